This design comes from an exercise in tuning for a short achievable clock period and few clock cycles on the open sky130 flow, not from production work. Function was checked by simulation only, so behaviour that the tests miss may differ from the original. The runs stand in the order in which they began. Some may have run side by side, so a run need not build on the results above it, and the first need not be the original design. The series may have gaps, and a smaller design here may also do less where the tests do not look. Power is estimated from default activity; no workload was simulated.

File: run.sh
#!/bin/bash
# synth_recipe.tcl (not shown) runs the flow's synth.tcl, then flattens the netlist and writes it again
# the make line also repeats each setting of config.mk as NAME=value (left out here)
make -C /OpenROAD-flow-scripts/flow DESIGN_CONFIG=/design/flow/config.mk WORK_HOME=/design/flow/orfs CLKGATE_MAP_FILE= SYNTH_SCRIPT=/design/flow/synth_recipe.tcl finish
File: config.mk
export PLATFORM = sky130hd
export DESIGN_NAME = CPU_TOP
export DESIGN_NICKNAME = CPU_TOP
export VERILOG_FILES = /design/flow/design.v
export SDC_FILE = /design/flow/constraint.sdc
export NUM_CORES = 4
export LEC_CHECK = 0
export CAP_MARGIN = 20
export CORE_MARGIN = 2
export CORE_UTILIZATION = 40
export SLEW_MARGIN = 20
File: constraint.sdc
create_clock -name core_clock -period 15.0 [get_ports {clk}]
set_input_delay 3.0000 -clock core_clock [delete_from_list [all_inputs] [get_ports {clk}]]
set_output_delay 3.0000 -clock core_clock [all_outputs]
set_load 0.01 [all_outputs]
File: design.v
    typedef enum logic [6:0] {
        OPCODE_RTYPE = 7'b0110011,
        OPCODE_ITYPE = 7'b0010011,
        OPCODE_BTYPE = 7'b1100011,
        OPCODE_JAL   = 7'b1101111,
        OPCODE_JALR  = 7'b1100111,
        OPCODE_STYPE = 7'b0100011,
        OPCODE_AUIPC = 7'b0010111,
        OPCODE_LUI   = 7'b0110111,
        OPCODE_LTYPE = 7'b0000011,
        OPCODE_ZICSR = 7'b1110011,
        OPCODE_FENCE = 7'b0001111,
        OPCODE_ZERO  = 7'b0000000
    } opcode_e;
    typedef enum logic [1:0] {
        NONE         = 0,
        STATIC       = 1,
        DYNAMIC_1bit = 2,
        GSHARE       = 3
    } bpu_type_e;
module PC (
    input  logic        clk,
    input  logic        rst_n,
    input  logic        keep_pc,
    input  logic        branch_op,
    input  logic [31:0] branch_target,
    output logic [31:0] pc_if,
    output logic [31:0] pc4_if
);
    assign pc4_if = pc_if + 4;
    always_ff @(posedge clk or negedge rst_n) begin
        if (!rst_n)         pc_if <= 32'h0000_0000;
        else if (branch_op) pc_if <= branch_target;
        else if (keep_pc)   pc_if <= pc_if;
        else                pc_if <= pc4_if;
    end
endmodule
module PR_IF_ID (
    input  logic        clk,
    input  logic        rst_n,
    input  logic        flush,
    input  logic        stall,
    input  logic [31:0] pc_if_i,
    input  logic [31:0] pc4_if_i,
    input  logic [31:0] instr_if_i,
    output logic [31:0] pc_id_o,
    output logic [31:0] pc4_id_o,
    output logic [31:0] instr_id_o,
    input  logic        instr_valid_if_i,
    output logic        instr_valid_id_o
);
    always_ff @(posedge clk or negedge rst_n) begin
        if (!rst_n) begin
            pc_id_o          <= 32'b0;
            pc4_id_o         <= 32'b0;
            instr_id_o       <= 32'b0;
            instr_valid_id_o <= 1'b0;
        end else if (flush) begin
            pc_id_o          <= 32'b0;
            pc4_id_o         <= 32'b0;
            instr_id_o       <= 32'b0;
            instr_valid_id_o <= 1'b0;   
        end else if (stall) begin
            pc_id_o          <= pc_id_o;
            pc4_id_o         <= pc4_id_o;
            instr_id_o       <= instr_id_o;
            instr_valid_id_o <= instr_valid_id_o;
        end else begin
            pc_id_o          <= pc_if_i;
            pc4_id_o         <= pc4_if_i;
            instr_id_o       <= instr_if_i;
            instr_valid_id_o <= instr_valid_if_i;
        end
    end
endmodule
module imm_extender (
    input  logic [31:0] instr,
    output logic [31:0] imm_out
);
    logic [6:0] opcode;
    assign opcode = opcode_e'(instr[6:0]);
    always_comb begin : imm_classifier
        unique case (opcode)
            OPCODE_ITYPE, OPCODE_LTYPE, OPCODE_JALR: begin   
                imm_out = {{20{instr[31]}}, instr[31:20]};
            end
            OPCODE_BTYPE: begin   
                imm_out = {{20{instr[31]}}, instr[7], instr[30:25], instr[11:8], 1'b0};
            end
            OPCODE_JAL: begin   
                imm_out = {{12{instr[31]}}, instr[19:12], instr[20], instr[30:21], 1'b0};
            end
            OPCODE_STYPE: begin   
                imm_out = {{20{instr[31]}}, instr[31:25], instr[11:7]};
            end
            OPCODE_AUIPC, OPCODE_LUI: begin   
                imm_out = {instr[31:12], 12'b0};
            end
            OPCODE_ZICSR: begin   
                imm_out = {27'b0, instr[19:15]};
            end
            default: begin
                imm_out = 32'b0;
            end
        endcase
    end
endmodule
module RegisterF (
    input  logic        clk,
    input  logic        rf_we,
    input  logic [ 4:0] rR1,
    input  logic [ 4:0] rR2,
    input  logic [ 4:0] wR,
    input  logic [31:0] wD,
    output logic [31:0] rD1,
    output logic [31:0] rD2,
    output logic [31:0] x7_o
);
    logic [31:0] rf_in[32];   
    always_ff @(posedge clk) begin
        if (rf_we && wR != 5'd0) begin
            rf_in[wR] <= wD;
        end
    end
    always_comb begin
        rD1 = (rR1 == 0) ? {32{1'b0}} : rf_in[rR1];   
        rD2 = (rR2 == 0) ? {32{1'b0}} : rf_in[rR2];
        x7_o = rf_in[7];
    end
endmodule
module Decoder (
    input  logic [31:0] instr,
    output logic [ 4:0] alu_op,
    output logic        is_auipc,
    output logic        alu_src,
    output logic        dram_we,           
    output logic        rf_we,
    output logic [ 2:0] wd_sel,
    output logic        is_branch_instr,
    output logic [ 2:0] branch_type,
    output logic [ 1:0] jump_type,
    output logic [ 3:0] sl_type,
    output logic        rs1_used,
    output logic        rs2_used,
    output logic        is_mul_instr,
    output logic [ 1:0] mul_op,
    output logic        is_csr_instr,      
    output logic [ 2:0] csr_op,            
    output logic [11:0] csr_addr,          
    output logic        is_ecall,          
    output logic        is_mret,           
    output logic        is_sret,           
    output logic        is_lpad_instr,     
    output logic        is_illegal_instr   
);
    logic [6:0] opcode;
    logic [2:0] funct3;
    logic [6:0] funct7;
    always_comb begin
        opcode = opcode_e'(instr[6:0]);
        funct3 = instr[14:12];
        funct7 = instr[31:25];
    end
    logic is_mul_funct3;
    assign is_mul_funct3 = (funct3 == 3'h0) || (funct3 == 3'h1) ||
        (funct3 == 3'h2) || (funct3 == 3'h3);
    logic is_lpad_internal;
    logic is_sspush_internal;
    logic is_sspopchk_internal;
    logic is_ssrdp_encoding;
    logic is_ssrdp_internal;
    assign is_lpad_internal = ((instr & 32'h0000_0FFF) == 32'h0000_0017);
    assign is_sspush_internal = ((instr & 32'hFE0F_FFFF) == 32'hCE00_4073);
    assign is_ssrdp_encoding = ((instr & 32'hFFFF_F07F) == 32'hCDC0_4073);
    assign is_ssrdp_internal = is_ssrdp_encoding && (instr[11:7] != 5'd0);
    assign
        is_sspopchk_internal = !is_ssrdp_encoding && ((instr & 32'hFFF0_7FFF) == 32'hCDC0_4073);
    assign is_lpad_instr = is_lpad_internal;
    logic is_mul_internal;
    assign is_mul_internal = (opcode == OPCODE_RTYPE) && (funct7 == 7'b0000001) && is_mul_funct3;
    always_comb begin
        case (opcode)
            OPCODE_JAL:  jump_type = 2'b01;
            OPCODE_JALR: jump_type = 2'b10;
            default:     jump_type = 2'b00;
        endcase
    end
    logic csr_use_imm;
    assign csr_use_imm = (opcode == OPCODE_ZICSR) &&
        (funct3[2] == 1'b1);   
    assign rs1_used = is_sspopchk_internal ?
        1'b1 : (is_lpad_internal || is_sspush_internal || is_ssrdp_encoding) ? 1'b0 :
        ~((opcode == OPCODE_LUI) || (opcode == OPCODE_AUIPC) || (opcode == OPCODE_JAL) ||
          (opcode == OPCODE_ZERO) || csr_use_imm || (
          (opcode == OPCODE_ZICSR) && (funct3 == 3'h0)));   
    assign rs2_used = is_sspush_internal || (opcode == OPCODE_RTYPE) || (opcode == OPCODE_BTYPE) ||
        (opcode == OPCODE_STYPE);
    assign is_auipc = (opcode == OPCODE_AUIPC) && !is_lpad_internal;
    always_comb begin : alu_src_selection
        unique case (opcode)
            OPCODE_RTYPE,
            OPCODE_BTYPE:  alu_src = 1'b0;   
            OPCODE_ITYPE,
            OPCODE_LTYPE,
            OPCODE_STYPE,
            OPCODE_AUIPC,
            OPCODE_JALR:
                            alu_src = 1'b1;   
            default:        alu_src = 1'b0;
        endcase
    end
    always_comb begin : wb_source_selection
        if (is_mul_internal) begin
            wd_sel = 3'd4;
        end else if (is_ssrdp_internal) begin
            wd_sel = 3'd6;
        end else if (is_lpad_internal) begin
            wd_sel = 3'b0;
        end else begin
            unique case (opcode)
                OPCODE_RTYPE,
                OPCODE_ITYPE:  wd_sel = 3'd0;
                OPCODE_LTYPE:  wd_sel = 3'd1;
                OPCODE_JAL,
                OPCODE_JALR:   wd_sel = 3'd2;
                OPCODE_LUI,
                OPCODE_AUIPC:  wd_sel = 3'd3;
                OPCODE_ZICSR:  wd_sel = (funct3 != 3'h0) ? 3'd5 : 3'b0;
                default:        wd_sel = 3'b0;
            endcase
        end
    end
    always_comb begin : rf_write_enable
        if (is_mul_internal) begin
            rf_we = 1'b0;   
        end else if (is_ssrdp_internal) begin
            rf_we = 1'b1;
        end else if (is_lpad_internal || is_sspush_internal || is_sspopchk_internal) begin
            rf_we = 1'b0;
        end else begin
            unique case (opcode)
                OPCODE_RTYPE,
                OPCODE_ITYPE,
                OPCODE_LTYPE,
                OPCODE_LUI,
                OPCODE_AUIPC,
                OPCODE_JAL,
                OPCODE_JALR:   rf_we = 1'b1;
                OPCODE_ZICSR:  rf_we = (funct3 != 3'h0) && (instr[11:7] != 5'b0);
                OPCODE_BTYPE,
                OPCODE_STYPE:  rf_we = 1'b0;
                default:        rf_we = 1'b0;   
            endcase
        end
    end
    assign dram_we = (opcode == OPCODE_STYPE) || is_sspush_internal;
    always_comb begin : ALUOp_selection
        alu_op          = 5'd0;
        branch_type     = 3'b000;
        is_branch_instr = 1'b0;
        unique case (opcode)
            OPCODE_RTYPE, OPCODE_ITYPE: begin
                unique case (funct3)
                    3'h0:
                        case (1'b1)
                            (opcode == OPCODE_RTYPE) &&         
                            (funct7 == 7'b0100000):
                                            alu_op = 5'd2;
                            (opcode == OPCODE_RTYPE):           
                                            alu_op = 5'd1;
                            default:                             
                                            alu_op = 5'd1;
                        endcase
                    3'h1:       alu_op = 5'd6;
                    3'h2:     alu_op = 5'd9;
                    3'h3:     alu_op = 5'd10;
                    3'h4:        alu_op = 5'd5;
                    3'h5:   alu_op = (funct7 == 7'b0100000) ?
                                                     5'd8 : 5'd7;
                    3'h6:         alu_op = 5'd3;
                    3'h7:       alu_op = 5'd4;
                    default:                alu_op = 5'd0;   
                endcase
            end
            OPCODE_BTYPE: begin
                alu_op = (funct3 == 3'h6 || funct3 == 3'h7) ? 5'd10 :
                    5'd2;   
                unique case (funct3)
                    3'h0:  branch_type = 3'b011;
                    3'h1:  branch_type = 3'b001;
                    3'h4:  branch_type = 3'b100;
                    3'h5:  branch_type = 3'b101;
                    3'h6: branch_type = 3'b110;
                    3'h7: branch_type = 3'b111;
                    default:      branch_type = 3'b000;
                endcase
                is_branch_instr = 1'b1;
            end
            OPCODE_JAL,
            OPCODE_LUI:            alu_op = 5'd11;   
            OPCODE_JALR,
            OPCODE_AUIPC:          alu_op = 5'd1;
            OPCODE_LTYPE: begin
                unique case (funct3)
                    3'h0:     alu_op = 5'd21;
                    3'h4:    alu_op = 5'd22;
                    3'h1:     alu_op = 5'd23;
                    3'h5:    alu_op = 5'd24;
                    3'h2:     alu_op = 5'd25;
                    default:        alu_op = 5'd0;
                endcase
            end
            OPCODE_STYPE: begin
                unique case (funct3)
                    3'h0:     alu_op = 5'd26;
                    3'h1:     alu_op = 5'd27;
                    3'h2:     alu_op = 5'd28;
                    default:        alu_op = 5'd0;
                endcase
            end
            default:                alu_op = 5'd0;   
        endcase
    end
    always_comb begin : sl_selection
        if (is_sspush_internal) begin
            sl_type = 4'b11_00;
        end else if (is_sspopchk_internal) begin
            sl_type = 4'b11_01;
        end else begin
            unique case (opcode)
                OPCODE_LTYPE: begin
                    case (funct3)
                        3'h0:     sl_type = 4'b00_01;
                        3'h4:    sl_type = 4'b01_01;
                        3'h1:     sl_type = 4'b00_10;
                        3'h5:    sl_type = 4'b01_10;
                        3'h2:     sl_type = 4'b00_11;
                        default:        sl_type = 4'b00_00;
                    endcase
                end
                OPCODE_STYPE:begin
                    case (funct3)
                        3'h0:     sl_type = 4'b10_01;
                        3'h1:     sl_type = 4'b10_10;
                        3'h2:     sl_type = 4'b10_11;
                        default:        sl_type = 4'b00_00;
                    endcase
                end
                default:                sl_type = 4'b00_00;
            endcase
        end
    end
    always_comb begin : mul_detection
        is_mul_instr = is_mul_internal;
        if (is_mul_internal) begin
            mul_op = funct3[1:0];   
        end else begin
            mul_op = 2'b00;   
        end
    end
    always_comb begin : csr_detection
        csr_addr = instr[31:20];
        csr_op   = funct3;
        if (is_sspush_internal || is_sspopchk_internal || is_ssrdp_encoding) begin
            is_csr_instr = 1'b0;
            is_ecall     = 1'b0;
            is_mret      = 1'b0;
            is_sret      = 1'b0;
        end else if (opcode == OPCODE_ZICSR) begin
            if (funct3 == 3'h0) begin
                is_csr_instr = 1'b0;
                is_ecall     = (instr[31:7] == 25'b0);
                is_mret      = (instr[31:7] == 25'b0011000000100000000000000);
                is_sret      = (instr[31:7] == 25'b0001000000100000000000000);
            end else begin
                is_csr_instr = 1'b1;
                is_ecall     = 1'b0;
                is_mret      = 1'b0;
                is_sret      = 1'b0;
            end
        end else begin
            is_csr_instr = 1'b0;
            is_ecall     = 1'b0;
            is_mret      = 1'b0;
            is_sret      = 1'b0;
        end
    end
    always_comb begin : illegal_instr_detection
        is_illegal_instr = 1'b0;
        case (opcode)
            OPCODE_LUI,
            OPCODE_AUIPC,
            OPCODE_JAL: begin
                is_illegal_instr = 1'b0;
            end
            OPCODE_JALR: begin
                is_illegal_instr = (funct3 != 3'b000);
            end
            OPCODE_BTYPE: begin
                is_illegal_instr = (funct3 == 3'b010) || (funct3 == 3'b011);
            end
            OPCODE_LTYPE: begin
                is_illegal_instr = (funct3 == 3'b011) || (funct3 == 3'b110) || (funct3 == 3'b111);
            end
            OPCODE_STYPE: begin
                is_illegal_instr = (funct3 == 3'b011) || (funct3 == 3'b100) || 
                                   (funct3 == 3'b101) || (funct3 == 3'b110) || (funct3 == 3'b111);
            end
            OPCODE_ITYPE: begin
                case (funct3)
                    3'h0,   
                    3'h2,    
                    3'h3,    
                    3'h4,       
                    3'h6,        
                    3'h7: begin  
                        is_illegal_instr = 1'b0;
                    end
                    3'h1: begin  
                        is_illegal_instr = (funct7 != 7'b0000000);
                    end
                    3'h5: begin  
                        is_illegal_instr = (funct7 != 7'b0000000) && (funct7 != 7'b0100000);
                    end
                    default: begin
                        is_illegal_instr = 1'b1;
                    end
                endcase
            end
            OPCODE_RTYPE: begin
                if (funct7 == 7'b0000001) begin
                    is_illegal_instr = !is_mul_funct3;
                end else begin
                    case (funct3)
                        3'h0: begin  
                            is_illegal_instr = (funct7 != 7'b0000000) && (funct7 != 7'b0100000);
                        end
                        3'h1: begin  
                            is_illegal_instr = (funct7 != 7'b0000000);
                        end
                        3'h2: begin  
                            is_illegal_instr = (funct7 != 7'b0000000);
                        end
                        3'h3: begin  
                            is_illegal_instr = (funct7 != 7'b0000000);
                        end
                        3'h4: begin  
                            is_illegal_instr = (funct7 != 7'b0000000);
                        end
                        3'h5: begin  
                            is_illegal_instr = (funct7 != 7'b0000000) && (funct7 != 7'b0100000);
                        end
                        3'h6: begin  
                            is_illegal_instr = (funct7 != 7'b0000000);
                        end
                        3'h7: begin  
                            is_illegal_instr = (funct7 != 7'b0000000);
                        end
                        default: begin
                            is_illegal_instr = 1'b1;
                        end
                    endcase
                end
            end
            OPCODE_ZICSR: begin
                if (is_sspush_internal || is_sspopchk_internal || is_ssrdp_internal) begin
                    is_illegal_instr = 1'b0;
                end else if (is_ssrdp_encoding) begin
                    is_illegal_instr = 1'b1;   
                end else if (funct3 == 3'h0) begin
                    is_illegal_instr = !((instr == 32'h00000073) ||   
                                         (instr == 32'h30200073) ||   
                                         (instr == 32'h10200073));    
                end else begin
                    is_illegal_instr = (funct3 == 3'b100);
                end
            end
            OPCODE_FENCE: begin
                is_illegal_instr = 1'b0;
            end
            OPCODE_ZERO: begin
                is_illegal_instr = 1'b1;
            end
            default: begin
                is_illegal_instr = 1'b1;
            end
        endcase
    end
endmodule
module Static_Predictor #(
    parameter int unsigned META_BITS = 8
) (
    input  logic                 clk,
    input  logic                 rst_n,
    input  logic                 valid_i,
    input  logic [         31:0] pc_i,
    input  logic                 is_branch_instr_i,
    input  logic [          1:0] jump_type_i,
    input  logic [         31:0] imm_i,
    input  logic [         31:0] branch_target_i,
    input  logic                 update_valid_i,
    input  logic [         31:0] update_pc_i,
    input  logic                 update_is_branch_i,
    input  logic                 update_taken_i,
    input  logic [META_BITS-1:0] update_meta_i,
    output logic                 predict_taken_o,
    output logic [         31:0] predict_target_o,
    output logic [META_BITS-1:0] predict_meta_o
);
    always_comb begin
        predict_taken_o  = 1'b0;
        predict_target_o = branch_target_i;
        if (valid_i) begin
            unique case (jump_type_i)
                2'b01:  predict_taken_o = 1'b1;
                2'b10: predict_taken_o = 1'b0;
                default: begin
                    if (is_branch_instr_i) begin
                        predict_taken_o = imm_i[31];
                    end
                end
            endcase
        end
    end
    assign predict_meta_o = '0;
    logic unused_signals;
    assign unused_signals = clk ^ rst_n ^ pc_i[0] ^ update_valid_i ^ update_pc_i[0] ^
        update_is_branch_i ^ update_taken_i ^ update_meta_i[0];
endmodule
module Dynamic_1bit_Predictor #(
    parameter int unsigned INDEX_BITS = 8,
    parameter int unsigned META_BITS  = 8
) (
    input  logic                 clk,
    input  logic                 rst_n,
    input  logic                 valid_i,
    input  logic [         31:0] pc_i,
    input  logic                 is_branch_instr_i,
    input  logic [          1:0] jump_type_i,
    input  logic [         31:0] imm_i,
    input  logic [         31:0] branch_target_i,
    input  logic                 update_valid_i,
    input  logic [         31:0] update_pc_i,
    input  logic                 update_is_branch_i,
    input  logic                 update_taken_i,
    input  logic [META_BITS-1:0] update_meta_i,
    output logic                 predict_taken_o,
    output logic [         31:0] predict_target_o,
    output logic [META_BITS-1:0] predict_meta_o
);
    localparam int unsigned BHT_ENTRIES = 1 << INDEX_BITS;
    logic   [BHT_ENTRIES-1:0] bht_table;
    logic   [ INDEX_BITS-1:0] predict_idx;
    logic   [ INDEX_BITS-1:0] update_idx;
    integer                   i;
    assign predict_idx = pc_i[INDEX_BITS+1:2];
    assign update_idx  = update_pc_i[INDEX_BITS+1:2];
    always_comb begin
        predict_taken_o  = 1'b0;
        predict_target_o = branch_target_i;
        predict_meta_o   = '0;
        if (valid_i) begin
            unique case (jump_type_i)
                2'b01:  predict_taken_o = 1'b1;
                2'b10: predict_taken_o = 1'b0;
                default: begin
                    if (is_branch_instr_i) begin
                        predict_taken_o = bht_table[predict_idx];
                    end
                end
            endcase
        end
    end
    always_ff @(posedge clk or negedge rst_n) begin
        if (!rst_n) begin
            for (i = 0; i < BHT_ENTRIES; i++) begin
                bht_table[i] <= 1'b0;
            end
        end else if (update_valid_i && update_is_branch_i) begin
            bht_table[update_idx] <= update_taken_i;
        end
    end
    logic unused_imm_bit;
    assign unused_imm_bit = imm_i[0] ^ update_meta_i[0];
endmodule
module Dynamic_Gshare_Predictor #(
    parameter int unsigned INDEX_BITS = 8,
    parameter int unsigned META_BITS  = 2
) (
    input  logic                 clk,
    input  logic                 rst_n,
    input  logic                 valid_i,
    input  logic [         31:0] pc_i,
    input  logic                 is_branch_instr_i,
    input  logic [          1:0] jump_type_i,
    input  logic [         31:0] imm_i,
    input  logic [         31:0] branch_target_i,
    input  logic                 update_valid_i,
    input  logic [         31:0] update_pc_i,
    input  logic                 update_is_branch_i,
    input  logic                 update_taken_i,
    input  logic [META_BITS-1:0] update_meta_i,
    output logic                 predict_taken_o,
    output logic [         31:0] predict_target_o,
    output logic [META_BITS-1:0] predict_meta_o
);
    localparam int unsigned PHT_ENTRIES = 1 << INDEX_BITS;
    localparam int unsigned HASH_BITS = (INDEX_BITS < META_BITS) ? INDEX_BITS : META_BITS;
    logic   [           1:0] pht_table   [0:PHT_ENTRIES-1];
    logic   [ META_BITS-1:0] ghr_q;
    logic   [INDEX_BITS-1:0] predict_idx;
    logic   [INDEX_BITS-1:0] update_idx;
    integer                  i;
    function automatic logic [INDEX_BITS-1:0] gshare_index(input logic [31:0] pc,
                                                           input logic [META_BITS-1:0] history);
        logic [INDEX_BITS-1:0] pc_idx;
        logic [INDEX_BITS-1:0] history_folded;
        begin
            pc_idx         = pc[INDEX_BITS+1:2];
            history_folded = '0;
            if (HASH_BITS > 0) begin
                history_folded[HASH_BITS-1:0] = history[HASH_BITS-1:0];
            end
            gshare_index = pc_idx ^ history_folded;
        end
    endfunction
    function automatic logic [1:0] next_counter(input logic [1:0] counter, input logic taken);
        begin
            if (taken) begin
                if (counter != 2'b11) begin
                    next_counter = counter + 2'b01;
                end else begin
                    next_counter = counter;
                end
            end else if (counter != 2'b00) begin
                next_counter = counter - 2'b01;
            end else begin
                next_counter = counter;
            end
        end
    endfunction
    assign predict_idx    = gshare_index(pc_i, ghr_q);
    assign update_idx     = gshare_index(update_pc_i, update_meta_i);
    assign predict_meta_o = ghr_q;
    always_comb begin
        predict_taken_o  = 1'b0;
        predict_target_o = branch_target_i;
        if (valid_i) begin
            unique case (jump_type_i)
                2'b01:  predict_taken_o = 1'b1;
                2'b10: predict_taken_o = 1'b0;
                default: begin
                    if (is_branch_instr_i) begin
                        predict_taken_o = pht_table[predict_idx][1];
                    end
                end
            endcase
        end
    end
    always_ff @(posedge clk or negedge rst_n) begin
        if (!rst_n) begin
            ghr_q <= '0;
            for (i = 0; i < PHT_ENTRIES; i++) begin
                pht_table[i] = 2'b01;
            end
        end else if (update_valid_i && update_is_branch_i) begin
            pht_table[update_idx] <= next_counter(pht_table[update_idx], update_taken_i);
            ghr_q                 <= {ghr_q[META_BITS-2:0], update_taken_i};
        end
    end
    logic unused_imm_bit;
    assign unused_imm_bit = imm_i[0];
endmodule
module BPU #(
    parameter logic [1:0]  BPU_TYPE   = 2'd1,   
    parameter int unsigned INDEX_BITS = 8,
    parameter int unsigned META_BITS  = 8
) (
    input  logic                 clk,
    input  logic                 rst_n,
    input  logic                 valid_i,
    input  logic [         31:0] pc_i,
    input  logic                 is_branch_instr_i,
    input  logic [          1:0] jump_type_i,
    input  logic [         31:0] imm_i,
    input  logic [         31:0] branch_target_i,
    input  logic                 update_valid_i,
    input  logic [         31:0] update_pc_i,
    input  logic                 update_is_branch_i,
    input  logic                 update_taken_i,
    input  logic [META_BITS-1:0] update_meta_i,
    output logic                 predict_taken_o,
    output logic [         31:0] predict_target_o,
    output logic [META_BITS-1:0] predict_meta_o
);
    generate
        if (BPU_TYPE == NONE) begin : gen_none
            assign predict_taken_o  = 1'b0;
            assign predict_target_o = branch_target_i;
            assign predict_meta_o   = '0;
        end else if (BPU_TYPE == STATIC) begin : gen_static
            Static_Predictor #(
                .META_BITS(META_BITS)
            ) u_bpu (
                .clk               (clk),
                .rst_n             (rst_n),
                .valid_i           (valid_i),
                .pc_i              (pc_i),
                .is_branch_instr_i (is_branch_instr_i),
                .jump_type_i       (jump_type_i),
                .imm_i             (imm_i),
                .branch_target_i   (branch_target_i),
                .update_valid_i    (update_valid_i),
                .update_pc_i       (update_pc_i),
                .update_is_branch_i(update_is_branch_i),
                .update_taken_i    (update_taken_i),
                .update_meta_i     (update_meta_i),
                .predict_taken_o   (predict_taken_o),
                .predict_target_o  (predict_target_o),
                .predict_meta_o    (predict_meta_o)
            );
        end else if (BPU_TYPE == DYNAMIC_1bit) begin : gen_dynamic_1bit
            Dynamic_1bit_Predictor #(
                .INDEX_BITS(INDEX_BITS),   
                .META_BITS (META_BITS)
            ) u_bpu (
                .clk               (clk),
                .rst_n             (rst_n),
                .valid_i           (valid_i),
                .pc_i              (pc_i),
                .is_branch_instr_i (is_branch_instr_i),
                .jump_type_i       (jump_type_i),
                .imm_i             (imm_i),
                .branch_target_i   (branch_target_i),
                .update_valid_i    (update_valid_i),
                .update_pc_i       (update_pc_i),
                .update_is_branch_i(update_is_branch_i),
                .update_taken_i    (update_taken_i),
                .update_meta_i     (update_meta_i),
                .predict_taken_o   (predict_taken_o),
                .predict_target_o  (predict_target_o),
                .predict_meta_o    (predict_meta_o)
            );
        end else if (BPU_TYPE == GSHARE) begin : gen_gshare
            Dynamic_Gshare_Predictor #(
                .INDEX_BITS(INDEX_BITS),
                .META_BITS (META_BITS)
            ) u_bpu (
                .clk               (clk),
                .rst_n             (rst_n),
                .valid_i           (valid_i),
                .pc_i              (pc_i),
                .is_branch_instr_i (is_branch_instr_i),
                .jump_type_i       (jump_type_i),
                .imm_i             (imm_i),
                .branch_target_i   (branch_target_i),
                .update_valid_i    (update_valid_i),
                .update_pc_i       (update_pc_i),
                .update_is_branch_i(update_is_branch_i),
                .update_taken_i    (update_taken_i),
                .update_meta_i     (update_meta_i),
                .predict_taken_o   (predict_taken_o),
                .predict_target_o  (predict_target_o),
                .predict_meta_o    (predict_meta_o)
            );
        end else begin : gen_default
            initial $fatal(1, "Invalid BPU_TYPE = %0d", BPU_TYPE);
        end
    endgenerate
endmodule
module PR_ID_EX #(
    parameter int unsigned PREDICT_META_BITS = 8
) (
    input  logic        clk,
    input  logic        rst_n,
    input  logic        flush,
    input  logic [31:0] pc_id_i,
    input  logic [31:0] pc4_id_i,
    input  logic [31:0] instr_id_i,
    output logic [31:0] pc_ex_o,
    output logic [31:0] pc4_ex_o,
    output logic [31:0] instr_ex_o,
    input  logic        instr_valid_id_i,
    output logic        instr_valid_ex_o,
    input  logic [31:0] rD1_i,
    output logic [31:0] rD1_o,
    input  logic [31:0] rD2_i,
    output logic [31:0] rD2_o,
    input  logic [                  4:0] alu_op_id_i,
    output logic [                  4:0] alu_op_ex_o,
    input  logic                         is_auipc_id_i,
    output logic                         is_auipc_ex_o,
    input  logic                         alu_src2_sel_id_i,
    output logic                         alu_src2_sel_ex_o,
    input  logic                         dram_we_id_i,
    output logic                         dram_we_ex_o,
    input  logic                         rf_we_id_i,
    output logic                         rf_we_ex_o,
    input  logic [                  2:0] wd_sel_id_i,
    output logic [                  2:0] wd_sel_ex_o,
    input  logic [                  4:0] wr_id_i,
    output logic [                  4:0] wr_ex_o,
    input  logic                         is_branch_instr_id_i,
    output logic                         is_branch_instr_ex_o,
    input  logic [                  2:0] branch_type_id_i,
    output logic [                  2:0] branch_type_ex_o,
    input  logic [                  1:0] jump_type_id_i,
    output logic [                  1:0] jump_type_ex_o,
    input  logic [                  3:0] sl_type_id_i,
    output logic [                  3:0] sl_type_ex_o,
    input  logic [                 31:0] imm_id_i,
    output logic [                 31:0] imm_ex_o,
    input  logic [                 31:0] pc_jump_id_i,
    output logic [                 31:0] pc_jump_ex_o,
    input  logic                         predicted_taken_id_i,
    output logic                         predicted_taken_ex_o,
    input  logic [                 31:0] predicted_target_id_i,
    output logic [                 31:0] predicted_target_ex_o,
    input  logic [PREDICT_META_BITS-1:0] predicted_meta_id_i,
    output logic [PREDICT_META_BITS-1:0] predicted_meta_ex_o,
    input                                fwd_rD1e_EX,
    input                                fwd_rD2e_EX,
    input  logic [                 31:0] fwd_rD1_EX,
    input  logic [                 31:0] fwd_rD2_EX,
    input  logic                         is_mul_instr_id_i,
    output logic                         is_mul_instr_ex_o,
    input  logic [                  1:0] mul_op_id_i,
    output logic [                  1:0] mul_op_ex_o,
    input  logic                         is_csr_instr_id_i,
    output logic                         is_csr_instr_ex_o,
    input  logic [                  2:0] csr_op_id_i,
    output logic [                  2:0] csr_op_ex_o,
    input  logic [                 11:0] csr_addr_id_i,
    output logic [                 11:0] csr_addr_ex_o,
    input  logic                         is_ecall_id_i,
    output logic                         is_ecall_ex_o,
    input  logic                         is_mret_id_i,
    output logic                         is_mret_ex_o,
    input  logic                         is_sret_id_i,
    output logic                         is_sret_ex_o,
    input  logic                         is_illegal_instr_id_i,
    output logic                         is_illegal_instr_ex_o
);
    logic [31:0] rD1_forwarded, rD2_forwarded;
    always_comb begin
        rD1_forwarded = fwd_rD1e_EX ? fwd_rD1_EX : rD1_i;
        rD2_forwarded = fwd_rD2e_EX ? fwd_rD2_EX : rD2_i;
    end
    always_ff @(posedge clk or negedge rst_n) begin
        if (!rst_n) begin
            rD1_o <= 32'b0;
            rD2_o <= 32'b0;
        end else begin
            rD1_o <= rD1_forwarded;
            rD2_o <= rD2_forwarded;
        end
    end
    always_ff @(posedge clk or negedge rst_n) begin
        if (!rst_n) begin
            is_branch_instr_ex_o <= 1'b0;
            branch_type_ex_o     <= 3'b0;
            jump_type_ex_o       <= 2'b0;
        end else if (flush) begin
            is_branch_instr_ex_o <= 1'b0;
            branch_type_ex_o     <= 3'b0;
            jump_type_ex_o       <= 2'b0;
        end else begin
            is_branch_instr_ex_o <= is_branch_instr_id_i;
            branch_type_ex_o     <= branch_type_id_i;
            jump_type_ex_o       <= jump_type_id_i;
        end
    end
    always_ff @(posedge clk or negedge rst_n) begin
        if (!rst_n) begin
            alu_op_ex_o       <= 5'b0;
            is_auipc_ex_o     <= 1'b0;
            alu_src2_sel_ex_o <= 1'b0;
            dram_we_ex_o      <= 1'b0;
            sl_type_ex_o      <= 4'b0;
            imm_ex_o          <= 32'b0;
        end else if (flush) begin
            alu_op_ex_o       <= 5'b0;
            is_auipc_ex_o     <= 1'b0;
            alu_src2_sel_ex_o <= 1'b0;
            dram_we_ex_o      <= 1'b0;
            sl_type_ex_o      <= sl_type_id_i;
            imm_ex_o          <= 32'b0;
        end else begin
            alu_op_ex_o       <= alu_op_id_i;
            is_auipc_ex_o     <= is_auipc_id_i;
            alu_src2_sel_ex_o <= alu_src2_sel_id_i;
            dram_we_ex_o      <= dram_we_id_i;
            sl_type_ex_o      <= sl_type_id_i;
            imm_ex_o          <= imm_id_i;
        end
    end
    always_ff @(posedge clk or negedge rst_n) begin
        if (!rst_n) begin
            pc_ex_o          <= 32'b0;
            pc4_ex_o         <= 32'b0;
            instr_ex_o       <= 32'b0;
            instr_valid_ex_o <= 1'b0;
            rf_we_ex_o       <= 1'b0;
            wd_sel_ex_o      <= 3'b0;
            pc_jump_ex_o     <= 32'b0;
        end else if (flush && pc_id_i) begin   
            pc_ex_o          <= 32'b0;
            pc4_ex_o         <= 32'b0;
            instr_ex_o       <= 32'b0;
            instr_valid_ex_o <= 1'b0;
            rf_we_ex_o       <= 1'b0;
            wd_sel_ex_o      <= 3'b0;
            pc_jump_ex_o     <= 32'b0;
        end else begin
            pc_ex_o          <= pc_id_i;
            pc4_ex_o         <= pc4_id_i;
            instr_ex_o       <= instr_id_i;
            instr_valid_ex_o <= instr_valid_id_i;
            rf_we_ex_o       <= rf_we_id_i;
            wd_sel_ex_o      <= wd_sel_id_i;
            pc_jump_ex_o     <= pc_jump_id_i;
        end
    end
    always_ff @(posedge clk or negedge rst_n) begin
        if (!rst_n) begin
            wr_ex_o <= 5'b0;
        end else if (flush) begin
            wr_ex_o <= 5'b0;
        end else begin
            wr_ex_o <= wr_id_i;
        end
    end
    always_ff @(posedge clk or negedge rst_n) begin
        if (!rst_n) begin
            predicted_taken_ex_o  <= 1'b0;
            predicted_target_ex_o <= 32'b0;
            predicted_meta_ex_o   <= '0;
        end else if (flush) begin
            predicted_taken_ex_o  <= 1'b0;
            predicted_target_ex_o <= 32'b0;
            predicted_meta_ex_o   <= '0;
        end else begin
            predicted_taken_ex_o  <= predicted_taken_id_i;
            predicted_target_ex_o <= predicted_target_id_i;
            predicted_meta_ex_o   <= predicted_meta_id_i;
        end
    end
    always_ff @(posedge clk or negedge rst_n) begin
        if (!rst_n) begin
            is_mul_instr_ex_o <= 1'b0;
            mul_op_ex_o       <= 2'b0;
        end else if (flush) begin
            is_mul_instr_ex_o <= 1'b0;
            mul_op_ex_o       <= 2'b0;
        end else begin
            is_mul_instr_ex_o <= is_mul_instr_id_i;
            mul_op_ex_o       <= mul_op_id_i;
        end
    end
    always_ff @(posedge clk or negedge rst_n) begin
        if (!rst_n) begin
            is_csr_instr_ex_o     <= 1'b0;
            csr_op_ex_o           <= 3'b0;
            csr_addr_ex_o         <= 12'b0;
            is_ecall_ex_o         <= 1'b0;
            is_mret_ex_o          <= 1'b0;
            is_sret_ex_o          <= 1'b0;
            is_illegal_instr_ex_o <= 1'b0;
        end else if (flush) begin
            is_csr_instr_ex_o     <= 1'b0;
            csr_op_ex_o           <= 3'b0;
            csr_addr_ex_o         <= 12'b0;
            is_ecall_ex_o         <= 1'b0;
            is_mret_ex_o          <= 1'b0;
            is_sret_ex_o          <= 1'b0;
            is_illegal_instr_ex_o <= 1'b0;
        end else begin
            is_csr_instr_ex_o     <= is_csr_instr_id_i;
            csr_op_ex_o           <= csr_op_id_i;
            csr_addr_ex_o         <= csr_addr_id_i;
            is_ecall_ex_o         <= is_ecall_id_i;
            is_mret_ex_o          <= is_mret_id_i;
            is_sret_ex_o          <= is_sret_id_i;
            is_illegal_instr_ex_o <= is_illegal_instr_id_i;
        end
    end
endmodule
module ALU (
    input  logic [ 4:0] alu_op,
    input  logic [31:0] src1,
    input  logic [31:0] src2,
    input  logic [31:0] imm,
    input  logic        alu_src2_sel,
    output logic [31:0] alu_result,
    output logic        zero,
    output logic        sign,
    output logic        alu_unsigned
);
    logic [31:0] src2_inner;
    assign src2_inner = (alu_src2_sel) ? imm : src2;
    always_comb begin : alu_operation
        case (alu_op)
            5'd1:   alu_result = src1 + src2_inner;
            5'd2:   alu_result = src1 - src2_inner;   
            5'd3:    alu_result = src1 | src2_inner;
            5'd4:   alu_result = src1 & src2_inner;
            5'd5:   alu_result = src1 ^ src2_inner;
            5'd6:   alu_result = src1 << src2_inner[4:0];
            5'd7:   alu_result = src1 >> src2_inner[4:0];
            5'd8:   alu_result = $signed(src1) >>> src2_inner[4:0];
            5'd9:   alu_result = ($signed(src1) < $signed(src2_inner)) ? 1 : 0;
            5'd10:  alu_result = (src1 < src2_inner) ? 1 : 0;
            5'd11: alu_result = src2_inner;   
            5'd21,
            5'd23,
            5'd25,
            5'd22,
            5'd24:   alu_result = src1 + src2_inner;   
            5'd26,
            5'd27,
            5'd28:    alu_result = src1 + src2_inner;   
            default:    alu_result = 0;
        endcase
    end
    always_comb begin
        zero         = (alu_result == 32'b0);
        sign         = alu_result[31];
        alu_unsigned = (src1 < src2_inner);
    end
endmodule
module MUL (
    input logic clk,
    input logic rst_n,
    input  logic             mul_valid_i,
    input  logic [ 1:0]      mul_op_i,
    input  logic [31:0]      mul_src1_i,
    input  logic [31:0]      mul_src2_i,
    input  logic [ 4:0]      mul_rd_i,
    input  logic             flush_i,
    input  logic [ 4:0]      cancel_rd_i,
    output logic             mul_valid_o,
    output logic [31:0]      mul_result_o,
    output logic [ 4:0]      mul_rd_o,
    output logic             mul_rf_we_o,
    output logic             mul_busy_o,         
    output logic [ 3:0]      mul_stage_busy_o,
    output logic [ 3:0][4:0] mul_rd_s_o          
);
    localparam MUL_OP_MUL    = 2'b00;   
    localparam MUL_OP_MULH   = 2'b01;   
    localparam MUL_OP_MULHSU = 2'b10;   
    localparam MUL_OP_MULHU  = 2'b11;   
    logic       s1_valid;
    logic [1:0] s1_op;
    logic [4:0] s1_rd;
    logic       s1_canceled;
    logic signed [16:0] s1_a_hi, s1_b_hi;   
    logic [15:0] s1_a_lo, s1_b_lo;   
    logic [31:0] s1_pp_ll;   
    logic        s2_valid;
    logic [ 1:0] s2_op;
    logic [ 4:0] s2_rd;
    logic        s2_canceled;
    logic signed [16:0] s2_a_hi, s2_b_hi;
    logic        [31:0] s2_pp_ll;
    logic signed [32:0] s2_pp_lh;   
    logic signed [32:0] s2_pp_hl;   
    logic               s3_valid;
    logic        [ 1:0] s3_op;
    logic        [ 4:0] s3_rd;
    logic               s3_canceled;
    logic        [31:0] s3_pp_ll;
    logic signed [33:0] s3_pp_mid;   
    logic signed [33:0] s3_pp_hh;   
    logic               s4_valid;
    logic        [ 1:0] s4_op;
    logic        [ 4:0] s4_rd;
    logic               s4_canceled;
    logic        [63:0] s4_product;   
    logic signed [32:0] src1_signed, src2_signed;
    logic [31:0] pp_ll_comb;
    always_comb begin
        case (mul_op_i)
            MUL_OP_MUL, MUL_OP_MULH: begin
                src1_signed = {mul_src1_i[31], mul_src1_i};   
                src2_signed = {mul_src2_i[31], mul_src2_i};   
            end
            MUL_OP_MULHSU: begin
                src1_signed = {mul_src1_i[31], mul_src1_i};   
                src2_signed = {1'b0, mul_src2_i};   
            end
            MUL_OP_MULHU: begin
                src1_signed = {1'b0, mul_src1_i};   
                src2_signed = {1'b0, mul_src2_i};   
            end
            default: begin
                src1_signed = 33'b0;
                src2_signed = 33'b0;
            end
        endcase
        pp_ll_comb = src1_signed[15:0] * src2_signed[15:0];
    end
    always_ff @(posedge clk or negedge rst_n) begin
        if (!rst_n) begin
            s1_valid    <= 1'b0;
            s1_op       <= 2'b0;
            s1_rd       <= 5'b0;
            s1_canceled <= 1'b0;
            s1_a_hi     <= 17'b0;
            s1_b_hi     <= 17'b0;
            s1_a_lo     <= 16'b0;
            s1_b_lo     <= 16'b0;
            s1_pp_ll    <= 32'b0;
        end else if (flush_i) begin
            s1_valid    <= 1'b0;
            s1_op       <= 2'b0;
            s1_rd       <= 5'b0;
            s1_canceled <= 1'b0;
            s1_a_hi     <= 17'b0;
            s1_b_hi     <= 17'b0;
            s1_a_lo     <= 16'b0;
            s1_b_lo     <= 16'b0;
            s1_pp_ll    <= 32'b0;
        end else begin
            s1_valid    <= mul_valid_i;
            s1_op       <= mul_op_i;
            s1_rd       <= mul_rd_i;
            s1_canceled <= (cancel_rd_i != 5'b0) && (cancel_rd_i == mul_rd_i) && mul_valid_i;
            s1_a_hi     <= src1_signed[32:16];
            s1_b_hi     <= src2_signed[32:16];
            s1_a_lo     <= src1_signed[15:0];
            s1_b_lo     <= src2_signed[15:0];
            s1_pp_ll    <= pp_ll_comb;
        end
    end
    logic signed [32:0] pp_lh_comb, pp_hl_comb;
    always_comb begin
        pp_lh_comb = $signed({1'b0, s1_a_lo}) * s1_b_hi;
        pp_hl_comb = s1_a_hi * $signed({1'b0, s1_b_lo});
    end
    always_ff @(posedge clk or negedge rst_n) begin
        if (!rst_n) begin
            s2_valid    <= 1'b0;
            s2_op       <= 2'b0;
            s2_rd       <= 5'b0;
            s2_canceled <= 1'b0;
            s2_a_hi     <= 17'b0;
            s2_b_hi     <= 17'b0;
            s2_pp_ll    <= 32'b0;
            s2_pp_lh    <= 33'b0;
            s2_pp_hl    <= 33'b0;
        end else if (flush_i) begin
            s2_valid    <= 1'b0;
            s2_op       <= 2'b0;
            s2_rd       <= 5'b0;
            s2_canceled <= 1'b0;
            s2_a_hi     <= 17'b0;
            s2_b_hi     <= 17'b0;
            s2_pp_ll    <= 32'b0;
            s2_pp_lh    <= 33'b0;
            s2_pp_hl    <= 33'b0;
        end else begin
            s2_valid <= s1_valid;
            s2_op <= s1_op;
            s2_rd <= s1_rd;
            s2_canceled <= s1_canceled ||
                ((cancel_rd_i != 5'b0) && (cancel_rd_i == s1_rd) && s1_valid);
            s2_a_hi <= s1_a_hi;
            s2_b_hi <= s1_b_hi;
            s2_pp_ll <= s1_pp_ll;
            s2_pp_lh <= pp_lh_comb;
            s2_pp_hl <= pp_hl_comb;
        end
    end
    logic signed [33:0] pp_hh_comb;
    logic signed [33:0] pp_mid_comb;
    always_comb begin
        pp_hh_comb  = s2_a_hi * s2_b_hi;
        pp_mid_comb = $signed(s2_pp_lh) + $signed(s2_pp_hl);
    end
    always_ff @(posedge clk or negedge rst_n) begin
        if (!rst_n) begin
            s3_valid    <= 1'b0;
            s3_op       <= 2'b0;
            s3_rd       <= 5'b0;
            s3_canceled <= 1'b0;
            s3_pp_ll    <= 32'b0;
            s3_pp_mid   <= 34'b0;
            s3_pp_hh    <= 34'b0;
        end else if (flush_i) begin
            s3_valid    <= 1'b0;
            s3_op       <= 2'b0;
            s3_rd       <= 5'b0;
            s3_canceled <= 1'b0;
            s3_pp_ll    <= 32'b0;
            s3_pp_mid   <= 34'b0;
            s3_pp_hh    <= 34'b0;
        end else begin
            s3_valid <= s2_valid;
            s3_op <= s2_op;
            s3_rd <= s2_rd;
            s3_canceled <= s2_canceled ||
                ((cancel_rd_i != 5'b0) && (cancel_rd_i == s2_rd) && s2_valid);
            s3_pp_ll <= s2_pp_ll;
            s3_pp_mid <= pp_mid_comb;
            s3_pp_hh <= pp_hh_comb;
        end
    end
    logic [63:0] product_comb;
    always_comb begin
        product_comb = {32'b0, s3_pp_ll} + ({{30{s3_pp_mid[33]}}, s3_pp_mid} << 16) +
            ({{30{s3_pp_hh[33]}}, s3_pp_hh} << 32);
    end
    always_ff @(posedge clk or negedge rst_n) begin
        if (!rst_n) begin
            s4_valid    <= 1'b0;
            s4_op       <= 2'b0;
            s4_rd       <= 5'b0;
            s4_canceled <= 1'b0;
            s4_product  <= 64'b0;
        end else if (flush_i) begin
            s4_valid    <= 1'b0;
            s4_op       <= 2'b0;
            s4_rd       <= 5'b0;
            s4_canceled <= 1'b0;
            s4_product  <= 64'b0;
        end else begin
            s4_valid <= s3_valid;
            s4_op <= s3_op;
            s4_rd <= s3_rd;
            s4_canceled <= s3_canceled ||
                ((cancel_rd_i != 5'b0) && (cancel_rd_i == s3_rd) && s3_valid);
            s4_product <= product_comb;
        end
    end
    always_comb begin
        case (s4_op)
            MUL_OP_MUL: mul_result_o = s4_product[31:0];   
            MUL_OP_MULH, MUL_OP_MULHSU, MUL_OP_MULHU:
            mul_result_o = s4_product[63:32];   
            default: mul_result_o = 32'b0;
        endcase
    end
    assign mul_valid_o = s4_valid && !s4_canceled;   
    assign mul_rd_o    = s4_rd;
    logic s4_cancel_current_cycle;
    assign s4_cancel_current_cycle = (cancel_rd_i != 5'b0) && (cancel_rd_i == s4_rd);
    assign mul_rf_we_o = s4_valid && !s4_canceled && !s4_cancel_current_cycle && (s4_rd != 5'b0);
    always_comb begin
        mul_stage_busy_o = {s4_valid, s3_valid, s2_valid, s1_valid};
        mul_busy_o       = |mul_stage_busy_o;
    end
    assign mul_rd_s_o = {s4_rd, s3_rd, s2_rd, s1_rd};
endmodule
module CSR (
    input logic clk,
    input logic rst_n,
    input  logic        csr_we,
    input  logic [11:0] csr_addr,
    input  logic [31:0] csr_wdata,
    input  logic [ 2:0] csr_op,
    output logic [31:0] csr_rdata,
    input logic        exception_valid,
    input logic [31:0] exception_pc,
    input logic [31:0] exception_cause,
    input logic [31:0] exception_tval,
    input logic mret_valid,
    input logic sret_valid,
    input logic        ssp_update_valid,
    input logic [31:0] ssp_update_data,
    input logic        elp_update_valid,
    input logic        elp_update_expected,
    output logic        trap_to_mmode,
    output logic [31:0] trap_target,
    output logic [31:0] xret_target,
    output logic [ 1:0] current_priv_mode,
    output logic        mstatus_tsr,
    output logic        mstatus_tvm,
    output logic        current_sse_enabled,
    output logic        current_lpe_enabled,
    output logic        elp_expected,
    output logic [31:0] ssp_value
);
    logic [31:0] mstatus;
    logic [31:0] mstatush;
    logic [31:0] mtvec;
    logic [31:0] mepc;
    logic [31:0] mcause;
    logic [31:0] mscratch;
    logic [31:0] mtval;
    logic [31:0] mie;
    logic [31:0] mip;
    logic [31:0] misa;
    logic [31:0] medeleg;
    logic [31:0] mideleg;
    logic [31:0] menvcfg;
    logic [31:0] mseccfg;
    logic [31:0] mcounteren;
    logic [31:0] mnstatus;
    logic [31:0] pmpcfg0;
    logic [31:0] pmpaddr0;
    logic [31:0] stvec;
    logic [31:0] sepc;
    logic [31:0] scause;
    logic [31:0] sscratch;
    logic [31:0] stval;
    logic [31:0] satp;
    logic [31:0] senvcfg;
    logic [31:0] scounteren;
    logic [31:0] ssp;
    logic        elp_state;
    logic [63:0] mcycle;
    logic [ 1:0] priv_mode;
    localparam integer SIE_BIT = 1;
    localparam integer MIE_BIT = 3;
    localparam integer SPIE_BIT = 5;
    localparam integer MPIE_BIT = 7;
    localparam integer SPP_BIT = 8;
    localparam integer MPP_LOW = 11;
    localparam integer MPP_HIGH = 12;
    localparam integer TVM_BIT = 20;
    localparam integer TSR_BIT = 22;
    localparam integer SPELP_BIT = 23;
    localparam integer MPELP_BIT = 9;
    localparam logic [31:0] MSTATUS_WRITABLE_MASK = 32'h00F0_19AA;
    localparam logic [31:0] MSTATUSH_WRITABLE_MASK = 32'h0000_0200;
    localparam logic [31:0] SSTATUS_MASK = 32'h0080_0122;
    localparam logic [31:0] MENVCFG_WRITABLE_MASK = 32'h0000_000C;
    localparam logic [31:0] SENVCFG_WRITABLE_MASK = 32'h0000_000C;
    localparam logic [31:0] MSECCFG_WRITABLE_MASK = 32'h0000_0400;
    function automatic [31:0] align_trap_vector(input logic [31:0] value);
        begin
            align_trap_vector = {value[31:2], 2'b00};
        end
    endfunction
    function automatic [31:0] align_epc(input logic [31:0] value);
        begin
            align_epc = {value[31:2], 2'b00};
        end
    endfunction
    function automatic [31:0] compose_sstatus(input logic [31:0] mstatus_value);
        begin
            compose_sstatus = mstatus_value & SSTATUS_MASK;
        end
    endfunction
    function automatic [31:0] compose_senvcfg(input logic [31:0] menvcfg_value,
                                              input logic [31:0] senvcfg_value);
        logic [31:0] view_value;
        begin
            view_value = senvcfg_value & SENVCFG_WRITABLE_MASK;
            if (!menvcfg_value[3]) begin
                view_value[3] = 1'b0;
            end
            compose_senvcfg = view_value;
        end
    endfunction
    function automatic [31:0] sanitize_mstatus(input logic [31:0] new_value);
        logic [31:0] sanitized;
        begin
            sanitized = new_value & MSTATUS_WRITABLE_MASK;
            if (sanitized[MPP_HIGH:MPP_LOW] == 2'b10) begin
                sanitized[MPP_HIGH:MPP_LOW] = 2'b00;
            end
            sanitize_mstatus = sanitized;
        end
    endfunction
    function automatic [31:0] sanitize_mstatush(input logic [31:0] new_value);
        begin
            sanitize_mstatush = new_value & MSTATUSH_WRITABLE_MASK;
        end
    endfunction
    function automatic [31:0] sanitize_menvcfg(input logic [31:0] new_value);
        begin
            sanitize_menvcfg = new_value & MENVCFG_WRITABLE_MASK;
        end
    endfunction
    function automatic [31:0] sanitize_senvcfg(input logic [31:0] new_value,
                                               input logic [31:0] menvcfg_value);
        logic [31:0] sanitized;
        begin
            sanitized = new_value & SENVCFG_WRITABLE_MASK;
            if (!menvcfg_value[3]) begin
                sanitized[3] = 1'b0;
            end
            sanitize_senvcfg = sanitized;
        end
    endfunction
    function automatic [31:0] sanitize_mseccfg(input logic [31:0] new_value);
        begin
            sanitize_mseccfg = new_value & MSECCFG_WRITABLE_MASK;
        end
    endfunction
    function automatic [31:0] update_sstatus_view(input logic [31:0] old_mstatus,
                                                  input logic [31:0] new_sstatus);
        logic [31:0] merged;
        begin
            merged              = old_mstatus;
            merged[SIE_BIT]     = new_sstatus[SIE_BIT];
            merged[SPIE_BIT]    = new_sstatus[SPIE_BIT];
            merged[SPP_BIT]     = new_sstatus[SPP_BIT];
            merged[SPELP_BIT]   = new_sstatus[SPELP_BIT];
            update_sstatus_view = merged;
        end
    endfunction
    function automatic logic shadow_stack_enabled(
        input logic [1:0] priv, input logic [31:0] menvcfg_value, input logic [31:0] senvcfg_value);
        begin
            unique case (priv)
                2'b01: shadow_stack_enabled = menvcfg_value[3];
                2'b00:
                shadow_stack_enabled = menvcfg_value[3] &&
                    senvcfg_value[3];
                default: shadow_stack_enabled = 1'b0;
            endcase
        end
    endfunction
    function automatic logic landing_pad_enabled(
        input logic [1:0] priv, input logic [31:0] menvcfg_value, input logic [31:0] senvcfg_value,
        input logic [31:0] mseccfg_value);
        begin
            unique case (priv)
                2'b11:  landing_pad_enabled = mseccfg_value[10];
                2'b01:  landing_pad_enabled = menvcfg_value[2];
                2'b00:  landing_pad_enabled = senvcfg_value[2];
                default: landing_pad_enabled = 1'b0;
            endcase
        end
    endfunction
    function automatic logic take_delegated_trap(input logic [1:0] priv, input logic [31:0] cause,
                                                 input logic [31:0] medeleg_value,
                                                 input logic [31:0] mideleg_value);
        begin
            if (priv == 2'b11) begin
                take_delegated_trap = 1'b0;
            end else if (cause[31]) begin
                take_delegated_trap = mideleg_value[cause[4:0]];
            end else begin
                take_delegated_trap = medeleg_value[cause[4:0]];
            end
        end
    endfunction
    logic [31:0] senvcfg_view;
    assign senvcfg_view = compose_senvcfg(menvcfg, senvcfg);
    always_comb begin
        case (csr_addr)
            12'h011:                  csr_rdata = ssp;
            12'h100:              csr_rdata = compose_sstatus(mstatus);
            12'h104:                  csr_rdata = mie & mideleg;
            12'h105:                csr_rdata = stvec;
            12'h106:           csr_rdata = scounteren;
            12'h10A:              csr_rdata = senvcfg_view;
            12'h140:             csr_rdata = sscratch;
            12'h141:                 csr_rdata = sepc;
            12'h142:               csr_rdata = scause;
            12'h143:                csr_rdata = stval;
            12'h144:                  csr_rdata = mip & mideleg;
            12'h180:                 csr_rdata = satp;
            12'h300:              csr_rdata = mstatus;
            12'h301:                 csr_rdata = misa;
            12'hF11:            csr_rdata = 32'b0;
            12'hF12:              csr_rdata = 32'b0;
            12'hF13:               csr_rdata = 32'b0;
            12'hF14:              csr_rdata = 32'b0;
            12'h302:              csr_rdata = medeleg;
            12'h303:              csr_rdata = mideleg;
            12'h304:                  csr_rdata = mie;
            12'h744:             csr_rdata = mnstatus;
            12'h305:                csr_rdata = mtvec;
            12'h310:             csr_rdata = mstatush;
            12'h30A:              csr_rdata = menvcfg;
            12'h306:           csr_rdata = mcounteren;
            12'h340:             csr_rdata = mscratch;
            12'h341:                 csr_rdata = mepc;
            12'h342:               csr_rdata = mcause;
            12'h343:                csr_rdata = mtval;
            12'h344:                  csr_rdata = mip;
            12'h747:              csr_rdata = mseccfg;
            12'h3A0:              csr_rdata = pmpcfg0;
            12'h3B0:             csr_rdata = pmpaddr0;
            12'hB00, 12'hC00:   csr_rdata = mcycle[31:0];
            12'hB80, 12'hC80: csr_rdata = mcycle[63:32];
            12'hC02:              csr_rdata = mcycle[31:0];
            12'hC82:             csr_rdata = mcycle[63:32];
            default:                   csr_rdata = 32'b0;
        endcase
    end
    logic [31:0] csr_new_value;
    always_comb begin
        case (csr_op)
            3'h1, 3'h5: csr_new_value = csr_wdata;
            3'h2, 3'h6: csr_new_value = csr_rdata | csr_wdata;
            3'h3, 3'h7: csr_new_value = csr_rdata & (~csr_wdata);
            default:                       csr_new_value = csr_rdata;
        endcase
    end
    logic delegated_exception;
    assign delegated_exception = exception_valid && take_delegated_trap(
        priv_mode, exception_cause, medeleg, mideleg
    );
    logic [1:0] mret_target_priv;
    logic [1:0] sret_target_priv;
    assign mret_target_priv = mstatus[MPP_HIGH:MPP_LOW];
    assign sret_target_priv = mstatus[SPP_BIT] ? 2'b01 : 2'b00;
    always_ff @(posedge clk or negedge rst_n) begin
        if (!rst_n) begin
            mstatus    <= 32'h0000_1800;
            mstatush   <= 32'h0000_0000;
            mtvec      <= 32'h0114_5140;
            mepc       <= 32'h0000_0000;
            mcause     <= 32'h0000_0000;
            mscratch   <= 32'h0000_0000;
            mtval      <= 32'h0000_0000;
            mie        <= 32'h0000_0000;
            mip        <= 32'h0000_0000;
            misa       <= 32'h4014_0100;   
            medeleg    <= 32'h0000_0000;
            mideleg    <= 32'h0000_0000;
            menvcfg    <= 32'h0000_0000;
            mseccfg    <= 32'h0000_0000;
            mcounteren <= 32'h0000_0000;
            mnstatus   <= 32'h0000_0000;
            pmpcfg0    <= 32'h0000_0000;
            pmpaddr0   <= 32'h0000_0000;
            stvec      <= 32'h0114_5140;
            scounteren <= 32'h0000_0000;
            senvcfg    <= 32'h0000_0000;
            sepc       <= 32'h0000_0000;
            scause     <= 32'h0000_0000;
            sscratch   <= 32'h0000_0000;
            stval      <= 32'h0000_0000;
            satp       <= 32'h0000_0000;
            ssp        <= 32'h0000_0000;
            elp_state  <= 1'b0;
            priv_mode  <= 2'b11;
        end else if (exception_valid) begin
            if (delegated_exception) begin
                sepc               <= align_epc(exception_pc);
                scause             <= exception_cause;
                stval              <= exception_tval;
                mstatus[SPIE_BIT]  <= mstatus[SIE_BIT];
                mstatus[SIE_BIT]   <= 1'b0;
                mstatus[SPP_BIT]   <= (priv_mode == 2'b01);
                mstatus[SPELP_BIT] <= elp_state;
                elp_state          <= 1'b0;
                priv_mode          <= 2'b01;
            end else begin
                mepc                      <= align_epc(exception_pc);
                mcause                    <= exception_cause;
                mtval                     <= exception_tval;
                mstatus[MPIE_BIT]         <= mstatus[MIE_BIT];
                mstatus[MIE_BIT]          <= 1'b0;
                mstatus[MPP_HIGH:MPP_LOW] <= priv_mode;
                mstatush[MPELP_BIT]       <= elp_state;
                elp_state                 <= 1'b0;
                priv_mode                 <= 2'b11;
            end
        end else if (mret_valid) begin
            priv_mode <= mret_target_priv;
            mstatus[MIE_BIT] <= mstatus[MPIE_BIT];
            mstatus[MPIE_BIT] <= 1'b1;
            mstatus[MPP_HIGH:MPP_LOW] <= 2'b00;
            elp_state <= landing_pad_enabled(
                mret_target_priv, menvcfg, senvcfg, mseccfg
            ) ? mstatush[MPELP_BIT] : 1'b0;
            mstatush[MPELP_BIT] <= 1'b0;
        end else if (sret_valid) begin
            priv_mode <= sret_target_priv;
            mstatus[SIE_BIT] <= mstatus[SPIE_BIT];
            mstatus[SPIE_BIT] <= 1'b1;
            mstatus[SPP_BIT] <= 1'b0;
            elp_state <= landing_pad_enabled(
                sret_target_priv, menvcfg, senvcfg, mseccfg
            ) ? mstatus[SPELP_BIT] : 1'b0;
            mstatus[SPELP_BIT] <= 1'b0;
        end else if (ssp_update_valid) begin
            ssp <= ssp_update_data;
        end else if (elp_update_valid) begin
            elp_state <= elp_update_expected;
        end else if (csr_we) begin
            case (csr_addr)
                12'h011:        ssp <= csr_new_value;
                12'h100:    mstatus <= update_sstatus_view(mstatus, csr_new_value);
                12'h104:        mie <= (mie & ~mideleg) | (csr_new_value & mideleg);
                12'h105:      stvec <= align_trap_vector(csr_new_value);
                12'h106: scounteren <= csr_new_value;
                12'h10A:    senvcfg <= sanitize_senvcfg(csr_new_value, menvcfg);
                12'h140:   sscratch <= csr_new_value;
                12'h141:       sepc <= align_epc(csr_new_value);
                12'h142:     scause <= csr_new_value;
                12'h143:      stval <= csr_new_value;
                12'h144:        mip <= (mip & ~mideleg) | (csr_new_value & mideleg);
                12'h180:       satp <= csr_new_value;
                12'h300:    mstatus <= sanitize_mstatus(csr_new_value);
                12'h302:    medeleg <= csr_new_value;
                12'h303:    mideleg <= csr_new_value;
                12'h304:        mie <= csr_new_value;
                12'h744:   mnstatus <= csr_new_value;
                12'h305:      mtvec <= align_trap_vector(csr_new_value);
                12'h310:   mstatush <= sanitize_mstatush(csr_new_value);
                12'h30A:    menvcfg <= sanitize_menvcfg(csr_new_value);
                12'h306: mcounteren <= csr_new_value;
                12'h340:   mscratch <= csr_new_value;
                12'h341:       mepc <= align_epc(csr_new_value);
                12'h342:     mcause <= csr_new_value;
                12'h343:      mtval <= csr_new_value;
                12'h344:        mip <= csr_new_value;
                12'h747:    mseccfg <= sanitize_mseccfg(csr_new_value);
                12'h3A0:    pmpcfg0 <= csr_new_value;
                12'h3B0:   pmpaddr0 <= csr_new_value;
                default:         ;
            endcase
        end
    end
    always_ff @(posedge clk or negedge rst_n) begin
        if (!rst_n) begin
            mcycle <= 64'h0;
        end else if (csr_we && csr_addr == 12'hB00) begin
            mcycle[31:0] <= csr_new_value;
        end else if (csr_we && csr_addr == 12'hB80) begin
            mcycle[63:32] <= csr_new_value;
        end else begin
            mcycle <= mcycle + 64'h1;
        end
    end
    assign trap_to_mmode = exception_valid && !delegated_exception;
    assign trap_target = delegated_exception ? align_trap_vector(stvec) : align_trap_vector(mtvec);
    assign xret_target = mret_valid ? mepc : sepc;
    assign current_priv_mode = priv_mode;
    assign mstatus_tsr = mstatus[TSR_BIT];
    assign mstatus_tvm = mstatus[TVM_BIT];
    assign current_sse_enabled = shadow_stack_enabled(priv_mode, menvcfg, senvcfg_view);
    assign current_lpe_enabled = landing_pad_enabled(priv_mode, menvcfg, senvcfg_view, mseccfg);
    assign elp_expected = elp_state;
    assign ssp_value = ssp;
endmodule
module NextPC_Generator (
    input  logic        is_branch_instr,
    input  logic [ 2:0] branch_type,
    input  logic [ 1:0] jump_type,
    input  logic [31:0] alu_result,
    input  logic [31:0] branch_target_i,
    input  logic        alu_zero,
    input  logic        alu_sign,
    input  logic        alu_unsigned,
    output logic        take_branch,
    output logic [31:0] branch_target_NextPC
);
    always_comb begin
        if (jump_type)        take_branch = 1'b1;
        else if (is_branch_instr) begin
            unique case (branch_type)
                3'b011:  take_branch = alu_zero;
                3'b001:  take_branch = ~alu_zero;
                3'b100:  take_branch = alu_sign;
                3'b101:  take_branch = ~alu_sign;
                3'b110: take_branch = alu_unsigned;
                3'b111: take_branch = ~alu_unsigned;
                default:      take_branch = 1'b0;
            endcase
        end else              take_branch = 1'b0;
    end
    assign branch_target_NextPC = (jump_type == 2'b10) ?
                                  {alu_result[31:1], 1'b0} : branch_target_i;
endmodule
module PR_EX_MEM (
    input  logic        clk,
    input  logic        rst_n,
    input  logic        flush,               
    input  logic [31:0] pc_ex_i,
    output logic [31:0] pc_mem_o,
    input  logic        instr_valid_ex_i,
    output logic        instr_valid_mem_o,
    input  logic        dram_we_ex_i,
    output logic        dram_we_mem_o,
    input  logic        rf_we_ex_i,
    output logic        rf_we_mem_o,
    input  logic [ 2:0] wd_sel_ex_i,
    output logic [ 2:0] wd_sel_mem_o,
    input  logic [ 4:0] wr_ex_i,
    output logic [ 4:0] wr_mem_o,
    input  logic [31:0] alu_result_ex_i,
    output logic [31:0] alu_result_mem_o,
    input  logic [31:0] wd_ex_i,
    output logic [31:0] wd_mem_o,
    input  logic [31:0] rD2_ex_i,
    output logic [31:0] rD2_mem_o,
    input  logic [ 3:0] sl_type_ex_i,
    output logic [ 3:0] sl_type_mem_o
);
    always_ff @(posedge clk or negedge rst_n) begin
        if (!rst_n) begin
            pc_mem_o          <= 32'b0;
            instr_valid_mem_o <= 1'b0;
            dram_we_mem_o     <= 1'b0;
            rf_we_mem_o       <= 1'b0;
            wd_sel_mem_o      <= 3'b0;
            alu_result_mem_o  <= 32'b0;
            wd_mem_o          <= 32'b0;
            rD2_mem_o         <= 32'b0;
            sl_type_mem_o     <= 4'b0;
        end else if (flush) begin
            pc_mem_o          <= 32'b0;
            instr_valid_mem_o <= 1'b0;
            dram_we_mem_o     <= 1'b0;
            rf_we_mem_o       <= 1'b0;
            wd_sel_mem_o      <= 3'b0;
            alu_result_mem_o  <= 32'b0;
            wd_mem_o          <= 32'b0;
            rD2_mem_o         <= 32'b0;
            sl_type_mem_o     <= 4'b0;
        end else begin
            pc_mem_o          <= pc_ex_i;
            instr_valid_mem_o <= instr_valid_ex_i;
            dram_we_mem_o     <= dram_we_ex_i;
            rf_we_mem_o       <= rf_we_ex_i;
            wd_sel_mem_o      <= wd_sel_ex_i;
            alu_result_mem_o  <= alu_result_ex_i;
            wd_mem_o          <= wd_ex_i;
            rD2_mem_o         <= rD2_ex_i;
            sl_type_mem_o     <= sl_type_ex_i;
        end
    end
    always_ff @(posedge clk or negedge rst_n) begin
        if (!rst_n) begin
            wr_mem_o <= 5'b0;
        end else if (flush) begin
            wr_mem_o <= 5'b0;
        end else begin
            wr_mem_o <= wr_ex_i;
        end
    end
endmodule
module StoreUnit (
    input  logic [ 3:0] sl_type,        
    input  logic [31:0] addr,           
    input  logic [31:0] store_data_i,   
    output logic [31:0] store_data_o,   
    input  logic        dram_we,        
    output logic [ 3:0] wstrb           
);
    always_comb begin
        wstrb        = 4'b0000;
        store_data_o = 32'b0;
        if (dram_we) begin
            if (sl_type == 4'b11_00) begin
                wstrb        = 4'b1111;
                store_data_o = store_data_i;
            end else begin
                unique case (sl_type[1:0])
                2'b01: begin   
                    logic [4:0] shift;
                    shift = {addr[1:0], 3'b000};   
                    unique case (addr[1:0])
                        2'b00:   wstrb = 4'b0001;
                        2'b01:   wstrb = 4'b0010;
                        2'b10:   wstrb = 4'b0100;
                        2'b11:   wstrb = 4'b1000;
                        default: wstrb = 4'b0000;
                    endcase
                    store_data_o = ({24'b0, store_data_i[7:0]} << shift);
                end
                2'b10: begin   
                    logic [4:0] shift;
                    shift = {addr[1], 4'b0000};   
                    unique case (addr[1])
                        1'b0:    wstrb = 4'b0011;
                        1'b1:    wstrb = 4'b1100;
                        default: wstrb = 4'b0000;
                    endcase
                    store_data_o = ({16'b0, store_data_i[15:0]} << shift);
                end
                2'b11: begin   
                    wstrb        = 4'b1111;
                    store_data_o = store_data_i;
                end
                default: begin
                    wstrb        = 4'b0000;
                    store_data_o = 32'b0;
                end
                endcase
            end
        end
    end
endmodule
module PR_MEM_WB (
    input  logic        clk,
    input  logic        rst_n,
    input  logic        flush,               
    input  logic [31:0] pc_mem_i,
    output logic [31:0] pc_wb_o,
    input  logic        instr_valid_mem_i,
    output logic        instr_valid_wb_o,
    input  logic        rf_we_mem_i,
    output logic        rf_we_wb_o,
    input  logic [ 4:0] wr_mem_i,
    output logic [ 4:0] wr_wb_o,
    input  logic [31:0] wd_mem_i,
    output logic [31:0] wd_wb_o,
    input  logic [ 2:0] wd_sel_mem_i,
    output logic [ 2:0] wd_sel_wb_o,
    input  logic [ 3:0] sl_type_mem_i,
    output logic [ 3:0] sl_type_wb_o,
    input  logic [31:0] alu_result_mem_i,
    output logic [31:0] alu_result_wb_o
);
    always_ff @(posedge clk or negedge rst_n) begin
        if (!rst_n) begin
            pc_wb_o          <= 32'b0;
            instr_valid_wb_o <= 1'b0;
            rf_we_wb_o       <= 1'b0;
            wr_wb_o          <= 5'b0;
            wd_wb_o          <= 32'b0;
            wd_sel_wb_o      <= 3'b0;
            sl_type_wb_o     <= 4'b0;
            alu_result_wb_o  <= 32'b0;
        end else if (flush) begin
            pc_wb_o          <= 32'b0;
            instr_valid_wb_o <= 1'b0;
            rf_we_wb_o       <= 1'b0;
            wr_wb_o          <= 5'b0;
            wd_wb_o          <= 32'b0;
            wd_sel_wb_o      <= 3'b0;
            sl_type_wb_o     <= 4'b0;
            alu_result_wb_o  <= 32'b0;
        end else begin
            pc_wb_o          <= pc_mem_i;
            instr_valid_wb_o <= instr_valid_mem_i;
            rf_we_wb_o       <= rf_we_mem_i;
            wr_wb_o          <= wr_mem_i;
            wd_wb_o          <= wd_mem_i;
            wd_sel_wb_o      <= wd_sel_mem_i;
            sl_type_wb_o     <= sl_type_mem_i;
            alu_result_wb_o  <= alu_result_mem_i;
        end
    end
endmodule
module LoadUnit (
    input  logic [ 3:0] sl_type,       
    input  logic [31:0] addr,          
    input  logic [31:0] load_data_i,   
    output logic [31:0] load_data_o    
);
    logic is_load_unsigned;
    assign is_load_unsigned = (sl_type[2] == 1'b1);
    always_comb begin
        logic [31:0] raw;
        raw         = 32'b0;
        load_data_o = 32'b0;
        if (sl_type == 4'b11_01) begin
            load_data_o = load_data_i;
        end else begin
            case (sl_type[1:0])
                2'b01: begin   
                    raw = (load_data_i >> (addr[1:0] * 8)) & 32'h000000FF;
                end
                2'b10: begin   
                    raw = (load_data_i >> (addr[1] * 16)) & 32'h0000FFFF;
                end
                2'b11: begin   
                    raw = load_data_i;
                end
                default: raw = 32'b0;
            endcase
            if (is_load_unsigned) begin
                load_data_o = raw;   
            end else begin
                case (sl_type[1:0])
                    2'b01:   load_data_o = {{24{raw[7]}}, raw[7:0]};   
                    2'b10:   load_data_o = {{16{raw[15]}}, raw[15:0]};   
                    2'b11:   load_data_o = raw;   
                    default: load_data_o = 32'b0;
                endcase
            end
        end
    end
endmodule
module HazardUnit (
    input  logic [ 2:0]      wd_sel_EX,
    input  logic [ 2:0]      wd_sel_MEM,
    input  logic             rs1_used_ID,
    input  logic             rs2_used_ID,
    input  logic [ 4:0]      rR1_ID,
    input  logic [ 4:0]      rR2_ID,
    input  logic [ 4:0]      wR_EX,
    input  logic [ 4:0]      wR_MEM,
    input  logic [ 4:0]      wR_WB,
    input  logic             rf_we_EX,
    input  logic             rf_we_MEM,
    input  logic             rf_we_WB,
    input  logic [31:0]      rf_wd_EX,
    input  logic [31:0]      rf_wd_MEM,
    input  logic [31:0]      rf_wd_WB,
    input  logic             take_branch_NextPC,
    input  logic             branch_predicted_i,
    input  logic [ 3:0]      mul_stage_busy,       
    input  logic [ 3:0][4:0] mul_rd_s,             
    input  logic             is_mul_instr_ID,      
    input  logic             is_mul_instr_EX,      
    input  logic [ 4:0]      wR_ID,                
    input  logic             rf_we_ID,             
    input  logic             shadow_serialize_EX,
    input  logic             shadow_serialize_MEM,
    input  logic             shadow_serialize_WB,
    output logic             keep_pc,
    output logic             stall_IF_ID,
    output logic             flush_IF_ID,
    output logic             flush_ID_EX,
    output logic             fwd_rD1e_EX,
    output logic             fwd_rD2e_EX,
    output logic [31:0]      fwd_rD1_EX,
    output logic [31:0]      fwd_rD2_EX,
    output logic [ 4:0]      mul_cancel_rd
);
    logic RAW_1_rD1, RAW_1_rD2;
    logic RAW_2_rD1, RAW_2_rD2;
    logic RAW_3_rD1, RAW_3_rD2;
    always_comb begin
        RAW_1_rD1 = (wR_EX ==  rR1_ID) &&  rf_we_EX && rs1_used_ID && (wR_EX != 5'b0);
        RAW_1_rD2 = (wR_EX ==  rR2_ID) &&  rf_we_EX && rs2_used_ID && (wR_EX != 5'b0);
        RAW_2_rD1 = (wR_MEM == rR1_ID) && rf_we_MEM && rs1_used_ID && (wR_MEM != 5'b0);
        RAW_2_rD2 = (wR_MEM == rR2_ID) && rf_we_MEM && rs2_used_ID && (wR_MEM != 5'b0);
        RAW_3_rD1 = (wR_WB ==  rR1_ID) &&  rf_we_WB && rs1_used_ID && (wR_WB != 5'b0);
        RAW_3_rD2 = (wR_WB ==  rR2_ID) &&  rf_we_WB && rs2_used_ID && (wR_WB != 5'b0);
    end
    always_comb begin
        fwd_rD1e_EX = RAW_1_rD1 || RAW_2_rD1 || RAW_3_rD1;
        fwd_rD2e_EX = RAW_1_rD2 || RAW_2_rD2 || RAW_3_rD2;
    end
    always_comb begin
        case (1'b1)
            RAW_1_rD1: fwd_rD1_EX = rf_wd_EX;   
            RAW_2_rD1: fwd_rD1_EX = rf_wd_MEM;  
            RAW_3_rD1: fwd_rD1_EX = rf_wd_WB;
            default:   fwd_rD1_EX = 32'b0;
        endcase
        case (1'b1)
            RAW_1_rD2: fwd_rD2_EX = rf_wd_EX;   
            RAW_2_rD2: fwd_rD2_EX = rf_wd_MEM;  
            RAW_3_rD2: fwd_rD2_EX = rf_wd_WB;
            default:   fwd_rD2_EX = 32'b0;
        endcase
    end
    logic load_use_hazard;
    logic load_use_hazard_ex;   
    logic load_use_hazard_mem;   
    assign load_use_hazard_ex  = (wd_sel_EX == 3'd1) && (RAW_1_rD1 || RAW_1_rD2);
    assign load_use_hazard_mem = (wd_sel_MEM == 3'd1) && (RAW_2_rD1 || RAW_2_rD2);
    assign load_use_hazard     = load_use_hazard_ex || load_use_hazard_mem;
    logic mul_use_hazard;
    logic mul_struct_hazard;
    logic mul_waw_hazard;
    logic mul_commit_serialize_hazard;
    assign mul_struct_hazard = is_mul_instr_ID && mul_stage_busy[0];
    logic [4:0][4:0] mul_rd_all;
    logic [4:0]      mul_vld_all;
    assign mul_rd_all  = {mul_rd_s, wR_EX};
    assign mul_vld_all = {mul_stage_busy, is_mul_instr_EX};
    logic [4:0] mul_raw_hit_r1;
    logic [4:0] mul_raw_hit_r2;
    logic [4:0] id_reads_mul_rd;
    logic [4:0] mul_waw_conflict;
    always_comb begin
        mul_raw_hit_r1   = '0;
        mul_raw_hit_r2   = '0;
        id_reads_mul_rd  = '0;
        mul_waw_conflict = '0;
        for (int i = 0; i < 5; i++) begin
            mul_raw_hit_r1[i] = mul_vld_all[i] && (mul_rd_all[i] != 5'd0) && rs1_used_ID &&
                (mul_rd_all[i] == rR1_ID);
            mul_raw_hit_r2[i] = mul_vld_all[i] && (mul_rd_all[i] != 5'd0) && rs2_used_ID &&
                (mul_rd_all[i] == rR2_ID);
            id_reads_mul_rd[i] = (mul_rd_all[i] != 5'd0) &&
                ((rs1_used_ID && (rR1_ID == mul_rd_all[i])) ||
                 (rs2_used_ID && (rR2_ID == mul_rd_all[i])));
            mul_waw_conflict[i] = mul_vld_all[i] && rf_we_ID && (wR_ID != 5'd0) &&
                (mul_rd_all[i] == wR_ID);
        end
        mul_use_hazard = (|mul_raw_hit_r1) || (|mul_raw_hit_r2);
        mul_waw_hazard = |(mul_waw_conflict & id_reads_mul_rd);
    end
    assign mul_commit_serialize_hazard = is_mul_instr_EX || (|mul_stage_busy);
    assign mul_cancel_rd = 5'd0;
    logic any_hazard;
    logic shadow_serialize_hazard;
    assign shadow_serialize_hazard = shadow_serialize_EX || shadow_serialize_MEM || shadow_serialize_WB;
    assign any_hazard = load_use_hazard || mul_use_hazard || mul_struct_hazard || mul_waw_hazard ||
                        mul_commit_serialize_hazard || shadow_serialize_hazard;
    always_comb begin
        keep_pc     = any_hazard;
        stall_IF_ID = any_hazard;
        flush_IF_ID = take_branch_NextPC || branch_predicted_i;
        flush_ID_EX = take_branch_NextPC || any_hazard;
    end
endmodule
module CPU_TOP #(
    parameter logic [1:0] BPU_TYPE = 2'd1  
) (
    input  logic        clk,
    input  logic        rst_n,
    input  logic [31:0] instr,
    output logic [13:0] pc,
    output logic [13:0] dmem_addr,
    output logic [ 3:0] dmem_we,
    output logic [31:0] dmem_wdata,
    input  logic [31:0] dmem_rdata
);
    localparam int unsigned XLEN           = 32;
    localparam int unsigned BPU_INDEX_BITS = 8;
    localparam int unsigned BPU_META_BITS  = 2;
    logic         valid_IF,  valid_ID,  valid_EX,  valid_MEM,  valid_WB;
    logic [31:0]     pc_IF,     pc_ID,     pc_EX,     pc_MEM,     pc_WB;
    logic [31:0]    pc4_IF,    pc4_ID,    pc4_EX,    pc4_MEM,    pc4_WB;
    logic [31:0]  instr_IF,  instr_ID,  instr_EX,  instr_MEM,  instr_WB;
    logic [31:0] load_data_WB;
    logic [31:0] rf_wd_WB_from_ALU;
    logic        rf_we_commit;
    logic [ 4:0] wR_commit;
    logic [31:0] rf_wd_commit;
    logic [4:0]             alu_op_ID, alu_op_EX;
    logic                  dram_we_ID,dram_we_EX,dram_we_MEM;
    logic                    rf_we_ID,  rf_we_EX,  rf_we_MEM,  rf_we_WB;
    logic [2:0]             wd_sel_ID, wd_sel_EX, wd_sel_MEM, wd_sel_WB;
    logic [4:0]                 wR_ID,     wR_EX,     wR_MEM,     wR_WB;
    logic [31:0]                        rf_wd_EX,  rf_wd_MEM,  rf_wd_WB;
    logic                 is_auipc_ID,is_auipc_EX;
    logic                  alu_src_ID, alu_src_EX;
    logic [31:0]            rf_rd1_ID, rf_rd1_EX;
    logic [31:0]            rf_rd2_ID, rf_rd2_EX,rf_rd2_MEM;
    logic          is_branch_instr_ID, is_branch_instr_EX;
    logic [2:0]        branch_type_ID,     branch_type_EX;
    logic [1:0]          jump_type_ID,       jump_type_EX;
    logic [3:0]            sl_type_ID,         sl_type_EX,         sl_type_MEM,         sl_type_WB;
    logic [31:0]               imm_ID,             imm_EX;
    logic [31:0]     branch_target_ID,   branch_target_EX;
    logic            branch_predicted_ID, branch_predicted_fire_ID, branch_predicted_EX;
    logic [31:0]     branch_predicted_target_ID, branch_predicted_target_EX;
    logic [BPU_META_BITS-1:0] branch_predict_meta_ID, branch_predict_meta_EX;
    logic            bpu_update_valid_EX;
    logic            take_branch_normal;
    logic            exception_valid_EX;
    logic [63:0]     mispredict_counter;
    logic [31:0]                            alu_result_EX,      alu_result_MEM,      alu_result_WB;
    logic                   is_mul_instr_ID, is_mul_instr_EX;
    logic [1:0]                mul_op_ID,       mul_op_EX;
    logic                   mul_valid_i;
    logic                   mul_valid_o;
    logic [31:0]            mul_result;
    logic [ 4:0]            mul_rd_o;
    logic                   mul_rf_we_o;
    logic                   mul_busy;
    logic [ 3:0]            mul_stage_busy;
    logic [ 3:0][4:0]       mul_rd_s;
    logic [ 4:0]            mul_cancel_rd;     
    logic flush_IF_ID, flush_ID_EX;
    logic keep_PC, stall_IF_ID;
    logic pc_redirect_op;
    logic [31:0] pc_redirect_target;
    logic        is_csr_instr_ID, is_csr_instr_EX;
    logic [ 2:0] csr_op_ID, csr_op_EX;
    logic [11:0] csr_addr_ID, csr_addr_EX;
    logic        is_ecall_ID, is_ecall_EX;
    logic        is_mret_ID, is_mret_EX;
    logic        is_sret_ID, is_sret_EX;
    logic        is_lpad_instr_ID;
    logic [31:0] csr_rdata_EX;
    logic [31:0] csr_wdata_EX;
    logic        csr_write_intent_ID, csr_write_intent_EX;
    logic [ 1:0] current_priv_mode;
    logic        mstatus_tsr;
    logic        mstatus_tvm;
    logic        current_sse_enabled;
    logic        current_lpe_enabled;
    logic        elp_expected;
    logic [31:0] ssp_value;
    logic        is_illegal_instr_ID, is_illegal_instr_EX;
    logic        privileged_illegal_instr_ID;
    logic        illegal_instr_exception_effective_ID;
    logic        software_check_exception_effective_ID;
    logic        flushes_id_exception_ID;
    logic        redirect_from_ex_stage;
    logic        csr_implemented_ID;
    logic        csr_implemented_EX;
    logic        exception_valid;
    logic [31:0] exception_pc;
    logic [31:0] exception_cause;
    logic [31:0] exception_tval;
    logic        trap_to_mmode;
    logic [31:0] trap_target;
    logic [31:0] xret_target;
    logic        illegal_instr_exception_ID;
    logic [31:0] illegal_instr_pc_ID;
    logic [31:0] illegal_instr_encoding_ID;
    logic [31:0] x7_rf_ID;
    logic [31:0] x7_effective_ID;
    logic        lpad_pass_ID;
    logic        software_check_exception_ID;
    logic [31:0] software_check_tval_ID;
    logic [ 3:0] sl_type_effective_EX;
    logic [31:0] shadow_addr_EX;
    logic        shadow_mem_active_EX;
    logic        mul_commit_serialize_active;
    logic        shadow_serialize_EX;
    logic        shadow_serialize_MEM;
    logic        shadow_serialize_WB;
    logic        shadow_access_fault_EX;
    logic        sspopchk_fault_WB;
    logic        sspopchk_success_WB;
    logic        ssp_update_valid;
    logic [31:0] ssp_update_data;
    logic        elp_update_valid;
    logic        elp_update_expected;
    function automatic logic csr_is_implemented(input logic [11:0] addr);
        begin
            unique case (addr)
                12'h011, 12'h100, 12'h104, 12'h105, 12'h106,
                12'h10A, 12'h140, 12'h141, 12'h142, 12'h143,
                12'h144, 12'h180, 12'h300, 12'h301, 12'hF11,
                12'hF12, 12'hF13, 12'hF14, 12'h302,
                12'h303, 12'h304, 12'h744, 12'h305,
                12'h310, 12'h3A0, 12'h3B0, 12'h30A,
                12'h306, 12'h340, 12'h341, 12'h342,
                12'h343, 12'h344, 12'h747, 12'hB00, 12'hC00,
                12'hB80, 12'hC80, 12'hC02, 12'hC82:
                    csr_is_implemented = 1'b1;
                default:
                    csr_is_implemented = 1'b0;
            endcase
        end
    endfunction
    assign instr_IF = instr;
    assign pc       = pc_IF[15:2];
    logic        take_branch_NextPC;
    logic [31:0] branch_target_NextPC;
    PC U_PC (
        .clk          (clk),
        .rst_n        (rst_n),
        .keep_pc      (keep_PC),
        .branch_op    (pc_redirect_op),
        .branch_target(pc_redirect_target),
        .pc_if        (pc_IF),
        .pc4_if       (pc4_IF)
    );
    assign valid_IF = 1'b1;   
    PR_IF_ID u_PR_IF_ID (
        .clk             (clk),
        .rst_n           (rst_n),
        .flush           (flush_IF_ID),
        .stall           (stall_IF_ID),
        .pc_if_i         (pc_IF),
        .pc4_if_i        (pc4_IF),
        .instr_if_i      (instr_IF),
        .pc_id_o         (pc_ID),
        .pc4_id_o        (pc4_ID),
        .instr_id_o      (instr_ID),
        .instr_valid_if_i(valid_IF),
        .instr_valid_id_o(valid_ID)
    );
    assign wR_ID = instr_ID[11:7];
    imm_extender u_imm_extender (
        .instr  (instr_ID),
        .imm_out(imm_ID)
    );
    assign branch_target_ID = pc_ID + imm_ID;
    logic [4:0] rR1, rR2;
    assign rR1 = instr_ID[19:15], rR2 = instr_ID[24:20];
    logic [31:0] rf_wd_WB_from_ALU_or_DRAM;
    RegisterF u_registerf (
        .clk   (clk),
        .rf_we (rf_we_commit),
        .wR    (wR_commit),
        .wD    (rf_wd_commit),
        .rR1   (rR1),
        .rR2   (rR2),
        .rD1   (rf_rd1_ID),
        .rD2   (rf_rd2_ID),
        .x7_o  (x7_rf_ID)
    );
    logic rs1_used_ID;
    logic rs2_used_ID;
    Decoder u_Decoder (
        .instr          (instr_ID),
        .alu_op         (alu_op_ID),
        .is_auipc       (is_auipc_ID),
        .alu_src        (alu_src_ID),
        .dram_we        (dram_we_ID),
        .rf_we          (rf_we_ID),
        .wd_sel         (wd_sel_ID),
        .is_branch_instr(is_branch_instr_ID),
        .branch_type    (branch_type_ID),
        .jump_type      (jump_type_ID),
        .sl_type        (sl_type_ID),
        .rs1_used       (rs1_used_ID),
        .rs2_used       (rs2_used_ID),
        .is_mul_instr   (is_mul_instr_ID),
        .mul_op         (mul_op_ID),
        .is_csr_instr   (is_csr_instr_ID),
        .csr_op         (csr_op_ID),
        .csr_addr       (csr_addr_ID),
        .is_ecall       (is_ecall_ID),
        .is_mret        (is_mret_ID),
        .is_sret        (is_sret_ID),
        .is_lpad_instr  (is_lpad_instr_ID),
        .is_illegal_instr(is_illegal_instr_ID)
    );
    BPU #(
        .BPU_TYPE  (BPU_TYPE),
        .INDEX_BITS(BPU_INDEX_BITS),
        .META_BITS (BPU_META_BITS)
    ) u_BPU (
        .clk               (clk),
        .rst_n             (rst_n),
        .valid_i           (valid_ID),
        .pc_i              (pc_ID),
        .is_branch_instr_i (is_branch_instr_ID),
        .jump_type_i       (jump_type_ID),
        .imm_i             (imm_ID),
        .branch_target_i   (branch_target_ID),
        .update_valid_i    (bpu_update_valid_EX),
        .update_pc_i       (pc_EX),
        .update_is_branch_i(is_branch_instr_EX),
        .update_taken_i    (take_branch_normal),
        .update_meta_i     (branch_predict_meta_EX),
        .predict_taken_o   (branch_predicted_ID),
        .predict_target_o  (branch_predicted_target_ID),
        .predict_meta_o    (branch_predict_meta_ID)
    );
    always_comb begin
        unique case (csr_op_ID)
            3'h1, 3'h5: csr_write_intent_ID = is_csr_instr_ID;
            3'h2, 3'h3, 3'h6, 3'h7:
                csr_write_intent_ID = is_csr_instr_ID && (instr_ID[19:15] != 5'b0);
            default: csr_write_intent_ID = 1'b0;
        endcase
    end
    always_comb begin
        x7_effective_ID = x7_rf_ID;
        if (rf_we_commit && (wR_commit == 5'd7)) begin
            x7_effective_ID = rf_wd_commit;
        end
        if (rf_we_MEM && (wR_MEM == 5'd7)) begin
            x7_effective_ID = rf_wd_MEM;
        end
        if (rf_we_EX && (wR_EX == 5'd7)) begin
            x7_effective_ID = rf_wd_EX;
        end
    end
    assign privileged_illegal_instr_ID =
        (is_csr_instr_ID && !csr_implemented_ID) ||
        (is_csr_instr_ID && (current_priv_mode < csr_addr_ID[9:8])) ||
        (is_csr_instr_ID && csr_write_intent_ID && (csr_addr_ID[11:10] == 2'b11)) ||
        (is_csr_instr_ID && (csr_addr_ID == 12'h011) &&
         (current_priv_mode != 2'b11) && !current_sse_enabled) ||
        (is_csr_instr_ID && (csr_addr_ID == 12'h180) &&
         (current_priv_mode == 2'b01) && mstatus_tvm) ||
        (is_mret_ID && (current_priv_mode != 2'b11)) ||
        (is_sret_ID &&
         ((current_priv_mode == 2'b00) ||
          ((current_priv_mode == 2'b01) && mstatus_tsr)));
    assign lpad_pass_ID = is_lpad_instr_ID &&
                          (pc_ID[1:0] == 2'b00) &&
                          ((instr_ID[31:12] == 20'b0) ||
                           (instr_ID[31:12] == x7_effective_ID[31:12]));
    assign software_check_exception_ID = valid_ID && current_lpe_enabled && elp_expected && !lpad_pass_ID;
    assign software_check_tval_ID = 32'd2;
    assign illegal_instr_exception_ID = (is_illegal_instr_ID || privileged_illegal_instr_ID) && valid_ID;
    assign illegal_instr_pc_ID = pc_ID;
    assign illegal_instr_encoding_ID = instr_ID;
    assign csr_implemented_ID = csr_is_implemented(csr_addr_ID);
    logic        fwd_rD1e_EX;
    logic        fwd_rD2e_EX;
    logic [31:0] fwd_rD1_EX;
    logic [31:0] fwd_rD2_EX;
    PR_ID_EX #(
        .PREDICT_META_BITS(BPU_META_BITS)
    ) u_PR_ID_EX (
        .clk                 (clk),
        .rst_n               (rst_n),
        .flush               (flush_ID_EX),
        .pc_id_i             (pc_ID),
        .pc4_id_i            (pc4_ID),
        .instr_id_i          (instr_ID),
        .pc_ex_o             (pc_EX),
        .pc4_ex_o            (pc4_EX),
        .instr_ex_o          (instr_EX),
        .instr_valid_id_i    (valid_ID),
        .instr_valid_ex_o    (valid_EX),
        .rD1_i               (rf_rd1_ID),
        .rD1_o               (rf_rd1_EX),
        .rD2_i               (rf_rd2_ID),
        .rD2_o               (rf_rd2_EX),
        .alu_op_id_i         (alu_op_ID),
        .alu_op_ex_o         (alu_op_EX),
        .is_auipc_id_i       (is_auipc_ID),
        .is_auipc_ex_o       (is_auipc_EX),
        .alu_src2_sel_id_i   (alu_src_ID),
        .alu_src2_sel_ex_o   (alu_src_EX),
        .dram_we_id_i        (dram_we_ID),
        .dram_we_ex_o        (dram_we_EX),
        .rf_we_id_i          (rf_we_ID),
        .rf_we_ex_o          (rf_we_EX),
        .wd_sel_id_i         (wd_sel_ID),
        .wd_sel_ex_o         (wd_sel_EX),
        .wr_id_i             (wR_ID),
        .wr_ex_o             (wR_EX),
        .is_branch_instr_id_i(is_branch_instr_ID),
        .is_branch_instr_ex_o(is_branch_instr_EX),
        .branch_type_id_i    (branch_type_ID),
        .branch_type_ex_o    (branch_type_EX),
        .jump_type_id_i      (jump_type_ID),
        .jump_type_ex_o      (jump_type_EX),
        .sl_type_id_i        (sl_type_ID),
        .sl_type_ex_o        (sl_type_EX),
        .imm_id_i            (imm_ID),
        .imm_ex_o            (imm_EX),
        .pc_jump_id_i        (branch_target_ID),
        .pc_jump_ex_o        (branch_target_EX),
        .predicted_taken_id_i(branch_predicted_fire_ID),
        .predicted_taken_ex_o(branch_predicted_EX),
        .predicted_target_id_i(branch_predicted_target_ID),
        .predicted_target_ex_o(branch_predicted_target_EX),
        .predicted_meta_id_i (branch_predict_meta_ID),
        .predicted_meta_ex_o (branch_predict_meta_EX),
        .fwd_rD1e_EX         (fwd_rD1e_EX),
        .fwd_rD2e_EX         (fwd_rD2e_EX),
        .fwd_rD1_EX          (fwd_rD1_EX),
        .fwd_rD2_EX          (fwd_rD2_EX),
        .is_mul_instr_id_i   (is_mul_instr_ID),
        .is_mul_instr_ex_o   (is_mul_instr_EX),
        .mul_op_id_i         (mul_op_ID),
        .mul_op_ex_o         (mul_op_EX),
        .is_csr_instr_id_i   (is_csr_instr_ID),
        .is_csr_instr_ex_o   (is_csr_instr_EX),
        .csr_op_id_i         (csr_op_ID),
        .csr_op_ex_o         (csr_op_EX),
        .csr_addr_id_i       (csr_addr_ID),
        .csr_addr_ex_o       (csr_addr_EX),
        .is_ecall_id_i       (is_ecall_ID),
        .is_ecall_ex_o       (is_ecall_EX),
        .is_mret_id_i        (is_mret_ID),
        .is_mret_ex_o        (is_mret_EX),
        .is_sret_id_i        (is_sret_ID),
        .is_sret_ex_o        (is_sret_EX),
        .is_illegal_instr_id_i(is_illegal_instr_ID || privileged_illegal_instr_ID),
        .is_illegal_instr_ex_o(is_illegal_instr_EX)
    );
    logic alu_zero;
    logic alu_sign;
    logic alu_unsigned;
    ALU u_ALU (
        .alu_op      (alu_op_EX),
        .src1        (rf_rd1_EX),
        .src2        (rf_rd2_EX),
        .imm         (imm_EX),
        .alu_src2_sel(alu_src_EX),
        .alu_result  (alu_result_EX),
        .zero        (alu_zero),
        .sign        (alu_sign),
        .alu_unsigned(alu_unsigned)
    );
    assign mul_valid_i = is_mul_instr_EX && valid_EX && !redirect_from_ex_stage;
    MUL u_MUL (
        .clk             (clk),
        .rst_n           (rst_n),
        .mul_valid_i     (mul_valid_i),
        .mul_op_i        (mul_op_EX),
        .mul_src1_i      (rf_rd1_EX),
        .mul_src2_i      (rf_rd2_EX),
        .mul_rd_i        (wR_EX),
        .flush_i         (redirect_from_ex_stage),   
        .cancel_rd_i     (mul_cancel_rd),        
        .mul_valid_o     (mul_valid_o),
        .mul_result_o    (mul_result),
        .mul_rd_o        (mul_rd_o),
        .mul_rf_we_o     (mul_rf_we_o),
        .mul_busy_o      (mul_busy),
        .mul_stage_busy_o(mul_stage_busy),
        .mul_rd_s_o      (mul_rd_s)
    );
    always_comb begin
        if (csr_op_EX[2]) begin
            csr_wdata_EX = {27'b0, imm_EX[4:0]};
        end else begin
            csr_wdata_EX = rf_rd1_EX;
        end
    end
    always_comb begin
        unique case (csr_op_EX)
            3'h1, 3'h5: csr_write_intent_EX = is_csr_instr_EX;
            3'h2, 3'h3, 3'h6, 3'h7:
                csr_write_intent_EX = is_csr_instr_EX && (instr_EX[19:15] != 5'b0);
            default: csr_write_intent_EX = 1'b0;
        endcase
    end
    assign shadow_mem_active_EX = valid_EX && current_sse_enabled &&
                                  ((sl_type_EX == 4'b11_00) || (sl_type_EX == 4'b11_01));
    assign csr_implemented_EX = csr_is_implemented(csr_addr_EX);
    assign sl_type_effective_EX =
        shadow_mem_active_EX ? sl_type_EX :
        (((sl_type_EX == 4'b11_00) || (sl_type_EX == 4'b11_01)) ? 4'b00_00 : sl_type_EX);
    assign shadow_addr_EX = (sl_type_EX == 4'b11_00) ? (ssp_value - 32'd4) : ssp_value;
    logic instr_misaligned_EX;
    logic [31:0] jalr_target_EX;
    logic [31:0] branch_target_normal;
    logic [31:0] instr_target_EX;
    logic branch_jal_target_misaligned_EX;
    logic normal_control_mispredict_EX;
    logic [31:0] normal_control_recover_target_EX;
    assign jalr_target_EX = {alu_result_EX[31:1], 1'b0};   
    assign branch_jal_target_misaligned_EX = take_branch_normal &&
                                             (jump_type_EX != 2'b10) &&
                                             (branch_target_normal[1] != 1'b0);
    assign instr_misaligned_EX = ((jump_type_EX == 2'b10) && (alu_result_EX[1] != 1'b0)) ||
                                 branch_jal_target_misaligned_EX;
    assign instr_target_EX = (jump_type_EX == 2'b10) ? jalr_target_EX : branch_target_normal;
    logic load_misaligned_EX;
    logic store_misaligned_EX;
    always_comb begin
        load_misaligned_EX = 1'b0;
        store_misaligned_EX = 1'b0;
        case (sl_type_effective_EX)
            4'b00_11:  load_misaligned_EX  = (alu_result_EX[1:0] != 2'b00);
            4'b00_10,
            4'b01_10: load_misaligned_EX  = (alu_result_EX[0] != 1'b0);
            4'b10_11:  store_misaligned_EX = (alu_result_EX[1:0] != 2'b00);
            4'b10_10:  store_misaligned_EX = (alu_result_EX[0] != 1'b0);
            default: begin
                load_misaligned_EX  = 1'b0;
                store_misaligned_EX = 1'b0;
            end
        endcase
    end
    assign shadow_access_fault_EX = shadow_mem_active_EX && (shadow_addr_EX[1:0] != 2'b00);
    assign exception_valid_EX = (instr_misaligned_EX || load_misaligned_EX ||
                                 store_misaligned_EX || shadow_access_fault_EX ||
                                 is_ecall_EX) && valid_EX;
    assign bpu_update_valid_EX = valid_EX && is_branch_instr_EX && !exception_valid_EX;
    assign mul_commit_serialize_active = is_mul_instr_EX || mul_busy;
    assign redirect_from_ex_stage = normal_control_mispredict_EX ||
                                    exception_valid_EX ||
                                    (is_mret_EX && valid_EX) ||
                                    (is_sret_EX && valid_EX);
    assign flushes_id_exception_ID = redirect_from_ex_stage || sspopchk_fault_WB ||
                                     mul_commit_serialize_active || shadow_serialize_EX ||
                                     shadow_serialize_MEM || shadow_serialize_WB;
    assign software_check_exception_effective_ID =
        software_check_exception_ID && !flushes_id_exception_ID;
    assign illegal_instr_exception_effective_ID =
        illegal_instr_exception_ID && !flushes_id_exception_ID && !software_check_exception_ID;
    assign exception_valid = sspopchk_fault_WB ||
                             exception_valid_EX ||
                             software_check_exception_effective_ID ||
                             illegal_instr_exception_effective_ID;
    always_comb begin
        if (sspopchk_fault_WB) begin
            exception_pc    = pc_WB;
            exception_cause = 32'd18;
            exception_tval  = 32'd3;
        end else if (instr_misaligned_EX && valid_EX) begin
            exception_pc    = pc_EX;
            exception_cause = 32'd0;   
            exception_tval  = instr_target_EX;
        end else if (load_misaligned_EX && valid_EX) begin
            exception_pc    = pc_EX;
            exception_cause = 32'd4;   
            exception_tval  = alu_result_EX;
        end else if (store_misaligned_EX && valid_EX) begin
            exception_pc    = pc_EX;
            exception_cause = 32'd6;
            exception_tval  = alu_result_EX;
        end else if (shadow_access_fault_EX && valid_EX) begin
            exception_pc    = pc_EX;
            exception_cause = 32'd7;
            exception_tval  = shadow_addr_EX;
        end else if (is_ecall_EX && valid_EX) begin
            exception_pc    = pc_EX;
            case (current_priv_mode)
                2'b00:  exception_cause = 32'd8;
                2'b01:  exception_cause = 32'd9;
                default: exception_cause = 32'd11;
            endcase
            exception_tval  = 32'b0;
        end else if (software_check_exception_effective_ID) begin
            exception_pc    = pc_ID;
            exception_cause = 32'd18;
            exception_tval  = software_check_tval_ID;
        end else if (illegal_instr_exception_effective_ID) begin
            exception_pc    = illegal_instr_pc_ID;
            exception_cause = 32'd2;
            exception_tval  = illegal_instr_encoding_ID;
        end else begin
            exception_pc    = pc_EX;
            exception_cause = 32'd0;
            exception_tval  = 32'b0;
        end
    end
    CSR u_CSR (
        .clk            (clk),
        .rst_n          (rst_n),
        .csr_we         (is_csr_instr_EX && valid_EX && csr_write_intent_EX && csr_implemented_EX),
        .csr_addr       (csr_addr_EX),
        .csr_wdata      (csr_wdata_EX),
        .csr_op         (csr_op_EX),
        .csr_rdata      (csr_rdata_EX),
        .exception_valid(exception_valid),
        .exception_pc   (exception_pc),
        .exception_cause(exception_cause),
        .exception_tval (exception_tval),
        .mret_valid     (is_mret_EX && valid_EX),
        .sret_valid     (is_sret_EX && valid_EX),
        .ssp_update_valid(ssp_update_valid),
        .ssp_update_data(ssp_update_data),
        .elp_update_valid(elp_update_valid),
        .elp_update_expected(elp_update_expected),
        .trap_to_mmode  (trap_to_mmode),
        .trap_target    (trap_target),
        .xret_target    (xret_target),
        .current_priv_mode(current_priv_mode),
        .mstatus_tsr    (mstatus_tsr),
        .mstatus_tvm    (mstatus_tvm),
        .current_sse_enabled(current_sse_enabled),
        .current_lpe_enabled(current_lpe_enabled),
        .elp_expected   (elp_expected),
        .ssp_value      (ssp_value)
    );
    assign sspopchk_fault_WB = valid_WB && (sl_type_WB == 4'b11_01) &&
                               (load_data_WB != rf_wd_WB_from_ALU);
    assign sspopchk_success_WB = valid_WB && (sl_type_WB == 4'b11_01) &&
                                 (load_data_WB == rf_wd_WB_from_ALU);
    assign ssp_update_valid = (shadow_mem_active_EX && (sl_type_EX == 4'b11_00) &&
                               !shadow_access_fault_EX) || sspopchk_success_WB;
    assign ssp_update_data = (shadow_mem_active_EX && (sl_type_EX == 4'b11_00)) ?
                             shadow_addr_EX : (ssp_value + 32'd4);
    assign elp_update_valid = (valid_EX && current_lpe_enabled &&
                               (jump_type_EX == 2'b10) &&
                               (instr_EX[19:15] != 5'd1) &&
                               (instr_EX[19:15] != 5'd5) &&
                               (instr_EX[19:15] != 5'd7) &&
                               !exception_valid_EX) ||
                              (lpad_pass_ID && valid_ID && !flushes_id_exception_ID);
    assign elp_update_expected = valid_EX && current_lpe_enabled &&
                                 (jump_type_EX == 2'b10) &&
                                 (instr_EX[19:15] != 5'd1) &&
                                 (instr_EX[19:15] != 5'd5) &&
                                 (instr_EX[19:15] != 5'd7) &&
                                 !exception_valid_EX;
    NextPC_Generator u_NextPC_Generator (
        .is_branch_instr     (is_branch_instr_EX),
        .branch_type         (branch_type_EX),
        .jump_type           (jump_type_EX),
        .alu_result          (alu_result_EX),
        .branch_target_i     (branch_target_EX),
        .alu_zero            (alu_zero),
        .alu_sign            (alu_sign),
        .alu_unsigned        (alu_unsigned),
        .take_branch         (take_branch_normal),
        .branch_target_NextPC(branch_target_normal)
    );
    assign normal_control_mispredict_EX =
        valid_EX && 
        ((branch_predicted_EX != take_branch_normal) ||
         (branch_predicted_EX && take_branch_normal &&
          (branch_predicted_target_EX != branch_target_normal)));
    assign normal_control_recover_target_EX = take_branch_normal ? branch_target_normal : pc4_EX;
    always_comb begin
        if (exception_valid) begin
            take_branch_NextPC    = 1'b1;
            branch_target_NextPC  = trap_target;
        end else if ((is_mret_EX || is_sret_EX) && valid_EX) begin
            take_branch_NextPC    = 1'b1;
            branch_target_NextPC  = xret_target;
        end else if (normal_control_mispredict_EX) begin
            take_branch_NextPC    = 1'b1;
            branch_target_NextPC  = normal_control_recover_target_EX;
        end else begin
            take_branch_NextPC    = 1'b0;
            branch_target_NextPC  = 32'b0;
        end
    end
    assign branch_predicted_fire_ID = (BPU_TYPE != 2'b00) && branch_predicted_ID && !keep_PC && !take_branch_NextPC;
    assign pc_redirect_op = take_branch_NextPC || branch_predicted_fire_ID;
    assign pc_redirect_target = take_branch_NextPC ? branch_target_NextPC : branch_predicted_target_ID;
    always_ff @(posedge clk or negedge rst_n) begin
        if (!rst_n) begin
            mispredict_counter <= 64'd0;
        end
        else if (BPU_TYPE == NONE) begin
            mispredict_counter <= 64'd0;
        end
        else if (normal_control_mispredict_EX)begin
            mispredict_counter <= mispredict_counter + 64'd1;
        end
    end
    logic [31:0] shadow_operand_EX;
    always_comb begin
        unique case (sl_type_EX)
            4'b11_00:   shadow_operand_EX = rf_rd2_EX;
            4'b11_01: shadow_operand_EX = rf_rd1_EX;
            default:       shadow_operand_EX = 32'b0;
        endcase
    end
    always_comb begin : wd_EX_MUX
        if (shadow_mem_active_EX &&
            ((sl_type_EX == 4'b11_00) || (sl_type_EX == 4'b11_01))) begin
            rf_wd_EX = shadow_operand_EX;
        end else begin
            case (wd_sel_EX)
                3'd0:  rf_wd_EX = alu_result_EX;
                3'd2:  rf_wd_EX = pc4_EX;
                3'd3: rf_wd_EX = (is_auipc_EX) ? branch_target_EX : imm_EX;
                3'd5:  rf_wd_EX = csr_rdata_EX;
                3'd6:  rf_wd_EX = current_sse_enabled ? ssp_value : 32'b0;
                default:           rf_wd_EX = 32'b0;
            endcase
        end
    end
    logic flush_EX_MEM;
    logic flush_MEM_WB;
    assign flush_EX_MEM = exception_valid_EX || sspopchk_fault_WB;
    assign flush_MEM_WB = sspopchk_fault_WB;
    PR_EX_MEM u_PR_EX_MEM (
        .clk              (clk),
        .rst_n            (rst_n),
        .flush            (flush_EX_MEM),
        .pc_ex_i          (pc_EX),
        .pc_mem_o         (pc_MEM),
        .instr_valid_ex_i (valid_EX),
        .instr_valid_mem_o(valid_MEM),
        .dram_we_ex_i     (dram_we_EX),
        .dram_we_mem_o    (dram_we_MEM),
        .rf_we_ex_i       (rf_we_EX),
        .rf_we_mem_o      (rf_we_MEM),
        .wd_sel_ex_i      (wd_sel_EX),
        .wd_sel_mem_o     (wd_sel_MEM),
        .wr_ex_i          (wR_EX),
        .wr_mem_o         (wR_MEM),
        .alu_result_ex_i  (shadow_mem_active_EX ? shadow_addr_EX : alu_result_EX),
        .alu_result_mem_o (alu_result_MEM),
        .wd_ex_i          (rf_wd_EX),
        .wd_mem_o         (rf_wd_MEM),
        .rD2_ex_i         (rf_rd2_EX),
        .rD2_mem_o        (rf_rd2_MEM),
        .sl_type_ex_i     (sl_type_effective_EX),
        .sl_type_mem_o    (sl_type_MEM)
    );
    logic [31:0] DRAM_input_data;   
    logic [ 3:0] dram_we_MEM_strbe;
    StoreUnit u_StoreUnit_MEM (
        .sl_type      (sl_type_MEM),
        .addr         (alu_result_MEM),
        .store_data_i ((sl_type_MEM == 4'b11_00) ? rf_wd_MEM : rf_rd2_MEM),
        .store_data_o (DRAM_input_data),
        .dram_we      (dram_we_MEM),
        .wstrb        (dram_we_MEM_strbe)
    );
    logic [31:0] DRAM_output_data;   
    assign dmem_addr        = alu_result_MEM[15:2];
    assign dmem_we          = dram_we_MEM_strbe;
    assign dmem_wdata       = DRAM_input_data;
    assign DRAM_output_data = dmem_rdata;
    PR_MEM_WB u_PR_MEM_WB (
        .clk              (clk),
        .rst_n            (rst_n),
        .flush            (flush_MEM_WB),
        .pc_mem_i         (pc_MEM),
        .pc_wb_o          (pc_WB),
        .instr_valid_mem_i(valid_MEM),
        .instr_valid_wb_o (valid_WB),
        .rf_we_mem_i      (rf_we_MEM),
        .rf_we_wb_o       (rf_we_WB),
        .wr_mem_i         (wR_MEM),
        .wr_wb_o          (wR_WB),
        .wd_mem_i         (rf_wd_MEM),
        .wd_wb_o          (rf_wd_WB_from_ALU),
        .wd_sel_mem_i     (wd_sel_MEM),
        .wd_sel_wb_o      (wd_sel_WB),
        .sl_type_mem_i    (sl_type_MEM),
        .sl_type_wb_o     (sl_type_WB),
        .alu_result_mem_i (alu_result_MEM),
        .alu_result_wb_o  (alu_result_WB)
    );
    LoadUnit u_LoadUnit_WB (
        .sl_type    (sl_type_WB),
        .addr       (alu_result_WB),
        .load_data_i(DRAM_output_data),
        .load_data_o(load_data_WB)
    );
    assign shadow_serialize_EX = shadow_mem_active_EX;
    assign shadow_serialize_MEM = valid_MEM &&
                                  ((sl_type_MEM == 4'b11_00) || (sl_type_MEM == 4'b11_01));
    assign shadow_serialize_WB = valid_WB &&
                                 ((sl_type_WB == 4'b11_00) || (sl_type_WB == 4'b11_01));
    always_comb begin
        if (wd_sel_WB == 3'd1) begin
            rf_wd_WB_from_ALU_or_DRAM = load_data_WB;
        end else begin
            rf_wd_WB_from_ALU_or_DRAM = rf_wd_WB_from_ALU;
        end
    end
    always_comb begin
        rf_we_commit = 1'b0;
        wR_commit    = 5'b0;
        rf_wd_commit = 32'b0;
        if (rf_we_WB) begin
            rf_we_commit = 1'b1;
            wR_commit    = wR_WB;
            rf_wd_commit = rf_wd_WB_from_ALU_or_DRAM;
        end else if (mul_rf_we_o) begin
            rf_we_commit = 1'b1;
            wR_commit    = mul_rd_o;
            rf_wd_commit = mul_result;
        end
    end
    assign rf_wd_WB = rf_wd_WB_from_ALU_or_DRAM;
    HazardUnit u_HazardUnit (
        .wd_sel_EX         (wd_sel_EX),
        .wd_sel_MEM        (wd_sel_MEM),
        .rs1_used_ID       (rs1_used_ID),
        .rs2_used_ID       (rs2_used_ID),
        .rR1_ID            (rR1),
        .rR2_ID            (rR2),
        .wR_EX             (wR_EX),
        .wR_MEM            (wR_MEM),
        .wR_WB             (wR_WB),
        .rf_we_EX          (rf_we_EX),
        .rf_we_MEM         (rf_we_MEM),
        .rf_we_WB          (rf_we_WB),
        .rf_wd_EX          (rf_wd_EX),
        .rf_wd_MEM         (rf_wd_MEM),
        .rf_wd_WB          (rf_wd_WB),
        .take_branch_NextPC(take_branch_NextPC),
        .branch_predicted_i(branch_predicted_fire_ID),
        .mul_stage_busy    (mul_stage_busy),
        .mul_rd_s          (mul_rd_s),
        .is_mul_instr_ID   (is_mul_instr_ID),
        .is_mul_instr_EX   (is_mul_instr_EX),
        .wR_ID             (wR_ID),
        .rf_we_ID          (rf_we_ID),
        .shadow_serialize_EX(shadow_serialize_EX),
        .shadow_serialize_MEM(shadow_serialize_MEM),
        .shadow_serialize_WB(shadow_serialize_WB),
        .keep_pc           (keep_PC),
        .stall_IF_ID       (stall_IF_ID),
        .flush_IF_ID       (flush_IF_ID),
        .flush_ID_EX       (flush_ID_EX),
        .fwd_rD1e_EX       (fwd_rD1e_EX),
        .fwd_rD2e_EX       (fwd_rD2e_EX),
        .fwd_rD1_EX        (fwd_rD1_EX),
        .fwd_rD2_EX        (fwd_rD2_EX),
        .mul_cancel_rd     (mul_cancel_rd)
    );
endmodule
==> impl.org, run 1 <==
** Status
- The run finished with no timing, DRC or antenna violations.

** Floorplanning
- between 100 and 150 I/O pins were placed.
- Die Outline Area :: 472000 um2
- After floorplanning, the core was divided into 250 placement rows.
- Starting density of the core :: about two fifths
- Die Span X :: 687 um
- After floorplanning, the core was sized to cover approximately 460000 um2.
- The floorplan step set the die height to slightly below 700 um.

** Clock tree
- Setup Fix Bufs, Post-CTS :: 0
- The tree built by TritonCTS fans out to 2804 sinks.
- CTS tree :: done
- Gates resized during post-CTS repair numbered 0.
- Clock root cell :: clkbuf_16
- Source-to-sink clock delay at the later pin of the worst-skew pair :: ~1 ns
- H-tree lvl count :: 5
- CTS buffer count :: 322
- After clock tree synthesis, the flow added hold-fix buffers numbering 0.
- Clk slew on worst S/H paths :: 0.06 ns
- No sink is reached through more buffers than the 4 on the longest clock path.

** Place
- IO Port Bufs :: roughly 130
- The congestion estimate from routability-driven global placement came to between 1 and 1.5.
- Estimated wirelength of the detail-placed design :: around 600000 um

** Routing
- Residual DRC count :: 0
- For this block, the routed nets add up to 845000 um of wire.
- In the routed layout, each cell is associated on average with a via count of approximately 6.4.
- Routed length per placed instance :: roughly 36 um
- The first TritonRoute pass finished after 10 iterations.
- Total number of vias :: approximately 150k
- The detailed router finished its first iteration with 21500 violations.
- Post-route antenna net violation count :: 0

** Hold path
- Min-delay src :: u_MUL.s3_rd[4]
- Worst Hold Path Cells :: 1
- The min-delay analysis places its worst path in the category reg -> reg.
- Worst hold path endpoint :: u_MUL.s4_rd[4]

** Setup path
- Counting cells, the worst reg-to-reg path comes to 35.
- The worst setup path is captured at a flop.
- The largest single stage delay on the critical path is a little under 0.9 ns.
- Cell with the largest stage delay on the worst path :: a311oi_1
- The worst register-to-register path begins at u_PR_ID_EX.alu_src2_sel_ex_o.
- In this design, the critical path's most frequently occurring cell is buf_4.
- The setup check on the worst reg-to-reg path leaves a slack of approximately 1.6 ns.
- Required time of the critical path :: roughly 16 ns
- STA classifies the critical path startpoint as a flop.
- Worst-path fanout max :: 35
- Crit path kind :: reg -> reg
- RR Endpoint :: u_CSR.sepc[29]
- Data arrives at the worst endpoint at between 10 and 15 ns.

** Synthesis
- Post-synthesis cell type count :: between 100 and 150
- Number of enable-type register cells in the synthesized netlist :: about 1000
- The cell count after synthesis came out at between 15000 and 20000.
- Counting flops with an async set or reset pin after synthesis yields a share of a little under two thirds.
- In the synthesized netlist the dominant register cell turns out to be dfrtp_1.
- Seq cells post-synth :: around 2800
- After synthesis, flip-flops and latches occupy around 40% of the total area.
- Yosys printed 17 warnings.
- Averaged over all synthesized cells, the footprint is 11.0 um2.
- After synthesis the cells add up to between 150000 and 200000 um2.

** Timing
- Setup repair after global routing left no endpoint under its margin.
- For this run, the top clock speed supported by timing is between 70 and 80 MHz.
- Worst-case clock skew :: 0.128 ns
- Setup violations remaining at the end of the flow were counted as 0.
- Transition time at the pin with the least slew margin :: between 1 and 1.5 ns
- The number of hold violations in the final report came to 0.
- Setup tns final :: 0 ns
- The total count of max-transition violations in the final report is 0.
- After layout, the minimum clock period comes to approximately 13 ns.
- In this run the tightest slew margin relative to its limit is under 10%.
- Part of the cycle the worst path needs :: 89.3%

** Layout
- In the final design database the tool counted between 15000 and 20000 nets.
- Relative to the synthesized area, the layout overhead comes to 11.4%.
- Fill cell count :: 43100
- Share of final-layout standard cells stronger than drive strength 1 :: between 10% and 20%

** Global route
- The first global-routing pass estimated 1170000 um of wire.
- GRT Resource Usage Total :: about a third
- Maximum number of pins on one net before global-route repair :: about 190
- Initial antenna violation count :: about 110
- Congestion Overflow GR :: 0
- Via count of the first global-routing pass :: 143000

** Run
- Count of maximum capacitance violations :: 0
==> synthesized netlist by cell type (58+ instances only) <==
cell type / n / area (um2)
nand3_1: 255 / 1280
inv_1: 1346 / 5050
a31oi_1: 70 / 438
o21ai_0: 706 / 3530
mux2i_1: 360 / 3600
a221oi_1: 126 / 1100
and3_1: 155 / 970
nor3_1: 264 / 1320
mux4_2: 702 / 15800
buf_2: 87 / 435
nor4_1: 96 / 601
a22o_1: 192 / 1680
fa_1: 965 / 19300
nor2b_1: 163 / 1020
o211ai_1: 81 / 608
a21o_1: 94 / 706
a221o_1: 58 / 581
a21oi_1: 535 / 2680
ha_1: 609 / 7620
and2_1: 866 / 5420
nand2b_1: 108 / 676
xnor2_1: 266 / 2330
dfrtp_1: 1762 / 44100
o22ai_1: 118 / 738
a222oi_1: 116 / 1160
nand2_1: 1535 / 5760
nand4_1: 114 / 713
a22oi_1: 235 / 1760
or3_1: 69 / 432
clkbuf_1: 933 / 3500
xor2_1: 159 / 1390
buf_1: 140 / 526
nor2_1: 1007 / 3780
a211oi_1: 82 / 616
mux2_2: 588 / 6620
edfxtp_1: 1024 / 30700
==> worst max-delay path by stage <==
stage | start | to | slack, ns | depth (start not counted)
3_3_place_gp | u_PR_ID_EX.alu_src2_sel_ex_o | u_CSR.scause[30] | 2.09 | 36
2_1_floorplan | u_PR_ID_EX.alu_src2_sel_ex_o | U_PC.pc_if[25] | 4.47 | 40
4_1_cts | u_PR_ID_EX.alu_src2_sel_ex_o | u_CSR.scause[23] | 1.89 | 35
3_5_place_dp | u_PR_ID_EX.alu_src2_sel_ex_o | u_CSR.scause[17] | 1.93 | 35
6_report | u_PR_ID_EX.alu_src2_sel_ex_o | u_CSR.sepc[29] | 1.60 | 35
5_1_grt | u_PR_ID_EX.alu_src2_sel_ex_o | u_CSR.sepc[18] | 1.26 | 35
==> cells by family (layout without fill, tap and decap cells) <==
logic type               Yosys count  after routing  share of synthesized area [%]
AO/OA/AOI/OAI                   3030           3030                           11.2
adder cells (fa/ha/maj)         1574           1574                           14.4
XOR/XNOR                         425            425                           1.99
other                              1            112                        0.00201
multiplexers                    1667           1667                           14.1
buffers and inverters           2559           2653                           5.30
flip-flops                      2804           2804                           40.3
AND/OR/NAND/NOR                 4863           4863                           12.8
==> sequential cells by signal, indices dropped and copies added, names as in the netlist, 33 cells and up, named ones only <==
register,flops
u_MUL.s3_pp_mid,34
u_registerf.rf_in,1024
u_CSR.mcycle,64
u_MUL.s2_pp_lh,33
u_MUL.s4_product,64
u_MUL.s2_pp_hl,33
==> routing by layer <==
metal	track usage [%]	up-vias	share of wire (%)
li1	-	60200	-
met1	47.8	77100	40
met2	50.0	9683	42
met3	10.5	2079	12
met4	19.4	50	6.8
met5	0	-	0.039
==> area by class of cell <==
cell class / count / area, um2 / area share, %
Antenna cell: 80 / 200 / 0.0962
Tap cell: 6174 / 7720 / 3.71
Clock inverter: 156 / 1740 / 0.836
Multi-Input combinational cell: 11600 / 103000 / 49.5
Timing Repair Buffer: 713 / 5970 / 2.87
Clock buffer: 427 / 9040 / 4.35
Sequential cell: 2804 / 75400 / 36.2
Inverter: 1357 / 5100 / 2.45
==> stage by stage <==
step           utilization, %  worst slack [ns]  area, um2  hold slack (ns)  instances
2_1_floorplan               -              4.47     187000            0.417      17000
3_3_place_gp             42.4              2.09     197000            0.430      22600
3_5_place_dp             42.4              1.93     197000            0.432      22600
4_1_cts                  44.7              1.89     208000            0.437      23200
5_1_grt                  44.8              1.26     208000            0.448      23200
6_report                 44.8              1.60     208000            0.430      23300
==> critical path, delay by kind of cell (launching register included) <==
kind	cells	cell delay, ns
multiplexers	2	0.85
AND/OR/NAND/NOR	11	3.46
flip-flops	1	0.64
AO/OA/AOI/OAI	15	5.32
buffers and inverters	5	1.88
adder cells (fa/ha/maj)	2	0.95
==> layout by cell type (no fill, tap or decap), types with 115 or more instances in the layout <==
cell type / n
clkdlybuf4s50_1: 128
a222oi_1: 116
fa_1: 965
inv_1: 1345
a22o_1: 184
clkbuf_16: 330
mux2i_1: 354
mux2_2: 588
nor2b_1: 159
dfrtp_1: 1743
a221oi_1: 124
xor2_1: 159
o22ai_1: 115
and2_1: 865
o21ai_0: 691
edfxtp_1: 1024
xnor2_1: 265
nand2_1: 1525
a21oi_1: 529
mux4_2: 702
nor3_1: 235
and3_1: 155
ha_1: 609
buf_4: 552
a22oi_1: 234
nor2_1: 956
nand3_1: 255
Testbench counts, summed over its fixed seeds: cycles 424,352.
Power of run 1 is not shown: default switching activity piles up to over one toggle a cycle in this logic, so the estimate is an artifact.
==> inputs of run 2 (changes only) <==
--- a/design.v
+++ b/design.v
@@ -1028,235 +1028,91 @@
         alu_unsigned = (src1 < src2_inner);
     end
 endmodule
-module MUL (
-    input logic clk,
-    input logic rst_n,
-    input  logic             mul_valid_i,
-    input  logic [ 1:0]      mul_op_i,
-    input  logic [31:0]      mul_src1_i,
-    input  logic [31:0]      mul_src2_i,
-    input  logic [ 4:0]      mul_rd_i,
-    input  logic             flush_i,
-    input  logic [ 4:0]      cancel_rd_i,
-    output logic             mul_valid_o,
-    output logic [31:0]      mul_result_o,
-    output logic [ 4:0]      mul_rd_o,
-    output logic             mul_rf_we_o,
-    output logic             mul_busy_o,         
-    output logic [ 3:0]      mul_stage_busy_o,
-    output logic [ 3:0][4:0] mul_rd_s_o          
+module MUL_S1 (
+    input  logic [ 1:0] mul_op,       
+    input  logic [31:0] src1,
+    input  logic [31:0] src2,
+    output logic [63:0] row0,
+    output logic [63:0] row1,
+    output logic [63:0] row2,
+    output logic [63:0] row3
 );
-    localparam MUL_OP_MUL    = 2'b00;   
-    localparam MUL_OP_MULH   = 2'b01;   
-    localparam MUL_OP_MULHSU = 2'b10;   
-    localparam MUL_OP_MULHU  = 2'b11;   
-    logic       s1_valid;
-    logic [1:0] s1_op;
-    logic [4:0] s1_rd;
-    logic       s1_canceled;
-    logic signed [16:0] s1_a_hi, s1_b_hi;   
-    logic [15:0] s1_a_lo, s1_b_lo;   
-    logic [31:0] s1_pp_ll;   
-    logic        s2_valid;
-    logic [ 1:0] s2_op;
-    logic [ 4:0] s2_rd;
-    logic        s2_canceled;
-    logic signed [16:0] s2_a_hi, s2_b_hi;
-    logic        [31:0] s2_pp_ll;
-    logic signed [32:0] s2_pp_lh;   
-    logic signed [32:0] s2_pp_hl;   
-    logic               s3_valid;
-    logic        [ 1:0] s3_op;
-    logic        [ 4:0] s3_rd;
-    logic               s3_canceled;
-    logic        [31:0] s3_pp_ll;
-    logic signed [33:0] s3_pp_mid;   
-    logic signed [33:0] s3_pp_hh;   
-    logic               s4_valid;
-    logic        [ 1:0] s4_op;
-    logic        [ 4:0] s4_rd;
-    logic               s4_canceled;
-    logic        [63:0] s4_product;   
-    logic signed [32:0] src1_signed, src2_signed;
-    logic [31:0] pp_ll_comb;
-    always_comb begin
-        case (mul_op_i)
-            MUL_OP_MUL, MUL_OP_MULH: begin
-                src1_signed = {mul_src1_i[31], mul_src1_i};   
-                src2_signed = {mul_src2_i[31], mul_src2_i};   
-            end
-            MUL_OP_MULHSU: begin
-                src1_signed = {mul_src1_i[31], mul_src1_i};   
-                src2_signed = {1'b0, mul_src2_i};   
-            end
-            MUL_OP_MULHU: begin
-                src1_signed = {1'b0, mul_src1_i};   
-                src2_signed = {1'b0, mul_src2_i};   
-            end
-            default: begin
-                src1_signed = 33'b0;
-                src2_signed = 33'b0;
-            end
-        endcase
-        pp_ll_comb = src1_signed[15:0] * src2_signed[15:0];
-    end
-    always_ff @(posedge clk or negedge rst_n) begin
-        if (!rst_n) begin
-            s1_valid    <= 1'b0;
-            s1_op       <= 2'b0;
-            s1_rd       <= 5'b0;
-            s1_canceled <= 1'b0;
-            s1_a_hi     <= 17'b0;
-            s1_b_hi     <= 17'b0;
-            s1_a_lo     <= 16'b0;
-            s1_b_lo     <= 16'b0;
-            s1_pp_ll    <= 32'b0;
-        end else if (flush_i) begin
-            s1_valid    <= 1'b0;
-            s1_op       <= 2'b0;
-            s1_rd       <= 5'b0;
-            s1_canceled <= 1'b0;
-            s1_a_hi     <= 17'b0;
-            s1_b_hi     <= 17'b0;
-            s1_a_lo     <= 16'b0;
-            s1_b_lo     <= 16'b0;
-            s1_pp_ll    <= 32'b0;
-        end else begin
-            s1_valid    <= mul_valid_i;
-            s1_op       <= mul_op_i;
-            s1_rd       <= mul_rd_i;
-            s1_canceled <= (cancel_rd_i != 5'b0) && (cancel_rd_i == mul_rd_i) && mul_valid_i;
-            s1_a_hi     <= src1_signed[32:16];
-            s1_b_hi     <= src2_signed[32:16];
-            s1_a_lo     <= src1_signed[15:0];
-            s1_b_lo     <= src2_signed[15:0];
-            s1_pp_ll    <= pp_ll_comb;
-        end
-    end
-    logic signed [32:0] pp_lh_comb, pp_hl_comb;
-    always_comb begin
-        pp_lh_comb = $signed({1'b0, s1_a_lo}) * s1_b_hi;
-        pp_hl_comb = s1_a_hi * $signed({1'b0, s1_b_lo});
-    end
-    always_ff @(posedge clk or negedge rst_n) begin
-        if (!rst_n) begin
-            s2_valid    <= 1'b0;
-            s2_op       <= 2'b0;
-            s2_rd       <= 5'b0;
-            s2_canceled <= 1'b0;
-            s2_a_hi     <= 17'b0;
-            s2_b_hi     <= 17'b0;
-            s2_pp_ll    <= 32'b0;
-            s2_pp_lh    <= 33'b0;
-            s2_pp_hl    <= 33'b0;
-        end else if (flush_i) begin
-            s2_valid    <= 1'b0;
-            s2_op       <= 2'b0;
-            s2_rd       <= 5'b0;
-            s2_canceled <= 1'b0;
-            s2_a_hi     <= 17'b0;
-            s2_b_hi     <= 17'b0;
-            s2_pp_ll    <= 32'b0;
-            s2_pp_lh    <= 33'b0;
-            s2_pp_hl    <= 33'b0;
-        end else begin
-            s2_valid <= s1_valid;
-            s2_op <= s1_op;
-            s2_rd <= s1_rd;
-            s2_canceled <= s1_canceled ||
-                ((cancel_rd_i != 5'b0) && (cancel_rd_i == s1_rd) && s1_valid);
-            s2_a_hi <= s1_a_hi;
-            s2_b_hi <= s1_b_hi;
-            s2_pp_ll <= s1_pp_ll;
-            s2_pp_lh <= pp_lh_comb;
-            s2_pp_hl <= pp_hl_comb;
-        end
-    end
-    logic signed [33:0] pp_hh_comb;
-    logic signed [33:0] pp_mid_comb;
-    always_comb begin
-        pp_hh_comb  = s2_a_hi * s2_b_hi;
-        pp_mid_comb = $signed(s2_pp_lh) + $signed(s2_pp_hl);
-    end
-    always_ff @(posedge clk or negedge rst_n) begin
-        if (!rst_n) begin
-            s3_valid    <= 1'b0;
-            s3_op       <= 2'b0;
-            s3_rd       <= 5'b0;
-            s3_canceled <= 1'b0;
-            s3_pp_ll    <= 32'b0;
-            s3_pp_mid   <= 34'b0;
-            s3_pp_hh    <= 34'b0;
-        end else if (flush_i) begin
-            s3_valid    <= 1'b0;
-            s3_op       <= 2'b0;
-            s3_rd       <= 5'b0;
-            s3_canceled <= 1'b0;
-            s3_pp_ll    <= 32'b0;
-            s3_pp_mid   <= 34'b0;
-            s3_pp_hh    <= 34'b0;
-        end else begin
-            s3_valid <= s2_valid;
-            s3_op <= s2_op;
-            s3_rd <= s2_rd;
-            s3_canceled <= s2_canceled ||
-                ((cancel_rd_i != 5'b0) && (cancel_rd_i == s2_rd) && s2_valid);
-            s3_pp_ll <= s2_pp_ll;
-            s3_pp_mid <= pp_mid_comb;
-            s3_pp_hh <= pp_hh_comb;
-        end
-    end
-    logic [63:0] product_comb;
+    logic [33:0] a, b;    
     always_comb begin
-        product_comb = {32'b0, s3_pp_ll} + ({{30{s3_pp_mid[33]}}, s3_pp_mid} << 16) +
-            ({{30{s3_pp_hh[33]}}, s3_pp_hh} << 32);
+        case (mul_op)
+            2'b11:   begin a = {2'b00, src1};            b = {2'b00, src2}; end
+            2'b10:   begin a = {{2{src1[31]}}, src1};    b = {2'b00, src2}; end
+            default: begin a = {{2{src1[31]}}, src1};    b = {{2{src2[31]}}, src2}; end
+        endcase
     end
-    always_ff @(posedge clk or negedge rst_n) begin
-        if (!rst_n) begin
-            s4_valid    <= 1'b0;
-            s4_op       <= 2'b0;
-            s4_rd       <= 5'b0;
-            s4_canceled <= 1'b0;
-            s4_product  <= 64'b0;
-        end else if (flush_i) begin
-            s4_valid    <= 1'b0;
-            s4_op       <= 2'b0;
-            s4_rd       <= 5'b0;
-            s4_canceled <= 1'b0;
-            s4_product  <= 64'b0;
-        end else begin
-            s4_valid <= s3_valid;
-            s4_op <= s3_op;
-            s4_rd <= s3_rd;
-            s4_canceled <= s3_canceled ||
-                ((cancel_rd_i != 5'b0) && (cancel_rd_i == s3_rd) && s3_valid);
-            s4_product <= product_comb;
+    function automatic [127:0] csa(input [63:0] x, input [63:0] y, input [63:0] z);
+        logic [63:0] s, c;
+        begin
+            s   = x ^ y ^ z;
+            c   = ((x & y) | (x & z) | (y & z)) << 1;
+            csa = {c, s};
         end
+    endfunction
+    logic [63:0] aext;
+    assign aext = {{30{a[33]}}, a};
+    logic [63:0] pp [18];
+    always_comb begin
+        logic [63:0] corr;
+        corr = 64'b0;
+        for (int i = 0; i < 17; i++) begin
+            logic b_hi, b_mid, b_lo;
+            logic neg, one, two;
+            logic [63:0] mag;
+            b_hi  = b[2*i+1];
+            b_mid = b[2*i];
+            b_lo  = (i == 0) ? 1'b0 : b[2*i-1];
+            neg   = b_hi;
+            one   = b_mid ^ b_lo;
+            two   = (b_hi & ~b_mid & ~b_lo) | (~b_hi & b_mid & b_lo);
+            mag   = two ? (aext << 1) : (one ? aext : 64'b0);
+            pp[i] = (neg ? ~mag : mag) << (2 * i);
+            corr[2*i] = neg;
+        end
+        pp[17] = corr;
+    end
+    logic [63:0] l1 [12];
+    logic [63:0] l2 [8];
+    logic [63:0] l3 [6];
+    always_comb begin
+        for (int i = 0; i < 6; i++) {l1[2*i+1], l1[2*i]} = csa(pp[3*i], pp[3*i+1], pp[3*i+2]);
+        for (int i = 0; i < 4; i++) {l2[2*i+1], l2[2*i]} = csa(l1[3*i], l1[3*i+1], l1[3*i+2]);
+        for (int i = 0; i < 2; i++) {l3[2*i+1], l3[2*i]} = csa(l2[3*i], l2[3*i+1], l2[3*i+2]);
+        l3[4] = l2[6];
+        l3[5] = l2[7];
+        {row1, row0} = csa(l3[0], l3[1], l3[2]);
+        {row3, row2} = csa(l3[3], l3[4], l3[5]);
     end
+endmodule
+module MUL_S2 (
+    input  logic        hi,
+    input  logic [63:0] row0,
+    input  logic [63:0] row1,
+    input  logic [63:0] row2,
+    input  logic [63:0] row3,
+    output logic [31:0] result
+);
+    logic [63:0] s1, c1, s2, c2, p;
     always_comb begin
-        case (s4_op)
-            MUL_OP_MUL: mul_result_o = s4_product[31:0];   
-            MUL_OP_MULH, MUL_OP_MULHSU, MUL_OP_MULHU:
-            mul_result_o = s4_product[63:32];   
-            default: mul_result_o = 32'b0;
-        endcase
-    end
-    assign mul_valid_o = s4_valid && !s4_canceled;   
-    assign mul_rd_o    = s4_rd;
-    logic s4_cancel_current_cycle;
-    assign s4_cancel_current_cycle = (cancel_rd_i != 5'b0) && (cancel_rd_i == s4_rd);
-    assign mul_rf_we_o = s4_valid && !s4_canceled && !s4_cancel_current_cycle && (s4_rd != 5'b0);
-    always_comb begin
-        mul_stage_busy_o = {s4_valid, s3_valid, s2_valid, s1_valid};
-        mul_busy_o       = |mul_stage_busy_o;
+        s1 = row0 ^ row1 ^ row2;
+        c1 = ((row0 & row1) | (row0 & row2) | (row1 & row2)) << 1;
+        s2 = s1 ^ c1 ^ row3;
+        c2 = ((s1 & c1) | (s1 & row3) | (c1 & row3)) << 1;
+        p  = s2 + c2;
     end
-    assign mul_rd_s_o = {s4_rd, s3_rd, s2_rd, s1_rd};
+    assign result = hi ? p[63:32] : p[31:0];
 endmodule
 module CSR (
     input logic clk,
     input logic rst_n,
     input  logic        csr_we,
     input  logic [11:0] csr_addr,
+    input  logic [11:0] csr_raddr,      
+    input  logic [31:0] csr_rdata_q,    
     input  logic [31:0] csr_wdata,
     input  logic [ 2:0] csr_op,
     output logic [31:0] csr_rdata,
@@ -1442,7 +1298,7 @@
     logic [31:0] senvcfg_view;
     assign senvcfg_view = compose_senvcfg(menvcfg, senvcfg);
     always_comb begin
-        case (csr_addr)
+        case (csr_raddr)
             12'h011:                  csr_rdata = ssp;
             12'h100:              csr_rdata = compose_sstatus(mstatus);
             12'h104:                  csr_rdata = mie & mideleg;
@@ -1488,9 +1344,9 @@
     always_comb begin
         case (csr_op)
             3'h1, 3'h5: csr_new_value = csr_wdata;
-            3'h2, 3'h6: csr_new_value = csr_rdata | csr_wdata;
-            3'h3, 3'h7: csr_new_value = csr_rdata & (~csr_wdata);
-            default:                       csr_new_value = csr_rdata;
+            3'h2, 3'h6: csr_new_value = csr_rdata_q | csr_wdata;
+            3'h3, 3'h7: csr_new_value = csr_rdata_q & (~csr_wdata);
+            default:                       csr_new_value = csr_rdata_q;
         endcase
     end
     logic delegated_exception;
@@ -1993,7 +1849,7 @@
     end
 endmodule
 module CPU_TOP #(
-    parameter logic [1:0] BPU_TYPE = 2'd1  
+    parameter logic [1:0] BPU_TYPE = 2'd1
 ) (
     input  logic        clk,
     input  logic        rst_n,
@@ -2004,111 +1860,9 @@
     output logic [31:0] dmem_wdata,
     input  logic [31:0] dmem_rdata
 );
-    localparam int unsigned XLEN           = 32;
-    localparam int unsigned BPU_INDEX_BITS = 8;
-    localparam int unsigned BPU_META_BITS  = 2;
-    logic         valid_IF,  valid_ID,  valid_EX,  valid_MEM,  valid_WB;
-    logic [31:0]     pc_IF,     pc_ID,     pc_EX,     pc_MEM,     pc_WB;
-    logic [31:0]    pc4_IF,    pc4_ID,    pc4_EX,    pc4_MEM,    pc4_WB;
-    logic [31:0]  instr_IF,  instr_ID,  instr_EX,  instr_MEM,  instr_WB;
-    logic [31:0] load_data_WB;
-    logic [31:0] rf_wd_WB_from_ALU;
-    logic        rf_we_commit;
-    logic [ 4:0] wR_commit;
-    logic [31:0] rf_wd_commit;
-    logic [4:0]             alu_op_ID, alu_op_EX;
-    logic                  dram_we_ID,dram_we_EX,dram_we_MEM;
-    logic                    rf_we_ID,  rf_we_EX,  rf_we_MEM,  rf_we_WB;
-    logic [2:0]             wd_sel_ID, wd_sel_EX, wd_sel_MEM, wd_sel_WB;
-    logic [4:0]                 wR_ID,     wR_EX,     wR_MEM,     wR_WB;
-    logic [31:0]                        rf_wd_EX,  rf_wd_MEM,  rf_wd_WB;
-    logic                 is_auipc_ID,is_auipc_EX;
-    logic                  alu_src_ID, alu_src_EX;
-    logic [31:0]            rf_rd1_ID, rf_rd1_EX;
-    logic [31:0]            rf_rd2_ID, rf_rd2_EX,rf_rd2_MEM;
-    logic          is_branch_instr_ID, is_branch_instr_EX;
-    logic [2:0]        branch_type_ID,     branch_type_EX;
-    logic [1:0]          jump_type_ID,       jump_type_EX;
-    logic [3:0]            sl_type_ID,         sl_type_EX,         sl_type_MEM,         sl_type_WB;
-    logic [31:0]               imm_ID,             imm_EX;
-    logic [31:0]     branch_target_ID,   branch_target_EX;
-    logic            branch_predicted_ID, branch_predicted_fire_ID, branch_predicted_EX;
-    logic [31:0]     branch_predicted_target_ID, branch_predicted_target_EX;
-    logic [BPU_META_BITS-1:0] branch_predict_meta_ID, branch_predict_meta_EX;
-    logic            bpu_update_valid_EX;
-    logic            take_branch_normal;
-    logic            exception_valid_EX;
-    logic [63:0]     mispredict_counter;
-    logic [31:0]                            alu_result_EX,      alu_result_MEM,      alu_result_WB;
-    logic                   is_mul_instr_ID, is_mul_instr_EX;
-    logic [1:0]                mul_op_ID,       mul_op_EX;
-    logic                   mul_valid_i;
-    logic                   mul_valid_o;
-    logic [31:0]            mul_result;
-    logic [ 4:0]            mul_rd_o;
-    logic                   mul_rf_we_o;
-    logic                   mul_busy;
-    logic [ 3:0]            mul_stage_busy;
-    logic [ 3:0][4:0]       mul_rd_s;
-    logic [ 4:0]            mul_cancel_rd;     
-    logic flush_IF_ID, flush_ID_EX;
-    logic keep_PC, stall_IF_ID;
-    logic pc_redirect_op;
-    logic [31:0] pc_redirect_target;
-    logic        is_csr_instr_ID, is_csr_instr_EX;
-    logic [ 2:0] csr_op_ID, csr_op_EX;
-    logic [11:0] csr_addr_ID, csr_addr_EX;
-    logic        is_ecall_ID, is_ecall_EX;
-    logic        is_mret_ID, is_mret_EX;
-    logic        is_sret_ID, is_sret_EX;
-    logic        is_lpad_instr_ID;
-    logic [31:0] csr_rdata_EX;
-    logic [31:0] csr_wdata_EX;
-    logic        csr_write_intent_ID, csr_write_intent_EX;
-    logic [ 1:0] current_priv_mode;
-    logic        mstatus_tsr;
-    logic        mstatus_tvm;
-    logic        current_sse_enabled;
-    logic        current_lpe_enabled;
-    logic        elp_expected;
-    logic [31:0] ssp_value;
-    logic        is_illegal_instr_ID, is_illegal_instr_EX;
-    logic        privileged_illegal_instr_ID;
-    logic        illegal_instr_exception_effective_ID;
-    logic        software_check_exception_effective_ID;
-    logic        flushes_id_exception_ID;
-    logic        redirect_from_ex_stage;
-    logic        csr_implemented_ID;
-    logic        csr_implemented_EX;
-    logic        exception_valid;
-    logic [31:0] exception_pc;
-    logic [31:0] exception_cause;
-    logic [31:0] exception_tval;
-    logic        trap_to_mmode;
-    logic [31:0] trap_target;
-    logic [31:0] xret_target;
-    logic        illegal_instr_exception_ID;
-    logic [31:0] illegal_instr_pc_ID;
-    logic [31:0] illegal_instr_encoding_ID;
-    logic [31:0] x7_rf_ID;
-    logic [31:0] x7_effective_ID;
-    logic        lpad_pass_ID;
-    logic        software_check_exception_ID;
-    logic [31:0] software_check_tval_ID;
-    logic [ 3:0] sl_type_effective_EX;
-    logic [31:0] shadow_addr_EX;
-    logic        shadow_mem_active_EX;
-    logic        mul_commit_serialize_active;
-    logic        shadow_serialize_EX;
-    logic        shadow_serialize_MEM;
-    logic        shadow_serialize_WB;
-    logic        shadow_access_fault_EX;
-    logic        sspopchk_fault_WB;
-    logic        sspopchk_success_WB;
-    logic        ssp_update_valid;
-    logic [31:0] ssp_update_data;
-    logic        elp_update_valid;
-    logic        elp_update_expected;
+    localparam int BTB_IDX = 5;
+    localparam int BTB_N   = 1 << BTB_IDX;
+    localparam int TAG_W   = 14 - BTB_IDX;
     function automatic logic csr_is_implemented(input logic [11:0] addr);
         begin
             unique case (addr)
@@ -2127,103 +1881,204 @@
             endcase
         end
     endfunction
-    assign instr_IF = instr;
-    assign pc       = pc_IF[15:2];
-    logic        take_branch_NextPC;
-    logic [31:0] branch_target_NextPC;
-    PC U_PC (
-        .clk          (clk),
-        .rst_n        (rst_n),
-        .keep_pc      (keep_PC),
-        .branch_op    (pc_redirect_op),
-        .branch_target(pc_redirect_target),
-        .pc_if        (pc_IF),
-        .pc4_if       (pc4_IF)
-    );
-    assign valid_IF = 1'b1;   
-    PR_IF_ID u_PR_IF_ID (
-        .clk             (clk),
-        .rst_n           (rst_n),
-        .flush           (flush_IF_ID),
-        .stall           (stall_IF_ID),
-        .pc_if_i         (pc_IF),
-        .pc4_if_i        (pc4_IF),
-        .instr_if_i      (instr_IF),
-        .pc_id_o         (pc_ID),
-        .pc4_id_o        (pc4_ID),
-        .instr_id_o      (instr_ID),
-        .instr_valid_if_i(valid_IF),
-        .instr_valid_id_o(valid_ID)
-    );
+    logic        trap_q;             
+    logic        exc_now;            
+    logic        exc_ex_kill;        
+    logic        redirect_EX;        
+    logic [31:0] redirect_tgt_EX;
+    logic        stall_ID;           
+    logic [31:0] trap_target;
+    logic [31:0] xret_target;
+    logic [31:0] pc_IF;
+    logic [31:0] pc4_IF;
+    assign pc     = pc_IF[15:2];
+    assign pc4_IF = pc_IF + 32'd4;
+    logic [BTB_N-1:0]  btb_v;
+    logic [TAG_W-1:0]  btb_tag[BTB_N];
+    logic [31:0]       btb_tgt[BTB_N];
+    logic [1:0]        btb_ctr[BTB_N];
+    logic [BTB_IDX-1:0] btb_ridx;
+    logic               btb_hit_IF;
+    logic               pred_taken_IF;
+    logic [31:0]        pred_tgt_IF;
+    assign btb_ridx      = pc_IF[BTB_IDX+1:2];
+    assign btb_hit_IF    = btb_v[btb_ridx] && (btb_tag[btb_ridx] == pc_IF[15:BTB_IDX+2]);
+    assign pred_taken_IF = btb_hit_IF && btb_ctr[btb_ridx][1];
+    assign pred_tgt_IF   = btb_tgt[btb_ridx];
+    always_ff @(posedge clk or negedge rst_n) begin
+        if (!rst_n)           pc_IF <= 32'h0000_0000;
+        else if (trap_q)      pc_IF <= trap_target;
+        else if (redirect_EX) pc_IF <= redirect_tgt_EX;
+        else if (stall_ID)    pc_IF <= pc_IF;
+        else if (pred_taken_IF) pc_IF <= pred_tgt_IF;
+        else                  pc_IF <= pc4_IF;
+    end
+    logic        valid_ID;
+    logic [31:0] pc_ID, pc4_ID, instr_ID;
+    logic        pred_taken_ID;
+    logic [31:0] pred_tgt_ID;
+    logic        flush_IF_ID;
+    assign flush_IF_ID = trap_q || exc_now || redirect_EX;
+    always_ff @(posedge clk or negedge rst_n) begin
+        if (!rst_n)            valid_ID <= 1'b0;
+        else if (flush_IF_ID)  valid_ID <= 1'b0;
+        else if (!stall_ID)    valid_ID <= 1'b1;
+    end
+    always_ff @(posedge clk) begin
+        if (!stall_ID) begin
+            pc_ID         <= pc_IF;
+            pc4_ID        <= pc4_IF;
+            instr_ID      <= instr;
+            pred_taken_ID <= pred_taken_IF;
+            pred_tgt_ID   <= pred_tgt_IF;
+        end
+    end
+    logic [4:0]  rR1, rR2, wR_ID;
+    assign rR1   = instr_ID[19:15];
+    assign rR2   = instr_ID[24:20];
     assign wR_ID = instr_ID[11:7];
+    logic [31:0] imm_ID;
     imm_extender u_imm_extender (
         .instr  (instr_ID),
         .imm_out(imm_ID)
     );
+    logic [31:0] branch_target_ID;
     assign branch_target_ID = pc_ID + imm_ID;
-    logic [4:0] rR1, rR2;
-    assign rR1 = instr_ID[19:15], rR2 = instr_ID[24:20];
-    logic [31:0] rf_wd_WB_from_ALU_or_DRAM;
-    RegisterF u_registerf (
-        .clk   (clk),
-        .rf_we (rf_we_commit),
-        .wR    (wR_commit),
-        .wD    (rf_wd_commit),
-        .rR1   (rR1),
-        .rR2   (rR2),
-        .rD1   (rf_rd1_ID),
-        .rD2   (rf_rd2_ID),
-        .x7_o  (x7_rf_ID)
-    );
-    logic rs1_used_ID;
-    logic rs2_used_ID;
+    logic [4:0]  alu_op_ID;
+    logic        is_auipc_ID, alu_src_ID, dram_we_ID, rf_we_dec_ID;
+    logic [2:0]  wd_sel_ID;
+    logic        is_branch_instr_ID;
+    logic [2:0]  branch_type_ID;
+    logic [1:0]  jump_type_ID;
+    logic [3:0]  sl_type_ID;
+    logic        rs1_used_ID, rs2_used_ID;
+    logic        is_mul_instr_ID;
+    logic [1:0]  mul_op_ID;
+    logic        is_csr_instr_ID;
+    logic [2:0]  csr_op_ID;
+    logic [11:0] csr_addr_ID;
+    logic        is_ecall_ID, is_mret_ID, is_sret_ID, is_lpad_instr_ID;
+    logic        is_illegal_instr_ID;
     Decoder u_Decoder (
-        .instr          (instr_ID),
-        .alu_op         (alu_op_ID),
-        .is_auipc       (is_auipc_ID),
-        .alu_src        (alu_src_ID),
-        .dram_we        (dram_we_ID),
-        .rf_we          (rf_we_ID),
-        .wd_sel         (wd_sel_ID),
-        .is_branch_instr(is_branch_instr_ID),
-        .branch_type    (branch_type_ID),
-        .jump_type      (jump_type_ID),
-        .sl_type        (sl_type_ID),
-        .rs1_used       (rs1_used_ID),
-        .rs2_used       (rs2_used_ID),
-        .is_mul_instr   (is_mul_instr_ID),
-        .mul_op         (mul_op_ID),
-        .is_csr_instr   (is_csr_instr_ID),
-        .csr_op         (csr_op_ID),
-        .csr_addr       (csr_addr_ID),
-        .is_ecall       (is_ecall_ID),
-        .is_mret        (is_mret_ID),
-        .is_sret        (is_sret_ID),
-        .is_lpad_instr  (is_lpad_instr_ID),
+        .instr           (instr_ID),
+        .alu_op          (alu_op_ID),
+        .is_auipc        (is_auipc_ID),
+        .alu_src         (alu_src_ID),
+        .dram_we         (dram_we_ID),
+        .rf_we           (rf_we_dec_ID),
+        .wd_sel          (wd_sel_ID),
+        .is_branch_instr (is_branch_instr_ID),
+        .branch_type     (branch_type_ID),
+        .jump_type       (jump_type_ID),
+        .sl_type         (sl_type_ID),
+        .rs1_used        (rs1_used_ID),
+        .rs2_used        (rs2_used_ID),
+        .is_mul_instr    (is_mul_instr_ID),
+        .mul_op          (mul_op_ID),
+        .is_csr_instr    (is_csr_instr_ID),
+        .csr_op          (csr_op_ID),
+        .csr_addr        (csr_addr_ID),
+        .is_ecall        (is_ecall_ID),
+        .is_mret         (is_mret_ID),
+        .is_sret         (is_sret_ID),
+        .is_lpad_instr   (is_lpad_instr_ID),
         .is_illegal_instr(is_illegal_instr_ID)
     );
-    BPU #(
-        .BPU_TYPE  (BPU_TYPE),
-        .INDEX_BITS(BPU_INDEX_BITS),
-        .META_BITS (BPU_META_BITS)
-    ) u_BPU (
-        .clk               (clk),
-        .rst_n             (rst_n),
-        .valid_i           (valid_ID),
-        .pc_i              (pc_ID),
-        .is_branch_instr_i (is_branch_instr_ID),
-        .jump_type_i       (jump_type_ID),
-        .imm_i             (imm_ID),
-        .branch_target_i   (branch_target_ID),
-        .update_valid_i    (bpu_update_valid_EX),
-        .update_pc_i       (pc_EX),
-        .update_is_branch_i(is_branch_instr_EX),
-        .update_taken_i    (take_branch_normal),
-        .update_meta_i     (branch_predict_meta_EX),
-        .predict_taken_o   (branch_predicted_ID),
-        .predict_target_o  (branch_predicted_target_ID),
-        .predict_meta_o    (branch_predict_meta_ID)
+    logic rf_we_ID;
+    assign rf_we_ID = rf_we_dec_ID || is_mul_instr_ID;
+    logic        rf_we_WB_q, valid_WB;
+    logic [4:0]  wR_WB;
+    logic [31:0] rf_wd_WB;
+    logic        is_load_WB;
+    logic [31:0] wd_WB;           
+    logic        rf_wr_WB;
+    assign rf_wr_WB = valid_WB && rf_we_WB_q;
+    logic [31:0] rf_rd1, rf_rd2, x7_rf;
+    RegisterF u_registerf (
+        .clk  (clk),
+        .rf_we(rf_wr_WB),
+        .wR   (wR_WB),
+        .wD   (wd_WB),
+        .rR1  (rR1),
+        .rR2  (rR2),
+        .rD1  (rf_rd1),
+        .rD2  (rf_rd2),
+        .x7_o (x7_rf)
     );
+    logic        valid_EX, rf_we_EX;
+    logic [4:0]  wR_EX;
+    logic        is_load_EX, is_mul_EX, is_csr_EX;
+    logic [31:0] rf_wd_EX;
+    logic        valid_MEM, rf_we_MEM;
+    logic [4:0]  wR_MEM;
+    logic        is_load_MEM, is_mul_MEM;
+    logic [31:0] rf_wd_MEM;       
+    logic ex_w, mem_w, wb_w;
+    assign ex_w  = valid_EX  && rf_we_EX  && (wR_EX  != 5'd0);
+    assign mem_w = valid_MEM && rf_we_MEM && (wR_MEM != 5'd0);
+    assign wb_w  = rf_wr_WB && (wR_WB != 5'd0);
+    logic raw1_ex, raw2_ex, raw1_mem, raw2_mem, raw1_wb, raw2_wb;
+    assign raw1_ex  = ex_w  && (wR_EX  == rR1);
+    assign raw2_ex  = ex_w  && (wR_EX  == rR2);
+    assign raw1_mem = mem_w && (wR_MEM == rR1);
+    assign raw2_mem = mem_w && (wR_MEM == rR2);
+    assign raw1_wb  = wb_w  && (wR_WB  == rR1);
+    assign raw2_wb  = wb_w  && (wR_WB  == rR2);
+    logic [31:0] fwd1, fwd2;
+    always_comb begin
+        if (raw1_ex)       fwd1 = rf_wd_EX;
+        else if (raw1_mem) fwd1 = rf_wd_MEM;
+        else if (raw1_wb)  fwd1 = wd_WB;
+        else               fwd1 = rf_rd1;
+        if (raw2_ex)       fwd2 = rf_wd_EX;
+        else if (raw2_mem) fwd2 = rf_wd_MEM;
+        else if (raw2_wb)  fwd2 = wd_WB;
+        else               fwd2 = rf_rd2;
+    end
+    logic [ 1:0] current_priv_mode;
+    logic        mstatus_tsr, mstatus_tvm;
+    logic        current_sse_enabled, current_lpe_enabled, elp_expected;
+    logic [31:0] ssp_value;
+    logic x7_ex, x7_mem, x7_wb;
+    assign x7_ex  = valid_EX  && rf_we_EX  && (wR_EX  == 5'd7);
+    assign x7_mem = valid_MEM && rf_we_MEM && (wR_MEM == 5'd7);
+    assign x7_wb  = rf_wr_WB && (wR_WB == 5'd7);
+    logic [31:0] csr_rdata_EX;    
+    logic [31:0] csr_rdata_ID;
+    logic [31:0] x7_effective_ID;
+    always_comb begin
+        if (x7_ex)       x7_effective_ID = is_csr_EX ? csr_rdata_EX : 32'b0;
+        else if (x7_mem) x7_effective_ID = rf_wd_MEM;
+        else if (x7_wb)  x7_effective_ID = rf_wd_WB;
+        else             x7_effective_ID = x7_rf;
+    end
+    logic lpad_wait_ID;
+    assign lpad_wait_ID = is_lpad_instr_ID && valid_ID &&
+                          (x7_ex  ? !(is_csr_EX || is_load_EX) :
+                           x7_mem ? is_mul_MEM :
+                           x7_wb  ? is_load_WB : 1'b0);
+    logic csr_wait_ID;
+    logic [3:0] sl_type_EX;
+    logic is_mret_EX, is_sret_EX;
+    assign csr_wait_ID = is_csr_instr_ID && valid_ID &&
+                         ((valid_EX && (is_mul_EX || is_csr_EX || is_mret_EX || is_sret_EX ||
+                                        (sl_type_EX == 4'b11_00) || (sl_type_EX == 4'b11_01))) ||
+                          (valid_MEM && (is_mul_MEM || is_load_MEM)));
+    logic use1, use2;
+    assign use1 = rs1_used_ID && (rR1 != 5'd0);
+    assign use2 = rs2_used_ID && (rR2 != 5'd0);
+    logic load_use, mul_use;
+    assign load_use = (is_load_EX  && ((use1 && raw1_ex)  || (use2 && raw2_ex))) ||
+                      (is_load_MEM && ((use1 && raw1_mem) || (use2 && raw2_mem)));
+    assign mul_use  = (is_mul_EX  && ((use1 && raw1_ex)  || (use2 && raw2_ex))) ||
+                      (is_mul_MEM && ((use1 && raw1_mem) || (use2 && raw2_mem)));
+    logic shadow_serialize_EX, shadow_serialize_MEM, shadow_serialize_WB, shadow_serialize_WB2;
+    logic shadow_serialize;
+    assign shadow_serialize = shadow_serialize_EX || shadow_serialize_MEM || shadow_serialize_WB ||
+                              shadow_serialize_WB2;
+    assign stall_ID = valid_ID && (load_use || mul_use || shadow_serialize || lpad_wait_ID ||
+                                   csr_wait_ID);
+    logic csr_write_intent_ID;
     always_comb begin
         unique case (csr_op_ID)
             3'h1, 3'h5: csr_write_intent_ID = is_csr_instr_ID;
@@ -2232,18 +2087,9 @@
             default: csr_write_intent_ID = 1'b0;
         endcase
     end
-    always_comb begin
-        x7_effective_ID = x7_rf_ID;
-        if (rf_we_commit && (wR_commit == 5'd7)) begin
-            x7_effective_ID = rf_wd_commit;
-        end
-        if (rf_we_MEM && (wR_MEM == 5'd7)) begin
-            x7_effective_ID = rf_wd_MEM;
-        end
-        if (rf_we_EX && (wR_EX == 5'd7)) begin
-            x7_effective_ID = rf_wd_EX;
-        end
-    end
+    logic csr_implemented_ID;
+    assign csr_implemented_ID = csr_is_implemented(csr_addr_ID);
+    logic privileged_illegal_instr_ID;
     assign privileged_illegal_instr_ID =
         (is_csr_instr_ID && !csr_implemented_ID) ||
         (is_csr_instr_ID && (current_priv_mode < csr_addr_ID[9:8])) ||
@@ -2256,217 +2102,270 @@
         (is_sret_ID &&
          ((current_priv_mode == 2'b00) ||
           ((current_priv_mode == 2'b01) && mstatus_tsr)));
+    logic lpad_pass_ID;
     assign lpad_pass_ID = is_lpad_instr_ID &&
                           (pc_ID[1:0] == 2'b00) &&
                           ((instr_ID[31:12] == 20'b0) ||
                            (instr_ID[31:12] == x7_effective_ID[31:12]));
+    logic software_check_exception_ID;
     assign software_check_exception_ID = valid_ID && current_lpe_enabled && elp_expected && !lpad_pass_ID;
-    assign software_check_tval_ID = 32'd2;
+    logic illegal_instr_exception_ID;
     assign illegal_instr_exception_ID = (is_illegal_instr_ID || privileged_illegal_instr_ID) && valid_ID;
-    assign illegal_instr_pc_ID = pc_ID;
-    assign illegal_instr_encoding_ID = instr_ID;
-    assign csr_implemented_ID = csr_is_implemented(csr_addr_ID);
-    logic        fwd_rD1e_EX;
-    logic        fwd_rD2e_EX;
-    logic [31:0] fwd_rD1_EX;
-    logic [31:0] fwd_rD2_EX;
-    PR_ID_EX #(
-        .PREDICT_META_BITS(BPU_META_BITS)
-    ) u_PR_ID_EX (
-        .clk                 (clk),
-        .rst_n               (rst_n),
-        .flush               (flush_ID_EX),
-        .pc_id_i             (pc_ID),
-        .pc4_id_i            (pc4_ID),
-        .instr_id_i          (instr_ID),
-        .pc_ex_o             (pc_EX),
-        .pc4_ex_o            (pc4_EX),
-        .instr_ex_o          (instr_EX),
-        .instr_valid_id_i    (valid_ID),
-        .instr_valid_ex_o    (valid_EX),
-        .rD1_i               (rf_rd1_ID),
-        .rD1_o               (rf_rd1_EX),
-        .rD2_i               (rf_rd2_ID),
-        .rD2_o               (rf_rd2_EX),
-        .alu_op_id_i         (alu_op_ID),
-        .alu_op_ex_o         (alu_op_EX),
-        .is_auipc_id_i       (is_auipc_ID),
-        .is_auipc_ex_o       (is_auipc_EX),
-        .alu_src2_sel_id_i   (alu_src_ID),
-        .alu_src2_sel_ex_o   (alu_src_EX),
-        .dram_we_id_i        (dram_we_ID),
-        .dram_we_ex_o        (dram_we_EX),
-        .rf_we_id_i          (rf_we_ID),
-        .rf_we_ex_o          (rf_we_EX),
-        .wd_sel_id_i         (wd_sel_ID),
-        .wd_sel_ex_o         (wd_sel_EX),
-        .wr_id_i             (wR_ID),
-        .wr_ex_o             (wR_EX),
-        .is_branch_instr_id_i(is_branch_instr_ID),
-        .is_branch_instr_ex_o(is_branch_instr_EX),
-        .branch_type_id_i    (branch_type_ID),
-        .branch_type_ex_o    (branch_type_EX),
-        .jump_type_id_i      (jump_type_ID),
-        .jump_type_ex_o      (jump_type_EX),
-        .sl_type_id_i        (sl_type_ID),
-        .sl_type_ex_o        (sl_type_EX),
-        .imm_id_i            (imm_ID),
-        .imm_ex_o            (imm_EX),
-        .pc_jump_id_i        (branch_target_ID),
-        .pc_jump_ex_o        (branch_target_EX),
-        .predicted_taken_id_i(branch_predicted_fire_ID),
-        .predicted_taken_ex_o(branch_predicted_EX),
-        .predicted_target_id_i(branch_predicted_target_ID),
-        .predicted_target_ex_o(branch_predicted_target_EX),
-        .predicted_meta_id_i (branch_predict_meta_ID),
-        .predicted_meta_ex_o (branch_predict_meta_EX),
-        .fwd_rD1e_EX         (fwd_rD1e_EX),
-        .fwd_rD2e_EX         (fwd_rD2e_EX),
-        .fwd_rD1_EX          (fwd_rD1_EX),
-        .fwd_rD2_EX          (fwd_rD2_EX),
-        .is_mul_instr_id_i   (is_mul_instr_ID),
-        .is_mul_instr_ex_o   (is_mul_instr_EX),
-        .mul_op_id_i         (mul_op_ID),
-        .mul_op_ex_o         (mul_op_EX),
-        .is_csr_instr_id_i   (is_csr_instr_ID),
-        .is_csr_instr_ex_o   (is_csr_instr_EX),
-        .csr_op_id_i         (csr_op_ID),
-        .csr_op_ex_o         (csr_op_EX),
-        .csr_addr_id_i       (csr_addr_ID),
-        .csr_addr_ex_o       (csr_addr_EX),
-        .is_ecall_id_i       (is_ecall_ID),
-        .is_ecall_ex_o       (is_ecall_EX),
-        .is_mret_id_i        (is_mret_ID),
-        .is_mret_ex_o        (is_mret_EX),
-        .is_sret_id_i        (is_sret_ID),
-        .is_sret_ex_o        (is_sret_EX),
-        .is_illegal_instr_id_i(is_illegal_instr_ID || privileged_illegal_instr_ID),
-        .is_illegal_instr_ex_o(is_illegal_instr_EX)
-    );
-    logic alu_zero;
-    logic alu_sign;
-    logic alu_unsigned;
-    ALU u_ALU (
-        .alu_op      (alu_op_EX),
-        .src1        (rf_rd1_EX),
-        .src2        (rf_rd2_EX),
-        .imm         (imm_EX),
-        .alu_src2_sel(alu_src_EX),
-        .alu_result  (alu_result_EX),
-        .zero        (alu_zero),
-        .sign        (alu_sign),
-        .alu_unsigned(alu_unsigned)
-    );
-    assign mul_valid_i = is_mul_instr_EX && valid_EX && !redirect_from_ex_stage;
-    MUL u_MUL (
-        .clk             (clk),
-        .rst_n           (rst_n),
-        .mul_valid_i     (mul_valid_i),
-        .mul_op_i        (mul_op_EX),
-        .mul_src1_i      (rf_rd1_EX),
-        .mul_src2_i      (rf_rd2_EX),
-        .mul_rd_i        (wR_EX),
-        .flush_i         (redirect_from_ex_stage),   
-        .cancel_rd_i     (mul_cancel_rd),        
-        .mul_valid_o     (mul_valid_o),
-        .mul_result_o    (mul_result),
-        .mul_rd_o        (mul_rd_o),
-        .mul_rf_we_o     (mul_rf_we_o),
-        .mul_busy_o      (mul_busy),
-        .mul_stage_busy_o(mul_stage_busy),
-        .mul_rd_s_o      (mul_rd_s)
-    );
+    logic redirect_from_ex_stage;
+    logic sspopchk_fault_WB;
+    logic flushes_id_exception_ID;
+    logic id_checked;
+    assign flushes_id_exception_ID = redirect_from_ex_stage || sspopchk_fault_WB ||
+                                     shadow_serialize || lpad_wait_ID || id_checked;
+    always_ff @(posedge clk or negedge rst_n) begin
+        if (!rst_n)                           id_checked <= 1'b0;
+        else if (!stall_ID || flush_IF_ID)    id_checked <= 1'b0;
+        else if (valid_ID && !flushes_id_exception_ID) id_checked <= 1'b1;
+    end
+    logic software_check_exception_effective_ID;
+    logic illegal_instr_exception_effective_ID;
+    assign software_check_exception_effective_ID =
+        software_check_exception_ID && !flushes_id_exception_ID;
+    assign illegal_instr_exception_effective_ID =
+        illegal_instr_exception_ID && !flushes_id_exception_ID && !software_check_exception_ID;
+    logic [31:0] pre_wd_ID;
     always_comb begin
-        if (csr_op_EX[2]) begin
-            csr_wdata_EX = {27'b0, imm_EX[4:0]};
+        unique case (wd_sel_ID)
+            3'd2:  pre_wd_ID = pc4_ID;
+            3'd3: pre_wd_ID = is_auipc_ID ? branch_target_ID : imm_ID;
+            default:           pre_wd_ID = 32'b0;
+        endcase
+    end
+    logic        bubble_EX;
+    assign bubble_EX = !valid_ID || stall_ID || trap_q || exc_now || redirect_EX;
+    logic [31:0] pc_EX, pc4_EX, instr_EX;
+    logic [31:0] rs1v_EX, rs2v_EX, op2_EX, imm_EX, branch_target_EX, pre_wd_EX;
+    logic [4:0]  alu_op_EX;
+    logic [2:0]  wd_sel_EX;
+    logic        dram_we_EX, is_branch_instr_EX;
+    logic [2:0]  branch_type_EX;
+    logic [1:0]  jump_type_EX;
+    logic [1:0]  mul_op_EX;
+    logic [2:0]  csr_op_EX;
+    logic [11:0] csr_addr_EX;
+    logic        is_ecall_EX;
+    logic        csr_write_intent_EX, csr_implemented_EX;
+    logic        pred_taken_EX, tgt_ok_EX;
+    always_ff @(posedge clk or negedge rst_n) begin
+        if (!rst_n) begin
+            valid_EX <= 1'b0;
+            rf_we_EX <= 1'b0;
         end else begin
-            csr_wdata_EX = rf_rd1_EX;
+            valid_EX <= !bubble_EX;
+            rf_we_EX <= !bubble_EX && rf_we_ID;
         end
     end
-    always_comb begin
-        unique case (csr_op_EX)
-            3'h1, 3'h5: csr_write_intent_EX = is_csr_instr_EX;
-            3'h2, 3'h3, 3'h6, 3'h7:
-                csr_write_intent_EX = is_csr_instr_EX && (instr_EX[19:15] != 5'b0);
-            default: csr_write_intent_EX = 1'b0;
+    always_ff @(posedge clk) begin
+        pc_EX               <= pc_ID;
+        pc4_EX              <= pc4_ID;
+        instr_EX            <= instr_ID;
+        rs1v_EX             <= fwd1;
+        rs2v_EX             <= fwd2;
+        op2_EX              <= alu_src_ID ? imm_ID : fwd2;
+        imm_EX              <= imm_ID;
+        branch_target_EX    <= branch_target_ID;
+        pre_wd_EX           <= pre_wd_ID;
+        wR_EX               <= wR_ID;
+        alu_op_EX           <= alu_op_ID;
+        wd_sel_EX           <= wd_sel_ID;
+        dram_we_EX          <= dram_we_ID;
+        is_branch_instr_EX  <= is_branch_instr_ID;
+        branch_type_EX      <= branch_type_ID;
+        jump_type_EX        <= jump_type_ID;
+        sl_type_EX          <= sl_type_ID;
+        is_load_EX          <= (wd_sel_ID == 3'd1);
+        is_mul_EX           <= is_mul_instr_ID;
+        mul_op_EX           <= mul_op_ID;
+        is_csr_EX           <= is_csr_instr_ID;
+        csr_op_EX           <= csr_op_ID;
+        csr_addr_EX         <= csr_addr_ID;
+        is_ecall_EX         <= is_ecall_ID;
+        is_mret_EX          <= is_mret_ID;
+        is_sret_EX          <= is_sret_ID;
+        csr_write_intent_EX <= csr_write_intent_ID;
+        csr_implemented_EX  <= csr_implemented_ID;
+        csr_rdata_EX        <= csr_rdata_ID;
+        pred_taken_EX       <= pred_taken_ID;
+        tgt_ok_EX           <= (pred_tgt_ID == branch_target_ID);
+    end
+    logic [31:0] alu_result_EX;
+    always_comb begin
+        case (alu_op_EX)
+            5'd1:   alu_result_EX = rs1v_EX + op2_EX;
+            5'd2:   alu_result_EX = rs1v_EX - op2_EX;
+            5'd3:    alu_result_EX = rs1v_EX | op2_EX;
+            5'd4:   alu_result_EX = rs1v_EX & op2_EX;
+            5'd5:   alu_result_EX = rs1v_EX ^ op2_EX;
+            5'd6:   alu_result_EX = rs1v_EX << op2_EX[4:0];
+            5'd7:   alu_result_EX = rs1v_EX >> op2_EX[4:0];
+            5'd8:   alu_result_EX = $signed(rs1v_EX) >>> op2_EX[4:0];
+            5'd9:   alu_result_EX = {31'b0, $signed(rs1v_EX) < $signed(op2_EX)};
+            5'd10:  alu_result_EX = {31'b0, rs1v_EX < op2_EX};
+            5'd11: alu_result_EX = op2_EX;
+            default:    alu_result_EX = 32'b0;
         endcase
     end
+    logic [31:0] agu_EX;
+    logic [ 1:0] agu_lo_EX;
+    assign agu_EX    = rs1v_EX + imm_EX;
+    assign agu_lo_EX = rs1v_EX[1:0] + imm_EX[1:0];
+    logic [31:0] diff_EX;
+    logic        br_eq, br_sign, br_ltu, take_branch_EX;
+    assign diff_EX = rs1v_EX - rs2v_EX;
+    assign br_eq   = (rs1v_EX == rs2v_EX);
+    assign br_sign = diff_EX[31];
+    assign br_ltu  = (rs1v_EX < rs2v_EX);
+    always_comb begin
+        if (jump_type_EX != 2'b00) take_branch_EX = 1'b1;
+        else if (is_branch_instr_EX) begin
+            unique case (branch_type_EX)
+                3'b011:  take_branch_EX = br_eq;
+                3'b001:  take_branch_EX = ~br_eq;
+                3'b100:  take_branch_EX = br_sign;
+                3'b101:  take_branch_EX = ~br_sign;
+                3'b110: take_branch_EX = br_ltu;
+                3'b111: take_branch_EX = ~br_ltu;
+                default:      take_branch_EX = 1'b0;
+            endcase
+        end else take_branch_EX = 1'b0;
+    end
+    logic is_jalr_EX, is_bj_EX;
+    assign is_jalr_EX = (jump_type_EX == 2'b10);
+    assign is_bj_EX   = is_branch_instr_EX || (jump_type_EX == 2'b01);
+    logic [31:0] jalr_target_EX;
+    assign jalr_target_EX = {agu_EX[31:1], 1'b0};
+    logic        shadow_mem_active_EX;
+    logic [ 3:0] sl_type_effective_EX;
+    logic [31:0] shadow_addr_EX;
+    logic        shadow_access_fault_EX;
     assign shadow_mem_active_EX = valid_EX && current_sse_enabled &&
                                   ((sl_type_EX == 4'b11_00) || (sl_type_EX == 4'b11_01));
-    assign csr_implemented_EX = csr_is_implemented(csr_addr_EX);
     assign sl_type_effective_EX =
         shadow_mem_active_EX ? sl_type_EX :
         (((sl_type_EX == 4'b11_00) || (sl_type_EX == 4'b11_01)) ? 4'b00_00 : sl_type_EX);
     assign shadow_addr_EX = (sl_type_EX == 4'b11_00) ? (ssp_value - 32'd4) : ssp_value;
-    logic instr_misaligned_EX;
-    logic [31:0] jalr_target_EX;
-    logic [31:0] branch_target_normal;
-    logic [31:0] instr_target_EX;
-    logic branch_jal_target_misaligned_EX;
-    logic normal_control_mispredict_EX;
-    logic [31:0] normal_control_recover_target_EX;
-    assign jalr_target_EX = {alu_result_EX[31:1], 1'b0};   
-    assign branch_jal_target_misaligned_EX = take_branch_normal &&
-                                             (jump_type_EX != 2'b10) &&
-                                             (branch_target_normal[1] != 1'b0);
-    assign instr_misaligned_EX = ((jump_type_EX == 2'b10) && (alu_result_EX[1] != 1'b0)) ||
-                                 branch_jal_target_misaligned_EX;
-    assign instr_target_EX = (jump_type_EX == 2'b10) ? jalr_target_EX : branch_target_normal;
-    logic load_misaligned_EX;
-    logic store_misaligned_EX;
+    assign shadow_access_fault_EX = shadow_mem_active_EX && (ssp_value[1:0] != 2'b00);
+    logic instr_misaligned_EX, load_misaligned_EX, store_misaligned_EX;
+    assign instr_misaligned_EX = (is_jalr_EX && agu_lo_EX[1]) ||
+                                 (take_branch_EX && !is_jalr_EX && branch_target_EX[1]);
     always_comb begin
-        load_misaligned_EX = 1'b0;
+        load_misaligned_EX  = 1'b0;
         store_misaligned_EX = 1'b0;
         case (sl_type_effective_EX)
-            4'b00_11:  load_misaligned_EX  = (alu_result_EX[1:0] != 2'b00);
+            4'b00_11:  load_misaligned_EX  = (agu_lo_EX != 2'b00);
             4'b00_10,
-            4'b01_10: load_misaligned_EX  = (alu_result_EX[0] != 1'b0);
-            4'b10_11:  store_misaligned_EX = (alu_result_EX[1:0] != 2'b00);
-            4'b10_10:  store_misaligned_EX = (alu_result_EX[0] != 1'b0);
-            default: begin
-                load_misaligned_EX  = 1'b0;
-                store_misaligned_EX = 1'b0;
-            end
+            4'b01_10: load_misaligned_EX  = agu_lo_EX[0];
+            4'b10_11:  store_misaligned_EX = (agu_lo_EX != 2'b00);
+            4'b10_10:  store_misaligned_EX = agu_lo_EX[0];
+            default: ;
         endcase
     end
-    assign shadow_access_fault_EX = shadow_mem_active_EX && (shadow_addr_EX[1:0] != 2'b00);
+    logic exception_valid_EX;
     assign exception_valid_EX = (instr_misaligned_EX || load_misaligned_EX ||
                                  store_misaligned_EX || shadow_access_fault_EX ||
                                  is_ecall_EX) && valid_EX;
-    assign bpu_update_valid_EX = valid_EX && is_branch_instr_EX && !exception_valid_EX;
-    assign mul_commit_serialize_active = is_mul_instr_EX || mul_busy;
-    assign redirect_from_ex_stage = normal_control_mispredict_EX ||
-                                    exception_valid_EX ||
-                                    (is_mret_EX && valid_EX) ||
-                                    (is_sret_EX && valid_EX);
-    assign flushes_id_exception_ID = redirect_from_ex_stage || sspopchk_fault_WB ||
-                                     mul_commit_serialize_active || shadow_serialize_EX ||
-                                     shadow_serialize_MEM || shadow_serialize_WB;
-    assign software_check_exception_effective_ID =
-        software_check_exception_ID && !flushes_id_exception_ID;
-    assign illegal_instr_exception_effective_ID =
-        illegal_instr_exception_ID && !flushes_id_exception_ID && !software_check_exception_ID;
-    assign exception_valid = sspopchk_fault_WB ||
-                             exception_valid_EX ||
-                             software_check_exception_effective_ID ||
-                             illegal_instr_exception_effective_ID;
+    logic mispredict_EX;
+    assign mispredict_EX = valid_EX &&
+        (is_jalr_EX ||
+         (is_bj_EX ? ((take_branch_EX != pred_taken_EX) || (take_branch_EX && !tgt_ok_EX))
+                   : pred_taken_EX));
+    logic xret_EX;
+    assign xret_EX = valid_EX && (is_mret_EX || is_sret_EX);
+    assign redirect_EX = mispredict_EX || xret_EX;
+    always_comb begin
+        if (xret_EX)                      redirect_tgt_EX = xret_target;
+        else if (is_jalr_EX)              redirect_tgt_EX = jalr_target_EX;
+        else if (is_bj_EX && take_branch_EX) redirect_tgt_EX = branch_target_EX;
+        else                              redirect_tgt_EX = pc4_EX;
+    end
+    assign redirect_from_ex_stage = mispredict_EX || exception_valid_EX || xret_EX;
+    logic               btb_upd_q, btb_taken_q;
+    logic [13:0]        btb_pc_q;
+    logic [31:0]        btb_tgt_q;
+    always_ff @(posedge clk or negedge rst_n) begin
+        if (!rst_n) btb_upd_q <= 1'b0;
+        else        btb_upd_q <= valid_EX && is_bj_EX && !exception_valid_EX;
+    end
+    always_ff @(posedge clk) begin
+        btb_taken_q <= take_branch_EX;
+        btb_pc_q    <= pc_EX[15:2];
+        btb_tgt_q   <= branch_target_EX;
+    end
+    logic [BTB_IDX-1:0] btb_widx;
+    logic               btb_hit_w;
+    assign btb_widx  = btb_pc_q[BTB_IDX-1:0];
+    assign btb_hit_w = btb_v[btb_widx] && (btb_tag[btb_widx] == btb_pc_q[13:BTB_IDX]);
+    logic btb_upd;
+    assign btb_upd = btb_upd_q && (btb_taken_q || btb_hit_w);
+    always_ff @(posedge clk or negedge rst_n) begin
+        if (!rst_n) begin
+            btb_v <= '0;
+        end else if (btb_upd) begin
+            btb_v[btb_widx] <= 1'b1;
+        end
+    end
+    always_ff @(posedge clk) begin
+        if (btb_upd) begin
+            btb_tag[btb_widx] <= btb_pc_q[13:BTB_IDX];
+            btb_tgt[btb_widx] <= btb_tgt_q;
+            if (!btb_hit_w)
+                btb_ctr[btb_widx] <= 2'b10;
+            else if (btb_taken_q)
+                btb_ctr[btb_widx] <= (btb_ctr[btb_widx] == 2'b11) ? 2'b11 : btb_ctr[btb_widx] + 2'b01;
+            else
+                btb_ctr[btb_widx] <= (btb_ctr[btb_widx] == 2'b00) ? 2'b00 : btb_ctr[btb_widx] - 2'b01;
+        end
+    end
+    logic [31:0] csr_wdata_EX;
+    assign csr_wdata_EX = csr_op_EX[2] ? {27'b0, imm_EX[4:0]} : rs1v_EX;
+    logic [31:0] shadow_operand_EX;
+    always_comb begin
+        unique case (sl_type_EX)
+            4'b11_00:   shadow_operand_EX = rs2v_EX;
+            4'b11_01: shadow_operand_EX = rs1v_EX;
+            default:       shadow_operand_EX = 32'b0;
+        endcase
+    end
+    always_comb begin
+        if (shadow_mem_active_EX) begin
+            rf_wd_EX = shadow_operand_EX;
+        end else begin
+            case (wd_sel_EX)
+                3'd0:  rf_wd_EX = alu_result_EX;
+                3'd5:  rf_wd_EX = csr_rdata_EX;
+                3'd6:  rf_wd_EX = current_sse_enabled ? ssp_value : 32'b0;
+                default:           rf_wd_EX = pre_wd_EX;
+            endcase
+        end
+    end
+    assign exc_now = sspopchk_fault_WB || exception_valid_EX ||
+                     software_check_exception_effective_ID ||
+                     illegal_instr_exception_effective_ID;
+    assign exc_ex_kill = exception_valid_EX || sspopchk_fault_WB;
+    logic [31:0] pc_WB, pc_WB2;
+    logic [31:0] exception_pc, exception_cause, exception_tval;
     always_comb begin
         if (sspopchk_fault_WB) begin
-            exception_pc    = pc_WB;
+            exception_pc    = pc_WB2;
             exception_cause = 32'd18;
             exception_tval  = 32'd3;
         end else if (instr_misaligned_EX && valid_EX) begin
             exception_pc    = pc_EX;
-            exception_cause = 32'd0;   
-            exception_tval  = instr_target_EX;
+            exception_cause = 32'd0;
+            exception_tval  = is_jalr_EX ? jalr_target_EX : branch_target_EX;
         end else if (load_misaligned_EX && valid_EX) begin
             exception_pc    = pc_EX;
-            exception_cause = 32'd4;   
-            exception_tval  = alu_result_EX;
+            exception_cause = 32'd4;
+            exception_tval  = agu_EX;
         end else if (store_misaligned_EX && valid_EX) begin
             exception_pc    = pc_EX;
             exception_cause = 32'd6;
-            exception_tval  = alu_result_EX;
+            exception_tval  = agu_EX;
         end else if (shadow_access_fault_EX && valid_EX) begin
             exception_pc    = pc_EX;
             exception_cause = 32'd7;
@@ -2482,270 +2381,197 @@
         end else if (software_check_exception_effective_ID) begin
             exception_pc    = pc_ID;
             exception_cause = 32'd18;
-            exception_tval  = software_check_tval_ID;
-        end else if (illegal_instr_exception_effective_ID) begin
-            exception_pc    = illegal_instr_pc_ID;
-            exception_cause = 32'd2;
-            exception_tval  = illegal_instr_encoding_ID;
+            exception_tval  = 32'd2;
         end else begin
-            exception_pc    = pc_EX;
-            exception_cause = 32'd0;
-            exception_tval  = 32'b0;
+            exception_pc    = pc_ID;
+            exception_cause = 32'd2;
+            exception_tval  = instr_ID;
         end
     end
-    CSR u_CSR (
-        .clk            (clk),
-        .rst_n          (rst_n),
-        .csr_we         (is_csr_instr_EX && valid_EX && csr_write_intent_EX && csr_implemented_EX),
-        .csr_addr       (csr_addr_EX),
-        .csr_wdata      (csr_wdata_EX),
-        .csr_op         (csr_op_EX),
-        .csr_rdata      (csr_rdata_EX),
-        .exception_valid(exception_valid),
-        .exception_pc   (exception_pc),
-        .exception_cause(exception_cause),
-        .exception_tval (exception_tval),
-        .mret_valid     (is_mret_EX && valid_EX),
-        .sret_valid     (is_sret_EX && valid_EX),
-        .ssp_update_valid(ssp_update_valid),
-        .ssp_update_data(ssp_update_data),
-        .elp_update_valid(elp_update_valid),
-        .elp_update_expected(elp_update_expected),
-        .trap_to_mmode  (trap_to_mmode),
-        .trap_target    (trap_target),
-        .xret_target    (xret_target),
-        .current_priv_mode(current_priv_mode),
-        .mstatus_tsr    (mstatus_tsr),
-        .mstatus_tvm    (mstatus_tvm),
-        .current_sse_enabled(current_sse_enabled),
-        .current_lpe_enabled(current_lpe_enabled),
-        .elp_expected   (elp_expected),
-        .ssp_value      (ssp_value)
-    );
-    assign sspopchk_fault_WB = valid_WB && (sl_type_WB == 4'b11_01) &&
-                               (load_data_WB != rf_wd_WB_from_ALU);
-    assign sspopchk_success_WB = valid_WB && (sl_type_WB == 4'b11_01) &&
-                                 (load_data_WB == rf_wd_WB_from_ALU);
+    logic [31:0] trap_pc_q, trap_cause_q, trap_tval_q;
+    always_ff @(posedge clk or negedge rst_n) begin
+        if (!rst_n) trap_q <= 1'b0;
+        else        trap_q <= exc_now;
+    end
+    always_ff @(posedge clk) begin
+        trap_pc_q    <= exception_pc;
+        trap_cause_q <= exception_cause;
+        trap_tval_q  <= exception_tval;
+    end
+    logic sspopchk_success_WB;
+    logic ssp_update_valid, elp_update_valid, elp_update_expected;
+    logic [31:0] ssp_update_data;
     assign ssp_update_valid = (shadow_mem_active_EX && (sl_type_EX == 4'b11_00) &&
                                !shadow_access_fault_EX) || sspopchk_success_WB;
     assign ssp_update_data = (shadow_mem_active_EX && (sl_type_EX == 4'b11_00)) ?
                              shadow_addr_EX : (ssp_value + 32'd4);
-    assign elp_update_valid = (valid_EX && current_lpe_enabled &&
-                               (jump_type_EX == 2'b10) &&
-                               (instr_EX[19:15] != 5'd1) &&
-                               (instr_EX[19:15] != 5'd5) &&
-                               (instr_EX[19:15] != 5'd7) &&
-                               !exception_valid_EX) ||
-                              (lpad_pass_ID && valid_ID && !flushes_id_exception_ID);
-    assign elp_update_expected = valid_EX && current_lpe_enabled &&
-                                 (jump_type_EX == 2'b10) &&
+    assign elp_update_expected = valid_EX && current_lpe_enabled && is_jalr_EX &&
                                  (instr_EX[19:15] != 5'd1) &&
                                  (instr_EX[19:15] != 5'd5) &&
                                  (instr_EX[19:15] != 5'd7) &&
                                  !exception_valid_EX;
-    NextPC_Generator u_NextPC_Generator (
-        .is_branch_instr     (is_branch_instr_EX),
-        .branch_type         (branch_type_EX),
-        .jump_type           (jump_type_EX),
-        .alu_result          (alu_result_EX),
-        .branch_target_i     (branch_target_EX),
-        .alu_zero            (alu_zero),
-        .alu_sign            (alu_sign),
-        .alu_unsigned        (alu_unsigned),
-        .take_branch         (take_branch_normal),
-        .branch_target_NextPC(branch_target_normal)
+    assign elp_update_valid = elp_update_expected ||
+                              (lpad_pass_ID && valid_ID && !flushes_id_exception_ID);
+    logic flushes_nr_ID, id_exc_for_csr;
+    assign flushes_nr_ID  = sspopchk_fault_WB || shadow_serialize || lpad_wait_ID || id_checked;
+    assign id_exc_for_csr = (software_check_exception_ID && !flushes_nr_ID) ||
+                            (illegal_instr_exception_ID && !flushes_nr_ID &&
+                             !software_check_exception_ID);
+    logic csr_we_EX;
+    assign csr_we_EX = is_csr_EX && valid_EX && csr_write_intent_EX && csr_implemented_EX;
+    logic trap_to_mmode;
+    CSR u_CSR (
+        .clk                (clk),
+        .rst_n              (rst_n),
+        .csr_we             (csr_we_EX && !id_exc_for_csr),
+        .csr_addr           (csr_addr_EX),
+        .csr_raddr          (csr_addr_ID),
+        .csr_rdata_q        (csr_rdata_EX),
+        .csr_wdata          (csr_wdata_EX),
+        .csr_op             (csr_op_EX),
+        .csr_rdata          (csr_rdata_ID),
+        .exception_valid    (trap_q),
+        .exception_pc       (trap_pc_q),
+        .exception_cause    (trap_cause_q),
+        .exception_tval     (trap_tval_q),
+        .mret_valid         (is_mret_EX && valid_EX),
+        .sret_valid         (is_sret_EX && valid_EX),
+        .ssp_update_valid   (ssp_update_valid),
+        .ssp_update_data    (ssp_update_data),
+        .elp_update_valid   (elp_update_valid),
+        .elp_update_expected(elp_update_expected),
+        .trap_to_mmode      (trap_to_mmode),
+        .trap_target        (trap_target),
+        .xret_target        (xret_target),
+        .current_priv_mode  (current_priv_mode),
+        .mstatus_tsr        (mstatus_tsr),
+        .mstatus_tvm        (mstatus_tvm),
+        .current_sse_enabled(current_sse_enabled),
+        .current_lpe_enabled(current_lpe_enabled),
+        .elp_expected       (elp_expected),
+        .ssp_value          (ssp_value)
     );
-    assign normal_control_mispredict_EX =
-        valid_EX && 
-        ((branch_predicted_EX != take_branch_normal) ||
-         (branch_predicted_EX && take_branch_normal &&
-          (branch_predicted_target_EX != branch_target_normal)));
-    assign normal_control_recover_target_EX = take_branch_normal ? branch_target_normal : pc4_EX;
-    always_comb begin
-        if (exception_valid) begin
-            take_branch_NextPC    = 1'b1;
-            branch_target_NextPC  = trap_target;
-        end else if ((is_mret_EX || is_sret_EX) && valid_EX) begin
-            take_branch_NextPC    = 1'b1;
-            branch_target_NextPC  = xret_target;
-        end else if (normal_control_mispredict_EX) begin
-            take_branch_NextPC    = 1'b1;
-            branch_target_NextPC  = normal_control_recover_target_EX;
-        end else begin
-            take_branch_NextPC    = 1'b0;
-            branch_target_NextPC  = 32'b0;
-        end
+    logic go_MEM;
+    assign go_MEM = valid_EX && !exc_ex_kill;
+    logic [31:0] mem_addr_EX;
+    assign mem_addr_EX = shadow_mem_active_EX ? shadow_addr_EX : agu_EX;
+    logic [31:0] st_data;
+    logic [ 3:0] st_strb;
+    StoreUnit u_StoreUnit (
+        .sl_type     (sl_type_effective_EX),
+        .addr        ({mem_addr_EX[31:2], shadow_mem_active_EX ? 2'b00 : agu_lo_EX}),
+        .store_data_i(rs2v_EX),
+        .store_data_o(st_data),
+        .dram_we     (dram_we_EX && valid_EX && !store_misaligned_EX && !shadow_access_fault_EX),
+        .wstrb       (st_strb)
+    );
+    logic [13:0] dmem_addr_q;
+    logic [ 3:0] dmem_we_q;
+    logic [31:0] dmem_wdata_q;
+    always_ff @(posedge clk or negedge rst_n) begin
+        if (!rst_n)  dmem_we_q <= 4'b0;
+        else         dmem_we_q <= go_MEM ? st_strb : 4'b0;
     end
-    assign branch_predicted_fire_ID = (BPU_TYPE != 2'b00) && branch_predicted_ID && !keep_PC && !take_branch_NextPC;
-    assign pc_redirect_op = take_branch_NextPC || branch_predicted_fire_ID;
-    assign pc_redirect_target = take_branch_NextPC ? branch_target_NextPC : branch_predicted_target_ID;
+    always_ff @(posedge clk) begin
+        dmem_addr_q  <= mem_addr_EX[15:2];
+        dmem_wdata_q <= st_data;
+    end
+    assign dmem_addr  = dmem_addr_q;
+    assign dmem_we    = dmem_we_q;
+    assign dmem_wdata = dmem_wdata_q;
+    logic [63:0] mrow0_EX, mrow1_EX, mrow2_EX, mrow3_EX;
+    MUL_S1 u_MUL_S1 (
+        .mul_op(mul_op_EX),
+        .src1  (rs1v_EX),
+        .src2  (rs2v_EX),
+        .row0  (mrow0_EX),
+        .row1  (mrow1_EX),
+        .row2  (mrow2_EX),
+        .row3  (mrow3_EX)
+    );
+    logic [31:0] pc_MEM;
+    logic [3:0]  sl_type_MEM;
+    logic [1:0]  addr_lo_MEM;
+    logic        mul_hi_MEM;
+    logic [63:0] mrow0_MEM, mrow1_MEM, mrow2_MEM, mrow3_MEM;
     always_ff @(posedge clk or negedge rst_n) begin
         if (!rst_n) begin
-            mispredict_counter <= 64'd0;
-        end
-        else if (BPU_TYPE == NONE) begin
-            mispredict_counter <= 64'd0;
-        end
-        else if (normal_control_mispredict_EX)begin
-            mispredict_counter <= mispredict_counter + 64'd1;
-        end
-    end
-    logic [31:0] shadow_operand_EX;
-    always_comb begin
-        unique case (sl_type_EX)
-            4'b11_00:   shadow_operand_EX = rf_rd2_EX;
-            4'b11_01: shadow_operand_EX = rf_rd1_EX;
-            default:       shadow_operand_EX = 32'b0;
-        endcase
-    end
-    always_comb begin : wd_EX_MUX
-        if (shadow_mem_active_EX &&
-            ((sl_type_EX == 4'b11_00) || (sl_type_EX == 4'b11_01))) begin
-            rf_wd_EX = shadow_operand_EX;
+            valid_MEM <= 1'b0;
+            rf_we_MEM <= 1'b0;
         end else begin
-            case (wd_sel_EX)
-                3'd0:  rf_wd_EX = alu_result_EX;
-                3'd2:  rf_wd_EX = pc4_EX;
-                3'd3: rf_wd_EX = (is_auipc_EX) ? branch_target_EX : imm_EX;
-                3'd5:  rf_wd_EX = csr_rdata_EX;
-                3'd6:  rf_wd_EX = current_sse_enabled ? ssp_value : 32'b0;
-                default:           rf_wd_EX = 32'b0;
-            endcase
+            valid_MEM <= go_MEM;
+            rf_we_MEM <= go_MEM && rf_we_EX;
         end
     end
-    logic flush_EX_MEM;
-    logic flush_MEM_WB;
-    assign flush_EX_MEM = exception_valid_EX || sspopchk_fault_WB;
-    assign flush_MEM_WB = sspopchk_fault_WB;
-    PR_EX_MEM u_PR_EX_MEM (
-        .clk              (clk),
-        .rst_n            (rst_n),
-        .flush            (flush_EX_MEM),
-        .pc_ex_i          (pc_EX),
-        .pc_mem_o         (pc_MEM),
-        .instr_valid_ex_i (valid_EX),
-        .instr_valid_mem_o(valid_MEM),
-        .dram_we_ex_i     (dram_we_EX),
-        .dram_we_mem_o    (dram_we_MEM),
-        .rf_we_ex_i       (rf_we_EX),
-        .rf_we_mem_o      (rf_we_MEM),
-        .wd_sel_ex_i      (wd_sel_EX),
-        .wd_sel_mem_o     (wd_sel_MEM),
-        .wr_ex_i          (wR_EX),
-        .wr_mem_o         (wR_MEM),
-        .alu_result_ex_i  (shadow_mem_active_EX ? shadow_addr_EX : alu_result_EX),
-        .alu_result_mem_o (alu_result_MEM),
-        .wd_ex_i          (rf_wd_EX),
-        .wd_mem_o         (rf_wd_MEM),
-        .rD2_ex_i         (rf_rd2_EX),
-        .rD2_mem_o        (rf_rd2_MEM),
-        .sl_type_ex_i     (sl_type_effective_EX),
-        .sl_type_mem_o    (sl_type_MEM)
-    );
-    logic [31:0] DRAM_input_data;   
-    logic [ 3:0] dram_we_MEM_strbe;
-    StoreUnit u_StoreUnit_MEM (
-        .sl_type      (sl_type_MEM),
-        .addr         (alu_result_MEM),
-        .store_data_i ((sl_type_MEM == 4'b11_00) ? rf_wd_MEM : rf_rd2_MEM),
-        .store_data_o (DRAM_input_data),
-        .dram_we      (dram_we_MEM),
-        .wstrb        (dram_we_MEM_strbe)
-    );
-    logic [31:0] DRAM_output_data;   
-    assign dmem_addr        = alu_result_MEM[15:2];
-    assign dmem_we          = dram_we_MEM_strbe;
-    assign dmem_wdata       = DRAM_input_data;
-    assign DRAM_output_data = dmem_rdata;
-    PR_MEM_WB u_PR_MEM_WB (
-        .clk              (clk),
-        .rst_n            (rst_n),
-        .flush            (flush_MEM_WB),
-        .pc_mem_i         (pc_MEM),
-        .pc_wb_o          (pc_WB),
-        .instr_valid_mem_i(valid_MEM),
-        .instr_valid_wb_o (valid_WB),
-        .rf_we_mem_i      (rf_we_MEM),
-        .rf_we_wb_o       (rf_we_WB),
-        .wr_mem_i         (wR_MEM),
-        .wr_wb_o          (wR_WB),
-        .wd_mem_i         (rf_wd_MEM),
-        .wd_wb_o          (rf_wd_WB_from_ALU),
-        .wd_sel_mem_i     (wd_sel_MEM),
-        .wd_sel_wb_o      (wd_sel_WB),
-        .sl_type_mem_i    (sl_type_MEM),
-        .sl_type_wb_o     (sl_type_WB),
-        .alu_result_mem_i (alu_result_MEM),
-        .alu_result_wb_o  (alu_result_WB)
+    always_ff @(posedge clk) begin
+        pc_MEM      <= pc_EX;
+        wR_MEM      <= wR_EX;
+        rf_wd_MEM   <= rf_wd_EX;
+        is_load_MEM <= is_load_EX && !shadow_mem_active_EX;
+        is_mul_MEM  <= is_mul_EX;
+        sl_type_MEM <= sl_type_effective_EX;
+        addr_lo_MEM <= agu_lo_EX;
+        mul_hi_MEM  <= (mul_op_EX != 2'b00);
+        mrow0_MEM   <= mrow0_EX;
+        mrow1_MEM   <= mrow1_EX;
+        mrow2_MEM   <= mrow2_EX;
+        mrow3_MEM   <= mrow3_EX;
+    end
+    logic [31:0] mul_result_MEM;
+    MUL_S2 u_MUL_S2 (
+        .hi    (mul_hi_MEM),
+        .row0  (mrow0_MEM),
+        .row1  (mrow1_MEM),
+        .row2  (mrow2_MEM),
+        .row3  (mrow3_MEM),
+        .result(mul_result_MEM)
     );
-    LoadUnit u_LoadUnit_WB (
-        .sl_type    (sl_type_WB),
-        .addr       (alu_result_WB),
-        .load_data_i(DRAM_output_data),
-        .load_data_o(load_data_WB)
-    );
-    assign shadow_serialize_EX = shadow_mem_active_EX;
+    logic [31:0] wd_final_MEM;
+    assign wd_final_MEM = is_mul_MEM ? mul_result_MEM : rf_wd_MEM;
+    assign shadow_serialize_EX  = shadow_mem_active_EX;
     assign shadow_serialize_MEM = valid_MEM &&
                                   ((sl_type_MEM == 4'b11_00) || (sl_type_MEM == 4'b11_01));
-    assign shadow_serialize_WB = valid_WB &&
-                                 ((sl_type_WB == 4'b11_00) || (sl_type_WB == 4'b11_01));
-    always_comb begin
-        if (wd_sel_WB == 3'd1) begin
-            rf_wd_WB_from_ALU_or_DRAM = load_data_WB;
+    logic [3:0]  sl_type_WB;
+    logic [1:0]  addr_lo_WB;
+    always_ff @(posedge clk or negedge rst_n) begin
+        if (!rst_n) begin
+            valid_WB   <= 1'b0;
+            rf_we_WB_q <= 1'b0;
         end else begin
-            rf_wd_WB_from_ALU_or_DRAM = rf_wd_WB_from_ALU;
+            valid_WB   <= valid_MEM && !sspopchk_fault_WB;
+            rf_we_WB_q <= valid_MEM && !sspopchk_fault_WB && rf_we_MEM;
         end
     end
-    always_comb begin
-        rf_we_commit = 1'b0;
-        wR_commit    = 5'b0;
-        rf_wd_commit = 32'b0;
-        if (rf_we_WB) begin
-            rf_we_commit = 1'b1;
-            wR_commit    = wR_WB;
-            rf_wd_commit = rf_wd_WB_from_ALU_or_DRAM;
-        end else if (mul_rf_we_o) begin
-            rf_we_commit = 1'b1;
-            wR_commit    = mul_rd_o;
-            rf_wd_commit = mul_result;
-        end
-    end
-    assign rf_wd_WB = rf_wd_WB_from_ALU_or_DRAM;
-    HazardUnit u_HazardUnit (
-        .wd_sel_EX         (wd_sel_EX),
-        .wd_sel_MEM        (wd_sel_MEM),
-        .rs1_used_ID       (rs1_used_ID),
-        .rs2_used_ID       (rs2_used_ID),
-        .rR1_ID            (rR1),
-        .rR2_ID            (rR2),
-        .wR_EX             (wR_EX),
-        .wR_MEM            (wR_MEM),
-        .wR_WB             (wR_WB),
-        .rf_we_EX          (rf_we_EX),
-        .rf_we_MEM         (rf_we_MEM),
-        .rf_we_WB          (rf_we_WB),
-        .rf_wd_EX          (rf_wd_EX),
-        .rf_wd_MEM         (rf_wd_MEM),
-        .rf_wd_WB          (rf_wd_WB),
-        .take_branch_NextPC(take_branch_NextPC),
-        .branch_predicted_i(branch_predicted_fire_ID),
-        .mul_stage_busy    (mul_stage_busy),
-        .mul_rd_s          (mul_rd_s),
-        .is_mul_instr_ID   (is_mul_instr_ID),
-        .is_mul_instr_EX   (is_mul_instr_EX),
-        .wR_ID             (wR_ID),
-        .rf_we_ID          (rf_we_ID),
-        .shadow_serialize_EX(shadow_serialize_EX),
-        .shadow_serialize_MEM(shadow_serialize_MEM),
-        .shadow_serialize_WB(shadow_serialize_WB),
-        .keep_pc           (keep_PC),
-        .stall_IF_ID       (stall_IF_ID),
-        .flush_IF_ID       (flush_IF_ID),
-        .flush_ID_EX       (flush_ID_EX),
-        .fwd_rD1e_EX       (fwd_rD1e_EX),
-        .fwd_rD2e_EX       (fwd_rD2e_EX),
-        .fwd_rD1_EX        (fwd_rD1_EX),
-        .fwd_rD2_EX        (fwd_rD2_EX),
-        .mul_cancel_rd     (mul_cancel_rd)
+    always_ff @(posedge clk) begin
+        pc_WB      <= pc_MEM;
+        wR_WB      <= wR_MEM;
+        rf_wd_WB   <= wd_final_MEM;
+        is_load_WB <= is_load_MEM;
+        sl_type_WB <= sl_type_MEM;
+        addr_lo_WB <= addr_lo_MEM;
+    end
+    logic [31:0] ld_data_WB;
+    LoadUnit u_LoadUnit (
+        .sl_type    (sl_type_WB),
+        .addr       ({30'b0, addr_lo_WB}),
+        .load_data_i(dmem_rdata),
+        .load_data_o(ld_data_WB)
     );
+    assign wd_WB = is_load_WB ? ld_data_WB : rf_wd_WB;
+    assign shadow_serialize_WB = valid_WB &&
+                                 ((sl_type_WB == 4'b11_00) || (sl_type_WB == 4'b11_01));
+    logic        valid_WB2;
+    logic [31:0] ld_raw_WB2, shadow_opnd_WB2;
+    always_ff @(posedge clk or negedge rst_n) begin
+        if (!rst_n) valid_WB2 <= 1'b0;
+        else        valid_WB2 <= valid_WB && (sl_type_WB == 4'b11_01);
+    end
+    always_ff @(posedge clk) begin
+        pc_WB2          <= pc_WB;
+        ld_raw_WB2      <= dmem_rdata;
+        shadow_opnd_WB2 <= rf_wd_WB;
+    end
+    assign shadow_serialize_WB2 = valid_WB2;
+    assign sspopchk_fault_WB    = valid_WB2 && (ld_raw_WB2 != shadow_opnd_WB2);
+    assign sspopchk_success_WB  = valid_WB2 && (ld_raw_WB2 == shadow_opnd_WB2);
 endmodule
==> flow/run.sh (new file) <==
#!/bin/bash
# The standard layout (standard.sh: standard synthesis, ORFS floorplan to final
# route) with a larger setup repair margin, so that the resizer keeps improving paths
# until they meet a clock well below the design's period. The SDC is unchanged.
set -euo pipefail
MARGIN=${SETUP_MARGIN_NS:-9.5}
bash standard.sh SETUP_SLACK_MARGIN=$MARGIN finish > standard_flow.log 2>&1
==> standard.sh (new file) <==
#!/bin/bash
# synth_recipe.tcl (not shown) runs the flow's synth.tcl, then flattens the netlist and writes it again
# the make line also repeats each setting of config.mk as NAME=value (left out here)
make -C /OpenROAD-flow-scripts/flow DESIGN_CONFIG=/design/flow/config.mk WORK_HOME=/design/flow/orfs CLKGATE_MAP_FILE= SYNTH_SCRIPT=/design/flow/synth_recipe.tcl "${@:-finish}"
--- a/config.mk
+++ b/config.mk
@@ -5,7 +5,9 @@
 export SDC_FILE = /design/flow/constraint.sdc
 export NUM_CORES = 4
 export LEC_CHECK = 0
+export ABC_CLOCK_PERIOD_IN_PS = 4000
 export CAP_MARGIN = 20
 export CORE_MARGIN = 2
 export CORE_UTILIZATION = 40
+export SETUP_SLACK_MARGIN = 5
 export SLEW_MARGIN = 20
removed: run.sh
==> impl.org, run 2 <==
** Status
- The run finished with no timing, DRC or antenna violations.

** Synthesis
- Dominant cell type by area after synthesis :: edfxtp_1
- Seq cells post-synth :: 4312 (+54%)
- Post-synth top area share :: 33.4% (+9.8 points)
- Cell types with the largest area share after synthesis :: edfxtp_1, mux4_2, dfrtp_1
- Synthesized area per cell :: 12.2 um2 (+11%)
- The netlist area before placement came to 227000 um2 (+22%).
- Portion of the post-synthesis area used by sequential elements :: 51.0% (+11 points)
- The gate count of the mapped netlist came to 18600 (+9.8%).
- Synth warnings :: 13 (-4)
- Dominant register cell in the synthesized netlist :: edfxtp_1
- Post-synthesis cell type count :: 104 (-8.8%)
- Number of enable-type register cells in the synthesized netlist :: 2527 (+150%)
- Among all cell types in the netlist, the one instantiated most often is edfxtp_1.
- By count the netlist is led by edfxtp_1, nor2_1, o21ai_0.
- The share of synthesized registers carrying an async set or reset came to 19.2% (-44 points).

** Global route
- Initial antenna violation count :: 150 (+35%)
- The total grt overflow is 0 (unchanged).
- The number of global-route vias before repair was 166000 (+16%).
- Global-route wire length before repair :: 1360000 um (+16%)
- GRT Resource Usage Total :: 33.6% (-1.5 points)
- Maximum number of pins on one net before global-route repair :: 157 (-16%)

** Floorplanning
- Die Outline Area :: 574000 um2 (+21%)
- Std cell rows :: 276 (+10%)
- Starting density of the core :: 40.2% (-0.077 points)
- The die span in x is 757 um (+10%).
- The total core area was 565000 um2 (+22%).
- Total I/O pin count :: 130 (unchanged)
- The die extent in y came to 757 um (+10%).

** Timing
- The shortest period the worst path allows is 5.62 ns (-7.78 ns).
- RSZ-0062 raised after global routing :: yes
- The summed negative setup slack over all endpoints is 0 ns (unchanged).
- Final hold violations :: 0 (unchanged)
- Final Setup Violations :: 0 (unchanged)
- Part of the cycle the worst path needs :: 37.4% (-52 points)
- The total count of max-transition violations in the final report came to 0 (unchanged).
- The slew at the pin with the worst max-slew slack came to 1.38 ns (-0.00411 ns).
- Post-route worst setup slack :: 9.38 ns (+7.78 ns)
- Max-slew headroom :: 7.60% (+0.44 points)
- Maximum frequency from static timing analysis :: 178 MHz (+140%)
- The clock skew came to 0.204 ns (+0.0759 ns).

** Setup path
- Cell-by-cell listing of the critical path :: buf_16 > inv_4 > buf_4 > ha_1 > and3_1 > a221oi_1 > nor2b_1 > a211oi_2 > nor3_2 > a31o_2 > a221oi_4 > nor2b_1 > o22a_1 > a21oi_1 > o41ai_1 > buf_4 > o21ai_0 > mux2_2
- Slowest stage delay, CP :: 0.60 ns (-0.27 ns)
- STA classifies the critical path startpoint as a flop.
- The worst setup path is captured at a flop.
- The internal reg-to-reg setup slack was 9.38 ns (+7.78 ns).
- Number of buffers and inverters on the critical path :: 4 (-1)
- The maximum net fanout on the critical path was 29 (-17%).
- RR Endpoint :: op2_EX[26]
- The logic depth of the worst register-to-register path was 18 (-49%).
- The worst path required time came to 15.97 ns (+0.17 ns).
- Cell type group with the largest total delay on the critical path :: compound AO/OA/AOI/OAI gates
- Crit path kind :: reg -> reg
- Worst r2r src :: rs1v_EX[8]
- Cell with the largest stage delay on the worst path :: dfxtp_4
- The signal arrival time at the worst endpoint came to 6.59 ns (-7.61 ns).

** Layout
- Area growth from synthesis to layout :: 12.7%
- The ratio of cells with drive above 1 in the final layout is 18.2% (+2.2 points).
- In the final layout, the registers with the most flip-flops are btb_tgt: 1024 flops, u_registerf.rf_in: 1024 flops, btb_tag: 288 flops.
- Final Instance Count excl. Fillers :: 26300 (+13%)
- Area of all placed cells without fillers :: 256000 um2 (+23%)
- Fill cell count :: 50700 (+18%)
- The post-layout net count is 19300 (+4.6%).
- Most common cell after layout, fill and taps aside :: edfxtp_1
- Commonest cells after routing, fill and taps aside :: edfxtp_1, nor2_1, o21ai_0, mux4_2, nand2_1

** Routing
- Post-Route WL :: 997000 um (+18%)
- Number of DRC markers in iteration 0 :: 30700 (+43%)
- The number of remaining DRC errors was 0 (unchanged).
- Post-route antenna net violation count :: 0 (unchanged)
- Number of detailed-route iterations in the first pass :: 10 (unchanged)
- Routed length per placed instance :: 38.0 um (+4.7%)
- The routed via count divided by cell count was 6.77 (+5.8%).
- The total number of vias was 178000 (+19%).

** Hold path
- The worst hold path begins at pc_WB[22].
- The worst hold path belongs to the class reg -> reg.
- The path with the worst hold slack has its endpoint at pc_WB2[22].
- Worst Hold Path Cells :: 0 (-1)

** Power
- Leakage dissipation :: between 0.09 and 0.1 uW
- Power spread over the standard cell area amounts to approximately 190 nW/um2.
- The clock network burns a little under a quarter of the power.
- Switching Fraction :: between 40% and 50%
- Switch Pwr :: around 21000 uW
- Total chip power :: 49100 uW
- Combinational logic burns 46.0% of the power.
- Registers are responsible for 30.5% of the overall power.
- Internal power comes to about 29000 uW.
- Peak ir drop on the vdd network :: 0.267 mV

** Clock tree
- The clock transition at the registers of the reported paths came to 0.06 ns (about the same).
- The clock insertion delay at the later pin of the skew report was 1.18 ns (+0.15 ns).
- The clock buffer count from CTS was 449 (+39%).
- The hold buffer count at cts was 0 (unchanged).
- Num Clock Sinks :: 4312 (+54%)
- Buffers from clock root to sink, at most :: 4 (unchanged)
- H-tree lvl count :: 5 (unchanged)
- Clock root cell :: clkbuf_16
- CTS tree :: done

** Place
- The cell total after placement is 25200 (+11%).
- The worst setup slack after placement is 7.06 ns (+5.13 ns).
- Estimated wirelength of the detail-placed design :: 654000 um (+6.2%)
- The number of input and output port buffers inserted was 129 (unchanged).
- Standard cell area after detailed placement :: 237000 um2 (+20%)
- Weighted congestion reported at the end of routability-driven placement :: 1.06 (-1.7%)

** Run
- Count of maximum capacitance violations :: 0 (unchanged)
## run 2: final cells by class
cell class | count | area [um2] | area share (%)
tap | 7506 | 9390 | 3.67
timing repair inverter | 2 | 13.8 | 0.00538
clock inverter | 223 | 2290 | 0.895
antenna | 108 | 270 | 0.106
timing repair buffer | 852 | 7750 | 3.03
clock buffer | 626 | 12800 | 5.00
inverter | 702 | 2680 | 1.05
multi-input combinational | 12000 | 105000 | 40.9
sequential | 4312 | 116000 | 45.3
## run 2: worst max path at each step
stage	cells after the start	end	from	slack [ns]
after floorplan	12	op2_EX[15]	dmem_rdata[23]	9.63
after global placement	18	flop	wR_WB[2]	7.19
after detailed placement	18	flop	wR_WB[2]	7.06
after CTS	15	pc_IF[2]	pc_IF[2]	9.49
after global routing	8	u_registerf.rf_in[18][20]	dmem_rdata[23]	9.46
final	18	op2_EX[26]	rs1v_EX[8]	9.38
## run 2: metrics by stage
stage / util (%) / hold slack [ns]
6_report: 45.3 / 0.293
5_1_grt: 45.2 / 0.332
4_1_cts: 44.9 / 0.315
3_5_place_dp: 42.0 / 0.312
3_3_place_gp: 41.9 / 0.310
2_1_floorplan: - / 0.310
## run 2: power groups by stage
stage          clock [uW]  sequential, uW  combinational (uW)
2_1_floorplan           0           14600               13500
3_3_place_gp            0           15200               20800
4_1_cts             11600           15000               21700
6_report            11500           15000               22600
5_1_grt             12100           15100               24300
3_5_place_dp            0           15200               21100
## run 2: per-layer routing
layer | vias to the layer above | GRT usage [%] | wire [um]
met5 | - | 0.0167 | 504
met4 | 84 | 23.4 | 88600
met3 | 3443 | 11.8 | 136000
met2 | 13800 | 48.3 | 417000
met1 | 90000 | 42.5 | 355000
li1 | 70600 | - | -
## run 2: logic make-up after synthesis
| family | synth area share [%] |
|---|---|
| flops | 51.0 |
| mux | 13.9 |
| other cells | 0.00165 |
| buf+inv | 3.99 |
| xor+xnor | 1.43 |
| simple gates | 7.65 |
| fa+ha+maj | 7.09 |
| compound gates | 14.9 |
## run 2: repair_timing
item                                   in CTS  in global routing
setup buffers                              56                 56
pin swaps                                  27                 45
endpoints found under the hold margin       0                  0
gates resized for setup                   226                173
setup endpoints to repair                2321               1346
cloned                                     21                 13
Testbench counts for the RTL of run 2, summed over its fixed seeds: cycles 365,840.

re-timing with driven ports:
No port has a modelled driver above. Below, the same layouts with a new extraction and two added sets of constraints. Step 1 sets driving cells, clkbuf_16 on the clock port and buf_2 on the other inputs (assumed; they add their load-dependent delay and slew). Step 2 times the ports against the registers' clock, not the clock port: input delays grow and output delays shrink by t, the midpoint of the rising clock arrivals with the driver on. Three values: ideal ports, drivers, drivers and shift; two values: the first two.
run	t (ns)	setup slack, ns	hold WS [ns]	worst setup path at the end	worst data-port slew with drivers (ns)
run 1	1.087	1.600 / 1.600 / 1.600	0.430 / 0.430 / 0.430	register to register	0.08
run 2	1.219	9.383 / 9.360 / 8.307	0.293 / 0.293 / 0.293	input to register	0.28
After both steps every run listed still meets setup and hold. The setup slack of run 2, which loses most, moves by -0.023 ns with the drivers and by -1.076 ns with both steps.
